What follows belongs to an exercise in optimizing a design on an open flow for small area, a short achievable clock period and few clock cycles; a production flow would make more cautious choices.
Where RTL was checked, it was by simulation tests only, not by an equivalence proof against the original.
Runs are listed by start time; runs that overlapped did not see each other's results, and the first one shown may already differ from the original design.
Some runs may be left out. An edit can pass the tests and still lose a function that they never use.
For runs 7 to 9, 11, 12 and 23, only the layout was checked, not whether the RTL still works.
Power and IR drop assume default switching activity.

==> design/flow/design.v <==
`timescale 1ns / 1ps
module arithmetic_logic_unit(
    input [15:0] input1,
    input [15:0] input2,
    input Cin,
    input [3:0] OP,
    output reg [15:0] result,
    output reg Cout
    );
    reg [16:0] temp;
    always @ (*) begin
        result = 0;
        temp = 0;
        Cout = 0;
        case (OP)
            4'b0000: begin
                temp = input1 + input2 + Cin;
                result = temp[15:0];
                Cout = temp[16];
            end
            4'b0001: begin
                temp = input1 - (input2 + Cin);
                result = temp[15:0];
                Cout = temp[16];
            end
            4'b0010: begin
                result = input1;
            end
            4'b0011: begin
                result = input1 == input2;
            end
            4'b0100: begin
                result = input1 != input2;
            end
            4'b0101: begin
                result = (input1[15] == 0 && input1 != 0);
            end
            4'b0110: begin
                result = ~input1;
            end
            4'b0111: begin
                result = input1 & input2;
            end
            4'b1000: begin
                result = input1 | input2;
            end
            4'b1001: begin
                result = input1 ^ input2;
            end
            4'b1010: begin
                result = ~input1 + 1;
            end
            4'b1011: begin
                result = input1 >> 1;
                result[15] = input1[15];
            end
            4'b1100: begin
                result = { input2[7:0], 8'b0 };
            end
            4'b1101: begin
                result = input1[15] == 1;
            end
            4'b1110: begin
                result = input1 <<< 1;
            end
            4'b1111: begin
                result = input1 | { 8'b0, input2[7:0] };
            end
        endcase
    end
endmodule
`timescale 1ns / 1ps
module control_unit(
    input clk,
    input reset_n,
    input [3:0] opcode,
    input [5:0] func_code,
    output reg [17-1:0] control_signal
    );
    reg [17-1:0] next_control_signal;
    always @ (*) begin
        control_signal = 0;
        case (opcode)
            4'd15: begin
                control_signal[6:5] = 2'd2;
                control_signal[15] = 1;
                case (func_code)
                    6'd28: begin
                        control_signal[2] = 1;
                        control_signal[11:8] = 4'b0010;
                    end
                    6'd25: begin
                        control_signal[1:0] = 2'd3;
                    end
                    6'd26: begin
                        control_signal[1:0] = 2'd3;
                        control_signal[4] = 1;
                        control_signal[6:5] = 2'd3;
                    end
                    6'd29: begin
                        control_signal[3] = 1;
                        control_signal[15] = 0;
                    end
                    6'd0: begin
                        control_signal[4] = 1;
                        control_signal[11:8] = 4'b0000;
                        control_signal[16] = 1;
                    end
                    6'd1: begin
                        control_signal[4] = 1;
                        control_signal[11:8] = 4'b0001;
                        control_signal[16] = 1;
                    end
                    6'd2: begin
                        control_signal[4] = 1;
                        control_signal[11:8] = 4'b0111;
                        control_signal[16] = 1;
                    end
                    6'd3: begin
                        control_signal[4] = 1;
                        control_signal[11:8] = 4'b1000;
                        control_signal[16] = 1;
                    end
                    6'd4: begin
                        control_signal[4] = 1;
                        control_signal[11:8] = 4'b0110;
                    end
                    6'd5: begin
                        control_signal[4] = 1;
                        control_signal[11:8] = 4'b1010;
                    end
                    6'd6: begin
                        control_signal[4] = 1;
                        control_signal[11:8] = 4'b1110;
                    end
                    6'd7: begin
                        control_signal[4] = 1;
                        control_signal[11:8] = 4'b1011;
                    end
                endcase
            end
            4'd4: begin
                control_signal[4] = 1;
                control_signal[7] = 2'd1;
                control_signal[11:8] = 4'b0000;
                control_signal[15] = 1;
                control_signal[16] = 1;
            end
            4'd5: begin
                control_signal[4] = 1;
                control_signal[7] = 2'd1;
                control_signal[11:8] = 4'b1111;
                control_signal[15] = 1;
                control_signal[16] = 1;
            end
            4'd6: begin
                control_signal[4] = 1;
                control_signal[7] = 2'd1;
                control_signal[11:8] = 4'b1100;
                control_signal[16] = 1;
            end
            4'd7: begin
                control_signal[4] = 1;
                control_signal[7] = 2'd1;
                control_signal[11:8] = 4'b0000;
                control_signal[12] = 1;
                control_signal[14] = 1;
                control_signal[15] = 1;
                control_signal[16] = 1;
            end
            4'd8: begin
                control_signal[7] = 2'd1;
                control_signal[11:8] = 4'b0000;
                control_signal[13] = 1;
                control_signal[15] = 1;
                control_signal[16] = 1;
            end
            4'd0: begin
                control_signal[1:0] = 2'd2;
                control_signal[11:8] = 4'b0100;
                control_signal[15] = 1;
                control_signal[16] = 1;
            end
            4'd1: begin
                control_signal[1:0] = 2'd2;
                control_signal[11:8] = 4'b0011;
                control_signal[15] = 1;
                control_signal[16] = 1;
            end
            4'd2: begin
                control_signal[1:0] = 2'd2;
                control_signal[11:8] = 4'b0101;
                control_signal[15] = 1;
            end
            4'd3: begin
                control_signal[1:0] = 2'd2;
                control_signal[11:8] = 4'b1101;
                control_signal[15] = 1;
            end
            4'd9: begin
                control_signal[1:0] = 2'd1;
            end
            4'd10: begin
                control_signal[1:0] = 2'd1;
                control_signal[4] = 1;
                control_signal[6:5] = 2'd3;
            end
        endcase
    end
endmodule
`timescale 1ns / 1ps
module hazard_detector (
    input [1:0] rs_if,            
    input is_jump_rs,             
    input [1:0] rs_id,            
    input [1:0] rt_id,            
    input use_rs,                 
    input use_rt,                 
    input [1:0] dest_id,          
    input [1:0] dest_ex,          
    input [1:0] dest_mem,         
    input [1:0] dest_wb,          
    input reg_write_id,           
    input reg_write_ex,           
    input reg_write_mem,          
    input reg_write_wb,           
    input ex_load,                
    output [5:0] hazard_signal_if,
    output [5:0] hazard_signal_id,
    output stall_pc,                 
    output stall                     
);
    wire rs_ex_hazard_if  = (rs_if == dest_ex)  && is_jump_rs && reg_write_ex;
    wire rs_mem_hazard_if = (rs_if == dest_mem) && is_jump_rs && reg_write_mem;
    wire rs_wb_hazard_if  = (rs_if == dest_wb)  && is_jump_rs && reg_write_wb;
    wire rs_ex_hazard_id  = (rs_id == dest_ex)  && use_rs && reg_write_ex;
    wire rs_mem_hazard_id = (rs_id == dest_mem) && use_rs && reg_write_mem;
    wire rs_wb_hazard_id  = (rs_id == dest_wb)  && use_rs && reg_write_wb;
    wire rt_ex_hazard_id  = (rt_id == dest_ex)  && use_rt && reg_write_ex;
    wire rt_mem_hazard_id = (rt_id == dest_mem) && use_rt && reg_write_mem;
    wire rt_wb_hazard_id  = (rt_id == dest_wb)  && use_rt && reg_write_wb;
    assign hazard_signal_if = { rs_wb_hazard_if, rs_mem_hazard_if, rs_ex_hazard_if };
    assign hazard_signal_id = { rt_wb_hazard_id, rt_mem_hazard_id, rt_ex_hazard_id, rs_wb_hazard_id, rs_mem_hazard_id, rs_ex_hazard_id };
    assign stall_pc = is_jump_rs && (((rs_if == dest_id) && reg_write_id) ||
                                     ((rs_if == dest_ex) && ex_load));
    assign stall    = (rs_ex_hazard_id || rt_ex_hazard_id) && ex_load;
endmodule
`timescale 1ns / 1ps
module program_counter(
        input clk,
        input reset_n,
        input stall,
        input stall_pc,
        input bubble,
        input [15:0] pc_recovered,
        input jump,
        input [15:0] jump_target,
        output reg [15:0] pc_out,
        output [15:0] pc_plus_one
    );
    reg [15:0] next_pc;
    assign pc_plus_one = pc_out + 1;
    always @ (negedge reset_n, posedge clk) begin
        if (!reset_n) begin
            pc_out <= 0;
        end
        else if (bubble) begin
            pc_out <= pc_recovered;
        end
        else if (!stall_pc && !stall) begin
            if (jump) begin
                pc_out <= jump_target;
            end
            else begin
                pc_out <= pc_plus_one;
            end
        end
    end
endmodule
`timescale 1ns / 1ps
module pipeline_register_if_id(
    input clk,
    input reset_n,
    input stall,
    input stall_pc,
    input bubble,
    input [15:0] pc_in,
    input [15:0] instruction_in,
    output reg [15:0] pc_out,
    output reg [15:0] instruction_out
    );
    always @ (negedge reset_n, posedge clk) begin
        if (!reset_n) begin
            pc_out <= 0;
            instruction_out <= 16'hb000;
        end
        else if (bubble || (stall_pc && !stall)) begin
            pc_out <= 0;
            instruction_out <= 16'hb000;
        end
        else if (!stall) begin
            pc_out <= pc_in;
            instruction_out <= instruction_in;
        end
    end
endmodule
`timescale 1ns / 1ps
module pipeline_register_id_ex(
    input clk,
    input reset_n,
    input stall,
    input bubble,
    input [15:0] pc_in,
    input [15:0] read_data1_in,
    input [15:0] read_data2_in,
    input [15:0] sign_extend_imm_in,        
    input [1:0] rt_in,
    input [1:0] rd_in,
    input [17-1:0] control_signal_in,
    output reg [15:0] pc_out,
    output reg [15:0] read_data1_out,
    output reg [15:0] read_data2_out,
    output reg [15:0] sign_extend_imm_out,  
    output reg [1:0] rt_out,
    output reg [1:0] rd_out,
    output reg [17-1:0] control_signal_out
    );
    reg ignore_control_signal;       
    always @ (negedge reset_n, posedge clk) begin
        if (!reset_n) begin
            pc_out <= 0;
            read_data1_out <= 0;
            read_data2_out <= 0;
            sign_extend_imm_out <= 0;
            rt_out <= 0;
            rd_out <= 0;
            control_signal_out <= 0;
            ignore_control_signal <= 0;
        end
        else if (stall | bubble) begin
            pc_out <= 0;
            read_data1_out <= 0;
            read_data2_out <= 0;
            sign_extend_imm_out <= 0;
            rt_out <= 0;
            rd_out <= 0;
            control_signal_out <= 0;
            if (bubble) begin
                ignore_control_signal <= 1;
            end
            else begin
                ignore_control_signal <= 0;
            end
        end
        else if (ignore_control_signal) begin
            pc_out <= 0;
            read_data1_out <= 0;
            read_data2_out <= 0;
            sign_extend_imm_out <= 0;
            rt_out <= 0;
            rd_out <= 0;
            control_signal_out <= 0;
            ignore_control_signal <= 0;
        end
        else begin
            pc_out <= pc_in;
            read_data1_out <= read_data1_in;
            read_data2_out <= read_data2_in;
            sign_extend_imm_out <= sign_extend_imm_in;
            rt_out <= rt_in;
            rd_out <= rd_in;
            control_signal_out <= control_signal_in;
        end
    end
endmodule
`timescale 1ns / 1ps
module pipeline_register_ex_mem(
    input clk,
    input reset_n,
    input bubble,
    input [15:0] pc_in,
    input branch_cond_in,
    input [15:0] alu_result_in,          
    input [15:0] read_data2_in,
    input [1:0] reg_dst_in,
    input [17-1:0] control_signal_in,
    output reg [15:0] pc_out,
    output reg branch_cond_out,
    output reg [15:0] alu_result_out,
    output reg [15:0] read_data2_out,
    output reg [1:0] reg_dst_out,
    output reg [17-1:0] control_signal_out
    );
    always @ (negedge reset_n, posedge clk) begin
        if (!reset_n) begin
            pc_out <= 0;
            branch_cond_out <= 0;
            alu_result_out <= 0;
            read_data2_out <= 0;
            reg_dst_out <= 0;
            control_signal_out <= 0;
        end
        else if (bubble) begin
            pc_out <= 0;
            branch_cond_out <= 0;
            alu_result_out <= 0;
            read_data2_out <= 0;
            reg_dst_out <= 0;
            control_signal_out <= 0;
        end
        else begin
            pc_out <= pc_in;
            branch_cond_out <= branch_cond_in;
            alu_result_out <= alu_result_in;
            read_data2_out <= read_data2_in;
            reg_dst_out <= reg_dst_in;
            control_signal_out <= control_signal_in;
        end
    end
endmodule
`timescale 1ns / 1ps
module pipeline_register_mem_wb(
    input clk,
    input reset_n,
    input [15:0] pc_in,
    input [15:0] mem_data_in,
    input [15:0] alu_result_in,
    input [1:0] reg_dst_in,
    input [17-1:0] control_signal_in,
    output reg [15:0] pc_out,
    output reg [15:0] mem_data_out,
    output reg [15:0] alu_result_out,
    output reg [1:0] reg_dst_out,
    output reg [17-1:0] control_signal_out
    );
    always @ (negedge reset_n, posedge clk) begin
        if (!reset_n) begin
            pc_out <= 0;
            mem_data_out <= 0;
            alu_result_out <= 0;
            reg_dst_out <= 0;
            control_signal_out <= 0;
        end
        else begin
            pc_out <= pc_in;
            mem_data_out <= mem_data_in;
            alu_result_out <= alu_result_in;
            reg_dst_out <= reg_dst_in;
            control_signal_out <= control_signal_in;
        end
    end
endmodule
`timescale 1ns / 1ps
module register_file(
    input write,
    input clk,
    input reset_n,
    input [1:0] read_addr1,                  
    input [1:0] read_addr2,                  
    input [1:0] jump_addr_forwarding_in,     
    input [1:0] write_addr,                  
    input [15:0] write_data,                 
    output [15:0] read_data1,                
    output [15:0] read_data2,                
    output [15:0] jump_addr_forwarding_out,  
    output reg [15:0] wb_forwarding         
    );
    reg [15:0] memory [3:0];
    assign read_data1 = memory[read_addr1];
    assign read_data2 = memory[read_addr2];
    assign jump_addr_forwarding_out = memory[jump_addr_forwarding_in];
    always @ (negedge reset_n, posedge clk) begin
        if (!reset_n) begin
            memory[0] <= 16'h0000;
            memory[1] <= 16'h0000;
            memory[2] <= 16'h0000;
            memory[3] <= 16'h0000;
            wb_forwarding <= 16'h0000;
        end
        else begin
            if (write) begin
                memory[write_addr] <= write_data;
                wb_forwarding      <= write_data;
            end
        end
    end
endmodule
`timescale 1ns / 1ps
module datapath #(
    parameter WORD_SIZE = 16
)(
    input clk,
    input reset_n,
    output [16-1:0] i_address, 
    input  [16-1:0] i_data, 
    output reg d_readM, 
    output reg d_writeM, 
    output [16-1:0] d_address, 
    output [16-1:0] d_wdata, 
    input  [16-1:0] d_rdata, 
    output reg [16-1:0] num_inst, 
    output reg [WORD_SIZE-1:0] output_port,
    output reg is_halted,
    input  [17-1:0] control_signal,
    output [3:0] opcode,
    output [5:0] func_code
    );
    reg [15:0]  next_num_inst;
    wire [5:0]  hazard_signal_if;    
    wire [5:0]  hazard_signal_id;    
    reg  [5:0]  hazard_signal_ex;    
    wire        stall;               
    wire        stall_pc;            
    wire        bubble;
    wire [15:0] pc_recovered;
    wire        is_jump_rs;
    wire [15:0] reg_dst_id_ex;
    wire        ex_load;
    wire [1:0]  jump_addr_forwarding_in;
    wire [15:0] jump_addr_forwarding_out;
    wire [15:0] wb_forwarding;
    wire [15:0] pc_cand;
    wire [15:0] pc_out;
    wire [15:0] pc_plus_one;
    wire [15:0] jump_predicted;
    wire        jump;
    wire [15:0] jump_target;
    wire [15:0] pc_if_id_in;
    wire [15:0] pc_if_id_out;
    wire [15:0] instruction_if_id_in;
    wire [15:0] instruction_if_id_out;
    wire [1:0]  rs;
    wire [1:0]  rt;
    wire [1:0]  rd;
    wire [7:0]  immediate;
    wire [15:0] read_data1;
    wire [15:0] read_data2;
    wire [1:0]  write_addr;
    wire [15:0] write_data;
    wire [15:0] pc_id_ex_in;
    wire [15:0] pc_id_ex_out;
    wire [17-1:0] control_signal_id_ex_in;
    wire [17-1:0] control_signal_id_ex_out;
    wire [15:0] read_data1_id_ex_in;
    wire [15:0] read_data1_id_ex_out;
    wire [15:0] read_data2_id_ex_in;
    wire [15:0] read_data2_id_ex_out;
    wire [15:0] sign_extend_imm_id_ex_in;
    wire [15:0] sign_extend_imm_id_ex_out;
    wire [1:0]  rt_id_ex_in;
    wire [1:0]  rt_id_ex_out;
    wire [1:0]  rd_id_ex_in;
    wire [1:0]  rd_id_ex_out;
    wire [15:0] alu_input1;
    wire [15:0] alu_input2;
    wire [15:0] alu_result;
    wire [15:0] write_data_ex;       
    wire [15:0] pc_ex_mem_in;
    wire [15:0] pc_ex_mem_out;
    wire [17-1:0] control_signal_ex_mem_in;
    wire [17-1:0] control_signal_ex_mem_out;
    wire        branch_cond_ex_mem_in;
    wire        branch_cond_ex_mem_out;
    wire [15:0] alu_result_ex_mem_in;
    wire [15:0] alu_result_ex_mem_out;
    wire [15:0] read_data2_ex_mem_in;
    wire [15:0] read_data2_ex_mem_out;
    wire [15:0] reg_dst_ex_mem_in;
    wire [15:0] reg_dst_ex_mem_out;
    wire [15:0] write_data_mem;      
    wire [15:0] pc_mem_wb_in;
    wire [15:0] pc_mem_wb_out;
    wire [17-1:0] control_signal_mem_wb_in;
    wire [17-1:0] control_signal_mem_wb_out;
    wire [15:0] mem_data_mem_wb_in;
    wire [15:0] mem_data_mem_wb_out;
    wire [15:0] alu_resullt_mem_wb_in;
    wire [15:0] alu_resullt_mem_wb_out;
    wire [15:0] reg_dst_mem_wb_in;
    wire [15:0] reg_dst_mem_wb_out;
    assign is_jump_rs = instruction_if_id_in[15:12] == 4'd15 && 
                        (instruction_if_id_in[5:0] == 6'd25 || instruction_if_id_in[5:0] == 6'd26);
    assign reg_dst_id_ex = 
        (control_signal_id_ex_in[6:5] == 2'd0) ? rt :
        (control_signal_id_ex_in[6:5] == 2'd2) ? rd : 2'd2;    
    assign ex_load = control_signal_id_ex_out[14];
    hazard_detector HD (
        .rs_if(instruction_if_id_in[11:10]),
        .is_jump_rs(is_jump_rs),
        .rs_id(rs),
        .rt_id(rt_id_ex_in),
        .use_rs(control_signal_id_ex_in[15]),
        .use_rt(control_signal_id_ex_in[16]),
        .dest_id(reg_dst_id_ex),
        .dest_ex(reg_dst_ex_mem_in),
        .dest_mem(reg_dst_ex_mem_out),
        .dest_wb(reg_dst_mem_wb_out),
        .reg_write_id(control_signal_id_ex_in[4]),
        .reg_write_ex(control_signal_id_ex_out[4]), 
        .reg_write_mem(control_signal_ex_mem_out[4]),
        .reg_write_wb(control_signal_mem_wb_out[4]),
        .ex_load(ex_load),
        .hazard_signal_if(hazard_signal_if),
        .hazard_signal_id(hazard_signal_id),
        .stall_pc(stall_pc),
        .stall(stall)
    );
    arithmetic_logic_unit ALU_BRANCH (
        .input1(pc_plus_one),
        .input2({ { 8{instruction_if_id_in[7]}}, instruction_if_id_in[7:0] }),
        .Cin(0),
        .OP(4'b0000),
        .result(jump_predicted)
    );
    assign jump_addr_forwarding_in = instruction_if_id_in[11:10];
    assign jump = (instruction_if_id_in[15:12] == 4'd15 && 
                  (instruction_if_id_in[5:0] == 6'd25 || instruction_if_id_in[5:0] == 6'd26))
                  || instruction_if_id_in[15:12] == 4'd9
                  || instruction_if_id_in[15:12] == 4'd10
                  || instruction_if_id_in[15:12] == 4'd0
                  || instruction_if_id_in[15:12] == 4'd1
                  || instruction_if_id_in[15:12] == 4'd2
                  || instruction_if_id_in[15:12] == 4'd3;
    assign jump_target = 
           (instruction_if_id_in[15:12] == 4'd15 && 
           (instruction_if_id_in[5:0] == 6'd25 || instruction_if_id_in[5:0] == 6'd26)) ? 
               hazard_signal_if[0]  ? write_data_ex          :
               hazard_signal_if[1] ? write_data_mem         :
               hazard_signal_if[2]  ? write_data             : jump_addr_forwarding_out :
           (instruction_if_id_in[15:12] == 4'd9 || instruction_if_id_in[15:12] == 4'd10) ? { pc_plus_one[15:12], instruction_if_id_in[11:0] }
           : jump_predicted;
    program_counter PC (
        .clk(clk),
        .reset_n(reset_n),
        .stall(stall),
        .stall_pc(stall_pc),
        .bubble(bubble),
        .pc_recovered(pc_recovered),
        .jump(jump),
        .jump_target(jump_target),
        .pc_out(pc_out),
        .pc_plus_one(pc_plus_one)
    );
    assign i_address = pc_out;
    assign pc_if_id_in = pc_plus_one;
    assign instruction_if_id_in = i_data;
    pipeline_register_if_id PR_IF_ID (
        .clk(clk),
        .reset_n(reset_n),
        .stall(stall),
        .stall_pc(stall_pc),
        .bubble(bubble),
        .pc_in(pc_if_id_in),
        .instruction_in(instruction_if_id_in),
        .pc_out(pc_if_id_out),
        .instruction_out(instruction_if_id_out)
    );
    assign opcode    = instruction_if_id_out[15:12];
    assign rs        = instruction_if_id_out[11:10];
    assign rt        = instruction_if_id_out[9:8];
    assign rd        = instruction_if_id_out[7:6];
    assign func_code = instruction_if_id_out[5:0];
    assign immediate = instruction_if_id_out[7:0];
    register_file RF (
        .write(control_signal_mem_wb_out[4]),
        .clk(clk),
        .reset_n(reset_n),
        .read_addr1(rs),
        .read_addr2(rt),
        .jump_addr_forwarding_in(jump_addr_forwarding_in),
        .write_addr(write_addr),
        .write_data(write_data),
        .read_data1(read_data1),
        .read_data2(read_data2),
        .jump_addr_forwarding_out(jump_addr_forwarding_out),
        .wb_forwarding(wb_forwarding)
    );
    assign pc_id_ex_in = pc_if_id_out;
    assign control_signal_id_ex_in = control_signal;
    assign read_data1_id_ex_in = read_data1;
    assign read_data2_id_ex_in = read_data2;
    assign sign_extend_imm_id_ex_in = { { 8{immediate[7]}}, immediate };
    assign rt_id_ex_in = rt;
    assign rd_id_ex_in = rd;
    pipeline_register_id_ex PR_ID_EX (
        .clk(clk),
        .reset_n(reset_n),
        .stall(stall),
        .bubble(bubble),
        .pc_in(pc_id_ex_in),
        .read_data1_in(read_data1_id_ex_in),
        .read_data2_in(read_data2_id_ex_in),
        .sign_extend_imm_in(sign_extend_imm_id_ex_in),
        .rt_in(rt_id_ex_in),
        .rd_in(rd_id_ex_in),
        .control_signal_in(control_signal_id_ex_in),
        .pc_out(pc_id_ex_out),
        .read_data1_out(read_data1_id_ex_out),
        .read_data2_out(read_data2_id_ex_out),
        .sign_extend_imm_out(sign_extend_imm_id_ex_out),
        .rt_out(rt_id_ex_out),
        .rd_out(rd_id_ex_out),
        .control_signal_out(control_signal_id_ex_out)
    );
    assign alu_input1 = hazard_signal_ex[0]  ? write_data_mem         :
                        hazard_signal_ex[1] ? write_data             :
                        hazard_signal_ex[2]  ? wb_forwarding          :
                        read_data1_id_ex_out;
    assign alu_input2 = (control_signal_id_ex_out[7] == 2'd1) ? sign_extend_imm_id_ex_out :
                        hazard_signal_ex[3]  ? write_data_mem         :
                        hazard_signal_ex[4] ? write_data             :
                        hazard_signal_ex[5]  ? wb_forwarding          :
                        read_data2_id_ex_out;
    assign read_data2_ex_mem_in = 
                        hazard_signal_ex[3]  ? write_data_mem         :
                        hazard_signal_ex[4] ? write_data             :
                        hazard_signal_ex[5]  ? wb_forwarding          :
                        read_data2_id_ex_out;
    arithmetic_logic_unit ALU (
        .input1(alu_input1),
        .input2(alu_input2),
        .Cin(0),
        .OP(control_signal_id_ex_out[11:8]),
        .result(alu_result)
    );
    assign write_data_ex =
            control_signal_id_ex_out[6:5] == 2'd3 ? pc_id_ex_out :
            alu_result_ex_mem_in;
    assign pc_ex_mem_in = pc_id_ex_out;
    assign control_signal_ex_mem_in = control_signal_id_ex_out;
    assign branch_cond_ex_mem_in = alu_result;                       
    assign alu_result_ex_mem_in = alu_result;
    assign reg_dst_ex_mem_in = 
            (control_signal_id_ex_out[6:5] == 2'd0) ? rt_id_ex_out :
            (control_signal_id_ex_out[6:5] == 2'd2) ? rd_id_ex_out : 2'd2;    
    pipeline_register_ex_mem PR_EX_MEM (
        .clk(clk),
        .reset_n(reset_n),
        .bubble(bubble),
        .pc_in(pc_ex_mem_in),
        .branch_cond_in(branch_cond_ex_mem_in),
        .alu_result_in(alu_result_ex_mem_in),
        .read_data2_in(read_data2_ex_mem_in),
        .reg_dst_in(reg_dst_ex_mem_in),
        .control_signal_in(control_signal_ex_mem_in),
        .pc_out(pc_ex_mem_out),
        .branch_cond_out(branch_cond_ex_mem_out),
        .alu_result_out(alu_result_ex_mem_out),
        .read_data2_out(read_data2_ex_mem_out),
        .reg_dst_out(reg_dst_ex_mem_out),
        .control_signal_out(control_signal_ex_mem_out)
    );
    assign bubble = (control_signal_ex_mem_out[1:0] == 2'd2) && !branch_cond_ex_mem_out;        
    assign pc_recovered = pc_ex_mem_out;
    assign write_data_mem =
            control_signal_ex_mem_out[14] ? mem_data_mem_wb_in : 
            control_signal_ex_mem_out[6:5] == 2'd3 ? pc_ex_mem_out :
            alu_result_ex_mem_out;
    assign d_address = alu_result_ex_mem_out;
    assign d_wdata = read_data2_ex_mem_out;
    assign pc_mem_wb_in = pc_ex_mem_out;
    assign control_signal_mem_wb_in = control_signal_ex_mem_out;
    assign mem_data_mem_wb_in = d_rdata;
    assign alu_resullt_mem_wb_in = alu_result_ex_mem_out;
    assign reg_dst_mem_wb_in = reg_dst_ex_mem_out;
    pipeline_register_mem_wb PR_MEM_WB (
        .clk(clk),
        .reset_n(reset_n),
        .pc_in(pc_mem_wb_in),
        .mem_data_in(mem_data_mem_wb_in),
        .alu_result_in(alu_resullt_mem_wb_in),
        .reg_dst_in(reg_dst_mem_wb_in),
        .control_signal_in(control_signal_mem_wb_in),
        .pc_out(pc_mem_wb_out),
        .mem_data_out(mem_data_mem_wb_out),
        .alu_result_out(alu_resullt_mem_wb_out),
        .reg_dst_out(reg_dst_mem_wb_out),
        .control_signal_out(control_signal_mem_wb_out)
    );
    assign write_addr = 
            control_signal_mem_wb_out[6:5] == 2'd3 ? 2'd2 : reg_dst_mem_wb_out;
    assign write_data = 
            control_signal_mem_wb_out[14] ? mem_data_mem_wb_out : 
            control_signal_mem_wb_out[6:5] == 2'd3 ? pc_mem_wb_out :
            alu_resullt_mem_wb_out;
    always @ (negedge reset_n, posedge clk) begin
        if (!reset_n) begin
            d_readM <= 0;
            d_writeM <= 0;
            num_inst <= 0;
            output_port <= 0;
            is_halted <= 0;
            hazard_signal_ex <= 0;
        end
        else begin
            num_inst <= next_num_inst;
            hazard_signal_ex <= hazard_signal_id;
            if (control_signal_ex_mem_in[12] && !bubble) begin
                d_readM <= 1;
            end
            else begin
                d_readM <= 0;
            end
            if (control_signal_ex_mem_in[13] && !bubble) begin
                d_writeM <= 1;
            end
            else begin
                d_writeM <= 0;
            end
            if (control_signal_mem_wb_out[2]) begin
                output_port <= write_data;
            end
            if (control_signal_mem_wb_out[3]) begin
                is_halted <= 1;
            end
        end
    end
    always @ (*) begin
        next_num_inst = num_inst;
        if (control_signal_mem_wb_out) begin
            next_num_inst = next_num_inst + 1;
        end
    end
endmodule
`timescale 1ns / 1ps
module cpu(
        input Clk, 
        input Reset_N, 
        output [16-1:0] i_address, 
        input  [16-1:0] i_data, 
        output d_readM, 
        output d_writeM, 
        output [16-1:0] d_address, 
        output [16-1:0] d_wdata, 
        input  [16-1:0] d_rdata, 
        output [16-1:0] num_inst, 
        output [16-1:0] output_port, 
        output is_halted
);
    wire [3:0] opcode;
    wire [5:0] func_code;
    wire [17-1:0] control_signal;
    control_unit Control (
        .clk(Clk),
        .reset_n(Reset_N),
        .opcode(opcode),
        .func_code(func_code),
        .control_signal(control_signal)
        ); 
    datapath #(.WORD_SIZE (16)) 
        DP (
        .clk(Clk),
        .reset_n(Reset_N),
        .i_address(i_address),
        .i_data(i_data),
        .d_readM(d_readM),
        .d_writeM(d_writeM),
        .d_address(d_address),
        .d_wdata(d_wdata),
        .d_rdata(d_rdata),
        .num_inst(num_inst),
        .output_port(output_port),
        .is_halted(is_halted),
        .control_signal(control_signal),
        .opcode(opcode),
        .func_code (func_code)
        );
endmodule
==> design/flow/run.sh <==
#!/bin/bash
# synth_recipe.tcl (not shown) runs the flow's synth.tcl, then flattens the netlist and writes it again
# the make line also repeats each setting of config.mk as NAME=value (left out here)
make -C /OpenROAD-flow-scripts/flow DESIGN_CONFIG=/design/flow/config.mk WORK_HOME=/design/flow/orfs CLKGATE_MAP_FILE= SYNTH_SCRIPT=/design/flow/synth_recipe.tcl finish
==> design/flow/config.mk <==
export PLATFORM = sky130hd
export DESIGN_NAME = cpu
export DESIGN_NICKNAME = cpu
export VERILOG_FILES = /design/flow/design.v
export SDC_FILE = /design/flow/constraint.sdc
export NUM_CORES = 4
export LEC_CHECK = 0
export CAP_MARGIN = 20
export CORE_MARGIN = 2
export CORE_UTILIZATION = 40
export SLEW_MARGIN = 20
==> design/flow/constraint.sdc <==
create_clock -name core_clock -period 8.0 [get_ports {Clk}]
set_input_delay 1.6000 -clock core_clock [delete_from_list [all_inputs] [get_ports {Clk}]]
set_output_delay 1.6000 -clock core_clock [all_outputs]
set_load 0.01 [all_outputs]
==> out/qor.yml, run 1 <==
status: "complete, no violations"
synth_edf_count: 0
core-area_um2: 54030
place_congestion: 0.9796
p_leak_nw: 10.82
min_period_over_period_pct: 83.65
cts.path.max_buffers: 3
synth_area_per_cell_um2: 9.726
max_flop_register: "DP.RF.memory"
r2r_start: "DP.PR_EX_MEM.control_signal_out[6]"
hold_path_depth: 0
cts_made_buffers: 43
routed_wl_mm: 84.00
setup_violations: 0
hold_class: "flop to flop"
yosysWarnings: 20
area_growth_pct: 15.28
vias: 18930
place_hpwl_mm: 61.08
drive_gt1_share_pct: 11.02
tns_ns: 0
fp.dieW_um: 238.1
worstMarginPinSlew_ns: 1.123
grt_max_degree: 120
slowest_delay_ns: 0.87
path_cells: "clkdlybuf4s50_1 -> nand2_1 -> o311ai_0 -> nand2_1 -> o21ai_0 -> mux2i_1 -> inv_1 -> ha_1 -> fa_1 -> a211oi_1 -> nor2_1 -> or4_1 -> a21oi_1 -> o22a_1 -> a21oi_1 -> a2111oi_0 -> o221ai_1 -> a31o_2"
overflow: 0
ant_nets: 0
io-pin-count: 117
syn_nets: 2361
numClockSinks: 374
worstHoldStart: "DP.PR_EX_MEM.control_signal_out[2]"
cts_root_buf: "clkbuf_16"
grt_pass1_vias: 18510
syn_inst: 2253
cts_hold_buf: 0
preCtsSetupSlack_ns: 0.9107
start_util_pct: 40.56
clk_latency_ns: 0.60
drc: 0
maxCapViolations: 0
synth_ff_type: "dfrtp_1"
finalHoldViolations: 0
cpMaxStageDelayCell: "a2111oi_0"
post-cts-setup-buffers: 0
dr.pass1.iters: 6
cts_tree: "done"
antenna_found_initial: 1
largest_register_ffs: 64
synthArstFlopShare_pct: 100.0
die_h_um: 238.1
worst_slack_ns: 1.308
io_buffers: 116
rrSetupSlack_ns: 1.46
clk_pin_slew_worst_paths_ns: 0.06
viasPerCell: 6.216
drv_slew: 0
crit_type: "primary input to flop"
grt_pass1_wl_mm: 125.3
ys_seq_area_share_pct: 42.73
htreeDepth: 2
synth_cell_types: 93
rows: 85
start_kind: "primary input"
cp_max_fo: 4
rsz0062_at_grt: "false"
critPathRequiredTime_ns: 8.47
nets: 2427
gr-usage-all-layers_pct: 29.77
netlist_area_um2: 21910
slew_headroom_pct: 24.67
synth_seq_cells: 374
holdPathEnd: "DP.PR_MEM_WB.control_signal_out[2]"
ir_drop_uv: 186.1
antennaDiodeCount: 0
drt_iter0_markers: 2120
r2r.worst_path.cells: 17
crit_arrival_ns: 7.17
ctsResizeCount: 0
max_clock_freq_ghz: 0.1494
dieArea_um2: 56670
skew_ns: 0.02484
wl_per_cell_um: 27.58
r2r-end: "DP.PC.pc_out[8]"
crit_path_end_kind: "flop"
fillers: 5064
fin_crit_ns: 6.692
p_per_area_nw_per_um2: 441.4
## logic make-up (layout without fill, tap and decap cells)
group	count (synthesis)	after routing	synth area share [%]
AOI/OAI and AO/OA	602	602	18.76
xor gates and xnor gates	82	82	3.278
adders and majority gates	74	74	4.328
buffers and inverters	251	348	4.676
DFF	374	374	42.73
muxes	122	122	8.502
and+or+nand+nor	748	748	17.72
## critical path: cells and delay by family
family          cells  cell delay (ns)
buf+inv             2             0.68
simple gates        4             0.82
mux                 1             0.57
compound gates      9             2.67
fa+ha+maj           2             0.82
## placed cells by master (no fill, tap or decap), types with 22 or more instances in the layout
cell and instances:
nand2b_1 23, and3_1 33, nor3_1 29, clkdlybuf4s50_1 114
xnor2_1 55, nor2_1 148, o211ai_1 27, nand2_1 207
buf_4 53, xor2_1 27, nand4_1 22, mux4_2 48
o21ai_0 180, dfrtp_1 369, nand3_1 44, ha_1 71
a21oi_1 87, inv_1 95, a211oi_1 45, and2_1 113
clkbuf_16 43, mux2i_1 41, mux2_2 33, nor2b_1 25
## per-layer routing
layer / vias up / GRT usage, % / routed length (um)
met5: - / 0 / 0
met4: 0 / 12.48 / 3838
met3: 189 / 6.398 / 7272
met2: 932 / 46.19 / 37570
met1: 9507 / 40.47 / 35320
li1: 8305 / - / -
## layout make-up
class	instances	area (um^2)	area share [%]
Tap cell	696	870.8	3.447
Clock inverter	18	236.5	0.9362
Clock buffer	58	1232	4.879
Inverter	101	379.1	1.501
Timing Repair Buffer	171	1607	6.360
Sequential cell	374	9365	37.07
Multi-Input combinational cell	1628	11570	45.80
## synth_stat cells, types with 30 or more instances
library cell	number	area, um^2
and2_1	113	706.9
dfrtp_1	371	9284
a211oi_1	46	345.3
clkbuf_1	104	390.4
nand3_1	44	220.2
inv_1	95	356.6
o21ai_0	180	900.9
mux2i_1	41	410.4
nand2_1	208	780.8
mux4_2	48	1081
and3_1	33	206.5
a21oi_1	87	435.4
mux2_2	33	371.6
nor2_1	149	559.3
ha_1	71	888.4
xnor2_1	55	481.7
nor3_1	30	150.1
## worst max-delay path by stage
stage                           from               to  slack, ns  cells after the start
after floorplan           d_rdata[0]  DP.PC.pc_out[8]       2.77                     15
after global placement    d_rdata[0]  DP.PC.pc_out[8]       1.00                     18
after detailed placement  d_rdata[0]  DP.PC.pc_out[8]       0.91                     18
after CTS                 d_rdata[0]  DP.PC.pc_out[8]       1.50                     18
after global routing      d_rdata[5]  DP.PC.pc_out[8]       1.19                     15
final                     d_rdata[0]  DP.PC.pc_out[8]       1.31                     18
## per-stage QoR
| step | hold WS, ns | utilization [%] | instance area [um^2] | instances | total power [mW] |
|---|---|---|---|---|---|
| 5_1_grt | 0.3550 | 46.76 | 25260 | 3046 | 11.75 |
| 2_1_floorplan | 0.3312 | - | 21910 | 2253 | 6.660 |
| 3_5_place_dp | 0.3347 | 43.98 | 23760 | 2969 | 8.973 |
| 4_1_cts | 0.3438 | 46.70 | 25230 | 3045 | 11.05 |
| 6_report | 0.3460 | 46.76 | 25260 | 3046 | 11.15 |
| 3_3_place_gp | 0.3331 | 43.98 | 23760 | 2969 | 8.944 |
## power breakdown
group          internal (mW)  switching, mW  leakage, nW
clock                   1.19          0.866        0.709
combinational           2.26           3.52         5.37
sequential              2.59          0.734         4.74
total                   6.03           5.12         10.8
Testbench counts, summed over its fixed seeds: cycles 383,420.
==> inputs of run 2 (changes only) <==
==> design/flow/design.v (replaced) <==
`timescale 1ns / 1ps
module cpu(
    input             Clk,
    input             Reset_N,
    output     [15:0] i_address,
    input      [15:0] i_data,
    output reg        d_readM,
    output reg        d_writeM,
    output     [15:0] d_address,
    output     [15:0] d_wdata,
    input      [15:0] d_rdata,
    output reg [15:0] num_inst,
    output reg [15:0] output_port,
    output reg        is_halted
);
    reg [15:0] pc;
    reg [15:0] r0, r1, r2, r3;
    reg        ex_v;           
    reg [15:0] ex_ir;
    reg [15:0] ex_pc1;         
    reg        ex_pt;          
    reg        ex_wen;         
    reg [1:0]  ex_dst;
    reg        mem_wen;
    reg [1:0]  mem_dst;
    reg        mem_ld;
    reg [15:0] mem_res;        
    reg [15:0] mem_wd;
    assign i_address = pc;
    assign d_address = mem_res;
    assign d_wdata   = mem_wd;
    wire [15:0] mem_val = mem_ld ? d_rdata : mem_res;
    function [15:0] rf;
        input [1:0] a;
        case (a)
            2'd0: rf = r0;
            2'd1: rf = r1;
            2'd2: rf = r2;
            default: rf = r3;
        endcase
    endfunction
    wire [3:0] op  = ex_ir[15:12];
    wire [1:0] rs  = ex_ir[11:10];
    wire [1:0] rt  = ex_ir[9:8];
    wire [5:0] fn  = ex_ir[5:0];
    wire [15:0] simm = {{8{ex_ir[7]}}, ex_ir[7:0]};
    wire [15:0] imm0 = {8'h00, ex_ir[7:0]};
    wire [15:0] a = (mem_wen && mem_dst == rs) ? mem_val : rf(rs);
    wire [15:0] b = (mem_wen && mem_dst == rt) ? mem_val : rf(rt);
    wire is_r   = op == 4'd15;
    wire is_br  = op[3:2] == 2'b00;
    wire is_ld  = op == 4'd7;
    wire is_st  = op == 4'd8;
    wire is_wwd = is_r && fn == 6'd28;
    wire is_hlt = is_r && fn == 6'd29;
    wire is_lnk = op == 4'd10 || (is_r && fn == 6'd26);
    reg [15:0] res;
    always @(*) begin
        case (op)
            4'd4, 4'd7, 4'd8: res = a + simm;
            4'd5:             res = a | imm0;
            4'd6:             res = {ex_ir[7:0], 8'h00};
            default: begin
                if (is_lnk) res = ex_pc1;
                else case (fn[2:0])
                    3'd0: res = a + b;
                    3'd1: res = a - b;
                    3'd2: res = a & b;
                    3'd3: res = a | b;
                    3'd4: res = ~a;
                    3'd5: res = -a;
                    3'd6: res = {a[14:0], 1'b0};
                    default: res = {a[15], a[15:1]};
                endcase
            end
        endcase
    end
    wire eq = a == b;
    reg  cond;
    always @(*) begin
        case (op[1:0])
            2'd0: cond = !eq;
            2'd1: cond = eq;
            2'd2: cond = !a[15] && a != 16'h0000;
            default: cond = a[15];
        endcase
    end
    wire        flush  = ex_v && is_br && (cond != ex_pt);
    wire [15:0] ex_tgt = ex_pc1 + simm;
    wire [15:0] fix_pc = ex_pt ? ex_pc1 : ex_tgt;
    wire [3:0]  iop   = i_data[15:12];
    wire [1:0]  irs   = i_data[11:10];
    wire [15:0] pc1   = pc + 16'd1;
    wire        i_r   = iop == 4'd15;
    wire        i_jmp = iop == 4'd9 || iop == 4'd10;
    wire        i_bt  = iop[3:2] == 2'b00 && i_data[7];
    wire        i_jr  = i_r && (i_data[5:0] == 6'd25 || i_data[5:0] == 6'd26);
    wire        i_wait = i_jr && ex_v && ex_wen && ex_dst == irs;
    wire [15:0] i_rsv = (mem_wen && mem_dst == irs) ? mem_val : rf(irs);
    reg        i_wen;
    reg [1:0]  i_dst;
    always @(*) begin
        i_wen = 1'b0;
        i_dst = i_data[9:8];
        case (iop)
            4'd4, 4'd5, 4'd6, 4'd7: i_wen = 1'b1;
            4'd10: begin i_wen = 1'b1; i_dst = 2'd2; end
            4'd15: begin
                i_dst = i_data[7:6];
                if (i_data[5:3] == 3'd0) i_wen = 1'b1;
                if (i_data[5:0] == 6'd26) begin i_wen = 1'b1; i_dst = 2'd2; end
            end
            default: ;
        endcase
    end
    reg [15:0] npc;
    always @(*) begin
        if (flush)       npc = fix_pc;
        else if (i_wait) npc = pc;
        else if (i_jmp)  npc = {pc1[15:12], i_data[11:0]};
        else if (i_bt)   npc = pc1 + {{8{i_data[7]}}, i_data[7:0]};
        else if (i_jr)   npc = i_rsv;
        else             npc = pc1;
    end
    always @(posedge Clk or negedge Reset_N) begin
        if (!Reset_N) begin
            pc          <= 16'h0000;
            r0 <= 16'h0000; r1 <= 16'h0000; r2 <= 16'h0000; r3 <= 16'h0000;
            ex_v        <= 1'b0;
            ex_wen      <= 1'b0;
            mem_wen     <= 1'b0;
            mem_ld      <= 1'b0;
            d_readM     <= 1'b0;
            d_writeM    <= 1'b0;
            num_inst    <= 16'h0000;
            output_port <= 16'h0000;
            is_halted   <= 1'b0;
        end else begin
            pc <= npc;
            ex_v   <= !flush && !i_wait;
            ex_wen <= !flush && !i_wait && i_wen;
            mem_wen  <= ex_v && ex_wen;
            mem_ld   <= ex_v && is_ld;
            d_readM  <= ex_v && is_ld;
            d_writeM <= ex_v && is_st;
            if (mem_wen) begin
                case (mem_dst)
                    2'd0: r0 <= mem_val;
                    2'd1: r1 <= mem_val;
                    2'd2: r2 <= mem_val;
                    default: r3 <= mem_val;
                endcase
            end
            if (ex_v) num_inst <= num_inst + 16'd1;
            if (ex_v && is_wwd) output_port <= a;
            if (ex_v && is_hlt) is_halted <= 1'b1;
        end
    end
    always @(posedge Clk) begin
        ex_ir   <= i_data;
        ex_pc1  <= pc1;
        ex_pt   <= i_bt;
        ex_dst  <= i_dst;
        mem_dst <= ex_dst;
        mem_res <= res;
        mem_wd  <= b;
    end
endmodule
==> run 2 against run 1 <==
Hold slack better by 0.020 ns. Synthesized cell count is 29% lower. Routed wire length is 39% lower. Clock-buffer cell count is 40 lower. Clock skew is 0.0096 ns lower. Non-clock buffer count is 4 lower. Sequential power is 48% lower. Via count is 31% lower. Register-to-register slack better by 0.85 ns. Clock power is 59% lower. Global-route usage is 1.3 points lower. Largest power group unchanged.
==> out/qor.yml, run 2 <==
status: "complete, no violations"
area_growth_pct: 16.21
post-cts-setup-buffers: 0  # unchanged
ctsResizeCount: 0  # unchanged
synth_area_per_cell_um2: 8.859  # -8.9%
htreeDepth: 4  # +2
path_cells: "clkdlybuf4s50_1 -> mux2i_1 -> o21ai_0 -> inv_1 -> ha_1 -> or4b_2 -> nor4_1 -> a21oi_2 -> xnor2_1 -> a41oi_2 -> xnor2_1 -> nor4b_4 -> buf_4 -> mux2i_1"
drt-met1-wl_mm: 23.08  # -35%
io_buffers: 116  # unchanged
clk_latency_ns: 0.46  # -0.14 ns
fin_util_pct: 47.36  # +0.61 points
skew_ns: 0.01526  # -0.009579 ns
place_hpwl_mm: 39.17  # -36%
synth_edf_count: 0  # unchanged
grt_pass1_wl_mm: 78.07  # -38%
ys_top_cells_by_area: "dfrtp_1 21%, dfxtp_1 9.8%, ha_1 9.1%, mux4_2 7.3%, o21ai_0 5.4%"
ys_seq_area_share_pct: 30.64  # -12 points
core-area_um2: 34710  # -36%
cts_tree: "done"
max_clock_freq_ghz: 0.1658  # +11%
maxCapViolations: 0  # unchanged
p_leak_nw: 6.807  # -37%
yosys.area.top_type: "dfrtp_1"
slowest_delay_ns: 0.71  # -0.16 ns
cts.path.max_buffers: 2  # -1
ir_drop_uv: 209.4  # +13%
io-pin-count: 117  # unchanged
syn_inst: 1597  # -29%
tns_ns: 0  # unchanged
final_common_cell: "nand2_1"
ant_nets: 0  # unchanged
cp_max_fo: 9  # +5
antenna_found_initial: 2  # +1
synthArstFlopShare_pct: 63.10  # -37 points
setup_violations: 0  # unchanged
synth_cell_types: 88  # -5.4%
synth_ff_type: "dfrtp_1"
dieArea_um2: 36890  # -35%
min_period_over_period_pct: 75.39  # -8.3 points
nets: 1835  # -24%
fillers: 3398  # -33%
start_kind: "primary input"
worstMarginPinSlew_ns: 1.076  # -0.04747 ns
vias: 13160  # -31%
antennaDiodeCount: 0  # unchanged
crit_path_end_kind: "flop"
numClockSinks: 187  # -50%
yosysWarnings: 1  # -95%
crit_arrival_ns: 6.41  # -0.76 ns
hold_class: "flop to flop"
drc: 0  # unchanged
cpMaxStageDelayCell: "or4b_2"
synth.most_common_cell: "nand2_1"
syn_nets: 1739  # -26%
place_congestion: 0.9806  # +0.10%
viasPerCell: 6.088  # -2.1%
grt_max_degree: 65  # -46%
routed_wl_mm: 51.37  # -39%
synth_seq_cells: 187  # -50%
cts_hold_buf: 0  # unchanged
layout_common_cells: "176 x nand2_1, 152 x o21ai_0, 118 x nor2_1, 118 x dfrtp_1, 115 x clkdlybuf4s50_1"
grt_pass1_vias: 12610  # -32%
cts_root_buf: "clkbuf_16"
wl_per_cell_um: 23.77  # -14%
routed.top_layer: "met4"
cts_made_buffers: 17  # -60%
gr-usage-all-layers_pct: 28.44  # -1.3 points
clk_pin_slew_worst_paths_ns: 0.08  # +0.02 ns
finalHoldViolations: 0  # unchanged
rows: 68  # -20%
overflow: 0  # unchanged
netlist_area_um2: 14150  # -35%
critPathRequiredTime_ns: 8.38  # -0.09 ns
crit_type: "primary input to flop"
fp.dieW_um: 192.1  # -19%
start_util_pct: 40.75  # +0.20 points
met3_length_mm: 4.663  # -36%
drive_gt1_share_pct: 9.848  # -1.2 points
drt_iter0_markers: 1459  # -31%
rsz0062_at_grt: "false"
met2_length_mm: 21.67  # -42%
synth_commonest_cells: "176 x nand2_1, 152 x o21ai_0, 118 x dfrtp_1, 118 x nor2_1, 114 x a21oi_1"
p_per_area_nw_per_um2: 415.3  # -5.9%
drv_slew: 0  # unchanged
slew_headroom_pct: 26.24  # +1.6 points
dr.pass1.iters: 5  # -1
yosysTopAreaCellShare_pct: 20.87  # -21 points
die_h_um: 192.1  # -19%
fin_crit_ns: 6.031  # -0.6609 ns
==> run 2: cell count changes after synthesis, sizes merged, moves of 22 or more <==
cell,change
mux2,-24
and2,-104
dfxtp,+69
clkbuf,-37
nand2,-34
a21oi,+29
nor2,-31
ha,+32
dfrtp,-253
and3,-22
inv,-35
o21ai,-29
buf,-23
==> run 2: cell families after synthesis <==
logic type | share of synthesized area (%)
AOI/OAI and AO/OA | 21.31
buffers and inverters | 4.625
DFF | 30.64
muxes | 11.04
adders and majority gates | 9.817
xor gates and xnor gates | 6.668
and+or+nand+nor | 15.90
==> run 2: critical path: cells and delay by family <==
family | cells | cell delay (ns)
compound gates | 3 | 0.61
fa+ha+maj | 1 | 0.31
xor+xnor | 2 | 0.29
buf+inv | 3 | 0.87
mux | 2 | 0.85
simple gates | 3 | 1.87
==> run 2: where the power goes <==
part | total, mW | internal [mW] | leakage (nW) | switching (mW)
Sequential | 1.72 | 1.30 | 1.97 | 0.420
Combinational | 4.27 | 1.84 | 4.57 | 2.44
Clock | 0.838 | 0.412 | 0.271 | 0.426
==> run 2: metrics by stage <==
stage	instances	cell area [um^2]	total power, mW	worst slack (ns)	hold WS (ns)
3_3_place_gp	2129	15870	5.864	1.635	0.3579
4_1_cts	2161	16430	6.755	2.037	0.3652
5_1_grt	2161	16440	7.312	1.722	0.3785
2_1_floorplan	1597	14150	4.354	2.992	0.3499
3_5_place_dp	2129	15880	5.892	1.541	0.3555
6_report	2161	16440	6.828	1.969	0.3660
==> run 2: cell type report <==
class                           instances  area (um^2)  area share (%)
Clock buffer                           18        429.2           2.610
Multi-Input combinational cell       1254         9190           55.90
Tap cell                              455        569.3           3.463
Sequential cell                       187         4334           26.36
Timing Repair Buffer                  167         1541           9.376
Clock inverter                         14        126.4          0.7686
Inverter                               66        250.2           1.522
==> run 2: path summary, 6_finish.rpt <==
kind / start / end / slack, ns / cells past startpoint
setup / recovery: d_rdata[2] / pc[2] / 1.97 / 14
hold / removal: ex_dst[1] / mem_dst[1] / 0.37 / 0
setup reg to reg: d_readM / pc[2] / 2.31 / 15
hold reg to reg: ex_dst[1] / mem_dst[1] / 0.37 / 0
max in group asynchronous: Reset_N / output_port[15] / 5.46 / 2
min in group asynchronous: Reset_N / r2[13] / 1.26 / 1
==> run 2: per-layer routing <==
metal,vias up,track usage [%]
li1,6046,-
met1,6379,40.97
met2,650,41.92
met3,81,5.354
met4,0,11.24
met5,-,0
Testbench counts for the RTL of run 2, summed over its fixed seeds: cycles 335,544.
==> inputs of run 3 (changes only) <==
==> design/flow/design.v (replaced) <==
`timescale 1ns / 1ps
module cpu(
    input             Clk,
    input             Reset_N,
    output     [15:0] i_address,
    input      [15:0] i_data,
    output reg        d_readM,
    output reg        d_writeM,
    output     [15:0] d_address,
    output     [15:0] d_wdata,
    input      [15:0] d_rdata,
    output reg [15:0] num_inst,
    output reg [15:0] output_port,
    output reg        is_halted
);
    reg [15:0] pc;
    reg [15:0] r0, r1, r2, r3;
    reg        ex_v;           
    reg [15:0] ex_ir;
    reg [15:0] ex_alt;         
    reg        ex_pt;          
    reg        ex_wen;         
    reg        ex_ld;          
    reg [1:0]  ex_dst;
    reg        ex_fa, ex_fb;   
    reg        mem_wen;
    reg [1:0]  mem_dst;
    reg        mem_ld;
    reg [15:0] mem_res;        
    reg [15:0] mem_wd;
    assign i_address = pc;
    assign d_address = mem_res;
    assign d_wdata   = mem_wd;
    wire [15:0] mem_val = mem_ld ? d_rdata : mem_res;
    function [15:0] rf;
        input [1:0] a;
        case (a)
            2'd0: rf = r0;
            2'd1: rf = r1;
            2'd2: rf = r2;
            default: rf = r3;
        endcase
    endfunction
    wire [3:0] op  = ex_ir[15:12];
    wire [1:0] rs  = ex_ir[11:10];
    wire [1:0] rt  = ex_ir[9:8];
    wire [5:0] fn  = ex_ir[5:0];
    wire [15:0] simm = {{8{ex_ir[7]}}, ex_ir[7:0]};
    wire [15:0] a = ex_fa ? mem_res : rf(rs);
    wire [15:0] b = ex_fb ? mem_res : rf(rt);
    wire is_r   = op == 4'd15;
    wire is_br  = op[3:2] == 2'b00;
    wire is_st  = op == 4'd8;
    wire is_wwd = is_r && fn == 6'd28;
    wire is_hlt = is_r && fn == 6'd29;
    wire is_lnk = op == 4'd10 || (is_r && fn == 6'd26);
    wire        r_sub = is_r && fn[2:0] == 3'd1;
    wire        r_tcp = is_r && fn[2:0] == 3'd5;
    wire [15:0] ax    = r_tcp ? 16'h0000 : a;
    wire [15:0] ay    = r_tcp ? ~a : r_sub ? ~b : is_r ? b : simm;
    wire [15:0] sum   = ax + ay + {15'd0, r_sub | r_tcp};
    reg [15:0] res;
    always @(*) begin
        case (op)
            4'd5:  res = a | {8'h00, ex_ir[7:0]};
            4'd6:  res = {ex_ir[7:0], 8'h00};
            4'd15: begin
                if (fn[4]) res = ex_alt;              
                else case (fn[2:0])
                    3'd2: res = a & b;
                    3'd3: res = a | b;
                    3'd4: res = ~a;
                    3'd6: res = {a[14:0], 1'b0};
                    3'd7: res = {a[15], a[15:1]};
                    default: res = sum;               
                endcase
            end
            4'd10: res = ex_alt;                      
            default: res = sum;                       
        endcase
    end
    reg cond;
    always @(*) begin
        case (op[1:0])
            2'd0: cond = a != b;
            2'd1: cond = a == b;
            2'd2: cond = !a[15] && a != 16'h0000;
            default: cond = a[15];
        endcase
    end
    wire flush = ex_v && is_br && (cond != ex_pt);
    wire [3:0]  iop  = i_data[15:12];
    wire [1:0]  irs  = i_data[11:10];
    wire [1:0]  irt  = i_data[9:8];
    wire [5:0]  ifn  = i_data[5:0];
    wire [15:0] pc1  = pc + 16'd1;
    wire        i_r   = iop == 4'd15;
    wire        i_br  = iop[3:2] == 2'b00;
    wire        i_jmp = iop == 4'd9 || iop == 4'd10;
    wire        i_jr  = i_r && (ifn == 6'd25 || ifn == 6'd26);
    wire [8:0]  t_lo  = {1'b0, pc1[7:0]} + {1'b0, i_data[7:0]};
    wire [7:0]  hi_p  = pc1[15:8] + 8'd1;
    wire [7:0]  hi_m  = pc1[15:8] - 8'd1;
    wire [7:0]  t_hi  = (t_lo[8] == i_data[7]) ? pc1[15:8] :
                        t_lo[8] ? hi_p : hi_m;
    wire [15:0] i_tgt = {t_hi, t_lo[7:0]};
    wire        i_req = irs == irt;
    reg         i_bt;
    always @(*) begin
        case (iop[1:0])
            2'd0: i_bt = i_data[7] || !i_req;
            2'd1: i_bt = i_data[7] || i_req;
            2'd2: i_bt = 1'b1;
            default: i_bt = i_data[7];
        endcase
        i_bt = i_bt && i_br;
    end
    wire i_use_rs = !(iop == 4'd6 || iop == 4'd9 || iop == 4'd10);
    wire i_use_rt = (i_r && ifn[5:2] == 4'd0) || iop == 4'd8 ||
                    iop == 4'd0 || iop == 4'd1;
    reg        i_wen;
    reg [1:0]  i_dst;
    always @(*) begin
        i_wen = 1'b0;
        i_dst = irt;
        case (iop)
            4'd4, 4'd5, 4'd6, 4'd7: i_wen = 1'b1;
            4'd10: begin i_wen = 1'b1; i_dst = 2'd2; end
            4'd15: begin
                i_dst = i_data[7:6];
                if (ifn[5:3] == 3'd0) i_wen = 1'b1;
                if (ifn == 6'd26) begin i_wen = 1'b1; i_dst = 2'd2; end
            end
            default: ;
        endcase
    end
    wire ex_w    = ex_v && ex_wen;
    wire hit_rs  = ex_w && ex_dst == irs;
    wire hit_rt  = ex_w && ex_dst == irt;
    wire ld_wait = ex_ld && ((i_use_rs && ex_dst == irs) || (i_use_rt && ex_dst == irt));
    wire ex_fwd  = op == 4'd5 || op == 4'd6;
    wire jr_wait = i_jr && hit_rs && !ex_fwd;
    wire stall   = ld_wait || jr_wait;
    wire [15:0] ex_fv = op[0] ? (a | {8'h00, ex_ir[7:0]}) : {ex_ir[7:0], 8'h00};
    wire [15:0] i_rsv = hit_rs ? ex_fv :
                        (mem_wen && mem_dst == irs) ? mem_val : rf(irs);
    reg [15:0] npc;
    always @(*) begin
        if (flush)      npc = ex_alt;
        else if (stall) npc = pc;
        else if (i_jmp) npc = {pc1[15:12], i_data[11:0]};
        else if (i_bt)  npc = i_tgt;
        else if (i_jr)  npc = i_rsv;
        else            npc = pc1;
    end
    wire go = !flush && !stall;
    always @(posedge Clk or negedge Reset_N) begin
        if (!Reset_N) begin
            pc          <= 16'h0000;
            r0 <= 16'h0000; r1 <= 16'h0000; r2 <= 16'h0000; r3 <= 16'h0000;
            ex_v        <= 1'b0;
            ex_wen      <= 1'b0;
            ex_ld       <= 1'b0;
            mem_wen     <= 1'b0;
            mem_ld      <= 1'b0;
            d_readM     <= 1'b0;
            d_writeM    <= 1'b0;
            num_inst    <= 16'h0000;
            output_port <= 16'h0000;
            is_halted   <= 1'b0;
        end else begin
            pc <= npc;
            ex_v   <= go;
            ex_wen <= go && i_wen;
            ex_ld  <= go && iop == 4'd7;
            mem_wen  <= ex_w;
            mem_ld   <= ex_ld;
            d_readM  <= ex_ld;
            d_writeM <= ex_v && is_st;
            if (mem_wen) begin
                case (mem_dst)
                    2'd0: r0 <= mem_val;
                    2'd1: r1 <= mem_val;
                    2'd2: r2 <= mem_val;
                    default: r3 <= mem_val;
                endcase
            end
            if (ex_v) num_inst <= num_inst + 16'd1;
            if (ex_v && is_wwd) output_port <= a;
            if (ex_v && is_hlt) is_halted <= 1'b1;
        end
    end
    always @(posedge Clk) begin
        ex_ir   <= i_data;
        ex_alt  <= (i_bt || !i_br) ? pc1 : i_tgt;
        ex_pt   <= i_bt;
        ex_dst  <= i_dst;
        ex_fa   <= hit_rs;
        ex_fb   <= hit_rt;
        mem_dst <= ex_dst;
        mem_res <= res;
        mem_wd  <= b;
    end
endmodule
==> run 3 against run 2 <==
Still clean. Area after synthesis decreased by 6.7%. Sequential power rose by 5%. Clock-buffer cell count is 2 higher. Combinational power shrank 21%. Clock power is 4.4% higher. Cell area down 6.4%. Synthesized cell count fell by 5.6%. Die area shrank 6.6%. Fmax increased by 13%. First-iteration DRC count down 24%. Critical path depth is 2 higher. Global-route usage grew 1.1 points. Largest cell class unchanged. Largest power group unchanged.
==> out/qor.yml, run 3 <==
crit_path_end_kind: "flop"
syn_inst: 1507  # -5.6%
tns_ns: 0  # unchanged
cp_max_fo: 11  # +2
cpMaxStageDelayCell: "o211ai_1"
cts_root_buf: "clkbuf_16"
grt_pass1_wl_mm: 75.51  # -3.3%
area_growth_pct: 16.57
synth.most_common_cell: "nand2_1"
ys_seq_area_share_pct: 33.33  # +2.7 points
place_hpwl_mm: 35.90  # -8.4%
rsz0062_at_grt: "false"
r2r.worst_path.cells: 17  # +2
yosysTopAreaCellShare_pct: 22.56  # +1.7 points
overflow: 0  # unchanged
nets: 1683  # -8.3%
drive_gt1_share_pct: 9.894  # +0.046 points
slew_headroom_pct: 22.62  # -3.6 points
synth_area_per_cell_um2: 8.759  # -1.1%
skew_ns: 0.02822  # +0.01296 ns
crit_buf_inv: 2  # -1
die_h_um: 185.7  # -3.3%
min_period_over_period_pct: 66.95  # -8.4 points
hold_class: "flop to flop"
layout_common_cells: "163 x nand2_1, 160 x o21ai_0, 119 x dfrtp_1"
setup_violations: 0  # unchanged
wl_per_cell_um: 24.43  # +2.8%
synth_commonest_cells: "163 x nand2_1, 160 x o21ai_0, 119 x dfrtp_1"
cts_made_buffers: 17  # unchanged
gr-usage-all-layers_pct: 29.53  # +1.1 points
io-pin-count: 117  # unchanged
maxCapViolations: 0  # unchanged
post-cts-setup-buffers: 0  # unchanged
synth_edf_count: 0  # unchanged
yosysWarnings: 1  # unchanged
syn_nets: 1606  # -7.6%
hold_path_depth: 0  # unchanged
start_util_pct: 40.57  # -0.18 points
final_common_cell: "nand2_1"
core-area_um2: 32540  # -6.3%
htreeDepth: 4  # unchanged
antennaDiodeCount: 0  # unchanged
dr.pass1.iters: 5  # unchanged
numClockSinks: 190  # +1.6%
worstMarginPinSlew_ns: 1.156  # +0.08068 ns
place_congestion: 0.9774  # -0.33%
ys_top_cells_by_area: "dfrtp_1 23%, dfxtp_1 11%, mux4_2 7.8%, o21ai_0 6.1%, ha_1 5.8%"
synth_ff_type: "dfrtp_1"
fin_crit_ns: 5.356  # -0.6749 ns
ir_drop_uv: 187.9  # -10%
finalHoldViolations: 0  # unchanged
cts_tree: "done"
path_delay_family: "compound AO/OA/AOI/OAI gates"
p_leak_nw: 6.274  # -7.8%
cts.path.max_buffers: 2  # unchanged
io_buffers: 116  # unchanged
fp.dieW_um: 185.7  # -3.3%
path_cells: "clkdlybuf4s50_1 -> ha_1 -> fa_1 -> a21oi_1 -> o2111ai_1 -> o211ai_1 -> inv_1 -> fa_1 -> nor2b_1 -> o21ai_0 -> a21boi_0 -> o21ai_0 -> a21boi_0 -> o211ai_1 -> a32oi_1 -> a21oi_1"
vias: 12530  # -4.8%
fin_util_pct: 47.29  # -0.069 points
yosys.area.top_type: "dfrtp_1"
clk_pin_slew_worst_paths_ns: 0.08  # about the same
dieArea_um2: 34470  # -6.6%
grt_pass1_vias: 12090  # -4.1%
synth_cell_types: 71  # -19%
ctsResizeCount: 0  # unchanged
p_per_area_nw_per_um2: 392.1  # -5.6%
antenna_found_initial: 1  # -1
max_clock_freq_ghz: 0.1867  # +13%
grt_max_degree: 51  # -22%
ant_nets: 0  # unchanged
synthArstFlopShare_pct: 62.63  # -0.47 points
rows: 66  # -2.9%
clk_latency_ns: 0.48  # +0.02 ns
crit_type: "primary input to flop"
viasPerCell: 6.143  # +0.91%
netlist_area_um2: 13200  # -6.7%
cts_hold_buf: 0  # unchanged
drv_slew: 0  # unchanged
crit_arrival_ns: 5.67  # -0.74 ns
slowest_delay_ns: 0.51  # -0.20 ns
start_kind: "primary input"
critPathRequiredTime_ns: 8.32  # -0.06 ns
status: "complete, no violations"
drc: 0  # unchanged
drt_iter0_markers: 1108  # -24%
synth_seq_cells: 190  # +1.6%
worstSetupPathDepth: 16  # +2
routed_wl_mm: 49.82  # -3.0%
run 3: cell types whose count changed in the layout (fill, tap and decap cells not counted), moves of 9 or more:
cell / previous run / this run
nand2_1: 176 / 163
mux2_2: 4 / 24
o211ai_1: 17 / 30
xnor2_1: 74 / 37
mux2i_1: 33 / 48
buf_4: 52 / 33
a21o_1: 14 / 5
inv_1: 62 / 72
ha_1: 103 / 61
a221oi_1: 18 / 6
a211oi_1: 27 / 17
a21oi_1: 114 / 104
a31oi_1: 11 / 25
run 3: final timing paths:
check | from | endpoint | slack, ns
setup / recovery | i_data[0] | pc[14] | 2.64
hold / removal | ex_ld | mem_ld | 0.37
setup reg to reg | ex_ir[9] | mem_res[12] | 2.88
hold reg to reg | ex_ld | mem_ld | 0.37
max in group asynchronous | Reset_N | pc[11] | 5.31
min in group asynchronous | Reset_N | output_port[12] | 1.10
run 3: area by class of cell:
class                      count  area, um^2
sequential                   190        4399
inverter                      77       289.0
tap                          442       553.0
fill                        3222       17150
timing repair buffer         150        1421
clock inverter                12       92.59
multi-input combinational   1148        8153
clock buffer                  20       479.2
run 3: kinds of logic after synthesis:
family	count (synthesis)	share of synthesized area, %
flops	190	33.33
simple gates	446	15.47
xor+xnor	65	4.455
compound gates	448	20.93
mux	124	14.28
buf+inv	169	5.147
fa+ha+maj	65	6.389
run 3: routing by layer:
metal  GRT usage (%)  vias up  part of all wire, %
li1                -     5666                    -
met1           40.86     6189                   44
met2           44.69      576                   44
met3           5.733       95                  7.7
met4           13.39        0                  4.2
met5               0        -                    0
run 3: power breakdown:
group	internal, mW	total, mW	switching [mW]
registers	1.32	1.80	0.481
logic	1.44	3.36	1.91
clock network	0.442	0.875	0.433
total	3.21	6.03	2.83
run 3: stage by stage:
step	instances	hold WS, ns	total power, mW	worst slack (ns)	cell area [um^2]
6_report	2039	0.3714	6.033	2.644	15390
5_1_grt	2039	0.3977	6.410	2.328	15390
4_1_cts	2037	0.3786	5.973	2.482	15360
3_5_place_dp	2005	0.3646	5.085	2.262	14790
3_3_place_gp	2005	0.3660	5.042	2.411	14790
2_1_floorplan	1507	0.3478	3.739	3.342	13200
Testbench counts for the RTL of run 3, summed over its fixed seeds: cycles 315,823.
==> inputs of run 4 (changes only) <==
--- a/design/flow/config.mk
+++ b/design/flow/config.mk
@@ -8,4 +8,5 @@
 export CAP_MARGIN = 20
 export CORE_MARGIN = 2
 export CORE_UTILIZATION = 40
+export SETUP_SLACK_MARGIN = 4.5
 export SLEW_MARGIN = 20
==> run 4 against run 3 <==
Still clean on timing, DRC and antenna. Combinational power increased by 51%. Via count rose by 8.8%. Area after synthesis stayed put. Synthesized cell count did not move. First-iteration DRC count increased by 38%. Die area unchanged.
==> out/qor.yml, run 4 <==
core-area_um2: 32540  # unchanged
crit_start: "i_data[0]"
max_clock_freq_ghz: 0.2444  # +31%
critPathRequiredTime_ns: 8.37  # +0.05 ns
antennaDiodeCount: 0  # unchanged
cts_hold_buf: 0  # unchanged
min_period_over_period_pct: 51.14  # -16 points
numClockSinks: 190  # unchanged
switching_share_pct: 45.80  # -1.0 points
rows: 66  # unchanged
cts_made_buffers: 17  # unchanged
grt_pass1_vias: 13110  # +8.5%
routed_wl_mm: 54.80  # +10%
p_int_mw: 4.238  # +32%
clk_latency_ns: 0.46  # -0.02 ns
multi_input_area_um2: 9415  # +15%
syn_inst: 1507  # unchanged
worst_slack_ns: 3.908  # +1.265 ns
place_congestion: 0.9587  # -1.9%
synth_edf_count: 0  # unchanged
start_util_pct: 40.57  # unchanged
ys_seq_area_share_pct: 33.33  # unchanged
synth.most_common_cell: "nand2_1"
synth_area_per_cell_um2: 8.759  # unchanged
path_common_cell: "ha_4"
ant_nets: 0  # unchanged
die_h_um: 185.7  # unchanged
critPathCapture: "pc[15]"
synthArstFlopShare_pct: 62.63  # unchanged
path_cells: "buf_8 -> ha_4 -> fa_2 -> a21oi_2 -> o2111ai_1 -> o211ai_1 -> buf_4 -> ha_4 -> buf_6 -> a21oi_4 -> nand4_1 -> a21boi_4 -> nor2_1 -> a211o_1 -> a41o_1 -> o221ai_1"
yosysWarnings: 1  # unchanged
htreeDepth: 4  # unchanged
preCtsSetupSlack_ns: 2.584  # +0.3221 ns
setup_violations: 0  # unchanged
drv_slew: 0  # unchanged
ir_drop_uv: 221.2  # +18%
synth_seq_cells: 190  # unchanged
r2r.worst_path.cells: 20  # +3
layout_common_cells: "160 x nand2_1, 134 x o21ai_0, 115 x dfrtp_1, 115 x buf_4, 111 x nor2_1"
regArea_um2: 4428  # +0.65%
grt_pass1_wl_mm: 81.35  # +7.7%
clk_pin_slew_worst_paths_ns: 0.08  # about the same
io-pin-count: 117  # unchanged
gr-usage-all-layers_pct: 31.87  # +2.3 points
r2r_start: "ex_ir[8]"
skew_ns: 0.01454  # -0.01368 ns
start_kind: "primary input"
status: "complete, no violations"
nets: 1829  # +8.7%
cp_max_fo: 6  # -5
worstMarginPinSlew_ns: 0.9169  # -0.2394 ns
vias: 13630  # +8.8%
slowest_delay_ns: 0.39  # -0.12 ns
seq_power_share_pct: 23.3  # -6.5 points
tns_ns: 0  # unchanged
p_leak_nw: 7.343  # +17%
crit_arrival_ns: 4.46  # -1.21 ns
final_common_cell: "nand2_1"
hold_path_depth: 0  # unchanged
yosys.area.top_type: "dfrtp_1"
cts_tree: "done"
p_clk_share_pct: 11.6  # -2.9 points
power_mw: 7.819  # +30%
cts.path.max_buffers: 2  # unchanged
cpMaxStageDelayCell: "fa_2"
synth_commonest_cells: "163 x nand2_1, 160 x o21ai_0, 119 x dfrtp_1"
worstHoldStart: "ex_ld"
dieArea_um2: 34470  # unchanged
synth_ff_type: "dfrtp_1"
fillers: 2864  # -11%
drive_gt1_share_pct: 28.46  # +19 points
wl_per_cell_um: 25.08  # +2.7%
rrSetupSlack_ns: 3.98  # +1.10 ns
io_buffers: 116  # unchanged
crit_buf_inv: 3  # +1
slew_headroom_pct: 38.64  # +16 points
antenna_found_initial: 0  # -1
ys_top_cells_by_area: "dfrtp_1 23%, dfxtp_1 11%, mux4_2 7.8%, o21ai_0 6.1%, ha_1 5.8%"
viasPerCell: 6.238  # +1.6%
worstSetupPathDepth: 16  # unchanged
finalHoldViolations: 0  # unchanged
netlist_area_um2: 13200  # unchanged
synth_cell_types: 71  # unchanged
hold_class: "flop to flop"
dr.pass1.iters: 8  # +3
crit_path_end_kind: "flop"
maxCapViolations: 0  # unchanged
area_growth_pct: 38.16
r2r-end: "mem_res[8]"
drc: 0  # unchanged
drt_iter0_markers: 1527  # +38%
syn_nets: 1606  # unchanged
cts_root_buf: "clkbuf_16"
fp.dieW_um: 185.7  # unchanged
rsz0062_at_grt: "true"
p_sw_mw: 3.581  # +27%
yosysTopAreaCellShare_pct: 22.56  # unchanged
fin_util_pct: 56.05  # +8.8 points
grt_max_degree: 62  # +22%
overflow: 0  # unchanged
p_per_area_nw_per_um2: 428.7  # +9.3%
path_delay_family: "compound AO/OA/AOI/OAI gates"
pwr-share-comb_pct: 65.0  # +9.4 points
crit_type: "primary input to flop"
fin_crit_ns: 4.092  # -1.265 ns
place_hpwl_mm: 35.78  # -0.33%
run 4: cell counts after synthesis:
No cell type changed its count.
run 4: how the worst min path moves through the flow:
stage | endpoint | slack, ns
floorplan | mem_ld | 0.35
global placement | mem_ld | 0.37
detailed placement | mem_ld | 0.38
CTS | mem_ld | 0.39
global route | mem_ld | 0.40
finish | mem_ld | 0.39
run 4: through the flow:
step	std cells	instance area, um^2	hold slack [ns]
3_5_place_dp	1997	14880	0.3752
6_report	2185	18240	0.3919
2_1_floorplan	1507	13420	0.3478
4_1_cts	2169	17670	0.3949
3_3_place_gp	1996	14870	0.3660
5_1_grt	2185	18240	0.4029
run 4: worst reg2reg max path, stage by stage, from the launching register on:
cell	delay, ns
dfxtp_2	0.35
buf_12	0.10
mux4_2	0.52
mux2i_4	0.19
buf_12	0.15
clkinv_8	0.06
nor2_4	0.09
a21oi_2	0.06
o21ai_2	0.16
a21oi_2	0.08
fa_2	0.40
inv_2	0.07
fa_2	0.21
a21oi_2	0.08
o211ai_1	0.22
a31oi_2	0.16
buf_4	0.18
xnor2_4	0.14
a211oi_2	0.33
o221ai_2	0.17
o21a_2	0.18
run 4: timing repair:
action	4_1_cts	5_1_grt
endpoints found under the setup margin	46	43
pin swaps	86	58
gates cloned	5	1
gates resized for setup	246	95
setup buffers	135	15
run 4: metal layers:
layer / vias to the layer above / part of all wire (%) / GRT usage [%]
li1: 5981 / - / -
met1: 6600 / 40 / 42.02
met2: 838 / 44 / 49.76
met3: 212 / 9.6 / 6.457
met4: 0 / 5.9 / 16.13
met5: - / 0 / 0
run 4: cells by family (layout without fill, tap and decap cells):
kind of cell / Yosys count / count (layout) / synth area share, %
compound gates: 448 / 448 / 20.93
xor+xnor: 65 / 65 / 4.455
fa+ha+maj: 65 / 65 / 6.389
buf+inv: 169 / 404 / 5.147
flops: 190 / 190 / 33.33
mux: 124 / 124 / 14.28
simple gates: 446 / 447 / 15.47
run 4: area by class of cell:
class,instances,share of cell area (%)
well taps,442,3.032
flip-flops and latches,190,24.28
clock buffers,18,2.408
repair buffers,294,15.87
repair inverters,1,0.02744
clock inverters,14,0.9605
multi-input cells,1149,51.63
inverters,77,1.797
run 4: power by group through the flow:
stage,clock network (mW),registers [mW],logic (mW)
after floorplan,0,1.68,2.16
after global placement,0,1.80,3.34
after detailed placement,0,1.81,3.37
after CTS,0.915,1.80,4.44
after global routing,0.955,1.86,5.36
final,0.908,1.83,5.09
==> inputs of run 5 (changes only) <==
==> design/flow/design.v (replaced) <==
`timescale 1ns / 1ps
module cpu(
    input             Clk,
    input             Reset_N,
    output     [15:0] i_address,
    input      [15:0] i_data,
    output reg        d_readM,
    output reg        d_writeM,
    output     [15:0] d_address,
    output     [15:0] d_wdata,
    input      [15:0] d_rdata,
    output reg [15:0] num_inst,
    output reg [15:0] output_port,
    output reg        is_halted
);
    reg [15:0] pc;
    reg [15:0] r0, r1, r2, r3;
    reg        ex_v;           
    reg [15:0] ex_a;           
    reg [15:0] ex_y;           
    reg [15:0] ex_b;           
    reg        ex_cin;         
    reg [15:0] ex_alt;         
    reg        ex_pt;          
    reg        ex_br;          
    reg [1:0]  ex_bop;         
    reg [5:0]  ex_sel;         
    reg        ex_wen;         
    reg        ex_ld;          
    reg        ex_st;          
    reg        ex_wwd;         
    reg        ex_hlt;         
    reg        ex_fwd;         
    reg [1:0]  ex_dst;
    reg        mem_wen;
    reg [1:0]  mem_dst;
    reg        mem_ld;
    reg [15:0] mem_res;        
    reg [15:0] mem_wd;
    assign i_address = pc;
    assign d_address = mem_res;
    assign d_wdata   = mem_wd;
    wire [15:0] mem_val = mem_ld ? d_rdata : mem_res;
    function [15:0] rf;
        input [1:0] a;
        case (a)
            2'd0: rf = r0;
            2'd1: rf = r1;
            2'd2: rf = r2;
            default: rf = r3;
        endcase
    endfunction
    wire [16:0] s_g0 = {ex_a & ex_y, ex_cin};
    wire [16:0] s_p0 = {ex_a ^ ex_y, 1'b0};
    wire [16:0] s_g1 = s_g0 | (s_p0 & {s_g0[15:0], 1'b0});
    wire [16:0] s_p1 = s_p0 & {s_p0[15:0], 1'b0};
    wire [16:0] s_g2 = s_g1 | (s_p1 & {s_g1[14:0], 2'b0});
    wire [16:0] s_p2 = s_p1 & {s_p1[14:0], 2'b0};
    wire [16:0] s_g3 = s_g2 | (s_p2 & {s_g2[12:0], 4'b0});
    wire [16:0] s_p3 = s_p2 & {s_p2[12:0], 4'b0};
    wire [16:0] s_g4 = s_g3 | (s_p3 & {s_g3[8:0], 8'b0});
    wire [15:0] sum  = s_p0[16:1] ^ s_g4[15:0];
    wire [15:0] res = ({16{ex_sel[0]}} & sum) |
                      ({16{ex_sel[1]}} & (ex_a & ex_y)) |
                      ({16{ex_sel[2]}} & (ex_a | ex_y)) |
                      ({16{ex_sel[3]}} & ~ex_a) |
                      ({16{ex_sel[4]}} & {ex_a[14:0], 1'b0}) |
                      ({16{ex_sel[5]}} & {ex_a[15], ex_a[15:1]});
    reg cond;
    always @(*) begin
        case (ex_bop)
            2'd0: cond = ex_a != ex_y;
            2'd1: cond = ex_a == ex_y;
            2'd2: cond = !ex_a[15] && ex_a != 16'h0000;
            default: cond = ex_a[15];
        endcase
    end
    wire flush = ex_br && (cond != ex_pt);
    wire [3:0]  iop  = i_data[15:12];
    wire [1:0]  irs  = i_data[11:10];
    wire [1:0]  irt  = i_data[9:8];
    wire [5:0]  ifn  = i_data[5:0];
    wire [7:0]  imm  = i_data[7:0];
    wire [15:0] pc1  = pc + 16'd1;
    wire i_r    = iop == 4'd15;
    wire i_br   = iop[3:2] == 2'b00;
    wire i_jmp  = iop == 4'd9 || iop == 4'd10;
    wire i_jal  = iop == 4'd10;
    wire i_jr   = i_r && (ifn == 6'd25 || ifn == 6'd26);
    wire i_jrl  = i_r && ifn == 6'd26;
    wire i_alu  = i_r && ifn[5:3] == 3'd0;
    wire i_tcp  = i_alu && ifn[2:0] == 3'd5;
    wire i_sub  = i_alu && ifn[2:0] == 3'd1;
    wire i_adi  = iop == 4'd4;
    wire i_ori  = iop == 4'd5;
    wire i_lhi  = iop == 4'd6;
    wire i_ld   = iop == 4'd7;
    wire i_st   = iop == 4'd8;
    wire [7:0]  k_g0 = pc1[7:0] & imm;
    wire [7:0]  k_p0 = pc1[7:0] ^ imm;
    wire [7:0]  k_g1 = k_g0 | (k_p0 & {k_g0[6:0], 1'b0});
    wire [7:0]  k_p1 = k_p0 & {k_p0[6:0], 1'b0};
    wire [7:0]  k_g2 = k_g1 | (k_p1 & {k_g1[5:0], 2'b0});
    wire [7:0]  k_p2 = k_p1 & {k_p1[5:0], 2'b0};
    wire [7:0]  k_g3 = k_g2 | (k_p2 & {k_g2[3:0], 4'b0});
    wire [7:0]  t_lo = k_p0 ^ {k_g3[6:0], 1'b0};
    wire        t_c8 = k_g3[7];
    wire [7:0]  hi_p = pc1[15:8] + 8'd1;
    wire [7:0]  hi_m = pc1[15:8] - 8'd1;
    wire [7:0]  hi_0 = imm[7] ? hi_m : pc1[15:8];    
    wire [7:0]  hi_1 = imm[7] ? pc1[15:8] : hi_p;    
    wire [7:0]  t_hi = ({8{t_c8}} & hi_1) | ({8{~t_c8}} & hi_0);
    wire [15:0] i_tgt = {t_hi, t_lo};
    wire        i_req = irs == irt;
    reg         i_bt;
    always @(*) begin
        case (iop[1:0])
            2'd0: i_bt = imm[7] || !i_req;
            2'd1: i_bt = imm[7] || i_req;
            2'd2: i_bt = 1'b1;
            default: i_bt = imm[7];
        endcase
        i_bt = i_bt && i_br;
    end
    wire i_use_rs = !(i_lhi || i_jmp);
    wire i_use_rt = (i_alu && ifn[2:1] == 2'd0) || (i_alu && ifn[2:1] == 2'd1) ||
                    i_st || iop == 4'd0 || iop == 4'd1;
    wire i_wen = i_adi || i_ori || i_lhi || i_ld || i_jal || i_alu || i_jrl;
    wire [1:0] i_dst = (i_jal || i_jrl) ? 2'd2 : i_r ? i_data[7:6] : irt;
    wire ex_w    = ex_v && ex_wen;
    wire hit_rs  = ex_w && ex_dst == irs;
    wire [1:0] i_srcb = i_tcp ? irs : irt;       
    wire hit_b   = ex_w && ex_dst == i_srcb;
    wire ld_wait = ex_ld && ((i_use_rs && ex_dst == irs) || (i_use_rt && ex_dst == irt));
    wire jr_wait = i_jr && hit_rs && !ex_fwd;
    wire stall   = ld_wait || jr_wait;
    wire [15:0] a_base = (mem_wen && mem_dst == irs) ? mem_val : rf(irs);
    wire [15:0] b_base = (mem_wen && mem_dst == i_srcb) ? mem_val : rf(i_srcb);
    wire [15:0] i_rsv  = hit_rs ? res : a_base;
    wire        a_zero = i_tcp || i_lhi || i_jal || i_jrl;
    wire        y_inv  = i_sub || i_tcp;
    wire        y_reg  = i_alu || i_br;
    reg  [15:0] y_imm;
    always @(*) begin
        if (i_ori)             y_imm = {8'h00, imm};
        else if (i_lhi)        y_imm = {imm, 8'h00};
        else if (i_jal || i_jrl) y_imm = pc1;
        else                   y_imm = {{8{imm[7]}}, imm};
    end
    reg [15:0] npc;
    always @(*) begin
        if (flush)      npc = ex_alt;
        else if (stall) npc = pc;
        else if (i_jmp) npc = {pc1[15:12], i_data[11:0]};
        else if (i_bt)  npc = i_tgt;
        else if (i_jr)  npc = i_rsv;
        else            npc = pc1;
    end
    wire go = !flush && !stall;
    always @(posedge Clk or negedge Reset_N) begin
        if (!Reset_N) begin
            pc          <= 16'h0000;
            r0 <= 16'h0000; r1 <= 16'h0000; r2 <= 16'h0000; r3 <= 16'h0000;
            ex_v        <= 1'b0;
            ex_wen      <= 1'b0;
            ex_ld       <= 1'b0;
            ex_st       <= 1'b0;
            ex_br       <= 1'b0;
            ex_wwd      <= 1'b0;
            ex_hlt      <= 1'b0;
            mem_wen     <= 1'b0;
            mem_ld      <= 1'b0;
            d_readM     <= 1'b0;
            d_writeM    <= 1'b0;
            num_inst    <= 16'h0000;
            output_port <= 16'h0000;
            is_halted   <= 1'b0;
        end else begin
            pc <= npc;
            ex_v   <= go;
            ex_wen <= go && i_wen;
            ex_ld  <= go && i_ld;
            ex_st  <= go && i_st;
            ex_br  <= go && i_br;
            ex_wwd <= go && i_r && ifn == 6'd28;
            ex_hlt <= go && i_r && ifn == 6'd29;
            mem_wen  <= ex_w;
            mem_ld   <= ex_ld;
            d_readM  <= ex_ld;
            d_writeM <= ex_st;
            if (mem_wen) begin
                case (mem_dst)
                    2'd0: r0 <= mem_val;
                    2'd1: r1 <= mem_val;
                    2'd2: r2 <= mem_val;
                    default: r3 <= mem_val;
                endcase
            end
            if (ex_v) num_inst <= num_inst + 16'd1;
            if (ex_wwd) output_port <= ex_a;
            if (ex_hlt) is_halted <= 1'b1;
        end
    end
    always @(posedge Clk) begin
        ex_a    <= a_zero ? 16'h0000 : hit_rs ? res : a_base;
        ex_y    <= !y_reg ? y_imm :
                   hit_b  ? (res ^ {16{y_inv}}) : (b_base ^ {16{y_inv}});
        ex_b    <= hit_b ? res : b_base;
        ex_cin  <= y_inv;
        ex_alt  <= (i_bt || !i_br) ? pc1 : i_tgt;
        ex_pt   <= i_bt;
        ex_bop  <= iop[1:0];
        ex_sel  <= {i_alu && ifn[2:0] == 3'd7,
                    i_alu && ifn[2:0] == 3'd6,
                    i_alu && ifn[2:0] == 3'd4,
                    (i_alu && ifn[2:0] == 3'd3) || i_ori || i_lhi || i_jal || i_jrl,
                    i_alu && ifn[2:0] == 3'd2,
                    (i_alu && (ifn[2:0] == 3'd0 || ifn[2:0] == 3'd1 || ifn[2:0] == 3'd5)) ||
                    i_adi || i_ld || i_st};
        ex_fwd  <= i_ori || i_lhi;
        ex_dst  <= i_dst;
        mem_dst <= ex_dst;
        mem_res <= res;
        mem_wd  <= ex_b;
    end
endmodule
--- a/design/flow/config.mk
+++ b/design/flow/config.mk
@@ -5,6 +5,7 @@
 export SDC_FILE = /design/flow/constraint.sdc
 export NUM_CORES = 4
 export LEC_CHECK = 0
+export ABC_AREA = 1
 export CAP_MARGIN = 20
 export CORE_MARGIN = 2
 export CORE_UTILIZATION = 40
==> run 5 against run 4 <==
Critical path type unchanged. Clock-buffer cell count increased by 23. Total power decreased by 35%. Worst setup slack improved by 0.64 ns. Die area increased by 2.7%. Largest cell class unchanged. Utilization decreased by 5.7 points. Fmax increased by 18%. Hold slack got worse by 0.066 ns.
==> out/qor.yml, run 5 <==
finalHoldViolations: 0  # unchanged
power_mw: 5.120  # -35%
critPathRequiredTime_ns: 8.44  # +0.07 ns
ys_top_cells_by_area: "dfrtp_1 23%, dfxtp_1 16%, nand2_1 16%, inv_1 6.9%, nand3_1 6.8%"
fp.dieW_um: 188.1  # +1.3%
worstHoldStart: "ex_b[9]"
worstMarginPinSlew_ns: 1.007  # +0.08976 ns
vias: 14030  # +2.9%
gr-usage-all-layers_pct: 27.87  # -4.0 points
grt_pass1_wl_mm: 76.78  # -5.6%
nets: 2181  # +19%
io_buffers: 116  # unchanged
crit_path_end_kind: "flop"
r2r-end: "pc[8]"
holdPathEnd: "mem_wd[9]"
syn_inst: 1958  # +30%
place_hpwl_mm: 37.63  # +5.2%
dr.pass1.iters: 6  # -2
max_clock_freq_ghz: 0.2894  # +18%
synth_edf_count: 0  # unchanged
clk_pin_slew_worst_paths_ns: 0.06  # -0.02 ns
cts_made_buffers: 27  # +10
cts_tree: "done"
crit_arrival_ns: 3.89  # -0.57 ns
io-pin-count: 117  # unchanged
synth_commonest_cells: "570 x nand2_1, 251 x inv_1, 184 x nand3_1"
preCtsSetupSlack_ns: 2.558  # -0.02694 ns
r2r.worst_path.cells: 21  # +5.0%
r2r_start: "pc[0]"
regArea_um2: 5301  # +20%
ys_seq_area_share_pct: 39.09  # +5.8 points
synth_seq_cells: 234  # +23%
clk_latency_ns: 0.57  # +0.11 ns
drv_slew: 0  # unchanged
start_kind: "primary input"
hold_class: "flop to flop"
drt_iter0_markers: 1322  # -13%
slew_headroom_pct: 32.18  # -6.5 points
numClockSinks: 234  # +23%
drive_gt1_share_pct: 10.32  # -18 points
grt_max_degree: 76  # +23%
netlist_area_um2: 13560  # +2.7%
setup_violations: 0  # unchanged
final_common_cell: "nand2_1"
syn_nets: 2038  # +27%
antenna_found_initial: 0  # unchanged
yosysTopAreaCellShare_pct: 22.70  # +0.14 points
dieArea_um2: 35380  # +2.7%
overflow: 0  # unchanged
fillers: 3279  # +14%
synth.most_common_cell: "nand2_1"
status: "complete, no violations"
cts.path.max_buffers: 3  # +1
crit_type: "primary input to flop"
multi_input_area_um2: 7381  # -22%
slowest_delay_ns: 0.43  # +0.04 ns
cts_hold_buf: 0  # unchanged
place_congestion: 0.9905  # +3.3%
core-area_um2: 33450  # +2.8%
layout_common_cells: "552 x nand2_1, 241 x inv_1, 171 x nand3_1"
cp_max_fo: 7  # +1
p_leak_nw: 7.950  # +8.3%
yosysWarnings: 1  # unchanged
min_period_over_period_pct: 43.19  # -8.0 points
fin_crit_ns: 3.455  # -0.6365 ns
cts_root_buf: "clkbuf_16"
tns_ns: 0  # unchanged
skew_ns: 0.02876  # +0.01422 ns
worst_slack_ns: 4.545  # +0.6365 ns
routed_wl_mm: 50.91  # -7.1%
rrSetupSlack_ns: 4.69  # +0.71 ns
crit_buf_inv: 3  # unchanged
p_per_area_nw_per_um2: 304.2  # -29%
synth_cell_types: 50  # -30%
cpMaxStageDelayCell: "fa_1"
viasPerCell: 5.458  # -13%
synthArstFlopShare_pct: 52.56  # -10 points
synth_area_per_cell_um2: 6.924  # -21%
path_delay_family: "simple AND/OR/NAND/NOR gates"
antennaDiodeCount: 0  # unchanged
maxCapViolations: 0  # unchanged
htreeDepth: 1  # -3
path_cells: "buf_2 -> ha_2 -> fa_1 -> nand3_1 -> nand3_2 -> buf_4 -> a21oi_2 -> nand4_1 -> nand3_1 -> nand3_1 -> nand2_1 -> inv_1 -> nand2_1 -> nand2_1 -> nand2_1 -> nand2_1"
wl_per_cell_um: 19.81  # -21%
grt_pass1_vias: 13180  # +0.48%
yosys.area.top_type: "dfrtp_1"
area_growth_pct: 24.17
rsz0062_at_grt: "true"
ir_drop_uv: 161.7  # -27%
path_common_cell: "nand2_1"
start_util_pct: 40.53  # about the same
hold_path_depth: 0  # unchanged
ant_nets: 0  # unchanged
synth_ff_type: "dfrtp_1"
die_h_um: 188.1  # +1.3%
rows: 67  # +1.5%
drc: 0  # unchanged
## run 5: where the power goes
group / internal [mW] / switching [mW] / leakage, nW
sequential: 1.51 / 0.296 / 2.43
combinational: 0.763 / 1.31 / 5.08
clock: 0.712 / 0.522 / 0.440
total: 2.99 / 2.13 / 7.95
## run 5: repair_timing
item	CTS	global route
gates resized for setup	78	63
buffers inserted	19	25
cloned	3	2
pin swaps	7	14
setup endpoints to repair	81	44
hold endpoints to repair	0	0
## run 5: metal layers
metal  track usage (%)  vias up  share of wire (%)
met5                 0        -                  0
met4             8.995        0                3.3
met3             4.585      123                7.2
met2             46.49      632                 46
met1             36.81     6614                 43
li1                  -     6657                  -
## run 5: how the worst max path moves through the flow
stage / start / endpoint / slack [ns] / depth (start not counted)
detailed placement: i_data[10] / pc[3] / 2.56 / 12
CTS: i_data[0] / pc[9] / 4.51 / 15
finish: i_data[0] / pc[11] / 4.54 / 16
global route: i_data[0] / pc[8] / 4.43 / 17
floorplan: i_data[0] / pc[9] / 4.51 / 14
global placement: i_data[10] / pc[3] / 2.58 / 12
## run 5: through the flow
step           hold WS, ns  util (%)  area [um^2]  cells
6_report            0.3261     50.33        16830   2570
5_1_grt             0.3284     50.33        16830   2570
4_1_cts             0.3254     49.03        16400   2543
3_5_place_dp        0.3121     45.15        15100   2471
3_3_place_gp        0.3126     45.15        15100   2471
2_1_floorplan       0.3096         -        13570   1958
## run 5: kinds of logic (layout without fill, tap and decap cells)
kind of cell	after synthesis	in the layout	share of synthesized area (%)
buffers and inverters	325	486	9.404
flip-flops	234	234	39.09
adder cells (fa/ha/maj)	46	46	4.356
AO/OA/AOI/OAI	326	326	13.64
XOR/XNOR	29	29	1.929
AND/OR/NAND/NOR	992	995	31.13
multiplexers	6	6	0.4522
## run 5: worst register-to-register path, cell delays in order (launching register included)
cell	delay [ns]
dfrtp_2	0.47
ha_1	0.24
nand3_1	0.18
nor2_1	0.23
inv_1	0.07
nand2_1	0.22
inv_1	0.12
ha_4	0.32
nand2_1	0.07
nor3_2	0.19
nand2_2	0.10
nand3_4	0.12
nor2_4	0.07
inv_1	0.07
nand2_1	0.10
xor2_2	0.17
nor2_1	0.11
nor2_1	0.06
nand2_1	0.07
nand2_1	0.04
nand2_1	0.12
nand2_1	0.06
## run 5: layout make-up
class | count | area share (%)
multi-input combinational | 1402 | 43.84
sequential | 234 | 31.49
timing repair buffer | 173 | 9.862
inverter | 261 | 6.109
clock buffer | 41 | 4.876
tap | 448 | 3.330
clock inverter | 9 | 0.4013
timing repair inverter | 2 | 0.08919
Testbench counts for the RTL of run 5, summed over its fixed seeds: cycles 315,823.
==> inputs of run 6 (changes only) <==
--- a/design/flow/config.mk
+++ b/design/flow/config.mk
@@ -9,5 +9,5 @@
 export CAP_MARGIN = 20
 export CORE_MARGIN = 2
 export CORE_UTILIZATION = 40
-export SETUP_SLACK_MARGIN = 4.5
+export SETUP_SLACK_MARGIN = 4
 export SLEW_MARGIN = 20
==> run 6 against run 5 <==
Still clean. Clock skew increased by 0.0067 ns. Hold slack got worse by 0.0015 ns. Sequential share of layout area increased by 1.1 points. First-iteration DRC count down 2.8%. Routed wire length is 3.6% lower. Die area unchanged. Critical path depth down 5. Critical endpoint is now ex_y[8]. Highest routed layer unchanged.
==> out/qor.yml, run 6 <==
ir_drop_uv: 180.1  # +11%
synth_edf_count: 0  # unchanged
synth_commonest_cells: "570 x nand2_1, 251 x inv_1, 184 x nand3_1"
r2r_start: "pc[0]"
cts_tree: "done"
rows: 67  # unchanged
synth.most_common_cell: "nand2_1"
viasPerCell: 5.416  # -0.76%
gr-usage-all-layers_pct: 27.40  # -0.47 points
drv_slew: 0  # unchanged
ant_nets: 0  # unchanged
cts_root_buf: "clkbuf_16"
tns_ns: 0  # unchanged
fin_crit_ns: 3.837  # +0.3815 ns
setup_violations: 0  # unchanged
drt_iter0_markers: 1285  # -2.8%
routed_wl_mm: 49.10  # -3.6%
crit_type: "primary input to flop"
fin_cells: 2537  # -1.3%
drc: 0  # unchanged
grt_max_degree: 73  # -3.9%
syn_nets: 2038  # unchanged
synth_seq_cells: 234  # unchanged
cts_made_buffers: 27  # unchanged
ys_seq_area_share_pct: 39.09  # unchanged
finalHoldViolations: 0  # unchanged
dieArea_um2: 35380  # unchanged
dr.pass1.iters: 5  # -1
hold_path_depth: 0  # unchanged
core-area_um2: 33450  # unchanged
cts_hold_buf: 0  # unchanged
cp_max_fo: 9  # +2
wl_per_cell_um: 19.35  # -2.3%
p_per_area_nw_per_um2: 310.4  # +2.1%
io-pin-count: 117  # unchanged
synth_area_per_cell_um2: 6.924  # unchanged
die_h_um: 188.1  # unchanged
start_kind: "primary input"
preCtsSetupSlack_ns: 2.555  # -0.002590 ns
worst_slack_ns: 4.163  # -0.3815 ns
vias: 13740  # -2.0%
place_congestion: 0.9761  # -1.5%
rrSetupSlack_ns: 4.38  # -0.31 ns
overflow: 0  # unchanged
start_util_pct: 40.53  # unchanged
synth_ff_type: "dfrtp_1"
p_leak_nw: 7.754  # -2.5%
hold_class: "flop to flop"
yosysWarnings: 1  # unchanged
r2r-end: "pc[10]"
synthArstFlopShare_pct: 52.56  # unchanged
area_growth_pct: 19.96
clk_latency_ns: 0.57  # about the same
antenna_found_initial: 1  # +1
netlist_area_um2: 13560  # unchanged
r2r.worst_path.cells: 19  # -9.5%
clk_pin_slew_worst_paths_ns: 0.05  # about the same
crit_arrival_ns: 4.31  # +0.42 ns
grt_pass1_wl_mm: 75.37  # -1.8%
drive_gt1_share_pct: 6.513  # -3.8 points
synth_cell_types: 50  # unchanged
yosys.area.top_type: "dfrtp_1"
place_inst: 2470  # -0.040%
rsz0062_at_grt: "true"
numClockSinks: 234  # unchanged
cts.path.max_buffers: 3  # unchanged
slew_headroom_pct: 32.23  # +0.051 points
layout_common_cells: "567 x nand2_1, 245 x inv_1, 181 x nand3_1"
nets: 2147  # -1.6%
fin_util_pct: 48.63  # -1.7 points
io_buffers: 116  # unchanged
maxCapViolations: 0  # unchanged
worstMarginPinSlew_ns: 1.006  # -0.0007576 ns
final_common_cell: "nand2_1"
place_hpwl_mm: 37.58  # -0.12%
crit_path_end_kind: "flop"
skew_ns: 0.03545  # +0.006691 ns
holdPathEnd: "mem_wd[4]"
ys_top_cells_by_area: "dfrtp_1 23%, dfxtp_1 16%, nand2_1 16%, inv_1 6.9%, nand3_1 6.8%"
worstHoldStart: "ex_b[4]"
max_clock_freq_ghz: 0.2607  # -9.9%
grt_pass1_vias: 12790  # -3.0%
min_period_over_period_pct: 47.96  # +4.8 points
yosysTopAreaCellShare_pct: 22.70  # unchanged
syn_inst: 1958  # unchanged
status: "complete, no violations"
htreeDepth: 1  # unchanged
fp.dieW_um: 188.1  # unchanged
critPathRequiredTime_ns: 8.47  # +0.03 ns
==> run 6: cell counts after synthesis <==
No cell type changed its count.
==> run 6: metal layers <==
metal / part of all wire [%] / vias to the layer above / global-route usage, %
met2: 47 / 621 / 45.98
met3: 6.7 / 107 / 2.826
li1: - / 6581 / -
met1: 43 / 6431 / 37.15
met4: 3.4 / 0 / 8.601
met5: 0 / - / 0
==> run 6: final cells by class <==
cell class | count | area, um^2
timing repair buffer | 142 | 1374
timing repair inverter | 2 | 12.51
sequential | 234 | 5300
clock buffer | 40 | 850.8
tap | 448 | 560.5
clock inverter | 10 | 100.1
fill | 3372 | 17180
antenna | 1 | 2.502
multi-input combinational | 1399 | 7061
inverter | 261 | 1003
==> run 6: cell families after synthesis <==
group | Yosys count | synth area share (%)
and+or+nand+nor | 992 | 31.13
AOI/OAI and AO/OA | 326 | 13.64
buffers and inverters | 325 | 9.404
DFF | 234 | 39.09
adders and majority gates | 46 | 4.356
xor gates and xnor gates | 29 | 1.929
muxes | 6 | 0.4522
==> run 6: worst max-delay path, stage by stage <==
cell and delay [ns]:
clkdlybuf4s50_1 0.63, inv_2 0.10, nand3_1 0.18, nor2_4 0.08, nor2_1 0.50, inv_1 0.21, a21oi_1 0.22, o21ai_0 0.11
inv_1 0.21, o221ai_1 0.30, nand3_1 0.17
==> run 6: how the worst max path moves through the flow <==
stage	start	end	slack, ns	cells past startpoint
2_1_floorplan	i_data[0]	pc[9]	4.42	14
3_3_place_gp	i_data[11]	ex_wwd	2.62	12
3_5_place_dp	i_data[11]	pc[2]	2.55	15
4_1_cts	i_data[10]	pc[2]	4.00	15
5_1_grt	i_data[0]	pc[9]	3.97	15
6_report	i_data[4]	ex_y[8]	4.16	11
==> run 6: repair_timing <==
item	in CTS	in global routing
endpoints found under the hold margin	0	0
setup endpoints to repair	54	58
resized for setup	18	24
buffers inserted	5	9
pin swaps	1	1
cloned	2	0
==> run 6: through the flow <==
stage          hold WS [ns]  cell area [um^2]  power [mW]
3_3_place_gp         0.3121             15090       3.700
2_1_floorplan        0.3096             13560       2.920
3_5_place_dp         0.3128             15090       3.714
4_1_cts              0.3256             16120       5.027
5_1_grt              0.3289             16260       5.373
6_report             0.3246             16260       5.049
==> run 6: report_power, final <==
group	switching, mW	leakage [nW]	internal (mW)
Clock	0.524	0.468	0.776
Sequential	0.286	2.43	1.51
Combinational	1.25	4.85	0.705
==> inputs of run 7 (changes only) <==
--- a/design/flow/design.v
+++ b/design/flow/design.v
@@ -18,7 +18,6 @@
     reg        ex_v;           
     reg [15:0] ex_a;           
     reg [15:0] ex_y;           
-    reg [15:0] ex_b;           
     reg        ex_cin;         
     reg [15:0] ex_alt;         
     reg        ex_pt;          
@@ -31,15 +30,14 @@
     reg        ex_wwd;         
     reg        ex_hlt;         
     reg        ex_fwd;         
-    reg [1:0]  ex_dst;
+    reg [1:0]  ex_dst;         
     reg        mem_wen;
     reg [1:0]  mem_dst;
     reg        mem_ld;
     reg [15:0] mem_res;        
-    reg [15:0] mem_wd;
     assign i_address = pc;
     assign d_address = mem_res;
-    assign d_wdata   = mem_wd;
+    assign d_wdata   = rf(mem_dst);
     wire [15:0] mem_val = mem_ld ? d_rdata : mem_res;
     function [15:0] rf;
         input [1:0] a;
@@ -96,14 +94,17 @@
     wire i_lhi  = iop == 4'd6;
     wire i_ld   = iop == 4'd7;
     wire i_st   = iop == 4'd8;
-    wire [7:0]  k_g0 = pc1[7:0] & imm;
-    wire [7:0]  k_p0 = pc1[7:0] ^ imm;
-    wire [7:0]  k_g1 = k_g0 | (k_p0 & {k_g0[6:0], 1'b0});
+    wire [7:0]  k_x  = pc1[7:0];
+    wire [7:0]  k_g0 = k_x & imm;
+    wire [7:0]  k_p0 = k_x | imm;
+    wire        k_gb = (k_x[1] & imm[1]) | ((k_x[1] & k_x[0]) & imm[0]) |
+                       ((imm[1] & k_x[0]) & imm[0]);
+    wire [7:0]  k_g1 = {k_g0[7:2] | (k_p0[7:2] & k_g0[6:1]), k_gb, k_g0[0]};
     wire [7:0]  k_p1 = k_p0 & {k_p0[6:0], 1'b0};
     wire [7:0]  k_g2 = k_g1 | (k_p1 & {k_g1[5:0], 2'b0});
     wire [7:0]  k_p2 = k_p1 & {k_p1[5:0], 2'b0};
     wire [7:0]  k_g3 = k_g2 | (k_p2 & {k_g2[3:0], 4'b0});
-    wire [7:0]  t_lo = k_p0 ^ {k_g3[6:0], 1'b0};
+    wire [7:0]  t_lo = k_x ^ (imm ^ {k_g3[6:0], 1'b0});
     wire        t_c8 = k_g3[7];
     wire [7:0]  hi_p = pc1[15:8] + 8'd1;
     wire [7:0]  hi_m = pc1[15:8] - 8'd1;
@@ -205,7 +206,6 @@
         ex_a    <= a_zero ? 16'h0000 : hit_rs ? res : a_base;
         ex_y    <= !y_reg ? y_imm :
                    hit_b  ? (res ^ {16{y_inv}}) : (b_base ^ {16{y_inv}});
-        ex_b    <= hit_b ? res : b_base;
         ex_cin  <= y_inv;
         ex_alt  <= (i_bt || !i_br) ? pc1 : i_tgt;
         ex_pt   <= i_bt;
@@ -221,6 +221,5 @@
         ex_dst  <= i_dst;
         mem_dst <= ex_dst;
         mem_res <= res;
-        mem_wd  <= ex_b;
     end
 endmodule
--- a/design/flow/config.mk
+++ b/design/flow/config.mk
@@ -9,5 +9,5 @@
 export CAP_MARGIN = 20
 export CORE_MARGIN = 2
 export CORE_UTILIZATION = 40
-export SETUP_SLACK_MARGIN = 4
+export SETUP_SLACK_MARGIN = 5
 export SLEW_MARGIN = 20
==> run 7 against run 6 <==
Area after synthesis is 1.8% lower. Largest power group unchanged. Flip-flop and latch count down 32. Combinational power grew 17%. Via count increased by 9.1%. Utilization increased by 5.3 points. Fmax increased by 8.8%. Largest cell class unchanged. Clock power shrank 12%. Still clean. Critical path depth is 3 lower. Clock skew fell by 0.027 ns. First-iteration DRC count is 20% higher.
==> out/qor.yml, run 7 <==
holdPathEnd: "d_writeM"
synth_area_per_cell_um2: 6.661  # -3.8%
yosysTopAreaCellShare_pct: 23.12  # +0.41 points
maxCapViolations: 0  # unchanged
finalHoldViolations: 0  # unchanged
yosysWarnings: 1  # unchanged
dieArea_um2: 34760  # -1.8%
path_delay_family: "buffers and inverters"
antennaDiodeCount: 0  # -1
grt_pass1_vias: 14110  # +10%
cts_tree: "done"
drc: 0  # unchanged
path_cells: "buf_6 -> nor2_4 -> clkinvlp_4 -> buf_8 -> o22ai_2 -> a21oi_1 -> o21ai_2 -> buf_2"
place_hpwl_mm: 37.70  # +0.31%
syn_nets: 2072  # +1.7%
io_buffers: 116  # unchanged
ys_seq_area_share_pct: 34.99  # -4.1 points
syn_inst: 1999  # +2.1%
antenna_found_initial: 0  # -1
fp.dieW_um: 186.5  # -0.88%
tns_ns: 0  # unchanged
cts.path.max_buffers: 3  # unchanged
critPathRequiredTime_ns: 6.40  # -2.07 ns
drive_gt1_share_pct: 19.43  # +13 points
crit_buf_inv: 4  # unchanged
skew_ns: 0.008607  # -0.02684 ns
overflow: 0  # unchanged
worstHoldStart: "ex_st"
io-pin-count: 117  # unchanged
clk_pin_slew_worst_paths_ns: 0.06  # about the same
nets: 2273  # +5.9%
slowest_delay_ns: 0.36  # -0.27 ns
ys_top_cells_by_area: "dfrtp_1 23%, nand2_1 17%, dfxtp_1 12%, inv_1 6.9%, o21ai_0 6.5%"
final_common_cell: "nand2_1"
setup_violations: 0  # unchanged
max_clock_freq_ghz: 0.2835  # +8.8%
p_per_area_nw_per_um2: 285.2  # -8.1%
crit_type: "flop to output pin"
status: "complete, no violations"
grt_pass1_wl_mm: 81.08  # +7.6%
crit_arrival_ns: 1.93  # -2.38 ns
crit_path_end_kind: "output pin"
rsz0062_at_grt: "true"
synth_ff_type: "dfrtp_1"
area_growth_pct: 32.16
gr-usage-all-layers_pct: 29.65  # +2.2 points
synth.most_common_cell: "nand2_1"
rrSetupSlack_ns: 5.06  # +0.68 ns
synth_cell_types: 55  # +10%
yosys.area.top_type: "dfrtp_1"
r2r_start: "pc[0]"
hold_path_depth: 0  # unchanged
cts_root_buf: "clkbuf_16"
clk_latency_ns: 0.54  # -0.03 ns
r2r.worst_path.cells: 19  # unchanged
worstMarginPinSlew_ns: 0.9146  # -0.09135 ns
numClockSinks: 202  # -14%
cpMaxStageDelayCell: "dfxtp_4"
min_period_over_period_pct: 44.08  # -3.9 points
synth_commonest_cells: "619 x nand2_1, 246 x inv_1, 174 x o21ai_0"
drv_slew: 0  # unchanged
power_mw: 5.020  # -0.58%
ir_drop_uv: 198.4  # +10%
netlist_area_um2: 13320  # -1.8%
grt_max_degree: 67  # -8.2%
slew_headroom_pct: 39.03  # +6.8 points
wl_per_cell_um: 20.49  # +5.9%
fin_crit_ns: 3.527  # -0.3098 ns
synthArstFlopShare_pct: 60.89  # +8.3 points
place_congestion: 0.9938  # +1.8%
die_h_um: 186.5  # -0.88%
cp_max_fo: 7  # -2
rows: 66  # -1.5%
ant_nets: 0  # unchanged
start_util_pct: 40.82  # +0.29 points
dr.pass1.iters: 6  # +1
cts_made_buffers: 25  # -7.4%
drt_iter0_markers: 1545  # +20%
core-area_um2: 32620  # -2.5%
start_kind: "flop"
fillers: 3150  # -6.6%
hold_class: "flop to flop"
htreeDepth: 1  # unchanged
vias: 14990  # +9.1%
synth_seq_cells: 202  # -14%
synth_edf_count: 0  # unchanged
r2r-end: "pc[10]"
p_leak_nw: 8.432  # +8.7%
viasPerCell: 5.635  # +4.1%
layout_common_cells: "569 x nand2_1, 226 x inv_1, 149 x o21ai_0"
routed_wl_mm: 54.52  # +11%
-- run 7: changes by cell type in the layout (fill, tap and decap cells not counted), sizes merged, moves of 8 or more --
cell | previous run | this run
nand2 | 580 | 629
dfxtp | 111 | 79
dlygate4sd2 | 3 | 66
a221oi | 2 | 11
clkdlybuf4s50 | 106 | 16
nand3 | 194 | 174
o22ai | 18 | 26
a21oi | 115 | 92
buf | 27 | 144
o221ai | 15 | 27
clkinv | 8 | 16
o21ai | 129 | 179
inv | 258 | 247
-- run 7: what timing repair did --
action                                  CTS  global route
gates resized for setup                 362           144
buffers inserted                         66            41
cloned                                    5             3
pin swaps                                33            58
hold buffers                              0             0
endpoints found under the setup margin  156            67
-- run 7: cell type report --
type | count | area, um^2 | share of cell area [%]
clock buffers | 35 | 735.7 | 4.181
repair buffers | 234 | 2113 | 12.01
clock inverters | 10 | 80.08 | 0.4550
flip-flops and latches | 202 | 4695 | 26.68
well taps | 442 | 553.0 | 3.143
inverters | 260 | 1102 | 6.264
repair inverters | 1 | 7.507 | 0.04266
multi-input cells | 1476 | 8312 | 47.23
-- run 7: kinds of logic after synthesis --
group           synth area share (%)
fa+ha+maj                      3.721
xor+xnor                       2.039
simple gates                   32.53
compound gates                 16.72
buf+inv                        9.491
mux                           0.5074
flops                          34.99
-- run 7: how the worst max path moves through the flow --
stage,cells after the start,end,slack (ns),start
finish,8,d_wdata[4],4.47,mem_dst[0]
CTS,8,d_wdata[6],4.53,mem_dst[0]
global route,8,d_wdata[3],4.45,mem_dst[0]
detailed placement,13,pc[3],3.04,i_data[12]
global placement,13,pc[3],3.11,i_data[12]
floorplan,18,ex_y[10],4.77,i_data[12]
-- run 7: where the power goes --
group	total (mW)	switching (mW)	internal [mW]	leakage, nW
logic	2.28	1.48	0.801	5.81
registers	1.61	0.297	1.31	2.21
clock network	1.14	0.464	0.671	0.410
total	5.02	2.24	2.78	8.43
-- run 7: metal layers --
metal | share of wire, % | track usage (%) | routed length [um] | up-vias
li1 | - | - | - | 6963
met4 | 6.7 | 16.30 | 3675 | 0
met2 | 45 | 47.86 | 24410 | 834
met1 | 39 | 37.34 | 21320 | 6973
met5 | 0 | 0 | 0 | -
met3 | 9.4 | 5.868 | 5111 | 220
-- run 7: per-stage QoR --
step                cell area, um^2  hold WS, ns  worst slack, ns  util (%)  instances
detailed placement            14930       0.3511            3.036     45.77       2500
finish                        17600       0.3628            4.473     53.95       2660
floorplan                     13470       0.3312            4.767         -       1999
global placement              14930       0.3473            3.114     45.77       2500
global route                  17600       0.3742            4.449     53.95       2660
CTS                           16710       0.3648            4.535     51.23       2616
-- run 7: worst register-to-register path, cell delays in order, from the launching register on --
cell and delay [ns]:
dfrtp_2 0.43, buf_4 0.24, ha_4 0.20, inv_1 0.08
nor2_4 0.21, buf_4 0.15, nand2_1 0.06, nand2_1 0.22
nand2_2 0.13, nand2_1 0.10, nor2_2 0.05, nand2_4 0.11
nand3_4 0.16, buf_4 0.17, nand2_1 0.07, nand3_1 0.14
nand3b_1 0.12, nand2_1 0.07, nand2_1 0.06, nand2_1 0.04
==> inputs of run 8 (changes only) <==
==> design/flow/flow/run.sh (new file) <==
#!/bin/bash
# The standard layout, with repair aiming further below the clock period
set -euo pipefail
M=$(cat flow/margin.txt)
bash standard.sh SETUP_SLACK_MARGIN=$M finish > standard_flow.log 2>&1
==> design/flow/flow/margin.txt (new file) <==
6
==> design/flow/standard.sh (new file) <==
#!/bin/bash
# synth_recipe.tcl (not shown) runs the flow's synth.tcl, then flattens the netlist and writes it again
# the make line also repeats each setting of config.mk as NAME=value (left out here)
make -C /OpenROAD-flow-scripts/flow DESIGN_CONFIG=/design/flow/config.mk WORK_HOME=/design/flow/orfs CLKGATE_MAP_FILE= SYNTH_SCRIPT=/design/flow/synth_recipe.tcl "${@:-finish}"
removed: design/flow/run.sh
==> run 8 against run 7 <==
Register-to-register slack gained 0.10 ns. Flip-flop and latch count is the same. First-iteration DRC count grew 2.8%. Total power grew 13%. Largest cell class unchanged. Largest power group unchanged.
==> out/qor.yml, run 8 <==
status: "complete, no violations"
io-pin-count: 117  # unchanged
netlist_area_um2: 13320  # unchanged
die_h_um: 186.5  # unchanged
maxCapViolations: 0  # unchanged
cts_tree: "done"
overflow: 0  # unchanged
io_buffers: 116  # unchanged
antenna_found_initial: 1  # +1
start_kind: "flop"
yosysTopAreaCellShare_pct: 23.12  # unchanged
r2r.worst_path.cells: 15  # -4
yosys.area.top_type: "dfrtp_1"
synth_area_per_cell_um2: 6.661  # unchanged
clk_pin_slew_worst_paths_ns: 0.07  # about the same
area_growth_pct: 51.06
yosysWarnings: 1  # unchanged
p_leak_nw: 9.376  # +11%
rows: 66  # unchanged
synthMuxAreaShare_pct: 0.5074  # unchanged
start_util_pct: 40.82  # unchanged
fin_crit_ns: 3.347  # -0.1797 ns
met2_length_mm: 26.87  # +10%
clk_latency_ns: 0.56  # +0.02 ns
cts_made_buffers: 25  # unchanged
synth_commonest_cells: "619 x nand2_1, 246 x inv_1, 174 x o21ai_0"
ys_seq_area_share_pct: 34.99  # unchanged
critPathRequiredTime_ns: 6.40  # about the same
slew_headroom_pct: 39.24  # +0.21 points
nets: 2397  # +5.5%
antennaDiodeCount: 0  # unchanged
cts.path.max_buffers: 3  # unchanged
power_mw: 5.682  # +13%
synth_fa_ha_area_share_pct: 3.721  # unchanged
min_period_over_period_pct: 41.84  # -2.2 points
grt_pass1_vias: 14800  # +4.9%
gr-usage-all-layers_pct: 31.78  # +2.1 points
crit_type: "flop to output pin"
p_per_area_nw_per_um2: 282.5  # -0.97%
met3_length_mm: 4.757  # -6.9%
ant_nets: 0  # unchanged
synthArstFlopShare_pct: 60.89  # unchanged
drt-met1-wl_mm: 23.41  # +9.8%
grt_pass1_wl_mm: 86.93  # +7.2%
cts_root_buf: "clkbuf_16"
viasPerCell: 5.685  # +0.89%
synth_ff_type: "dfrtp_1"
layout_common_cells: "510 x nand2_1, 179 x inv_1, 161 x buf_4"
routed.top_layer: "met4"
crit_path_end_kind: "output pin"
synth.most_common_cell: "nand2_1"
syn_nets: 2072  # unchanged
final_common_cell: "nand2_1"
drive_gt1_share_pct: 36.83  # +17 points
cts_hold_buf: 0  # unchanged
place_inst: 2500  # unchanged
ir_drop_uv: 184.3  # -7.1%
hold_path_depth: 0  # unchanged
fin_cells: 2785  # +4.7%
synth_cell_types: 55  # unchanged
dieArea_um2: 34760  # unchanged
worstMarginPinSlew_ns: 0.9115  # -0.003121 ns
core-area_um2: 32620  # unchanged
rsz0062_at_grt: "true"
grt_max_degree: 54  # -19%
synth_seq_cells: 202  # unchanged
numClockSinks: 202  # unchanged
setup_violations: 0  # unchanged
drc: 0  # unchanged
synth_compound_area_share_pct: 16.72  # unchanged
place_hpwl_mm: 38.40  # +1.9%
wl_per_cell_um: 20.94  # +2.2%
vias: 15830  # +5.6%
drv_slew: 0  # unchanged
crit_arrival_ns: 1.75  # -0.18 ns
htreeDepth: 1  # unchanged
synth_xor_area_share_pct: 2.039  # unchanged
hold_class: "flop to flop"
synth-simple-area-share_pct: 32.53  # unchanged
synth_top_family_by_area: "simple AND/OR/NAND/NOR gates"
drt_iter0_markers: 1588  # +2.8%
skew_ns: 0.02096  # +0.01235 ns
synth_edf_count: 0  # unchanged
max_clock_freq_ghz: 0.2988  # +5.4%
finalHoldViolations: 0  # unchanged
tns_ns: 0  # unchanged
routed_wl_mm: 58.32  # +7.0%
ys_top_cells_by_area: "dfrtp_1 23%, nand2_1 17%, dfxtp_1 12%, inv_1 6.9%, o21ai_0 6.5%"
fp.dieW_um: 186.5  # unchanged
cp_max_fo: 5  # -2
place_congestion: 0.9617  # -3.2%
syn_inst: 1999  # unchanged
fillers: 2860  # -9.2%
dr.pass1.iters: 6  # unchanged
==> run 8: changes by cell type in the layout (fill, tap and decap cells not counted), moves of 54 or more <==
cell / before / now
dlygate4sd2_1: 66 / 12
buf_4: 95 / 161
o21ai_0: 149 / 49
nand2_1: 569 / 510
buf_6: 17 / 95
o21ai_1: 23 / 99
==> run 8: worst max-delay path, cell delays in order, from the launching register on <==
cell and delay (ns):
dfxtp_4 0.37, nor2_2 0.12, buf_6 0.12, clkinvlp_4 0.14, nor2_2 0.16, a221oi_2 0.04, o21ai_1 0.08, buf_2 0.14
==> run 8: final cells by class <==
| type | instances | area, um^2 | area share [%] |
|---|---|---|---|
| Sequential cell | 202 | 4745 | 23.59 |
| Timing Repair Buffer | 356 | 3281 | 16.31 |
| Inverter | 260 | 1264 | 6.283 |
| Tap cell | 442 | 553.0 | 2.749 |
| Clock inverter | 11 | 78.83 | 0.3919 |
| Clock buffer | 35 | 822.0 | 4.087 |
| Multi-Input combinational cell | 1479 | 9371 | 46.59 |
==> run 8: stage by stage <==
step                      instance area [um^2]  hold WS [ns]  util [%]  worst slack (ns)
after floorplan                          13890        0.3312         -             4.776
after global placement                   15240        0.3685     46.72             3.219
after detailed placement                 15240        0.3491     46.72             3.181
after CTS                                18640        0.3638     57.13             4.632
after global routing                     20110        0.3795     61.66             4.587
final                                    20110        0.3593     61.66             4.653
==> run 8: where the power goes <==
part | total (mW) | internal, mW | switching [mW]
clock | 1.23 | 0.727 | 0.504
sequential | 1.57 | 1.32 | 0.255
combinational | 2.88 | 1.16 | 1.71
total | 5.68 | 3.21 | 2.47
==> run 8: logic make-up after synthesis <==
kind of cell    after synthesis
simple gates               1014
compound gates              383
buf+inv                     327
flops                       202
fa+ha+maj                    39
xor+xnor                     28
mux                           6
==> run 8: path summary, 6_finish.rpt <==
| check | start | endpoint | slack [ns] |
|---|---|---|---|
| min in group asynchronous | Reset_N | r3[14] | 0.97 |
| setup / recovery | mem_dst[0] | d_wdata[9] | 4.65 |
| max in group asynchronous | Reset_N | pc[0] | 6.24 |
| setup reg to reg | ex_a[15] | pc[4] | 5.16 |
| hold / removal | ex_st | d_writeM | 0.36 |
| hold reg to reg | ex_st | d_writeM | 0.36 |
==> run 8: layer usage <==
metal	up-vias	GRT usage [%]
met5	-	0
met1	7503	41.25
met2	857	52.50
li1	7254	-
met4	0	14.07
met3	220	4.852
==> run 8: timing repair <==
item / CTS / global route
pin swaps: 68 / 108
setup endpoints to repair: 322 / 248
buffers inserted: 167 / 60
cloned: 9 / 3
resized for setup: 812 / 252
==> inputs of run 9 (changes only) <==
--- a/design/flow/design.v
+++ b/design/flow/design.v
@@ -18,6 +18,7 @@
     reg        ex_v;           
     reg [15:0] ex_a;           
     reg [15:0] ex_y;           
+    reg [15:0] ex_b;           
     reg        ex_cin;         
     reg [15:0] ex_alt;         
     reg        ex_pt;          
@@ -30,14 +31,15 @@
     reg        ex_wwd;         
     reg        ex_hlt;         
     reg        ex_fwd;         
-    reg [1:0]  ex_dst;         
+    reg [1:0]  ex_dst;
     reg        mem_wen;
     reg [1:0]  mem_dst;
     reg        mem_ld;
     reg [15:0] mem_res;        
+    reg [15:0] mem_wd;         
     assign i_address = pc;
     assign d_address = mem_res;
-    assign d_wdata   = rf(mem_dst);
+    assign d_wdata   = mem_wd;
     wire [15:0] mem_val = mem_ld ? d_rdata : mem_res;
     function [15:0] rf;
         input [1:0] a;
@@ -206,6 +208,7 @@
         ex_a    <= a_zero ? 16'h0000 : hit_rs ? res : a_base;
         ex_y    <= !y_reg ? y_imm :
                    hit_b  ? (res ^ {16{y_inv}}) : (b_base ^ {16{y_inv}});
+        ex_b    <= hit_b ? res : b_base;
         ex_cin  <= y_inv;
         ex_alt  <= (i_bt || !i_br) ? pc1 : i_tgt;
         ex_pt   <= i_bt;
@@ -221,5 +224,6 @@
         ex_dst  <= i_dst;
         mem_dst <= ex_dst;
         mem_res <= res;
+        mem_wd  <= ex_b;
     end
 endmodule
==> design/flow/run.sh (new file) <==
#!/bin/bash
# synth_recipe.tcl (not shown) runs the flow's synth.tcl, then flattens the netlist and writes it again
# the make line also repeats each setting of config.mk as NAME=value (left out here)
make -C /OpenROAD-flow-scripts/flow DESIGN_CONFIG=/design/flow/config.mk WORK_HOME=/design/flow/orfs CLKGATE_MAP_FILE= SYNTH_SCRIPT=/design/flow/synth_recipe.tcl finish
removed: design/flow/flow/run.sh
removed: design/flow/flow/margin.txt
removed: design/flow/standard.sh
==> run 9 against run 8 <==
Worst setup slack improved by 0.22 ns. Total power is 5.9% lower. First-iteration DRC count down 6.5%. Final cell count shrank 6.6%. Highest routed layer is now met5.
==> out/qor.yml, run 9 <==
synth_edf_count: 0  # unchanged
yosysTopAreaCellShare_pct: 22.89  # -0.23 points
syn_inst: 1952  # -2.4%
cts_root_buf: "clkbuf_16"
io_buffers: 116  # unchanged
layout_common_cells: "503 x nand2_1, 207 x inv_1, 161 x nor2_1"
rows: 67  # +1.5%
status: "complete, no violations"
tns_ns: 0  # unchanged
fin_crit_ns: 3.124  # -0.2230 ns
crit_type: "primary input to flop"
worstMarginPinSlew_ns: 0.9268  # +0.01528 ns
synth_cell_types: 51  # -7.3%
die_h_um: 187.4  # +0.49%
drive_gt1_share_pct: 19.00  # -18 points
vias: 14470  # -8.6%
grt_pass1_vias: 14110  # -4.6%
clk_latency_ns: 0.58  # +0.02 ns
routed_wl_mm: 52.78  # -9.5%
drv_slew: 0  # unchanged
io-pin-count: 117  # unchanged
slowest_delay_ns: 0.28  # -0.09 ns
grt_pass1_wl_mm: 80.80  # -7.0%
p_per_area_nw_per_um2: 299.0  # +5.9%
drt_iter0_markers: 1484  # -6.5%
p_leak_nw: 8.523  # -9.1%
synth_area_per_cell_um2: 6.889  # +3.4%
slew_headroom_pct: 38.22  # -1.0 points
critPathRequiredTime_ns: 8.43  # +2.03 ns
place_hpwl_mm: 36.34  # -5.4%
yosysWarnings: 1  # unchanged
overflow: 0  # unchanged
htreeDepth: 1  # unchanged
cpMaxStageDelayCell: "clkinvlp_4"
worst_slack_ns: 4.876  # +0.2230 ns
start_util_pct: 40.41  # -0.41 points
nets: 2205  # -8.0%
cts.path.max_buffers: 3  # unchanged
place_congestion: 0.9347  # -2.8%
area_growth_pct: 32.91
syn_nets: 2025  # -2.3%
finalHoldViolations: 0  # unchanged
ys_top_cells_by_area: "dfrtp_1 23%, dfxtp_1 17%, nand2_1 16%, inv_1 6.3%, nand3_1 5.9%"
final_common_cell: "nand2_1"
crit_arrival_ns: 3.56  # +1.81 ns
cts_hold_buf: 0  # unchanged
preCtsSetupSlack_ns: 2.639  # -0.5420 ns
numClockSinks: 234  # +16%
max_clock_freq_ghz: 0.3201  # +7.1%
crit_path_end_kind: "flop"
cts_tree: "done"
min_period_over_period_pct: 39.05  # -2.8 points
synth_commonest_cells: "573 x nand2_1, 224 x inv_1, 177 x nor2_1"
cp_max_fo: 6  # +1
dieArea_um2: 35100  # +0.97%
grt_max_degree: 68  # +26%
netlist_area_um2: 13450  # +1.0%
wl_per_cell_um: 20.28  # -3.1%
drc: 0  # unchanged
yosys.area.top_type: "dfrtp_1"
synth_ff_type: "dfrtp_1"
synth.most_common_cell: "nand2_1"
synthArstFlopShare_pct: 52.56  # -8.3 points
antenna_found_initial: 3  # +2
hold_class: "flop to flop"
core-area_um2: 33280  # +2.0%
rsz0062_at_grt: "true"
clk_pin_slew_worst_paths_ns: 0.06  # about the same
cts_made_buffers: 27  # +8.0%
synth_seq_cells: 234  # +16%
ys_seq_area_share_pct: 39.41  # +4.4 points
fp.dieW_um: 187.4  # +0.49%
ant_nets: 0  # unchanged
start_kind: "primary input"
maxCapViolations: 0  # unchanged
path_cells: "buf_12 -> nand2_8 -> inv_4 -> nand3_4 -> nor2_4 -> buf_6 -> buf_6 -> nand3_4 -> buf_4 -> nand2_8 -> a21oi_4 -> nand2_4 -> clkinvlp_4 -> nand2_2 -> nand2_2 -> nand2_1 -> nand3_2"
skew_ns: 0.03102  # +0.01007 ns
ir_drop_uv: 184.5  # +0.11%
setup_violations: 0  # unchanged
gr-usage-all-layers_pct: 29.44  # -2.3 points
viasPerCell: 5.560  # -2.2%
dr.pass1.iters: 6  # unchanged
-- run 9: cell count changes after synthesis, sizes merged, moves of 5 or more --
cell | previous run | this run
mux2 | 6 | 1
nand3 | 172 | 166
nand4 | 26 | 16
nor2 | 162 | 184
dfxtp | 79 | 111
o21ai | 179 | 144
nand2 | 625 | 581
o22ai | 26 | 16
a21oi | 92 | 125
xor2 | 18 | 24
o221ai | 27 | 22
o211ai | 20 | 14
inv | 254 | 228
-- run 9: layout make-up --
cell class	count	area, um^2
diodes	1	2.502
clock buffers	38	790.8
clock inverters	12	111.4
fillers	3221	15410
inverters	235	958.4
multi-input cells	1420	8068
flip-flops and latches	234	5318
well taps	448	560.5
repair buffers	210	2026
repair inverters	4	38.79
-- run 9: repair_timing --
item / in CTS / in global routing
endpoints found under the setup margin: 171 / 73
gates cloned: 13 / 0
resized for setup: 336 / 145
pin swaps: 52 / 64
buffers inserted: 73 / 7
-- run 9: metrics by stage --
step                      instances  util (%)  instance area [um^2]  power, mW  hold WS [ns]
final                          2602     53.71                 17870      5.344        0.3280
after global routing           2601     53.70                 17870      5.671        0.3317
after CTS                      2594     52.17                 17360      5.229        0.3298
after detailed placement       2458     45.30                 15080      3.863        0.3158
after global placement         2458     45.30                 15080      3.846        0.3147
after floorplan                1952         -                 13600      3.049        0.3096
-- run 9: where the power goes --
part | internal [mW] | switching (mW) | leakage (nW)
clock network | 0.729 | 0.542 | 0.450
registers | 1.53 | 0.282 | 2.42
logic | 0.790 | 1.47 | 5.65
total | 3.05 | 2.29 | 8.52
-- run 9: metal layers --
layer  track usage (%)  routed length, um  part of all wire (%)  vias up
li1                  -                  -                     -     6753
met1             37.70              21510                    41     6856
met2             49.13              24510                    46      691
met3             4.390               4065                   7.7      166
met4             13.43               2686                   5.1        2
met5                 0                  9                 0.017        -
-- run 9: critical path, delay by kind of cell --
family,cells,cell delay (ns)
simple gates,10,1.02
compound gates,1,0.08
buf+inv,6,0.82
-- run 9: worst paths after layout --
path / from / endpoint / slack [ns] / cells after the start
min: ex_b[10] / mem_wd[10] / 0.33 / 0
min reg2reg: ex_b[10] / mem_wd[10] / 0.33 / 0
min in group asynchronous: Reset_N / num_inst[0] / 1.16 / 1
max reg2reg: ex_a[9] / pc[14] / 5.11 / 14
max: i_data[13] / ex_y[8] / 4.88 / 17
max in group asynchronous: Reset_N / mem_ld / 5.30 / 2
-- run 9: cells by family (layout without fill, tap and decap cells) --
family | after synthesis | in the layout | synth area share, %
AOI/OAI and AO/OA | 355 | 355 | 15.06
xor gates and xnor gates | 38 | 38 | 2.531
adders and majority gates | 39 | 39 | 3.684
buffers and inverters | 304 | 499 | 8.718
DFF | 234 | 234 | 39.41
muxes | 2 | 2 | 0.1582
other | 0 | 1 | 0
and+or+nand+nor | 980 | 986 | 30.43
==> inputs of run 10 (changes only) <==
--- a/design/flow/design.v
+++ b/design/flow/design.v
@@ -36,7 +36,7 @@
     reg [1:0]  mem_dst;
     reg        mem_ld;
     reg [15:0] mem_res;        
-    reg [15:0] mem_wd;         
+    reg [15:0] mem_wd;
     assign i_address = pc;
     assign d_address = mem_res;
     assign d_wdata   = mem_wd;
@@ -96,17 +96,14 @@
     wire i_lhi  = iop == 4'd6;
     wire i_ld   = iop == 4'd7;
     wire i_st   = iop == 4'd8;
-    wire [7:0]  k_x  = pc1[7:0];
-    wire [7:0]  k_g0 = k_x & imm;
-    wire [7:0]  k_p0 = k_x | imm;
-    wire        k_gb = (k_x[1] & imm[1]) | ((k_x[1] & k_x[0]) & imm[0]) |
-                       ((imm[1] & k_x[0]) & imm[0]);
-    wire [7:0]  k_g1 = {k_g0[7:2] | (k_p0[7:2] & k_g0[6:1]), k_gb, k_g0[0]};
+    wire [7:0]  k_g0 = pc1[7:0] & imm;
+    wire [7:0]  k_p0 = pc1[7:0] ^ imm;
+    wire [7:0]  k_g1 = k_g0 | (k_p0 & {k_g0[6:0], 1'b0});
     wire [7:0]  k_p1 = k_p0 & {k_p0[6:0], 1'b0};
     wire [7:0]  k_g2 = k_g1 | (k_p1 & {k_g1[5:0], 2'b0});
     wire [7:0]  k_p2 = k_p1 & {k_p1[5:0], 2'b0};
     wire [7:0]  k_g3 = k_g2 | (k_p2 & {k_g2[3:0], 4'b0});
-    wire [7:0]  t_lo = k_x ^ (imm ^ {k_g3[6:0], 1'b0});
+    wire [7:0]  t_lo = k_p0 ^ {k_g3[6:0], 1'b0};
     wire        t_c8 = k_g3[7];
     wire [7:0]  hi_p = pc1[15:8] + 8'd1;
     wire [7:0]  hi_m = pc1[15:8] - 8'd1;
==> run 10 against run 9 <==
Final cell count increased by 1.2%. Synthesized cell count increased by 0.31%. Total power increased by 0.48%. Fmax increased by 1.2%. Non-clock buffer count increased by 23. Via count decreased by 0.53%. Critical path type unchanged. Largest power group unchanged.
==> out/qor.yml, run 10 <==
overflow: 0  # unchanged
hold_class: "flop to flop"
p_per_area_nw_per_um2: 292.2  # -2.3%
viasPerCell: 5.468  # -1.7%
regArea_um2: 5315  # about the same
place_area_um2: 15280  # +1.4%
cpMaxStageDelayCell: "fa_2"
rows: 67  # unchanged
crit_arrival_ns: 3.60  # +0.04 ns
finalHoldViolations: 0  # unchanged
yosys.area.top_type: "dfrtp_1"
ant_nets: 0  # unchanged
antennaDiodeCount: 0  # -1
area_growth_pct: 35.54
synthArstFlopShare_pct: 52.56  # unchanged
start_util_pct: 40.53  # +0.13 points
synth_edf_count: 0  # unchanged
min_period_over_period_pct: 38.58  # -0.47 points
clk_pin_slew_worst_paths_ns: 0.06  # about the same
skew_ns: 0.03547  # +0.004451 ns
ys_top_cells_by_area: "dfrtp_1 23%, dfxtp_1 16%, nand2_1 16%, inv_1 6.9%, nand3_1 6.8%"
ys_seq_area_share_pct: 39.09  # -0.32 points
syn_inst: 1958  # +0.31%
wl_per_cell_um: 19.97  # -1.5%
setup_violations: 0  # unchanged
cts_hold_buf: 0  # unchanged
synth_area_per_cell_um2: 6.924  # +0.51%
synth_seq_cells: 234  # unchanged
worstSetupPathDepth: 15  # -2
grt_max_degree: 72  # +5.9%
r2r.worst_path.cells: 18  # +4
path_delay_family: "simple AND/OR/NAND/NOR gates"
cts_made_buffers: 27  # unchanged
ir_drop_uv: 175.3  # -5.0%
crit_buf_inv: 2  # -4
dr.pass1.iters: 6  # unchanged
synth_cell_types: 50  # -2.0%
final_area_um2: 18380  # +2.8%
yosysWarnings: 1  # unchanged
worstMarginPinSlew_ns: 1.341  # +0.4145 ns
holdWs_ns: 0.3255  # -0.002532 ns
cts_tree: "done"
drt_iter0_markers: 1096  # -26%
cts_root_buf: "clkbuf_16"
r2r-end: "pc[9]"
nets: 2243  # +1.7%
syn_nets: 2038  # +0.64%
fin_util_pct: 54.94  # +1.2 points
htreeDepth: 1  # unchanged
r2r_start: "pc[0]"
drive_gt1_share_pct: 20.56  # +1.6 points
multi_input_area_um2: 8214  # +1.8%
start_kind: "primary input"
numClockSinks: 234  # unchanged
place_hpwl_mm: 37.32  # +2.7%
dieArea_um2: 35380  # +0.80%
vias: 14390  # -0.53%
cts.path.max_buffers: 3  # unchanged
layout_common_cells: "489 x nand2_1, 231 x inv_1, 141 x nor2_1"
final_common_cell: "nand2_1"
grt_pass1_vias: 13760  # -2.5%
drv_slew: 0  # unchanged
clk_latency_ns: 0.57  # about the same
fin_crit_ns: 3.087  # -0.03748 ns
drc: 0  # unchanged
place_congestion: 0.9728  # +4.1%
yosysTopAreaCellShare_pct: 22.70  # -0.19 points
fp.dieW_um: 188.1  # +0.40%
crit_path_end_kind: "flop"
die_h_um: 188.1  # +0.40%
slew_headroom_pct: 9.637  # -29 points
fillers: 3144  # -2.4%
core-area_um2: 33450  # +0.50%
synth_ff_type: "dfrtp_1"
path_cells: "buf_12 -> ha_4 -> fa_2 -> nand3_2 -> nand3_4 -> nand2_4 -> nand3_4 -> nor2_4 -> inv_2 -> nand2_4 -> o21ai_2 -> or2_4 -> nand3_2 -> nand2_2 -> nand2_1"
io-pin-count: 117  # unchanged
crit_start: "i_data[0]"
netlist_area_um2: 13560  # +0.82%
antenna_found_initial: 0  # -3
slowest_delay_ns: 0.37  # +0.09 ns
rrSetupSlack_ns: 5.01  # -0.10 ns
status: "complete, no violations"
p_leak_nw: 8.844  # +3.8%
routed_wl_mm: 52.57  # -0.39%
synth.most_common_cell: "nand2_1"
io_buffers: 116  # unchanged
rsz0062_at_grt: "true"
gr-usage-all-layers_pct: 28.73  # -0.71 points
tns_ns: 0  # unchanged
synth_commonest_cells: "570 x nand2_1, 251 x inv_1, 184 x nand3_1"
maxCapViolations: 0  # unchanged
crit_type: "primary input to flop"
grt_pass1_wl_mm: 78.97  # -2.3%
max_clock_freq_ghz: 0.3240  # +1.2%
cp_max_fo: 7  # +1
critPathCapture: "pc[9]"
critPathRequiredTime_ns: 8.51  # +0.08 ns
==> run 10: cell families (layout without fill, tap and decap cells) <==
| group | count (synthesis) | after routing | synth area share [%] |
|---|---|---|---|
| simple gates | 992 | 997 | 31.13 |
| compound gates | 326 | 326 | 13.64 |
| buf+inv | 325 | 546 | 9.404 |
| flops | 234 | 234 | 39.09 |
| fa+ha+maj | 46 | 46 | 4.356 |
| xor+xnor | 29 | 29 | 1.929 |
| mux | 6 | 6 | 0.4522 |
==> run 10: worst register-to-register path: cells and delay by family (launching register included) <==
| family | cells | cell delay (ns) |
|---|---|---|
| AO/OA/AOI/OAI | 1 | 0.09 |
| adder cells (fa/ha/maj) | 1 | 0.36 |
| AND/OR/NAND/NOR | 13 | 1.80 |
| buffers and inverters | 3 | 0.27 |
| flip-flops | 1 | 0.43 |
==> run 10: worst min-delay path by stage <==
stage,start,endpoint,slack (ns),cells after the start
after floorplan,ex_b[0],mem_wd[0],0.31,0
after detailed placement,ex_b[14],mem_wd[14],0.31,0
after global routing,ex_b[14],mem_wd[14],0.33,0
after CTS,ex_b[6],mem_wd[6],0.33,0
after global placement,ex_b[14],mem_wd[14],0.31,0
final,ex_b[14],mem_wd[14],0.33,0
==> run 10: what timing repair did <==
item | in CTS | in global routing
hold endpoints to repair | 0 | 0
buffers inserted | 64 | 37
pin swaps | 32 | 93
gates resized for setup | 284 | 214
endpoints found under the setup margin | 169 | 58
gates cloned | 6 | 4
==> run 10: metal layers <==
metal | global-route usage (%) | vias to the layer above | wire length [um]
li1 | - | 6785 | -
met1 | 36.82 | 6818 | 21220
met2 | 47.01 | 628 | 24430
met3 | 4.342 | 161 | 3818
met4 | 14.84 | 0 | 3100
met5 | 0 | - | 0
==> run 10: metrics by stage <==
step,setup slack [ns],std cells,power [mW]
6_report,4.913,2632,5.370
4_1_cts,4.875,2591,5.152
5_1_grt,4.812,2632,5.706
2_1_floorplan,4.711,1958,2.972
3_3_place_gp,3.120,2471,3.764
3_5_place_dp,3.075,2471,3.780
==> run 10: cell type report <==
type                    instances  area share, %
multi-input cells            1404          44.70
repair buffers                233          12.36
inverters                     261          5.910
well taps                     448          3.050
repair inverters                2         0.1021
flip-flops and latches        234          28.92
clock inverters                11         0.7626
clock buffers                  39          4.194
==> run 10: where the power goes <==
part,switching [mW],internal (mW),total (mW)
clock network,0.520,0.741,1.26
logic,1.46,0.866,2.33
registers,0.265,1.52,1.78
Testbench counts for the RTL of run 10, summed over its fixed seeds: cycles 315,823.
==> inputs of run 11 (changes only) <==
--- a/design/flow/design.v
+++ b/design/flow/design.v
@@ -36,7 +36,7 @@
     reg [1:0]  mem_dst;
     reg        mem_ld;
     reg [15:0] mem_res;        
-    reg [15:0] mem_wd;
+    reg [15:0] mem_wd;         
     assign i_address = pc;
     assign d_address = mem_res;
     assign d_wdata   = mem_wd;
@@ -96,14 +96,17 @@
     wire i_lhi  = iop == 4'd6;
     wire i_ld   = iop == 4'd7;
     wire i_st   = iop == 4'd8;
-    wire [7:0]  k_g0 = pc1[7:0] & imm;
-    wire [7:0]  k_p0 = pc1[7:0] ^ imm;
-    wire [7:0]  k_g1 = k_g0 | (k_p0 & {k_g0[6:0], 1'b0});
+    wire [7:0]  k_x  = pc1[7:0];
+    wire [7:0]  k_g0 = k_x & imm;
+    wire [7:0]  k_p0 = k_x | imm;
+    wire        k_gb = (k_x[1] & imm[1]) | ((k_x[1] & k_x[0]) & imm[0]) |
+                       ((imm[1] & k_x[0]) & imm[0]);
+    wire [7:0]  k_g1 = {k_g0[7:2] | (k_p0[7:2] & k_g0[6:1]), k_gb, k_g0[0]};
     wire [7:0]  k_p1 = k_p0 & {k_p0[6:0], 1'b0};
     wire [7:0]  k_g2 = k_g1 | (k_p1 & {k_g1[5:0], 2'b0});
     wire [7:0]  k_p2 = k_p1 & {k_p1[5:0], 2'b0};
     wire [7:0]  k_g3 = k_g2 | (k_p2 & {k_g2[3:0], 4'b0});
-    wire [7:0]  t_lo = k_p0 ^ {k_g3[6:0], 1'b0};
+    wire [7:0]  t_lo = k_x ^ (imm ^ {k_g3[6:0], 1'b0});
     wire        t_c8 = k_g3[7];
     wire [7:0]  hi_p = pc1[15:8] + 8'd1;
     wire [7:0]  hi_m = pc1[15:8] - 8'd1;
--- a/design/flow/config.mk
+++ b/design/flow/config.mk
@@ -8,6 +8,7 @@
 export ABC_AREA = 1
 export CAP_MARGIN = 20
 export CORE_MARGIN = 2
-export CORE_UTILIZATION = 40
+export CORE_UTILIZATION = 65
+export CTS_BUF_LIST = sky130_fd_sc_hd__clkbuf_4 sky130_fd_sc_hd__clkbuf_8
 export SETUP_SLACK_MARGIN = 5
 export SLEW_MARGIN = 20
==> run 11 against run 10 <==
The run now fails in global routing. Synthesized cell count fell by 0.31%. Area after synthesis fell by 0.81%.
==> out/qor.yml, run 11 <==
worstEpCategory: "register data pin"
place_inst: 2277  # -7.9%
cts_made_buffers: 39  # +44%
io-pin-count: 117  # unchanged
preCtsSetupSlack_ns: 2.803  # -0.2720 ns
status: "did not finish"
gr-usage-all-layers_pct: 78.93
place_hpwl_mm: 34.40  # -7.8%
syn_inst: 1952  # -0.31%
io_buffers: 116  # unchanged
synth_seq_cells: 234  # unchanged
synth_cell_types: 51  # +2.0%
stop_stage: "global routing"
syn_nets: 2025  # -0.64%
start_util_pct: 66.25  # +26 points
ys_seq_area_share_pct: 39.41  # +0.32 points
htreeDepth: 2  # +1
synth.most_common_cell: "nand2_1"
synth_commonest_cells: "573 x nand2_1, 224 x inv_1, 177 x nor2_1"
ys_top_cells_by_area: "dfrtp_1 23%, dfxtp_1 17%, nand2_1 16%, inv_1 6.3%, nand3_1 5.9%"
cts_hold_buf: 0  # unchanged
rows: 52  # -22%
cts.path.max_buffers: 3  # unchanged
netlist_area_um2: 13450  # -0.81%
numClockSinks: 234  # unchanged
error_line: "[ERROR GRT-0232] Routing congestion too high. Check the congestion heatmap in the GUI."
grt_max_degree: 78
fp.dieW_um: 147.8  # -21%
crit_endpoint: "ex_y[4]$_DFF_P_/D"
die_h_um: 147.8  # -21%
cts_root_buf: "clkbuf_8"
synth_edf_count: 0  # unchanged
overflow: 42
yosysWarnings: 1  # unchanged
synth_ff_type: "dfrtp_1"
place_congestion: 0.9882  # +1.6%
yosys.area.top_type: "dfrtp_1"
synth_area_per_cell_um2: 6.889  # -0.51%
antenna_found_initial: 13
synthArstFlopShare_pct: 52.56  # unchanged
yosysTopAreaCellShare_pct: 22.89  # +0.19 points
## run 11: cell types whose count changed after synthesis, moves of 7 or more
cell      before  now
a21oi_1      114  125
inv_1        251  224
nand3_1      184  158
nor2_1       157  177
o21ai_0      126  140
o221ai_1      15   22
## run 11: worst max path at each step
stage	startpoint	to	slack, ns	cells after the start
floorplan	i_data[12]	ex_y[10]	4.69	18
global placement	i_data[12]	ex_y[7]	2.95	13
detailed placement	i_data[12]	ex_y[11]	2.80	16
CTS	i_data[5]	ex_y[11]	4.94	17
## run 11: stage by stage
step | hold slack, ns | power, mW | instance area [um^2]
CTS | 0.3366 | 5.019 | 16620
detailed placement | 0.3256 | 3.830 | 14850
global placement | 0.3217 | 3.768 | 14830
floorplan | 0.3096 | 3.049 | 13600
## run 11: what timing repair did
action                                  4_1_cts
buffers inserted                             59
endpoints found under the setup margin      168
gates cloned                                 12
resized for setup                           281
pin swaps                                    29
## run 11: cell families after synthesis
group           Yosys count  share of synthesized area (%)
mux                       2                         0.1582
compound gates          355                          15.06
flops                   234                          39.41
fa+ha+maj                39                          3.684
simple gates            980                          30.43
xor+xnor                 38                          2.531
buf+inv                 304                          8.718
## run 11: layer usage
| metal | GRT overflow | global-route usage (%) |
|---|---|---|
| met1 | 0 | 80.13 |
| met5 | 0 | 31.82 |
| met4 | 25 | 74.29 |
| met2 | 17 | 91.51 |
| met3 | 0 | 69.78 |
## run 11: power groups by stage
stage | clock network [mW] | registers, mW | logic [mW]
floorplan | 0 | 1.78 | 1.27
global placement | 0 | 1.81 | 1.96
detailed placement | 0 | 1.83 | 2.00
CTS | 1.12 | 1.78 | 2.11
==> inputs of run 12 (changes only) <==
--- a/design/flow/config.mk
+++ b/design/flow/config.mk
@@ -9,6 +9,5 @@
 export CAP_MARGIN = 20
 export CORE_MARGIN = 2
 export CORE_UTILIZATION = 65
-export CTS_BUF_LIST = sky130_fd_sc_hd__clkbuf_4 sky130_fd_sc_hd__clkbuf_8
 export SETUP_SLACK_MARGIN = 5
 export SLEW_MARGIN = 20
==> run 12 against run 11 <==
The flow again stops in global routing. Synthesized cell count unchanged. Area after synthesis unchanged.
==> out/qor.yml, run 12 <==
syn_inst: 1952  # unchanged
cts.path.max_buffers: 3  # unchanged
rows: 52  # unchanged
place_congestion: 0.9882  # unchanged
die_h_um: 147.8  # unchanged
io_buffers: 116  # unchanged
numClockSinks: 234  # unchanged
synth_area_per_cell_um2: 6.889  # unchanged
fp.dieW_um: 147.8  # unchanged
synth.most_common_cell: "nand2_1"
io-pin-count: 117  # unchanged
yosysTopAreaCellShare_pct: 22.89  # unchanged
grt_max_degree: 78
cts_root_buf: "clkbuf_16"
synth_seq_cells: 234  # unchanged
place_inst: 2277  # unchanged
yosys.area.top_type: "dfrtp_1"
overflow: 98
synth_edf_count: 0  # unchanged
syn_nets: 2025  # unchanged
crit_endpoint: "ex_y[14]$_DFF_P_/D"
yosysWarnings: 1  # unchanged
ys_top_cells_by_area: "dfrtp_1 23%, dfxtp_1 17%, nand2_1 16%, inv_1 6.3%, nand3_1 5.9%"
synthArstFlopShare_pct: 52.56  # unchanged
synth_ff_type: "dfrtp_1"
place_area_um2: 14850  # unchanged
netlist_area_um2: 13450  # unchanged
htreeDepth: 1  # -1
error_line: "[ERROR GRT-0232] Routing congestion too high. Check the congestion heatmap in the GUI."
gr-usage-all-layers_pct: 78.98
cts_made_buffers: 25  # -36%
ys_seq_area_share_pct: 39.41  # unchanged
start_util_pct: 66.25  # unchanged
stop_stage: "global routing"
cts_hold_buf: 0  # unchanged
status: "did not finish"
place_hpwl_mm: 34.40  # unchanged
worstEpCategory: "register data pin"
synth_commonest_cells: "573 x nand2_1, 224 x inv_1, 177 x nor2_1"
synth_cell_types: 51  # unchanged
run 12: cell counts after synthesis:
Identical to the previous run, type by type.
run 12: layer usage:
layer / global-route usage, % / GRT overflow
met4: 76.38 / 35
met1: 79.57 / 3
met2: 94.56 / 50
met5: 41.36 / 0
met3: 64.17 / 10
run 12: metrics by stage:
| stage | power, mW | setup WS (ns) | utilization, % | hold slack [ns] |
|---|---|---|---|---|
| after floorplan | 3.049 | 4.687 | - | 0.3096 |
| after global placement | 3.768 | 2.948 | 73.06 | 0.3217 |
| after detailed placement | 3.830 | 2.803 | 73.13 | 0.3256 |
| after CTS | 5.147 | 4.919 | 83.19 | 0.3472 |
run 12: cells by family after synthesis:
family          after synthesis  share of synthesized area [%]
compound gates              355                          15.06
simple gates                980                          30.43
buf+inv                     304                          8.718
xor+xnor                     38                          2.531
mux                           2                         0.1582
fa+ha+maj                    39                          3.684
flops                       234                          39.41
run 12: power groups by stage:
stage	clock [mW]	combinational, mW	sequential [mW]
after floorplan	0	1.27	1.78
after global placement	0	1.96	1.81
after detailed placement	0	2.00	1.83
after CTS	1.19	2.18	1.77
run 12: what timing repair did:
| action | in CTS |
|---|---|
| pin swaps | 40 |
| setup buffers | 75 |
| cloned | 8 |
| setup endpoints to repair | 154 |
| hold endpoints to repair | 0 |
| gates resized for setup | 294 |
run 12: how the worst max path moves through the flow:
stage                           to  slack (ns)  cells after the start
after floorplan           ex_y[10]        4.69                     18
after global placement     ex_y[7]        2.95                     13
after detailed placement  ex_y[11]        2.80                     16
after CTS                  ex_y[8]        4.92                     16
==> inputs of run 13 (changes only) <==
--- a/design/flow/design.v
+++ b/design/flow/design.v
@@ -24,7 +24,7 @@
     reg        ex_pt;          
     reg        ex_br;          
     reg [1:0]  ex_bop;         
-    reg [5:0]  ex_sel;         
+    reg [6:0]  ex_sel;         
     reg        ex_wen;         
     reg        ex_ld;          
     reg        ex_st;          
@@ -65,7 +65,8 @@
                       ({16{ex_sel[2]}} & (ex_a | ex_y)) |
                       ({16{ex_sel[3]}} & ~ex_a) |
                       ({16{ex_sel[4]}} & {ex_a[14:0], 1'b0}) |
-                      ({16{ex_sel[5]}} & {ex_a[15], ex_a[15:1]});
+                      ({16{ex_sel[5]}} & {ex_a[15], ex_a[15:1]}) |
+                      ({16{ex_sel[6]}} & ex_alt);
     reg cond;
     always @(*) begin
         case (ex_bop)
@@ -132,23 +133,25 @@
     wire [1:0] i_dst = (i_jal || i_jrl) ? 2'd2 : i_r ? i_data[7:6] : irt;
     wire ex_w    = ex_v && ex_wen;
     wire hit_rs  = ex_w && ex_dst == irs;
-    wire [1:0] i_srcb = i_tcp ? irs : irt;       
-    wire hit_b   = ex_w && ex_dst == i_srcb;
+    wire hit_b   = ex_w && ex_dst == irt;
     wire ld_wait = ex_ld && ((i_use_rs && ex_dst == irs) || (i_use_rt && ex_dst == irt));
     wire jr_wait = i_jr && hit_rs && !ex_fwd;
     wire stall   = ld_wait || jr_wait;
     wire [15:0] a_base = (mem_wen && mem_dst == irs) ? mem_val : rf(irs);
-    wire [15:0] b_base = (mem_wen && mem_dst == i_srcb) ? mem_val : rf(i_srcb);
-    wire [15:0] i_rsv  = hit_rs ? res : a_base;
-    wire        a_zero = i_tcp || i_lhi || i_jal || i_jrl;
+    wire [15:0] b_base = (mem_wen && mem_dst == irt) ? mem_val : rf(irt);
+    wire [15:0] a_val  = hit_rs ? res : a_base;
+    wire [15:0] b_val  = hit_b ? res : b_base;
+    wire [15:0] i_rsv  = a_val;
+    wire        a_zero = i_tcp || i_lhi;
     wire        y_inv  = i_sub || i_tcp;
-    wire        y_reg  = i_alu || i_br;
+    wire        y_reg  = i_r || i_br;
     reg  [15:0] y_imm;
     always @(*) begin
-        if (i_ori)             y_imm = {8'h00, imm};
-        else if (i_lhi)        y_imm = {imm, 8'h00};
-        else if (i_jal || i_jrl) y_imm = pc1;
-        else                   y_imm = {{8{imm[7]}}, imm};
+        case (iop[1:0])
+            2'd1:    y_imm = {8'h00, imm};            
+            2'd2:    y_imm = {imm, 8'h00};            
+            default: y_imm = {{8{imm[7]}}, imm};      
+        endcase
     end
     reg [15:0] npc;
     always @(*) begin
@@ -205,18 +208,18 @@
         end
     end
     always @(posedge Clk) begin
-        ex_a    <= a_zero ? 16'h0000 : hit_rs ? res : a_base;
-        ex_y    <= !y_reg ? y_imm :
-                   hit_b  ? (res ^ {16{y_inv}}) : (b_base ^ {16{y_inv}});
-        ex_b    <= hit_b ? res : b_base;
+        ex_a    <= a_val & {16{~a_zero}};
+        ex_y    <= (i_tcp ? a_val : y_reg ? b_val : y_imm) ^ {16{y_inv}};
+        ex_b    <= b_val;
         ex_cin  <= y_inv;
         ex_alt  <= (i_bt || !i_br) ? pc1 : i_tgt;
         ex_pt   <= i_bt;
         ex_bop  <= iop[1:0];
-        ex_sel  <= {i_alu && ifn[2:0] == 3'd7,
+        ex_sel  <= {i_jal || i_jrl,
+                    i_alu && ifn[2:0] == 3'd7,
                     i_alu && ifn[2:0] == 3'd6,
                     i_alu && ifn[2:0] == 3'd4,
-                    (i_alu && ifn[2:0] == 3'd3) || i_ori || i_lhi || i_jal || i_jrl,
+                    (i_alu && ifn[2:0] == 3'd3) || i_ori || i_lhi,
                     i_alu && ifn[2:0] == 3'd2,
                     (i_alu && (ifn[2:0] == 3'd0 || ifn[2:0] == 3'd1 || ifn[2:0] == 3'd5)) ||
                     i_adi || i_ld || i_st};
--- a/design/flow/config.mk
+++ b/design/flow/config.mk
@@ -8,6 +8,6 @@
 export ABC_AREA = 1
 export CAP_MARGIN = 20
 export CORE_MARGIN = 2
-export CORE_UTILIZATION = 65
+export CORE_UTILIZATION = 40
 export SETUP_SLACK_MARGIN = 5
 export SLEW_MARGIN = 20
==> run 13 against run 12 <==
The run now finishes clean. Synthesized cell count up 4.1%. Area after synthesis up 3.6%.
==> out/qor.yml, run 13 <==
synth_seq_cells: 235  # +0.43%
maxCapViolations: 0
die_h_um: 190.6  # +29%
cts_hold_buf: 0  # unchanged
p_per_area_nw_per_um2: 320.3
start_util_pct: 40.42  # -26 points
cts_root_buf: "clkbuf_16"
fin_crit_ns: 2.975
hold_class: "flop to flop"
synth_area_per_cell_um2: 6.855  # -0.50%
place_hpwl_mm: 39.53  # +15%
wl_per_cell_um: 20.89
grt_pass1_vias: 13930
final_common_cell: "nand2_1"
grt_max_degree: 85
worstMarginPinSlew_ns: 1.030
routed_wl_mm: 55.66
syn_inst: 2032  # +4.1%
grt_pass1_wl_mm: 83.63
p_clk_share_pct: 22.1
io-pin-count: 117  # unchanged
ir_drop_uv: 184.3
setup_violations: 0
synth.most_common_cell: "nand2_1"
max_clock_freq_ghz: 0.3361
place_congestion: 0.9586  # -3.0%
numClockSinks: 235  # +0.43%
place_inst: 2539  # +12%
netlist_area_um2: 13930  # +3.6%
cts_made_buffers: 28  # +12%
viasPerCell: 5.533
syn_nets: 2109  # +4.1%
antennaDiodeCount: 0
synth_commonest_cells: "548 x nand2_1, 265 x inv_1, 173 x nor2_1"
ys_top_cells_by_area: "dfrtp_1 22%, dfxtp_1 16%, nand2_1 15%, inv_1 7.1%, nand3_1 5.5%"
clk_pin_slew_worst_paths_ns: 0.06
ant_nets: 0
place_area_um2: 15490  # +4.4%
cp_max_fo: 4
io_buffers: 116  # unchanged
synth_cell_types: 51  # unchanged
yosys.area.top_type: "dfrtp_1"
core-area_um2: 34460
clk_latency_ns: 0.58
preCtsSetupSlack_ns: 3.213  # +0.4093 ns
area_growth_pct: 24.09
overflow: 0
vias: 14750
yosysWarnings: 1  # unchanged
slew_headroom_pct: 31.32
min_period_over_period_pct: 37.19
critPathRequiredTime_ns: 8.44
pwr-share-comb_pct: 43.9
fin_util_pct: 50.16
rrSetupSlack_ns: 5.07
layout_common_cells: "530 x nand2_1, 248 x inv_1, 167 x nor2_1"
fp.dieW_um: 190.6  # +29%
start_kind: "primary input"
synth_edf_count: 0  # unchanged
status: "complete, no violations"
drc: 0
p_leak_nw: 8.508
synthArstFlopShare_pct: 52.34  # -0.22 points
crit_type: "primary input to flop"
finalHoldViolations: 0
rows: 68  # +31%
p_sw_mw: 2.422
crit_arrival_ns: 3.42
htreeDepth: 1  # unchanged
p_int_mw: 3.114
synth_ff_type: "dfrtp_1"
drt_iter0_markers: 1406
dieArea_um2: 36330
yosysTopAreaCellShare_pct: 22.10  # -0.79 points
final_area_um2: 17290
nets: 2266
tns_ns: 0
fillers: 3522
drv_slew: 0
gr-usage-all-layers_pct: 30.33
worst_slack_ns: 5.025
fin_cells: 2665
seq_power_share_pct: 34.0
drive_gt1_share_pct: 13.67
rsz0062_at_grt: "true"
cts.path.max_buffers: 3  # unchanged
skew_ns: 0.02470
cts_tree: "done"
crit_path_end_kind: "flop"
ys_seq_area_share_pct: 38.19  # -1.2 points
switching_share_pct: 43.75
dr.pass1.iters: 5
antenna_found_initial: 1
run 13: changes by cell type after synthesis, moves of 9 or more:
cell,previous run,this run
buf_2,15,25
inv_1,224,265
inv_2,4,17
nand2_1,573,548
o211ai_1,14,31
o21ai_1,3,12
o221ai_1,22,8
o22ai_1,16,29
or2_2,3,12
run 13: logic make-up (layout without fill, tap and decap cells):
family	after synthesis	after routing	synth area share, %
DFF	235	235	38.19
buffers and inverters	359	532	10.01
and+or+nand+nor	972	977	29.83
AOI/OAI and AO/OA	392	392	16.08
adders and majority gates	43	43	3.916
xor gates and xnor gates	29	29	1.823
muxes	2	2	0.1527
run 13: path summary, 6_finish.rpt:
kind | to | cells after the start | start
max in group asynchronous | num_inst[14] | 2 | Reset_N
max reg2reg | ex_y[7] | 16 | ex_a[0]
min in group asynchronous | r3[0] | 1 | Reset_N
min reg2reg | mem_wd[4] | 0 | ex_b[4]
max | ex_y[15] | 10 | d_rdata[15]
min | mem_wd[4] | 0 | ex_b[4]
run 13: worst max-delay path, stage by stage:
cell and delay [ns]:
clkdlybuf4s50_1 0.39, or2_2 0.29, o21ai_1 0.30, inv_1 0.14, o21ai_0 0.20, o21ai_1 0.14
nand2_1 0.09, nand3_1 0.12, nand2_1 0.08, o21ai_0 0.07
run 13: metal layers:
metal | global-route usage [%] | routed length (um) | vias to the layer above
li1 | - | - | 6927
met1 | 41.72 | 24130 | 6943
met2 | 47.06 | 24400 | 735
met3 | 5.134 | 4798 | 141
met4 | 12.82 | 2331 | 0
met5 | 0 | 0 | -
run 13: area by class of cell:
| cell class | count | area, um^2 | share of cell area, % |
|---|---|---|---|
| timing repair inverter | 2 | 16.27 | 0.09410 |
| timing repair buffer | 197 | 1693 | 9.794 |
| inverter | 282 | 1119 | 6.471 |
| multi-input combinational | 1443 | 7666 | 44.35 |
| clock buffer | 41 | 800.8 | 4.633 |
| sequential | 235 | 5344 | 30.92 |
| clock inverter | 10 | 77.57 | 0.4488 |
| tap | 455 | 569.3 | 3.294 |
run 13: repair_timing:
action / in CTS / in global routing
endpoints found under the setup margin: 179 / 53
resized for setup: 239 / 75
pin swaps: 20 / 17
buffers inserted: 44 / 22
cloned: 7 / 2
run 13: through the flow:
stage | power, mW | hold WS [ns]
after floorplan | 3.229 | 0.3096
after global placement | 4.105 | 0.3116
after detailed placement | 4.127 | 0.3121
after CTS | 5.419 | 0.3249
after global routing | 5.890 | 0.3292
final | 5.536 | 0.3250
run 13: power groups by stage:
| stage | clock, mW | combinational (mW) | sequential [mW] |
|---|---|---|---|
| 2_1_floorplan | 0 | 1.39 | 1.84 |
| 3_5_place_dp | 0 | 2.19 | 1.93 |
| 5_1_grt | 1.29 | 2.68 | 1.91 |
| 6_report | 1.22 | 2.43 | 1.88 |
| 3_3_place_gp | 0 | 2.17 | 1.93 |
| 4_1_cts | 1.24 | 2.31 | 1.87 |
Testbench counts for the RTL of run 13, summed over its fixed seeds: cycles 315,823.
==> inputs of run 14 (changes only) <==
--- a/design/flow/config.mk
+++ b/design/flow/config.mk
@@ -9,5 +9,6 @@
 export CAP_MARGIN = 20
 export CORE_MARGIN = 2
 export CORE_UTILIZATION = 40
+export CTS_BUF_LIST = sky130_fd_sc_hd__clkbuf_4 sky130_fd_sc_hd__clkbuf_8
 export SETUP_SLACK_MARGIN = 5
 export SLEW_MARGIN = 20
==> run 14 against run 13 <==
Critical path type unchanged. First-iteration DRC count increased by 12%. Hold slack worse by 0.00091 ns. Clock-buffer cell count grew 27. Clock power grew 11%. Combinational power about the same. Non-clock buffer count down 4.
==> out/qor.yml, run 14 <==
antenna_found_initial: 2  # +1
cts_made_buffers: 43  # +54%
r2r.worst_path.cells: 14  # -2
max_clock_freq_ghz: 0.3363  # about the same
final_common_cell: "nand2_1"
area_growth_pct: 25.13
slew_headroom_pct: 34.45  # +3.1 points
ir_drop_uv: 177.2  # -3.8%
p_leak_nw: 8.597  # +1.0%
synth_area_per_cell_um2: 6.855  # unchanged
place_congestion: 0.9586  # unchanged
crit_arrival_ns: 3.49  # +0.07 ns
cts_hold_buf: 0  # unchanged
syn_inst: 2032  # unchanged
synth_commonest_cells: "548 x nand2_1, 265 x inv_1, 173 x nor2_1"
die_h_um: 190.6  # unchanged
critPathRequiredTime_ns: 8.51  # +0.07 ns
switching_share_pct: 43.15  # -0.59 points
ys_seq_area_share_pct: 38.19  # unchanged
worstMarginPinSlew_ns: 0.9833  # -0.04685 ns
wl_per_cell_um: 20.69  # -0.92%
antennaDiodeCount: 0  # unchanged
setup_violations: 0  # unchanged
yosysTopAreaCellShare_pct: 22.10  # unchanged
cpMaxStageDelayCell: "nor4_4"
p_int_mw: 3.207  # +3.0%
vias: 14820  # +0.50%
crit_type: "primary input to flop"
p_per_area_nw_per_um2: 323.7  # +1.1%
drv_slew: 0  # unchanged
rrSetupSlack_ns: 5.10  # +0.03 ns
viasPerCell: 5.511  # -0.40%
slowest_delay_ns: 0.28  # -0.11 ns
hold_path_depth: 0  # unchanged
nets: 2276  # +0.44%
grt_pass1_wl_mm: 83.59  # about the same
path_common_cell: "buf_4"
multi_input_area_um2: 7667  # about the same
grt_max_degree: 85  # unchanged
status: "complete, no violations"
core-area_um2: 34460  # unchanged
place_area_um2: 15490  # unchanged
drive_gt1_share_pct: 15.13  # +1.5 points
start_kind: "primary input"
synthArstFlopShare_pct: 52.34  # unchanged
fp.dieW_um: 190.6  # unchanged
htreeDepth: 2  # +1
cp_max_fo: 8  # +4
yosys.area.top_type: "dfrtp_1"
io_buffers: 116  # unchanged
cts_root_buf: "clkbuf_8"
drt_iter0_markers: 1579  # +12%
overflow: 0  # unchanged
path_cells: "buf_6 -> ha_4 -> nand3_4 -> buf_12 -> nor4_4 -> inv_2 -> nor2_4 -> buf_4 -> clkinvlp_4 -> buf_4 -> o21ai_1"
regArea_um2: 5344  # unchanged
p_sw_mw: 2.435  # +0.53%
seq_power_share_pct: 33.3  # -0.7 points
ant_nets: 0  # unchanged
syn_nets: 2109  # unchanged
path_delay_family: "buffers and inverters"
hold_class: "flop to flop"
rows: 68  # unchanged
r2r-end: "ex_y[7]"
rsz0062_at_grt: "false"
start_util_pct: 40.42  # unchanged
dieArea_um2: 36330  # unchanged
finalHoldViolations: 0  # unchanged
clk_pin_slew_worst_paths_ns: 0.06  # about the same
synth_cell_types: 51  # unchanged
drc: 0  # unchanged
netlist_area_um2: 13930  # unchanged
final_area_um2: 17430  # +0.84%
grt_pass1_vias: 13850  # -0.55%
yosysWarnings: 1  # unchanged
power_mw: 5.642  # +1.9%
synth_ff_type: "dfrtp_1"
synth_edf_count: 0  # unchanged
p_clk_share_pct: 23.9  # +1.8 points
fin_crit_ns: 2.973  # -0.002050 ns
r2r_start: "ex_a[2]"
crit_path_end_kind: "flop"
crit_buf_inv: 6  # +4
synth.most_common_cell: "nand2_1"
io-pin-count: 117  # unchanged
fillers: 3534  # +0.34%
clk_latency_ns: 0.59  # about the same
gr-usage-all-layers_pct: 30.22  # -0.11 points
synth_seq_cells: 235  # unchanged
worstHoldStart: "ex_b[11]"
min_period_over_period_pct: 37.16  # about the same
place_hpwl_mm: 39.53  # unchanged
maxCapViolations: 0  # unchanged
holdPathEnd: "mem_wd[11]"
numClockSinks: 235  # unchanged
pwr-share-comb_pct: 42.8  # -1.1 points
cts_tree: "done"
routed_wl_mm: 55.65  # about the same
cts.path.max_buffers: 3  # unchanged
skew_ns: 0.03332  # +0.008615 ns
ys_top_cells_by_area: "dfrtp_1 22%, dfxtp_1 16%, nand2_1 15%, inv_1 7.1%, nand3_1 5.5%"
layout_common_cells: "528 x nand2_1, 248 x inv_1, 167 x nor2_1"
dr.pass1.iters: 6  # +1
tns_ns: 0  # unchanged
## run 14: worst max path at each step
stage | from | end | slack [ns] | cells after the start
final | i_data[13] | ex_y[2] | 5.03 | 11
after detailed placement | i_data[2] | pc[1] | 3.21 | 12
after CTS | i_data[10] | pc[10] | 5.00 | 13
after floorplan | i_data[12] | pc[10] | 4.94 | 14
after global placement | i_data[2] | pc[4] | 3.18 | 12
after global routing | i_data[13] | ex_y[5] | 4.98 | 11
## run 14: routing by layer
metal / track usage, % / share of wire, % / vias to the layer above
met5: 0 / 0.025 / -
met1: 41.98 / 43 / 6938
met3: 4.693 / 8.8 / 143
met4: 12.10 / 4.0 / 4
met2: 47.03 / 44 / 767
li1: - / - / 6968
## run 14: worst reg2reg max path, stage by stage (launching register included)
cell and delay (ns):
dfxtp_1 0.31, inv_1 0.27, ha_1 0.37, a21oi_2 0.20, nand2_1 0.12, nand2_1 0.07
nand2_1 0.12, o21ai_1 0.38, nand2_2 0.16, o21ai_0 0.22, inv_1 0.13, nand2_1 0.08
nand3_1 0.13, o21ai_0 0.11, o21ai_0 0.11
## run 14: kinds of logic after synthesis
family,share of synthesized area (%)
multiplexers,0.1527
buffers and inverters,10.01
AO/OA/AOI/OAI,16.08
AND/OR/NAND/NOR,29.83
adder cells (fa/ha/maj),3.916
XOR/XNOR,1.823
flip-flops,38.19
## run 14: area by class of cell
type / instances / area share, %
sequential: 235 / 30.66
clock buffer: 68 / 5.010
tap: 455 / 3.266
inverter: 282 / 6.410
timing repair buffer: 193 / 9.705
timing repair inverter: 2 / 0.07178
clock inverter: 12 / 0.8901
multi-input combinational: 1442 / 43.99
## run 14: what timing repair did
action	4_1_cts	5_1_grt
setup endpoints to repair	179	52
setup buffers	40	22
cloned	4	4
pin swaps	18	22
gates resized for setup	227	96
## run 14: through the flow
step / setup slack, ns / hold slack (ns) / util, % / instances
floorplan: 4.938 / 0.3096 / - / 2032
global placement: 3.180 / 0.3116 / 44.96 / 2539
detailed placement: 3.213 / 0.3121 / 44.96 / 2539
CTS: 5.000 / 0.3249 / 49.25 / 2663
global route: 4.979 / 0.3308 / 50.58 / 2689
finish: 5.027 / 0.3241 / 50.58 / 2689
## run 14: power groups by stage
stage               Clock [mW]  Sequential, mW  Combinational (mW)
floorplan                    0            1.84                1.39
global placement             0            1.93                2.17
detailed placement           0            1.93                2.19
CTS                       1.37            1.87                2.31
global route              1.42            1.91                2.67
finish                    1.35            1.88                2.41
==> inputs of run 15 (changes only) <==
--- a/design/flow/config.mk
+++ b/design/flow/config.mk
@@ -8,7 +8,6 @@
 export ABC_AREA = 1
 export CAP_MARGIN = 20
 export CORE_MARGIN = 2
-export CORE_UTILIZATION = 40
-export CTS_BUF_LIST = sky130_fd_sc_hd__clkbuf_4 sky130_fd_sc_hd__clkbuf_8
+export CORE_UTILIZATION = 50
 export SETUP_SLACK_MARGIN = 5
 export SLEW_MARGIN = 20
==> run 15 against run 14 <==
Clock skew shrank 0.017 ns. Critical path depth shrank 10. Largest power group unchanged. Global-route usage rose by 5.8 points. Fmax shrank 0.44%.
==> out/qor.yml, run 15 <==
tns_ns: 0  # unchanged
syn_inst: 2032  # unchanged
r2r.worst_path.cells: 13  # -1
synth_edf_count: 0  # unchanged
place_inst: 2461  # -3.1%
max_clock_freq_ghz: 0.3349  # -0.44%
place_congestion: 0.9723  # +1.4%
die_h_um: 170.9  # -10%
switching_share_pct: 43.17  # about the same
crit_arrival_ns: 1.39  # -2.10 ns
dieArea_um2: 29210  # -20%
ys_top_cells_by_area: "dfrtp_1 22%, dfxtp_1 16%, nand2_1 15%, inv_1 7.1%, nand3_1 5.5%"
clk_latency_ns: 0.55  # -0.04 ns
cpMaxStageDelayCell: "clkdlybuf4s50_1"
nets: 2257  # -0.83%
synth_commonest_cells: "548 x nand2_1, 265 x inv_1, 173 x nor2_1"
synth_seq_cells: 235  # unchanged
viasPerCell: 5.734  # +4.0%
hold_class: "flop to flop"
io-pin-count: 117  # unchanged
yosysWarnings: 1  # unchanged
synthArstFlopShare_pct: 52.34  # unchanged
ir_drop_uv: 207.7  # +17%
cts.path.max_buffers: 3  # unchanged
rrSetupSlack_ns: 5.17  # +0.07 ns
holdWs_ns: 0.3267  # +0.002678 ns
cts_hold_buf: 0  # unchanged
path_cells: "clkdlybuf4s50_1"
place_hpwl_mm: 38.31  # -3.1%
yosysTopAreaCellShare_pct: 22.10  # unchanged
finalHoldViolations: 0  # unchanged
drive_gt1_share_pct: 14.36  # -0.77 points
start_util_pct: 50.42  # +10 points
p_sw_mw: 2.432  # -0.11%
start_kind: "flop"
cts_tree: "done"
synth_ff_type: "dfrtp_1"
setup_violations: 0  # unchanged
grt_pass1_wl_mm: 79.78  # -4.6%
rows: 61  # -10%
worstMarginPinSlew_ns: 1.005  # +0.02206 ns
worstSetupPathDepth: 1  # -10
core-area_um2: 27630  # -20%
numClockSinks: 235  # unchanged
crit_buf_inv: 1  # -5
cts_root_buf: "clkbuf_16"
worstHoldStart: "ex_b[2]"
seq_power_share_pct: 33.7  # +0.4 points
htreeDepth: 1  # -1
antennaDiodeCount: 0  # unchanged
wl_per_cell_um: 20.92  # +1.1%
overflow: 0  # unchanged
ys_seq_area_share_pct: 38.19  # unchanged
dr.pass1.iters: 6  # unchanged
synth_area_per_cell_um2: 6.855  # unchanged
drv_slew: 0  # unchanged
yosys.area.top_type: "dfrtp_1"
synth_cell_types: 51  # unchanged
p_int_mw: 3.202  # -0.16%
grt_pass1_vias: 13500  # -2.6%
path_delay_family: "buffers and inverters"
critPathCapture: "d_wdata[2]"
drc: 0  # unchanged
slowest_delay_ns: 0.53  # +0.25 ns
slew_headroom_pct: 32.98  # -1.5 points
synth.most_common_cell: "nand2_1"
p_clk_share_pct: 23.8  # about the same
antenna_found_initial: 1  # -1
drt_iter0_markers: 1782  # +13%
rsz0062_at_grt: "false"
crit_path_end_kind: "output pin"
critPathRequiredTime_ns: 6.40  # -2.11 ns
layout_common_cells: "526 x nand2_1, 249 x inv_1, 170 x nor2_1"
status: "complete, no violations"
fp.dieW_um: 170.9  # -10%
r2r-end: "pc[13]"
cp_max_fo: 1  # -7
area_growth_pct: 24.62
p_per_area_nw_per_um2: 324.6  # +0.27%
min_period_over_period_pct: 37.33  # +0.16 points
routed_wl_mm: 53.92  # -3.1%
fin_crit_ns: 2.986  # +0.01319 ns
vias: 14780  # -0.25%
final_common_cell: "nand2_1"
grt_max_degree: 69  # -19%
ant_nets: 0  # unchanged
netlist_area_um2: 13930  # unchanged
clk_pin_slew_worst_paths_ns: 0.06  # about the same
maxCapViolations: 0  # unchanged
cts_made_buffers: 27  # -37%
skew_ns: 0.01670  # -0.01662 ns
p_leak_nw: 8.583  # -0.17%
pwr-share-comb_pct: 42.4  # -0.4 points
r2r_start: "ex_a[14]"
crit_start: "mem_wd[2]"
syn_nets: 2109  # unchanged
io_buffers: 116  # unchanged
crit_type: "flop to output pin"
gr-usage-all-layers_pct: 36.04  # +5.8 points
fin_cells: 2578  # -4.1%
## run 15: cell counts after synthesis
Identical to the previous run, type by type.
## run 15: per-stage QoR
| step | total power, mW | utilization (%) | setup slack (ns) | area [um^2] |
|---|---|---|---|---|
| after floorplan | 3.229 | - | 4.938 | 14020 |
| after global placement | 4.078 | 55.71 | 3.014 | 15390 |
| after detailed placement | 4.106 | 55.71 | 3.016 | 15390 |
| after CTS | 5.515 | 61.19 | 5.000 | 16910 |
| after global routing | 5.955 | 62.83 | 4.965 | 17360 |
| final | 5.634 | 62.83 | 5.014 | 17360 |
## run 15: worst min-delay path by stage
stage / end / slack (ns) / depth (start not counted)
floorplan: mem_wd[0] / 0.31 / 0
global placement: mem_wd[2] / 0.31 / 0
detailed placement: mem_wd[2] / 0.31 / 0
CTS: mem_wd[2] / 0.33 / 0
global route: mem_wd[14] / 0.33 / 0
finish: mem_wd[2] / 0.33 / 0
## run 15: cell families after synthesis
family / count (synthesis) / share of synthesized area [%]
compound gates: 392 / 16.08
simple gates: 972 / 29.83
fa+ha+maj: 43 / 3.916
buf+inv: 359 / 10.01
mux: 2 / 0.1527
xor+xnor: 29 / 1.823
flops: 235 / 38.19
## run 15: layout make-up
| class | count | area [um^2] |
|---|---|---|
| Clock buffer | 31 | 753.2 |
| Clock inverter | 18 | 214.0 |
| Fill cell | 2610 | 10270 |
| Inverter | 282 | 1110 |
| Multi-Input combinational cell | 1442 | 7767 |
| Sequential cell | 235 | 5340 |
| Tap cell | 378 | 473.0 |
| Timing Repair Buffer | 191 | 1690 |
| Timing Repair inverter | 1 | 11.26 |
## run 15: power groups by stage
stage / sequential (mW) / combinational (mW) / clock (mW)
global placement: 1.93 / 2.15 / 0
global route: 1.94 / 2.63 / 1.39
detailed placement: 1.93 / 2.17 / 0
CTS: 1.88 / 2.29 / 1.35
finish: 1.90 / 2.39 / 1.34
floorplan: 1.84 / 1.39 / 0
## run 15: what timing repair did
item / CTS / global route
setup endpoints to repair: 172 / 65
pin swaps: 16 / 15
setup buffers: 45 / 16
cloned: 5 / 2
resized for setup: 221 / 113
## run 15: per-layer routing
metal	wire length, um	part of all wire [%]	global-route usage [%]
met1	21990	41	48.93
met2	24300	45	58.32
met3	5361	9.9	5.505
met4	2269	4.2	13.38
met5	0	0	0
==> inputs of run 16 (changes only) <==
--- a/design/flow/design.v
+++ b/design/flow/design.v
@@ -18,7 +18,6 @@
     reg        ex_v;           
     reg [15:0] ex_a;           
     reg [15:0] ex_y;           
-    reg [15:0] ex_b;           
     reg        ex_cin;         
     reg [15:0] ex_alt;         
     reg        ex_pt;          
@@ -210,9 +209,8 @@
     always @(posedge Clk) begin
         ex_a    <= a_val & {16{~a_zero}};
         ex_y    <= (i_tcp ? a_val : y_reg ? b_val : y_imm) ^ {16{y_inv}};
-        ex_b    <= b_val;
         ex_cin  <= y_inv;
-        ex_alt  <= (i_bt || !i_br) ? pc1 : i_tgt;
+        ex_alt  <= i_st ? b_val : (i_bt || !i_br) ? pc1 : i_tgt;
         ex_pt   <= i_bt;
         ex_bop  <= iop[1:0];
         ex_sel  <= {i_jal || i_jrl,
@@ -227,6 +225,6 @@
         ex_dst  <= i_dst;
         mem_dst <= ex_dst;
         mem_res <= res;
-        mem_wd  <= ex_b;
+        mem_wd  <= ex_alt;
     end
 endmodule
--- a/design/flow/config.mk
+++ b/design/flow/config.mk
@@ -8,6 +8,6 @@
 export ABC_AREA = 1
 export CAP_MARGIN = 20
 export CORE_MARGIN = 2
-export CORE_UTILIZATION = 50
-export SETUP_SLACK_MARGIN = 5
+export CORE_UTILIZATION = 40
+export SETUP_SLACK_MARGIN = 4.8
 export SLEW_MARGIN = 20
==> run 16 against run 15 <==
Sequential share of layout area fell by 0.53 points. Critical path depth is the same. Final cell count fell by 0.39%. Register-to-register slack lost 0.21 ns. Global-route usage fell by 5.7 points. Still clean. Routed wire length grew 2.1%. Worst setup slack got worse by 0.18 ns. Synthesized cell count fell by 2.8%. Hold slack improved by 0.091 ns.
==> out/qor.yml, run 16 <==
status: "complete, no violations"
nets: 2175  # -3.6%
wl_per_cell_um: 21.45  # +2.5%
cts_tree: "done"
r2r_start: "ex_a[1]"
yosys.area.top_type: "dfrtp_1"
p_per_area_nw_per_um2: 327.0  # +0.76%
htreeDepth: 1  # unchanged
synth_commonest_cells: "531 x nand2_1, 237 x inv_1, 170 x nor2_1"
vias: 14350  # -3.0%
syn_nets: 2052  # -2.7%
ys_top_cells_by_area: "dfrtp_1 23%, nand2_1 15%, dfxtp_1 14%, inv_1 6.5%, o21ai_0 5.7%"
crit_buf_inv: 1  # unchanged
hold_path_depth: 0  # unchanged
overflow: 0  # unchanged
tns_ns: 0  # unchanged
grt_pass1_wl_mm: 82.18  # +3.0%
finalHoldViolations: 0  # unchanged
fp.dieW_um: 188.5  # +10%
place_congestion: 1.056  # +8.6%
skew_ns: 0.01741  # +0.0007141 ns
place_hpwl_mm: 40.37  # +5.4%
slowest_delay_ns: 0.57  # +0.04 ns
core-area_um2: 33530  # +21%
place_area_um2: 15060  # -2.1%
dr.pass1.iters: 7  # +1
cts_made_buffers: 26  # -3.7%
cpMaxStageDelayCell: "clkdlybuf4s50_1"
yosysTopAreaCellShare_pct: 22.61  # +0.51 points
worst_slack_ns: 4.834  # -0.1799 ns
cp_max_fo: 6  # +5
routed_wl_mm: 55.08  # +2.1%
io-pin-count: 117  # unchanged
fillers: 3366  # +29%
crit_arrival_ns: 1.57  # +0.18 ns
min_period_over_period_pct: 39.58  # +2.2 points
numClockSinks: 219  # -6.8%
start_util_pct: 40.60  # -9.8 points
rows: 67  # +9.8%
drv_slew: 0  # unchanged
crit_path_end_kind: "output pin"
drive_gt1_share_pct: 11.85  # -2.5 points
synth_cell_types: 54  # +5.9%
rsz0062_at_grt: "false"
hold_class: "flop to flop"
netlist_area_um2: 13610  # -2.3%
path_cells: "clkdlybuf4s50_1"
synth_ff_type: "dfrtp_1"
critPathRequiredTime_ns: 6.40  # about the same
setup_violations: 0  # unchanged
worstHoldStart: "ex_dst[1]"
layout_common_cells: "513 x nand2_1, 220 x inv_1, 167 x nor2_1"
synth_seq_cells: 219  # -6.8%
ys_seq_area_share_pct: 36.72  # -1.5 points
gr-usage-all-layers_pct: 30.35  # -5.7 points
grt_max_degree: 69  # unchanged
preCtsSetupSlack_ns: 2.314  # -0.7024 ns
fin_crit_ns: 3.166  # +0.1799 ns
dieArea_um2: 35530  # +22%
worstMarginPinSlew_ns: 0.9276  # -0.07780 ns
synth.most_common_cell: "nand2_1"
viasPerCell: 5.586  # -2.6%
crit_type: "flop to output pin"
syn_inst: 1975  # -2.8%
yosysWarnings: 1  # unchanged
maxCapViolations: 0  # unchanged
synth_area_per_cell_um2: 6.893  # +0.56%
slew_headroom_pct: 38.16  # +5.2 points
fin_util_pct: 49.50  # -13 points
clk_latency_ns: 0.55  # about the same
cts.path.max_buffers: 3  # unchanged
final_area_um2: 16600  # -4.4%
ant_nets: 0  # unchanged
drc: 0  # unchanged
ir_drop_uv: 163.2  # -21%
crit_start: "pc[8]"
path_delay_family: "buffers and inverters"
area_growth_pct: 21.92
cts_root_buf: "clkbuf_16"
r2r.worst_path.cells: 13  # unchanged
drt_iter0_markers: 1618  # -9.2%
grt_pass1_vias: 13180  # -2.4%
io_buffers: 116  # unchanged
synthArstFlopShare_pct: 56.16  # +3.8 points
synth_edf_count: 0  # unchanged
clk_pin_slew_worst_paths_ns: 0.06  # about the same
die_h_um: 188.5  # +10%
antenna_found_initial: 1  # unchanged
final_common_cell: "nand2_1"
max_clock_freq_ghz: 0.3158  # -5.7%
worstSetupPathDepth: 1  # unchanged
start_kind: "flop"
p_leak_nw: 7.713  # -10%
-- run 16: cell types whose count changed after synthesis, moves of 7 or more --
| cell | previous run | this run |
|---|---|---|
| dfxtp_1 | 112 | 96 |
| a221oi_1 | 15 | 23 |
| o211ai_1 | 31 | 49 |
| and2_1 | 2 | 11 |
| nand3_1 | 152 | 133 |
| inv_2 | 17 | 8 |
| nand2_1 | 548 | 531 |
| xor2_1 | 18 | 25 |
| o22ai_1 | 29 | 21 |
| o21ai_0 | 141 | 154 |
| inv_1 | 265 | 237 |
-- run 16: cells by family after synthesis --
family | synth area share (%)
buffers and inverters | 9.567
adders and majority gates | 4.007
and+or+nand+nor | 29.58
AOI/OAI and AO/OA | 17.93
xor gates and xnor gates | 2.187
DFF | 36.72
-- run 16: path summary, 6_finish.rpt --
| kind | end | slack [ns] |
|---|---|---|
| max | i_address[8] | 4.83 |
| min | mem_dst[1] | 0.42 |
| max reg2reg | pc[2] | 4.96 |
| min reg2reg | mem_dst[1] | 0.42 |
| max in group asynchronous | pc[4] | 5.64 |
| min in group asynchronous | r2[11] | 1.06 |
-- run 16: stage by stage --
| step | total power, mW | cells | hold slack [ns] |
|---|---|---|---|
| floorplan | 3.109 | 1975 | 0.3312 |
| global placement | 4.092 | 2473 | 0.3927 |
| finish | 5.428 | 2568 | 0.4176 |
| global route | 5.758 | 2566 | 0.4184 |
| CTS | 5.349 | 2555 | 0.4112 |
| detailed placement | 4.109 | 2473 | 0.3937 |
-- run 16: per-layer routing --
metal | track usage, % | up-vias | share of wire [%]
met5 | 0 | - | 0
met4 | 13.64 | 0 | 4.6
met3 | 5.010 | 140 | 8.9
met2 | 46.27 | 716 | 43
met1 | 42.22 | 6747 | 43
li1 | - | 6742 | -
-- run 16: report_power, final --
group / total (mW) / internal, mW / switching, mW
sequential: 1.85 / 1.47 / 0.388
combinational: 2.41 / 0.866 / 1.55
clock: 1.16 / 0.681 / 0.482
-- run 16: final cells by class --
class	instances	area, um^2	share of cell area (%)
clock buffer	40	753.2	4.538
sequential	219	5017	30.23
antenna	2	5.005	0.03015
tap	448	560.5	3.377
clock inverter	8	82.58	0.4975
inverter	245	964.7	5.812
multi-input combinational	1434	7647	46.07
timing repair buffer	167	1531	9.227
timing repair inverter	5	36.28	0.2186
-- run 16: repair_timing --
item	CTS	global route
setup endpoints to repair	86	67
cloned	6	1
buffers inserted	28	10
pin swaps	13	14
gates resized for setup	116	76
hold buffers	0	0
Testbench counts for the RTL of run 16, summed over its fixed seeds: cycles 315,823.
==> inputs of run 17 (changes only) <==
--- a/design/flow/config.mk
+++ b/design/flow/config.mk
@@ -9,5 +9,6 @@
 export CAP_MARGIN = 20
 export CORE_MARGIN = 2
 export CORE_UTILIZATION = 40
-export SETUP_SLACK_MARGIN = 4.8
+export PLACE_DENSITY = 0.75
+export SETUP_SLACK_MARGIN = 5
 export SLEW_MARGIN = 20
==> run 17 against run 16 <==
Largest power group unchanged. Clock skew is 0.016 ns higher. Largest cell class unchanged. Global-route usage is 0.058 points higher. Synthesized cell count stayed put. Routed wire length is 1.1% higher. Non-clock buffer count is 45 higher. Hold slack worse by 0.071 ns. Clock-buffer cell count is 6 lower. Critical path type is now primary input to flop. Sequential power is 3% lower. Fmax is 5.0% higher.
==> out/qor.yml, run 17 <==
synth_cell_types: 54  # unchanged
crit_start: "i_data[9]"
io-pin-count: 117  # unchanged
crit_type: "primary input to flop"
antennaDiodeCount: 0  # -2
hold_class: "flop to flop"
r2r-end: "pc[8]"
cp_max_fo: 16  # +10
finalHoldViolations: 0  # unchanged
gr-usage-all-layers_pct: 30.40  # +0.058 points
vias: 14860  # +3.6%
numClockSinks: 219  # unchanged
p_leak_nw: 8.280  # +7.3%
critPathCapture: "ex_y[12]"
cts.path.max_buffers: 3  # unchanged
cts_tree: "done"
power_mw: 5.547  # +2.2%
crit_path_end_kind: "flop"
rrSetupSlack_ns: 5.11  # +0.15 ns
drive_gt1_share_pct: 16.94  # +5.1 points
start_kind: "primary input"
yosysWarnings: 1  # unchanged
viasPerCell: 5.697  # +2.0%
synth_seq_cells: 219  # unchanged
syn_inst: 1975  # unchanged
pwr-share-comb_pct: 45.7  # +1.3 points
rsz0062_at_grt: "true"
drv_slew: 0  # unchanged
netlist_area_um2: 13610  # unchanged
p_clk_share_pct: 22.0  # +0.6 points
critPathRequiredTime_ns: 8.41  # +2.01 ns
dieArea_um2: 35530  # unchanged
grt_max_degree: 67  # -2.9%
p_sw_mw: 2.476  # +2.5%
overflow: 0  # unchanged
clk_pin_slew_worst_paths_ns: 0.06  # about the same
synthArstFlopShare_pct: 56.16  # unchanged
fin_crit_ns: 3.017  # -0.1494 ns
synth_ff_type: "dfrtp_1"
ant_nets: 0  # unchanged
crit_arrival_ns: 3.42  # +1.85 ns
htreeDepth: 1  # unchanged
r2r.worst_path.cells: 16  # +3
synth_area_per_cell_um2: 6.893  # unchanged
fp.dieW_um: 188.5  # unchanged
p_per_area_nw_per_um2: 321.0  # -1.8%
area_growth_pct: 26.93
drt_iter0_markers: 1719  # +6.2%
setup_violations: 0  # unchanged
p_int_mw: 3.071  # +2.0%
ys_seq_area_share_pct: 36.72  # unchanged
ys_top_cells_by_area: "dfrtp_1 23%, nand2_1 15%, dfxtp_1 14%, inv_1 6.5%, o21ai_0 5.7%"
synth_edf_count: 0  # unchanged
start_util_pct: 40.60  # unchanged
grt_pass1_wl_mm: 83.66  # +1.8%
yosysTopAreaCellShare_pct: 22.61  # unchanged
cts_root_buf: "clkbuf_16"
seq_power_share_pct: 32.3  # -1.8 points
syn_nets: 2052  # unchanged
synth_commonest_cells: "531 x nand2_1, 237 x inv_1, 170 x nor2_1"
cts_hold_buf: 0  # unchanged
max_clock_freq_ghz: 0.3315  # +5.0%
skew_ns: 0.03329  # +0.01588 ns
tns_ns: 0  # unchanged
final_common_cell: "nand2_1"
die_h_um: 188.5  # unchanged
min_period_over_period_pct: 37.71  # -1.9 points
ir_drop_uv: 180.2  # +10%
yosys.area.top_type: "dfrtp_1"
status: "complete, no violations"
wl_per_cell_um: 21.35  # -0.47%
synth.most_common_cell: "nand2_1"
worstMarginPinSlew_ns: 0.8455  # -0.08204 ns
io_buffers: 116  # unchanged
slew_headroom_pct: 43.63  # +5.5 points
r2r_start: "pc[0]"
rows: 67  # unchanged
cts_made_buffers: 25  # -3.8%
core-area_um2: 33530  # unchanged
layout_common_cells: "503 x nand2_1, 210 x inv_1, 159 x nor2_1"
grt_pass1_vias: 14090  # +6.9%
maxCapViolations: 0  # unchanged
antenna_found_initial: 2  # +1
place_congestion: 1.008  # -4.5%
nets: 2219  # +2.0%
fillers: 3313  # -1.6%
switching_share_pct: 44.64  # +0.12 points
dr.pass1.iters: 7  # unchanged
routed_wl_mm: 55.70  # +1.1%
place_hpwl_mm: 39.43  # -2.3%
drc: 0  # unchanged
clk_latency_ns: 0.56  # about the same
==> run 17: timing repair <==
action / in CTS / in global routing
setup endpoints to repair: 143 / 57
cloned: 6 / 3
pin swaps: 24 / 21
buffers inserted: 63 / 24
resized for setup: 227 / 130
==> run 17: layout make-up <==
type / count / area, um^2 / share of cell area, %
clock buffers: 34 / 795.8 / 4.605
repair buffers: 212 / 1843 / 10.67
repair inverters: 4 / 26.28 / 0.1521
inverters: 245 / 992.2 / 5.742
multi-input cells: 1435 / 7943 / 45.96
flip-flops and latches: 219 / 5025 / 29.08
well taps: 448 / 560.5 / 3.244
clock inverters: 12 / 95.09 / 0.5503
==> run 17: cell families (layout without fill, tap and decap cells) <==
group	Yosys count	count (layout)	share of synthesized area (%)
buf+inv	324	507	9.567
simple gates	938	941	29.58
flops	219	219	36.72
fa+ha+maj	43	43	4.007
compound gates	417	417	17.93
xor+xnor	34	34	2.187
==> run 17: how the worst min path moves through the flow <==
| stage | startpoint | end | slack, ns | depth (start not counted) |
|---|---|---|---|---|
| floorplan | ex_st | d_writeM | 0.33 | 0 |
| global placement | ex_st | d_writeM | 0.34 | 0 |
| detailed placement | ex_st | d_writeM | 0.34 | 0 |
| CTS | ex_st | d_writeM | 0.35 | 0 |
| global route | ex_st | d_writeM | 0.37 | 0 |
| finish | ex_st | d_writeM | 0.35 | 0 |
==> run 17: power by group through the flow <==
| stage | Combinational [mW] | Sequential, mW | Clock, mW |
|---|---|---|---|
| 2_1_floorplan | 1.39 | 1.73 | 0 |
| 4_1_cts | 2.37 | 1.77 | 1.23 |
| 6_report | 2.53 | 1.79 | 1.22 |
| 3_5_place_dp | 2.21 | 1.85 | 0 |
| 3_3_place_gp | 2.18 | 1.84 | 0 |
| 5_1_grt | 2.75 | 1.82 | 1.28 |
==> run 17: critical path: stages <==
cell      delay, ns
clkbuf_4       0.20
o21ai_0        0.13
a21oi_2        0.26
nand2_8        0.16
o211ai_1       0.40
nand2_1        0.19
o211ai_1       0.33
o21ai_0        0.13
==> run 17: layer usage <==
layer	routed length (um)	vias up	global-route usage [%]	share of wire (%)
met4	3476	2	15.14	6.2
met3	5612	209	5.401	10
li1	-	6834	-	-
met1	22750	6909	41.07	41
met5	13	-	0	0.023
met2	23840	910	46.83	43
==> run 17: stage by stage <==
step	instances	worst slack (ns)	hold slack [ns]	cell area, um^2	utilization (%)
2_1_floorplan	1975	4.881	0.3312	13760	-
3_3_place_gp	2467	2.722	0.3362	15120	45.08
3_5_place_dp	2467	2.675	0.3358	15120	45.10
4_1_cts	2582	4.958	0.3489	16740	49.92
5_1_grt	2609	4.896	0.3665	17280	51.53
6_report	2609	4.983	0.3462	17280	51.53
==> inputs of run 18 (changes only) <==
--- a/design/flow/config.mk
+++ b/design/flow/config.mk
@@ -9,6 +9,6 @@
 export CAP_MARGIN = 20
 export CORE_MARGIN = 2
 export CORE_UTILIZATION = 40
-export PLACE_DENSITY = 0.75
+export PLACE_DENSITY = 0.45
 export SETUP_SLACK_MARGIN = 5
 export SLEW_MARGIN = 20
==> run 18 against run 17 <==
Clock power is essentially flat. Largest cell class unchanged. Critical path depth is 7 higher. Register-to-register slack improved by 0.07 ns. Still clean. Worst setup slack improved by 0.034 ns. Cell area is 1.3% higher. Area after synthesis is the same. Routed wire length increased by 4.8%. First-iteration DRC count shrank 14%. Hold slack better by 0.059 ns. Flip-flop and latch count stayed put. Fmax up 1.1%.
==> out/qor.yml, run 18 <==
synthMuxAreaShare_pct: 0  # unchanged
worst_slack_ns: 5.017  # +0.03379 ns
wl_per_cell_um: 22.21  # +4.1%
top_usage_layer: "met2"
ant_nets: 0  # unchanged
cts_root_buf: "clkbuf_16"
nets: 2235  # +0.72%
min_period_over_period_pct: 37.29  # -0.42 points
crit_buf_inv: 6  # +5
netlist_area_um2: 13610  # unchanged
ir_drop_uv: 193.7  # +7.5%
syn_inst: 1975  # unchanged
synth_ff_type: "dfrtp_1"
drive_gt1_share_pct: 17.71  # +0.78 points
place_congestion: 0.9671  # -4.1%
slowest_delay_ns: 0.24  # -0.16 ns
place_hpwl_mm: 41.65  # +5.6%
rsz0062_at_grt: "true"
synth_seq_cells: 219  # unchanged
synth_xor_area_share_pct: 2.187  # unchanged
core-area_um2: 33530  # unchanged
syn_nets: 2052  # unchanged
synth_top_family_by_area: "simple AND/OR/NAND/NOR gates"
synth_cell_types: 54  # unchanged
path_delay_family: "buffers and inverters"
yosysWarnings: 1  # unchanged
viasPerCell: 5.573  # -2.2%
fp.dieW_um: 188.5  # unchanged
worstHoldStart: "ex_dst[0]"
hold_class: "flop to flop"
synthArstFlopShare_pct: 56.16  # unchanged
gr-usage-all-layers_pct: 31.99  # +1.6 points
r2r_start: "pc[0]"
dieArea_um2: 35530  # unchanged
area_growth_pct: 28.63
clk_latency_ns: 0.56  # about the same
path_cells: "buf_6 -> clkinvlp_4 -> buf_4 -> nor2_4 -> buf_12 -> clkbuf_16 -> a221oi_2 -> o211ai_1 -> o211ai_1 -> buf_4 -> nand3_1 -> nand2_1 -> nand3_1 -> nand3_1 -> nand2_1"
p_per_area_nw_per_um2: 318.5  # -0.77%
p_leak_nw: 8.364  # +1.0%
cpMaxStageDelayCell: "a221oi_2"
start_kind: "primary input"
max_clock_freq_ghz: 0.3352  # +1.1%
status: "complete, no violations"
crit_type: "primary input to flop"
synth_area_per_cell_um2: 6.893  # unchanged
met1_usage_pct: 45.66  # +4.6 points
synth.most_common_cell: "nand2_1"
tns_ns: 0  # unchanged
numClockSinks: 219  # unchanged
fin_crit_ns: 2.983  # -0.03379 ns
clk_pin_slew_worst_paths_ns: 0.06  # about the same
grt_pass1_wl_mm: 86.40  # +3.3%
critPathRequiredTime_ns: 8.45  # +0.04 ns
synth_fa_ha_area_share_pct: 4.007  # unchanged
slew_headroom_pct: 35.63  # -8.0 points
synth_commonest_cells: "531 x nand2_1, 237 x inv_1, 170 x nor2_1"
setup_violations: 0  # unchanged
maxCapViolations: 0  # unchanged
use_met3_pct: 4.656  # -0.75 points
dr.pass1.iters: 6  # -1
crit_arrival_ns: 3.43  # about the same
start_util_pct: 40.60  # unchanged
routed_wl_mm: 58.36  # +4.8%
synth_edf_count: 0  # unchanged
met2_usage_pct: 49.77  # +2.9 points
drv_slew: 0  # unchanged
synth-simple-area-share_pct: 29.58  # unchanged
final_common_cell: "nand2_1"
die_h_um: 188.5  # unchanged
skew_ns: 0.01616  # -0.01713 ns
preCtsSetupSlack_ns: 2.694  # +0.01893 ns
crit_path_end_kind: "flop"
vias: 14640  # -1.5%
holdWs_ns: 0.4048  # +0.05862 ns
io-pin-count: 117  # unchanged
yosys.area.top_type: "dfrtp_1"
cts_made_buffers: 27  # +8.0%
overflow: 0  # unchanged
rows: 67  # unchanged
ys_top_cells_by_area: "dfrtp_1 23%, nand2_1 15%, dfxtp_1 14%, inv_1 6.5%, o21ai_0 5.7%"
layout_common_cells: "504 x nand2_1, 208 x inv_1, 159 x nor2_1"
ys_seq_area_share_pct: 36.72  # unchanged
grt_pass1_vias: 13630  # -3.2%
drt_iter0_markers: 1479  # -14%
drc: 0  # unchanged
io_buffers: 116  # unchanged
worstMarginPinSlew_ns: 0.9656  # +0.1201 ns
crit_start: "i_data[10]"
cp_max_fo: 6  # -10
cts.path.max_buffers: 3  # unchanged
path_common_cell: "nand3_1"
antenna_found_initial: 1  # -1
yosysTopAreaCellShare_pct: 22.61  # unchanged
antennaDiodeCount: 0  # unchanged
htreeDepth: 1  # unchanged
grt_max_degree: 65  # -3.0%
cts_tree: "done"
finalHoldViolations: 0  # unchanged
synth_compound_area_share_pct: 17.93  # unchanged
==> run 18: cell counts after synthesis <==
No cell type changed its count.
==> run 18: worst reg2reg max path: stages (launching register included) <==
cell	delay, ns
dfrtp_2	0.43
buf_4	0.19
ha_1	0.24
nand2_2	0.14
nor2_8	0.07
buf_4	0.14
nand3_4	0.06
nand2_1	0.05
nand2_1	0.17
nor2_1	0.13
a21oi_2	0.24
nand2_2	0.09
nor2_4	0.20
nand2_1	0.10
nand3_1	0.09
nand2_2	0.10
o21ai_1	0.18
nand2_1	0.07
==> run 18: repair_timing <==
action / 4_1_cts / 5_1_grt
cloned: 7 / 4
hold buffers: 0 / 0
setup buffers: 61 / 35
endpoints found under the setup margin: 155 / 72
gates resized for setup: 255 / 119
pin swaps: 31 / 32
==> run 18: area by class of cell <==
type,count,area (um^2)
clock buffers,42,813.3
clock inverters,8,82.58
fillers,3460,16020
inverters,245,998.5
multi-input cells,1434,7955
flip-flops and latches,219,5020
well taps,448,560.5
repair buffers,225,2041
repair inverters,6,41.29
==> run 18: per-stage QoR <==
stage / power (mW) / cells / utilization, % / instance area [um^2]
global route: 5.912 / 2627 / 52.22 / 17510
global placement: 4.109 / 2470 / 45.15 / 15140
CTS: 5.439 / 2588 / 50.16 / 16820
floorplan: 3.119 / 1975 / - / 13760
finish: 5.578 / 2627 / 52.22 / 17510
detailed placement: 4.116 / 2470 / 45.15 / 15140
==> run 18: where the power goes <==
group          internal (mW)  switching [mW]
clock                  0.734           0.511
combinational          0.876            1.64
sequential              1.47           0.351
==> run 18: cell families after synthesis <==
group / Yosys count
XOR/XNOR: 34
flip-flops: 219
AO/OA/AOI/OAI: 417
AND/OR/NAND/NOR: 938
buffers and inverters: 324
adder cells (fa/ha/maj): 43
==> run 18: final timing paths <==
path | end | slack (ns) | cells past startpoint
setup / recovery | pc[9] | 5.02 | 15
hold / removal | mem_dst[0] | 0.40 | 0
setup reg to reg | ex_alt[14] | 5.18 | 17
hold reg to reg | mem_dst[0] | 0.40 | 0
max in group asynchronous | pc[3] | 5.56 | 2
min in group asynchronous | num_inst[15] | 1.03 | 1
==> run 18: routing by layer <==
layer | up-vias | part of all wire, % | routed length [um]
li1 | 6870 | - | -
met1 | 7037 | 45 | 26200
met2 | 616 | 44 | 25790
met3 | 116 | 7.3 | 4239
met4 | 2 | 3.6 | 2109
met5 | - | 0.022 | 13
==> inputs of run 19 (changes only) <==
==> design/flow/flow/run.sh (new file) <==
#!/bin/bash
# The standard layout (standard.sh), with the port buffers that global
# placement inserts made from the smallest plain buffer; timing repair
# resizes them where needed.
set -euo pipefail
bash standard.sh "BUFFER_PORTS_ARGS=-buffer_cell sky130_fd_sc_hd__buf_1" finish > standard_flow.log 2>&1
==> design/flow/standard.sh (new file) <==
#!/bin/bash
# synth_recipe.tcl (not shown) runs the flow's synth.tcl, then flattens the netlist and writes it again
# the make line also repeats each setting of config.mk as NAME=value (left out here)
make -C /OpenROAD-flow-scripts/flow DESIGN_CONFIG=/design/flow/config.mk WORK_HOME=/design/flow/orfs CLKGATE_MAP_FILE= SYNTH_SCRIPT=/design/flow/synth_recipe.tcl "${@:-finish}"
--- a/design/flow/config.mk
+++ b/design/flow/config.mk
@@ -9,6 +9,5 @@
 export CAP_MARGIN = 20
 export CORE_MARGIN = 2
 export CORE_UTILIZATION = 40
-export PLACE_DENSITY = 0.45
 export SETUP_SLACK_MARGIN = 5
 export SLEW_MARGIN = 20
removed: design/flow/run.sh
==> run 19 against run 18 <==
Still clean. Total power decreased by 2.9%. Sequential share of layout area increased by 1.3 points. Worst setup slack got worse by 0.092 ns. Sequential power increased by 2%. Register-to-register slack got worse by 0.06 ns. Non-clock buffer count decreased by 17. Critical path type unchanged.
==> out/qor.yml, run 19 <==
htreeDepth: 1  # unchanged
seq_power_share_pct: 34.4  # +1.8 points
yosys.area.top_type: "dfrtp_1"
switching_share_pct: 45.90  # +1.0 points
p_int_mw: 2.929  # -4.8%
synthArstFlopShare_pct: 56.16  # unchanged
min_period_over_period_pct: 38.43  # +1.1 points
crit_type: "primary input to flop"
ys_top_cells_by_area: "dfrtp_1 23%, nand2_1 15%, dfxtp_1 14%, inv_1 6.5%, o21ai_0 5.7%"
grt_pass1_vias: 13430  # -1.5%
crit_arrival_ns: 3.50  # +0.07 ns
worstHoldStart: "ex_ld"
path_common_cell: "nand3_1"
synth_edf_count: 0  # unchanged
syn_inst: 1975  # unchanged
critPathRequiredTime_ns: 8.43  # -0.02 ns
synth_fa_ha_area_share_pct: 4.007  # unchanged
ys_seq_area_share_pct: 36.72  # unchanged
r2r_start: "ex_a[12]"
slowest_delay_ns: 0.28  # +0.04 ns
p_per_area_nw_per_um2: 323.5  # +1.6%
start_kind: "primary input"
synth_top_family_by_area: "simple AND/OR/NAND/NOR gates"
synth.most_common_cell: "nand2_1"
tns_ns: 0  # unchanged
r2r.worst_path.cells: 18  # +1
synth-simple-area-share_pct: 29.58  # unchanged
holdWs_ns: 0.4020  # -0.002825 ns
core-area_um2: 33530  # unchanged
multi_input_area_um2: 7943  # -0.16%
grt_pass1_wl_mm: 82.43  # -4.6%
crit_path_end_kind: "flop"
ant_nets: 0  # unchanged
drive_gt1_share_pct: 16.24  # -1.5 points
area_growth_pct: 22.93
synth_xor_area_share_pct: 2.187  # unchanged
numClockSinks: 219  # unchanged
cts_root_buf: "clkbuf_16"
start_util_pct: 40.60  # unchanged
io-pin-count: 117  # unchanged
slew_headroom_pct: 37.32  # +1.7 points
io_buffers: 116  # unchanged
cts.path.max_buffers: 3  # unchanged
dr.pass1.iters: 6  # unchanged
maxCapViolations: 0  # unchanged
cp_max_fo: 6  # unchanged
antenna_found_initial: 2  # +1
syn_nets: 2052  # unchanged
netlist_area_um2: 13610  # unchanged
gr-usage-all-layers_pct: 30.38  # -1.6 points
max_clock_freq_ghz: 0.3252  # -3.0%
yosysWarnings: 1  # unchanged
fin_util_pct: 49.91  # -2.3 points
overflow: 0  # unchanged
setup_violations: 0  # unchanged
viasPerCell: 5.624  # +0.92%
hold_path_depth: 0  # unchanged
nets: 2218  # -0.76%
synth_commonest_cells: "531 x nand2_1, 237 x inv_1, 170 x nor2_1"
place_hpwl_mm: 40.39  # -3.0%
routed_wl_mm: 56.02  # -4.0%
synth_cell_types: 54  # unchanged
p_leak_nw: 7.738  # -7.5%
worstMarginPinSlew_ns: 0.9402  # -0.02543 ns
clk_latency_ns: 0.55  # about the same
vias: 14670  # +0.23%
drv_slew: 0  # unchanged
synth_ff_type: "dfrtp_1"
crit_start: "i_data[10]"
dieArea_um2: 35530  # unchanged
clk_pin_slew_worst_paths_ns: 0.06  # about the same
final_common_cell: "nand2_1"
finalHoldViolations: 0  # unchanged
ir_drop_uv: 175.1  # -9.6%
drt_iter0_markers: 1675  # +13%
fin_crit_ns: 3.075  # +0.09162 ns
rows: 67  # unchanged
hold_class: "flop to flop"
p_sw_mw: 2.485  # -0.72%
skew_ns: 0.03026  # +0.01410 ns
antennaDiodeCount: 0  # unchanged
grt_max_degree: 67  # +3.1%
fin_cells: 2609  # -0.69%
cts_tree: "done"
fp.dieW_um: 188.5  # unchanged
cpMaxStageDelayCell: "o21ai_2"
cts_made_buffers: 26  # -3.7%
synth_compound_area_share_pct: 17.93  # unchanged
synth_seq_cells: 219  # unchanged
yosysTopAreaCellShare_pct: 22.61  # unchanged
rsz0062_at_grt: "true"
drc: 0  # unchanged
layout_common_cells: "498 x nand2_1, 217 x inv_1, 161 x nor2_1"
regArea_um2: 5011  # -0.17%
status: "complete, no violations"
synth_area_per_cell_um2: 6.893  # unchanged
path_cells: "buf_12 -> clkinvlp_4 -> o21ai_2 -> inv_4 -> nand2_8 -> buf_4 -> o211ai_1 -> o211ai_1 -> nand3_1 -> nand2_1 -> nand3_1 -> nand3_1 -> nand2_1"
p_clk_share_pct: 22.6  # +0.3 points
place_congestion: 0.9949  # +2.9%
fillers: 3408  # -1.5%
pwr-share-comb_pct: 42.9  # -2.2 points
synthMuxAreaShare_pct: 0  # unchanged
die_h_um: 188.5  # unchanged
wl_per_cell_um: 21.47  # -3.4%
place_inst: 2469  # -0.040%
## run 19: kinds of logic after synthesis
group | after synthesis
AOI/OAI and AO/OA | 417
xor gates and xnor gates | 34
adders and majority gates | 43
buffers and inverters | 324
DFF | 219
and+or+nand+nor | 938
## run 19: cell type report
cell class | count | area share [%]
clock inverter | 16 | 0.9943
multi-input combinational | 1437 | 47.46
sequential | 219 | 29.94
timing repair buffer | 208 | 7.783
tap | 448 | 3.349
clock buffer | 32 | 4.336
timing repair inverter | 4 | 0.1794
inverter | 245 | 5.958
## run 19: worst max-delay path: cells and delay by family
family / cells / cell delay [ns]
simple gates: 6 / 0.73
buf+inv: 4 / 0.54
compound gates: 3 / 0.60
## run 19: what timing repair did
item | in CTS | in global routing
gates cloned | 3 | 7
hold endpoints to repair | 0 | 0
endpoints found under the setup margin | 73 | 52
pin swaps | 16 | 56
buffers inserted | 38 | 44
gates resized for setup | 76 | 148
hold buffers | 0 | 0
## run 19: final timing paths
path / slack, ns / end
max in group asynchronous: 5.31 / pc[4]
hold / removal: 0.40 / mem_ld
min in group asynchronous: 1.17 / r0[7]
hold reg to reg: 0.40 / mem_ld
setup reg to reg: 5.12 / pc[6]
setup / recovery: 4.93 / pc[9]
## run 19: per-layer routing
metal  routed length (um)  global-route usage (%)  vias to the layer above
li1                     -                       -                     6830
met1                24320                   42.34                     7027
met2                24560                   47.30                      699
met3                 4968                   5.141                      118
met4                 2164                   11.15                        0
met5                    0                       0                        -
## run 19: power by group through the flow
stage | sequential [mW] | combinational [mW] | clock [mW]
finish | 1.86 | 2.32 | 1.23
detailed placement | 1.86 | 2.09 | 0
global route | 1.89 | 2.55 | 1.29
global placement | 1.85 | 2.08 | 0
floorplan | 1.73 | 1.39 | 0
CTS | 1.84 | 2.16 | 1.24
## run 19: through the flow
step | worst slack [ns] | instance area, um^2 | power, mW
2_1_floorplan | 4.881 | 13760 | 3.119
3_3_place_gp | 3.127 | 14410 | 3.928
3_5_place_dp | 3.026 | 14410 | 3.949
4_1_cts | 4.976 | 15870 | 5.237
5_1_grt | 4.861 | 16740 | 5.740
6_report | 4.925 | 16740 | 5.414
==> inputs of run 20 (changes only) <==
==> design/flow/run.sh (new file) <==
#!/bin/bash
# synth_recipe.tcl (not shown) runs the flow's synth.tcl, then flattens the netlist and writes it again
# the make line also repeats each setting of config.mk as NAME=value (left out here)
make -C /OpenROAD-flow-scripts/flow DESIGN_CONFIG=/design/flow/config.mk WORK_HOME=/design/flow/orfs CLKGATE_MAP_FILE= SYNTH_SCRIPT=/design/flow/synth_recipe.tcl finish
removed: design/flow/flow/run.sh
removed: design/flow/standard.sh
==> run 20 against run 19 <==
Clock power is essentially flat. Synthesized cell count is the same. Hold slack improved by 0.0047 ns. Fmax is 3.5% higher. Still clean. Largest cell class unchanged. Highest routed layer is now met5. Flip-flop and latch count is the same. Largest power group unchanged. Sequential share of layout area fell by 1.0 points. Clock skew down 0.016 ns. Cell area up 3.7%. Register-to-register slack about the same.
==> out/qor.yml, run 20 <==
path_cells: "clkdlybuf4s50_1"
final_area_um2: 17360  # +3.7%
area_growth_pct: 27.53
synthArstFlopShare_pct: 56.16  # unchanged
drv_slew: 0  # unchanged
p_leak_nw: 8.341  # +7.8%
critPathRequiredTime_ns: 6.40  # -2.03 ns
crit_path_end_kind: "output pin"
yosys.area.top_type: "dfrtp_1"
synth.most_common_cell: "nand2_1"
place_hpwl_mm: 40.95  # +1.4%
viasPerCell: 5.617  # -0.14%
max_clock_freq_ghz: 0.3365  # +3.5%
crit_type: "flop to output pin"
layout_common_cells: "503 x nand2_1, 213 x inv_1, 162 x nor2_1"
ant_nets: 0  # unchanged
crit_arrival_ns: 1.37  # -2.13 ns
tns_ns: 0  # unchanged
status: "complete, no violations"
wl_per_cell_um: 21.95  # +2.2%
skew_ns: 0.01418  # -0.01608 ns
worstHoldStart: "ex_dst[0]"
finalHoldViolations: 0  # unchanged
cts_root_buf: "clkbuf_16"
fp.dieW_um: 188.5  # unchanged
overflow: 0  # unchanged
nets: 2221  # +0.14%
setup_violations: 0  # unchanged
synth_edf_count: 0  # unchanged
hold_class: "flop to flop"
syn_inst: 1975  # unchanged
clk_pin_slew_worst_paths_ns: 0.06  # about the same
slowest_delay_ns: 0.52  # +0.24 ns
maxCapViolations: 0  # unchanged
crit_start: "mem_wd[2]"
fin_util_pct: 51.78  # +1.9 points
cp_max_fo: 1  # -5
numClockSinks: 219  # unchanged
yosysTopAreaCellShare_pct: 22.61  # unchanged
drt_iter0_markers: 1854  # +11%
grt_pass1_wl_mm: 85.21  # +3.4%
io-pin-count: 117  # unchanged
worstMarginPinSlew_ns: 0.8880  # -0.05220 ns
slew_headroom_pct: 40.80  # +3.5 points
dr.pass1.iters: 7  # +1
synth_commonest_cells: "531 x nand2_1, 237 x inv_1, 170 x nor2_1"
syn_nets: 2052  # unchanged
htreeDepth: 1  # unchanged
rows: 67  # unchanged
synth_cell_types: 54  # unchanged
grt_pass1_vias: 13510  # +0.64%
grt_max_degree: 65  # -3.0%
routed_wl_mm: 57.36  # +2.4%
ys_top_cells_by_area: "dfrtp_1 23%, nand2_1 15%, dfxtp_1 14%, inv_1 6.5%, o21ai_0 5.7%"
fin_crit_ns: 2.972  # -0.1032 ns
start_util_pct: 40.60  # unchanged
synth_area_per_cell_um2: 6.893  # unchanged
antenna_found_initial: 2  # unchanged
core-area_um2: 33530  # unchanged
path_delay_family: "buffers and inverters"
ys_seq_area_share_pct: 36.72  # unchanged
place_area_um2: 15140  # +5.1%
io_buffers: 116  # unchanged
drive_gt1_share_pct: 16.68  # +0.44 points
rsz0062_at_grt: "true"
r2r_start: "ex_a[7]"
min_period_over_period_pct: 37.14  # -1.3 points
p_per_area_nw_per_um2: 323.4  # about the same
ir_drop_uv: 172.0  # -1.8%
die_h_um: 188.5  # unchanged
dieArea_um2: 35530  # unchanged
yosysWarnings: 1  # unchanged
final_common_cell: "nand2_1"
clk_latency_ns: 0.55  # about the same
synth_seq_cells: 219  # unchanged
cts.path.max_buffers: 3  # unchanged
cpMaxStageDelayCell: "clkdlybuf4s50_1"
start_kind: "flop"
cts_made_buffers: 26  # unchanged
netlist_area_um2: 13610  # unchanged
crit_buf_inv: 1  # -3
gr-usage-all-layers_pct: 31.43  # +1.0 points
synth_ff_type: "dfrtp_1"
place_congestion: 1.030  # +3.5%
vias: 14680  # +0.014%
drc: 0  # unchanged
cts_tree: "done"
fillers: 3323  # -2.5%
run 20: cell counts after synthesis:
No cell type changed its count.
run 20: final timing paths:
| path | to | depth (start not counted) | slack [ns] |
|---|---|---|---|
| max | d_wdata[2] | 1 | 5.03 |
| max reg2reg | pc[12] | 14 | 5.11 |
| min reg2reg | mem_dst[0] | 0 | 0.41 |
| min | mem_dst[0] | 0 | 0.41 |
| min in group asynchronous | r2[3] | 1 | 1.05 |
| max in group asynchronous | r3[7] | 2 | 5.71 |
run 20: through the flow:
step	setup slack (ns)	hold slack [ns]	power (mW)	instances
final	5.028	0.4067	5.615	2613
after global routing	4.952	0.4124	5.921	2612
after CTS	5.000	0.4060	5.441	2585
after detailed placement	2.617	0.3863	4.126	2470
after global placement	2.826	0.3813	4.112	2470
after floorplan	4.881	0.3312	3.119	1975
run 20: final cells by class:
type | count | area (um^2) | area share (%)
inverters | 245 | 988.4 | 5.693
clock buffers | 38 | 745.7 | 4.295
well taps | 448 | 560.5 | 3.228
flip-flops and latches | 219 | 5019 | 28.90
repair buffers | 215 | 1969 | 11.34
clock inverters | 10 | 143.9 | 0.8287
multi-input cells | 1433 | 7904 | 45.52
repair inverters | 4 | 30.03 | 0.1729
diodes | 1 | 2.502 | 0.01441
run 20: cells by family (layout without fill, tap and decap cells):
family / Yosys count / after routing / synth area share, %
adders and majority gates: 43 / 43 / 4.007
DFF: 219 / 219 / 36.72
buffers and inverters: 324 / 512 / 9.567
other: 0 / 1 / 0
AOI/OAI and AO/OA: 417 / 417 / 17.93
xor gates and xnor gates: 34 / 34 / 2.187
and+or+nand+nor: 938 / 939 / 29.58
run 20: what timing repair did:
action / 4_1_cts / 5_1_grt
gates resized for setup: 236 / 127
setup buffers: 61 / 26
hold buffers: 0 / 0
gates cloned: 6 / 1
endpoints found under the setup margin: 149 / 73
pin swaps: 27 / 31
run 20: per-layer routing:
| metal | vias to the layer above | global-route usage (%) | share of wire, % |
|---|---|---|---|
| li1 | 6831 | - | - |
| met1 | 6958 | 44.68 | 43 |
| met2 | 749 | 47.75 | 43 |
| met3 | 136 | 4.768 | 9.1 |
| met4 | 2 | 12.68 | 4.5 |
| met5 | - | 0 | 0.024 |
run 20: power by group:
group	internal [mW]	switching, mW
Sequential	1.47	0.356
Clock	0.744	0.496
Combinational	0.893	1.66
Total	3.10	2.51
==> inputs of run 21 (changes only) <==
--- a/design/flow/config.mk
+++ b/design/flow/config.mk
@@ -5,7 +5,6 @@
 export SDC_FILE = /design/flow/constraint.sdc
 export NUM_CORES = 4
 export LEC_CHECK = 0
-export ABC_AREA = 1
 export CAP_MARGIN = 20
 export CORE_MARGIN = 2
 export CORE_UTILIZATION = 40
==> run 21 against run 20 <==
Still clean on timing, DRC and antenna. Die area is 4.8% lower. Routed wire length shrank 8.0%. First-iteration DRC count decreased by 7.2%. Largest cell class unchanged.
==> out/qor.yml, run 21 <==
status: "complete, no violations"
place_hpwl_mm: 34.73  # -15%
htreeDepth: 1  # unchanged
r2r-end: "ex_alt[15]"
fp.dieW_um: 183.9  # -2.4%
numClockSinks: 219  # unchanged
yosysWarnings: 1  # unchanged
place_congestion: 0.9766  # -5.2%
clk_latency_ns: 0.56  # about the same
io-pin-count: 117  # unchanged
worst_slack_ns: 4.599  # -0.4291 ns
fin_cells: 2103  # -20%
cts_root_buf: "clkbuf_16"
crit_path_end_kind: "flop"
syn_nets: 1516  # -26%
met1_usage_pct: 43.42  # -1.3 points
use_met3_pct: 4.358  # -0.41 points
drt_iter0_markers: 1720  # -7.2%
synth_area_per_cell_um2: 9.001  # +31%
yosys.area.top_type: "dfrtp_1"
critPathRequiredTime_ns: 8.43  # +2.03 ns
synthArstFlopShare_pct: 56.16  # unchanged
netlist_area_um2: 12950  # -4.9%
met2_usage_pct: 47.17  # -0.58 points
holdWs_ns: 0.3795  # -0.02719 ns
syn_inst: 1439  # -27%
crit_arrival_ns: 3.83  # +2.46 ns
synth_seq_cells: 219  # unchanged
overflow: 0  # unchanged
layout_common_cells: "149 x buf_4, 148 x nand2_1, 105 x dfrtp_1"
holdPathEnd: "d_writeM"
place_inst: 1890  # -23%
cts_made_buffers: 26  # unchanged
yosysTopAreaCellShare_pct: 23.76  # +1.2 points
fin_crit_ns: 3.401  # +0.4291 ns
place_area_um2: 14760  # -2.5%
p_leak_nw: 7.903  # -5.2%
gr-usage-all-layers_pct: 30.67  # -0.76 points
worstMarginPinSlew_ns: 0.9124  # +0.02447 ns
synth.most_common_cell: "nand2_1"
synth_ff_type: "dfrtp_1"
path_cells: "buf_2 -> a22oi_2 -> buf_4 -> a2111oi_4 -> and4bb_4 -> or4b_4 -> nand2_4 -> a211oi_1 -> or3_1"
fillers: 2733  # -18%
ys_seq_area_share_pct: 38.60  # +1.9 points
synth_cell_types: 85  # +57%
setup_violations: 0  # unchanged
nets: 1758  # -21%
start_kind: "primary input"
ys_top_cells_by_area: "dfrtp_1 24%, dfxtp_1 15%, mux4_2 5.6%, o21ai_0 5.3%, nand2_1 4.8%"
final_common_cell: "buf_4"
grt_pass1_wl_mm: 78.13  # -8.3%
crit_type: "primary input to flop"
vias: 13020  # -11%
hold_path_depth: 0  # unchanged
die_h_um: 183.9  # -2.4%
max_clock_freq_ghz: 0.2941  # -13%
drv_slew: 0  # unchanged
power_mw: 6.632  # +18%
rrSetupSlack_ns: 4.69  # -0.42 ns
min_period_over_period_pct: 42.51  # +5.4 points
cts_tree: "done"
drive_gt1_share_pct: 35.33  # +19 points
worstHoldStart: "ex_st"
r2r_start: "pc[0]"
preCtsSetupSlack_ns: 2.800  # +0.1835 ns
grt_max_degree: 79  # +22%
io_buffers: 116  # unchanged
synth_commonest_cells: "166 x nand2_1, 137 x o21ai_0, 123 x dfrtp_1"
cpMaxStageDelayCell: "or4b_4"
slowest_delay_ns: 0.50  # -0.02 ns
multi_input_area_um2: 8952  # +13%
area_growth_pct: 44.27
core-area_um2: 31720  # -5.4%
finalHoldViolations: 0  # unchanged
top_usage_layer: "met2"
rsz0062_at_grt: "true"
clk_pin_slew_worst_paths_ns: 0.07  # about the same
rows: 65  # -3.0%
cts.path.max_buffers: 3  # unchanged
drc: 0  # unchanged
p_per_area_nw_per_um2: 354.9  # +9.7%
dr.pass1.iters: 5  # -2
maxCapViolations: 0  # unchanged
ant_nets: 0  # unchanged
cp_max_fo: 10  # +9
grt_pass1_vias: 12340  # -8.7%
synth_edf_count: 0  # unchanged
ir_drop_uv: 232.5  # +35%
tns_ns: 0  # unchanged
routed_wl_mm: 52.80  # -8.0%
slew_headroom_pct: 38.73  # -2.1 points
regArea_um2: 5079  # +1.2%
hold_class: "flop to flop"
final_area_um2: 18690  # +7.6%
antenna_found_initial: 1  # -1
dieArea_um2: 33840  # -4.8%
skew_ns: 0.02091  # +0.006728 ns
viasPerCell: 6.193  # +10%
fin_util_pct: 58.92  # +7.1 points
r2r.worst_path.cells: 12  # -2
wl_per_cell_um: 25.10  # +14%
start_util_pct: 40.84  # +0.24 points
antennaDiodeCount: 0  # -1
-- run 21: worst max-delay path, delay by kind of cell --
| kind | cells | cell delay, ns |
|---|---|---|
| simple gates | 4 | 1.24 |
| compound gates | 3 | 0.53 |
| buf+inv | 2 | 0.46 |
-- run 21: power by group --
part           switching [mW]  internal (mW)  total, mW
sequential              0.405           1.52       1.92
combinational            1.87           1.58       3.45
clock                   0.517          0.741       1.26
-- run 21: worst max-delay path by stage --
| stage | startpoint | endpoint | cells past startpoint |
|---|---|---|---|
| floorplan | i_data[0] | ex_alt[15] | 9 |
| global placement | i_data[8] | ex_y[8] | 8 |
| detailed placement | i_data[2] | ex_alt[15] | 10 |
| CTS | i_data[0] | ex_alt[15] | 10 |
| global route | pc[0] | ex_alt[15] | 11 |
| finish | i_data[4] | ex_alt[15] | 9 |
-- run 21: timing repair --
| action | CTS | global route |
|---|---|---|
| hold buffers | 0 | 0 |
| setup endpoints to repair | 149 | 67 |
| gates cloned | 9 | 1 |
| resized for setup | 426 | 127 |
| pin swaps | 71 | 66 |
| setup buffers | 114 | 41 |
-- run 21: area by class of cell --
| type | instances | share of cell area (%) |
|---|---|---|
| inverter | 61 | 1.386 |
| timing repair buffer | 300 | 15.80 |
| tap | 402 | 2.692 |
| timing repair inverter | 1 | 0.03348 |
| multi-input combinational | 1072 | 47.91 |
| sequential | 219 | 27.18 |
| clock buffer | 36 | 4.473 |
| clock inverter | 12 | 0.5290 |
-- run 21: kinds of logic after synthesis --
family | synth area share (%)
mux | 10.93
flops | 38.60
fa+ha+maj | 4.376
buf+inv | 4.492
simple gates | 15.92
xor+xnor | 5.197
compound gates | 20.49
-- run 21: layer usage --
metal,share of wire [%],up-vias
li1,-,5746
met1,43,6437
met2,44,704
met3,8.5,134
met4,4.2,2
met5,0.025,-
==> inputs of run 22 (changes only) <==
==> design/flow/flow/run.sh (new file) <==
#!/bin/bash
# The standard layout (standard.sh), with the port buffers that global
# placement inserts made from the second-smallest plain buffer; timing repair
# resizes them where needed.
set -euo pipefail
bash standard.sh "BUFFER_PORTS_ARGS=-buffer_cell sky130_fd_sc_hd__buf_2" finish > standard_flow.log 2>&1
==> design/flow/standard.sh (new file) <==
#!/bin/bash
# synth_recipe.tcl (not shown) runs the flow's synth.tcl, then flattens the netlist and writes it again
# the make line also repeats each setting of config.mk as NAME=value (left out here)
make -C /OpenROAD-flow-scripts/flow DESIGN_CONFIG=/design/flow/config.mk WORK_HOME=/design/flow/orfs CLKGATE_MAP_FILE= SYNTH_SCRIPT=/design/flow/synth_recipe.tcl "${@:-finish}"
--- a/design/flow/config.mk
+++ b/design/flow/config.mk
@@ -5,6 +5,7 @@
 export SDC_FILE = /design/flow/constraint.sdc
 export NUM_CORES = 4
 export LEC_CHECK = 0
+export ABC_AREA = 1
 export CAP_MARGIN = 20
 export CORE_MARGIN = 2
 export CORE_UTILIZATION = 40
removed: design/flow/run.sh
==> run 22 against run 21 <==
Sequential share of layout area increased by 2.8 points. Sequential power is 4% lower. Register-to-register slack gained 0.46 ns. Critical path depth grew 1. Highest routed layer is now met4. Clock-buffer cell count is 2 lower. Hold slack improved by 0.024 ns. Synthesized cell count increased by 37%. Clock power down 6%. First-iteration DRC count is 5.3% lower. Flip-flop and latch count is the same.
==> out/qor.yml, run 22 <==
status: "complete, no violations"
cp_max_fo: 16  # +6
hold_path_depth: 0  # unchanged
crit_type: "primary input to flop"
die_h_um: 188.5  # +2.5%
grt_pass1_wl_mm: 82.76  # +5.9%
fp.dieW_um: 188.5  # +2.5%
grt_pass1_vias: 13440  # +8.9%
crit_buf_inv: 3  # +1
overflow: 0  # unchanged
rsz0062_at_grt: "true"
cts.path.max_buffers: 3  # unchanged
p_leak_nw: 7.985  # +1.0%
r2r_start: "ex_a[4]"
io-pin-count: 117  # unchanged
ys_seq_area_share_pct: 36.72  # -1.9 points
synth_commonest_cells: "531 x nand2_1, 237 x inv_1, 170 x nor2_1"
place_inst: 2469  # +31%
viasPerCell: 5.614  # -9.3%
path_delay_family: "compound AO/OA/AOI/OAI gates"
slowest_delay_ns: 0.40  # -0.10 ns
crit_arrival_ns: 3.48  # -0.35 ns
start_kind: "primary input"
ys_top_cells_by_area: "dfrtp_1 23%, nand2_1 15%, dfxtp_1 14%, inv_1 6.5%, o21ai_0 5.7%"
synth_area_per_cell_um2: 6.893  # -23%
synth_cell_types: 54  # -36%
nets: 2204  # +25%
io_buffers: 116  # unchanged
path_cells: "buf_4 -> inv_4 -> o22ai_1 -> inv_2 -> nand2_4 -> o211ai_1 -> nand2_1 -> o211ai_1 -> nand2_1 -> o21ai_1"
place_hpwl_mm: 40.84  # +18%
slew_headroom_pct: 39.31  # +0.58 points
r2r-end: "ex_y[12]"
yosysTopAreaCellShare_pct: 22.61  # -1.2 points
fin_crit_ns: 3.002  # -0.3989 ns
netlist_area_um2: 13610  # +5.1%
rrSetupSlack_ns: 5.15  # +0.46 ns
start_util_pct: 40.60  # -0.24 points
dieArea_um2: 35530  # +5.0%
numClockSinks: 219  # unchanged
critPathRequiredTime_ns: 8.48  # +0.05 ns
clk_pin_slew_worst_paths_ns: 0.06  # about the same
cpMaxStageDelayCell: "o211ai_1"
drt_iter0_markers: 1629  # -5.3%
min_period_over_period_pct: 37.52  # -5.0 points
cts_root_buf: "clkbuf_16"
yosysWarnings: 1  # unchanged
holdPathEnd: "mem_dst[1]"
htreeDepth: 1  # unchanged
worstHoldStart: "ex_dst[1]"
yosys.area.top_type: "dfrtp_1"
ant_nets: 0  # unchanged
synth.most_common_cell: "nand2_1"
gr-usage-all-layers_pct: 30.53  # -0.13 points
layout_common_cells: "498 x nand2_1, 218 x inv_1, 159 x nor2_1"
drv_slew: 0  # unchanged
dr.pass1.iters: 6  # +1
routed_wl_mm: 56.07  # +6.2%
syn_nets: 2052  # +35%
maxCapViolations: 0  # unchanged
synth_edf_count: 0  # unchanged
synthArstFlopShare_pct: 56.16  # unchanged
fin_cells: 2598  # +24%
crit_path_end_kind: "flop"
core-area_um2: 33530  # +5.7%
drive_gt1_share_pct: 20.08  # -15 points
skew_ns: 0.02544  # +0.004531 ns
area_growth_pct: 22.79
ir_drop_uv: 209.6  # -9.9%
rows: 67  # +3.1%
grt_max_degree: 74  # -6.3%
cts_made_buffers: 26  # unchanged
p_per_area_nw_per_um2: 323.7  # -8.8%
clk_latency_ns: 0.56  # about the same
synth_ff_type: "dfrtp_1"
synth_seq_cells: 219  # unchanged
setup_violations: 0  # unchanged
final_common_cell: "nand2_1"
tns_ns: 0  # unchanged
antenna_found_initial: 2  # +1
wl_per_cell_um: 21.58  # -14%
hold_class: "flop to flop"
vias: 14590  # +12%
drc: 0  # unchanged
max_clock_freq_ghz: 0.3331  # +13%
r2r.worst_path.cells: 14  # +2
syn_inst: 1975  # +37%
place_congestion: 0.9968  # +2.1%
cts_tree: "done"
worstMarginPinSlew_ns: 0.9103  # -0.002115 ns
finalHoldViolations: 0  # unchanged
## run 22: worst max-delay path by stage
stage,cells past startpoint,start,to,slack [ns]
after floorplan,13,i_data[12],pc[11],4.88
after global placement,13,i_data[12],pc[9],3.27
after detailed placement,13,i_data[12],pc[2],3.15
after CTS,12,i_data[10],pc[3],4.95
after global routing,14,i_data[10],pc[13],4.92
final,10,i_data[9],ex_y[11],5.00
## run 22: layout make-up
class | instances | area, um^2
diodes | 4 | 10.01
clock buffers | 34 | 730.7
clock inverters | 13 | 117.6
fillers | 3460 | 16810
inverters | 245 | 992.2
multi-input cells | 1435 | 7926
flip-flops and latches | 219 | 5009
well taps | 448 | 560.5
repair buffers | 196 | 1346
repair inverters | 4 | 25.02
## run 22: logic make-up after synthesis
group,after synthesis,share of synthesized area (%)
compound gates,417,17.93
flops,219,36.72
fa+ha+maj,43,4.007
xor+xnor,34,2.187
simple gates,938,29.58
buf+inv,324,9.567
## run 22: where the power goes
part | leakage [nW] | internal (mW) | switching (mW) | total (mW)
clock | 0.419 | 0.680 | 0.509 | 1.19
combinational | 5.23 | 0.793 | 1.58 | 2.37
sequential | 2.34 | 1.46 | 0.392 | 1.85
total | 7.99 | 2.93 | 2.48 | 5.41
## run 22: per-layer routing
layer  track usage (%)  share of wire (%)  vias up
met4             12.83                4.2        0
met5                 0                  0        -
met1             42.19                 43     6905
met2             46.76                 44      747
li1                  -                  -     6800
met3             5.774                9.0      133
## run 22: through the flow
step	utilization, %	instance area, um^2	worst slack [ns]	power, mW	hold slack [ns]
after global routing	49.84	16710	4.924	5.731	0.4163
after floorplan	-	13760	4.881	3.119	0.3312
after detailed placement	43.40	14550	3.149	3.972	0.3933
final	49.85	16720	4.998	5.412	0.4040
after global placement	43.40	14550	3.269	3.964	0.3847
after CTS	47.30	15860	4.952	5.220	0.4032
## run 22: timing repair
action / 4_1_cts / 5_1_grt
hold buffers: 0 / 0
buffers inserted: 23 / 45
cloned: 4 / 6
resized for setup: 68 / 123
pin swaps: 17 / 30
endpoints found under the setup margin: 72 / 49
==> inputs of run 23 (changes only) <==
--- a/design/flow/design.v
+++ b/design/flow/design.v
@@ -40,6 +40,30 @@
     assign d_address = mem_res;
     assign d_wdata   = mem_wd;
     wire [15:0] mem_val = mem_ld ? d_rdata : mem_res;
+    function [15:0] inc16;
+        input [15:0] x;
+        integer i;
+        begin
+            for (i = 0; i < 16; i = i + 1)
+                inc16[i] = x[i] ^ (&(x | ({16{1'b1}} << i)));
+        end
+    endfunction
+    function [7:0] inc8;
+        input [7:0] x;
+        integer i;
+        begin
+            for (i = 0; i < 8; i = i + 1)
+                inc8[i] = x[i] ^ (&(x | ({8{1'b1}} << i)));
+        end
+    endfunction
+    function [7:0] dec8;
+        input [7:0] x;
+        integer i;
+        begin
+            for (i = 0; i < 8; i = i + 1)
+                dec8[i] = x[i] ^ ~(|(x & ~({8{1'b1}} << i)));
+        end
+    endfunction
     function [15:0] rf;
         input [1:0] a;
         case (a)
@@ -81,7 +105,7 @@
     wire [1:0]  irt  = i_data[9:8];
     wire [5:0]  ifn  = i_data[5:0];
     wire [7:0]  imm  = i_data[7:0];
-    wire [15:0] pc1  = pc + 16'd1;
+    wire [15:0] pc1  = inc16(pc);
     wire i_r    = iop == 4'd15;
     wire i_br   = iop[3:2] == 2'b00;
     wire i_jmp  = iop == 4'd9 || iop == 4'd10;
@@ -108,8 +132,8 @@
     wire [7:0]  k_g3 = k_g2 | (k_p2 & {k_g2[3:0], 4'b0});
     wire [7:0]  t_lo = k_x ^ (imm ^ {k_g3[6:0], 1'b0});
     wire        t_c8 = k_g3[7];
-    wire [7:0]  hi_p = pc1[15:8] + 8'd1;
-    wire [7:0]  hi_m = pc1[15:8] - 8'd1;
+    wire [7:0]  hi_p = inc8(pc1[15:8]);
+    wire [7:0]  hi_m = dec8(pc1[15:8]);
     wire [7:0]  hi_0 = imm[7] ? hi_m : pc1[15:8];    
     wire [7:0]  hi_1 = imm[7] ? pc1[15:8] : hi_p;    
     wire [7:0]  t_hi = ({8{t_c8}} & hi_1) | ({8{~t_c8}} & hi_0);
@@ -201,7 +225,7 @@
                     default: r3 <= mem_val;
                 endcase
             end
-            if (ex_v) num_inst <= num_inst + 16'd1;
+            if (ex_v) num_inst <= inc16(num_inst);
             if (ex_wwd) output_port <= ex_a;
             if (ex_hlt) is_halted <= 1'b1;
         end
==> run 23 against run 22 <==
Still clean. Flip-flop and latch count is the same. Utilization fell by 0.38 points. Clock power about the same. Sequential share of layout area grew 0.32 points. Register-to-register slack worse by 0.05 ns. Routed wire length decreased by 6.1%. Worst setup slack got worse by 0.042 ns. Final cell count fell by 0.15%. Cell area is 1.0% lower. Combinational power down 2%. Total power is 1.4% lower. Clock skew rose by 0.0026 ns. Critical path type unchanged.
==> out/qor.yml, run 23 <==
status: "complete, no violations"
met3_length_mm: 4.397  # -13%
grt_pass1_vias: 13020  # -3.1%
gr-usage-all-layers_pct: 29.04  # -1.5 points
start_kind: "primary input"
tns_ns: 0  # unchanged
drt_iter0_markers: 1625  # -0.25%
numClockSinks: 219  # unchanged
final_common_cell: "nand2_1"
holdWs_ns: 0.3536  # -0.05039 ns
antennaDiodeCount: 0  # -4
die_h_um: 188.1  # -0.22%
grt_max_degree: 67  # -9.5%
path_delay_family: "compound AO/OA/AOI/OAI gates"
cts_root_buf: "clkbuf_16"
place_congestion: 0.9520  # -4.5%
fillers: 3323  # -4.0%
area_growth_pct: 22.09
place_hpwl_mm: 38.68  # -5.3%
hold_class: "flop to flop"
setup_violations: 0  # unchanged
fin_crit_ns: 3.044  # +0.04205 ns
crit_buf_inv: 3  # unchanged
ir_drop_uv: 200.3  # -4.4%
syn_inst: 1983  # +0.41%
worstHoldStart: "ex_st"
synth_area_per_cell_um2: 6.835  # -0.85%
drive_gt1_share_pct: 18.13  # -2.0 points
htreeDepth: 1  # unchanged
dieArea_um2: 35370  # -0.44%
synth.most_common_cell: "nand2_1"
synth_ff_type: "dfrtp_1"
synth_cell_types: 51  # -5.6%
viasPerCell: 5.442  # -3.1%
ys_top_cells_by_area: "dfrtp_1 23%, nand2_1 15%, dfxtp_1 14%, inv_1 7.0%, nand3_1 5.5%"
cpMaxStageDelayCell: "o21ai_0"
synth_seq_cells: 219  # unchanged
yosysTopAreaCellShare_pct: 22.71  # +0.10 points
antenna_found_initial: 0  # -2
cp_max_fo: 26  # +10
worstMarginPinSlew_ns: 1.052  # +0.1415 ns
crit_type: "primary input to flop"
synth_edf_count: 0  # unchanged
ant_nets: 0  # unchanged
place_inst: 2484  # +0.61%
slowest_delay_ns: 0.29  # -0.11 ns
grt_pass1_wl_mm: 79.23  # -4.3%
drv_slew: 0  # unchanged
netlist_area_um2: 13550  # -0.45%
overflow: 0  # unchanged
crit_path_end_kind: "flop"
drc: 0  # unchanged
io-pin-count: 117  # unchanged
final_area_um2: 16550  # -1.0%
yosys.area.top_type: "dfrtp_1"
maxCapViolations: 0  # unchanged
routed_wl_mm: 52.62  # -6.1%
r2r_start: "ex_a[1]"
syn_nets: 2070  # +0.88%
synthArstFlopShare_pct: 56.16  # unchanged
rsz0062_at_grt: "true"
fp.dieW_um: 188.1  # -0.22%
min_period_over_period_pct: 38.05  # +0.53 points
critPathRequiredTime_ns: 8.44  # -0.04 ns
start_util_pct: 40.52  # -0.082 points
cts_tree: "done"
finalHoldViolations: 0  # unchanged
core-area_um2: 33450  # -0.25%
crit_arrival_ns: 3.48  # about the same
p_per_area_nw_per_um2: 322.3  # -0.44%
synth_commonest_cells: "550 x nand2_1, 253 x inv_1, 164 x nor2_1"
p_leak_nw: 8.174  # +2.4%
dr.pass1.iters: 6  # unchanged
clk_pin_slew_worst_paths_ns: 0.06  # about the same
wl_per_cell_um: 20.29  # -6.0%
slew_headroom_pct: 29.14  # -10 points
place_area_um2: 14480  # -0.51%
cts.path.max_buffers: 3  # unchanged
cts_hold_buf: 0  # unchanged
clk_latency_ns: 0.55  # about the same
max_clock_freq_ghz: 0.3285  # -1.4%
rows: 67  # unchanged
met2_length_mm: 22.48  # -8.9%
path_cells: "buf_4 -> o21ai_0 -> a21oi_1 -> nand2_1 -> buf_12 -> clkinvlp_4 -> nand2_1 -> nand3_1 -> o21ai_1 -> o211ai_1 -> o21ai_0"
nets: 2213  # +0.41%
layout_common_cells: "521 x nand2_1, 242 x inv_1, 152 x nor2_1"
yosysWarnings: 1  # unchanged
crit_start: "i_data[8]"
vias: 14120  # -3.2%
skew_ns: 0.02802  # +0.002579 ns
cts_made_buffers: 26  # unchanged
routed.top_layer: "met4"
fin_cells: 2594  # -0.15%
drt-met1-wl_mm: 23.61  # -1.5%
ys_seq_area_share_pct: 36.89  # +0.17 points
io_buffers: 116  # unchanged
run 23: cell count changes after synthesis, sizes merged, moves of 12 or more:
cell    change
o21ai      -14
o211ai     -14
nand3      +14
a221oi     -21
nand2      +12
inv        +18
run 23: final cells by class:
| class | instances | area (um^2) | share of cell area (%) |
|---|---|---|---|
| timing repair buffer | 185 | 1334 | 8.061 |
| inverter | 265 | 1056 | 6.382 |
| tap | 448 | 560.5 | 3.388 |
| multi-input combinational | 1427 | 7705 | 46.56 |
| clock inverter | 15 | 120.1 | 0.7259 |
| sequential | 219 | 5011 | 30.28 |
| clock buffer | 33 | 749.5 | 4.529 |
| timing repair inverter | 2 | 11.26 | 0.06805 |
run 23: power breakdown:
group | total (mW) | switching [mW] | internal, mW
clock network | 1.19 | 0.519 | 0.675
registers | 1.81 | 0.349 | 1.46
logic | 2.33 | 1.51 | 0.815
total | 5.33 | 2.38 | 2.95
run 23: worst paths after layout:
path / end / slack [ns] / cells past startpoint
worst min register to register: d_writeM / 0.35 / 0
max in group asynchronous: pc[6] / 5.66 / 2
min in group asynchronous: r2[13] / 1.03 / 1
worst min-delay path: d_writeM / 0.35 / 0
worst max register to register: ex_y[10] / 5.10 / 15
worst max-delay path: ex_y[0] / 4.96 / 11
run 23: logic make-up (layout without fill, tap and decap cells):
kind of cell / after synthesis / after routing / share of synthesized area [%]
flip-flops: 219 / 219 / 36.89
AO/OA/AOI/OAI: 395 / 395 / 16.73
multiplexers: 7 / 7 / 0.5539
XOR/XNOR: 31 / 31 / 2.003
adder cells (fa/ha/maj): 53 / 53 / 4.948
buffers and inverters: 340 / 500 / 9.952
AND/OR/NAND/NOR: 938 / 941 / 28.92
run 23: layer usage:
| metal | up-vias | track usage (%) |
|---|---|---|
| li1 | 6749 | - |
| met1 | 6590 | 41.79 |
| met2 | 674 | 43.59 |
| met3 | 104 | 4.604 |
| met4 | 0 | 11.08 |
| met5 | - | 0 |
run 23: timing repair:
item,CTS,global route
gates resized for setup,76,113
pin swaps,9,37
buffers inserted,23,32
gates cloned,5,2
setup endpoints to repair,70,49
endpoints found under the hold margin,0,0
run 23: stage by stage:
stage / util, % / power, mW / setup WS [ns]
after floorplan: - / 3.093 / 4.877
after global routing: 49.47 / 5.669 / 4.899
after CTS: 47.44 / 5.168 / 4.984
after global placement: 43.29 / 3.887 / 3.749
final: 49.47 / 5.333 / 4.956
after detailed placement: 43.29 / 3.910 / 3.758

-- port drivers added, routing unchanged --
The results above use ideal ports. As a check the final layouts listed here were re-extracted and re-timed, cells and wires unchanged. Step 1 (the two cells are an assumption about what drives the block):
set clk [get_ports {Clk}]
set_driving_cell -lib_cell sky130_fd_sc_hd__clkbuf_16 $clk
set_driving_cell -lib_cell sky130_fd_sc_hd__buf_2 [delete_from_list [all_inputs] $clk]
Step 2 moves the port delays by t, midway between the first and last clock arrival at a register: inputs arrive t later, outputs are due t later. That takes back most of the time a late clock gives input paths. a / b / c = no drivers / after step 1 / after step 2; a / b = the first two.
run | shift t [ns] | setup WS [ns] | hold slack, ns | worst register clock-pin slew, ns | pins driven straight from the clock port
run 1 | 0.649 | 1.308 / 1.345 / 0.695 | 0.346 / 0.346 / 0.346 | 0.08 / 0.08 | 1
run 2 | 0.498 | 1.969 / 1.990 / 1.492 | 0.366 / 0.366 / 0.366 | 0.08 / 0.08 | 1
run 3 | 0.514 | 2.644 / 2.670 / 2.156 | 0.371 / 0.371 / 0.371 | 0.09 / 0.09 | 1
run 4 | 0.497 | 3.908 / 3.919 / 3.422 | 0.392 / 0.392 / 0.392 | 0.09 / 0.09 | 1
run 5 | 0.605 | 4.545 / 4.577 / 3.971 | 0.326 / 0.326 / 0.326 | 0.07 / 0.07 | 1
run 6 | 0.612 | 4.163 / 4.192 / 3.580 | 0.325 / 0.325 / 0.325 | 0.07 / 0.07 | 1
run 7 | 0.585 | 4.473 / 4.420 / 4.176 | 0.363 / 0.363 / 0.363 | 0.06 / 0.06 | 1
run 8 | 0.595 | 4.653 / 4.603 / 4.102 | 0.359 / 0.359 / 0.359 | 0.07 / 0.07 | 1
run 9 | 0.618 | 4.876 / 4.861 / 4.243 | 0.328 / 0.328 / 0.328 | 0.07 / 0.07 | 1
run 10 | 0.603 | 4.913 / 4.919 / 4.316 | 0.325 / 0.325 / 0.325 | 0.07 / 0.07 | 1
run 13 | 0.617 | 5.025 / 4.989 / 4.435 | 0.325 / 0.325 / 0.325 | 0.06 / 0.06 | 1
run 14 | 0.624 | 5.027 / 4.984 / 4.411 | 0.324 / 0.324 / 0.324 | 0.07 / 0.07 | 1
run 15 | 0.593 | 5.014 / 4.962 / 4.469 | 0.327 / 0.327 / 0.327 | 0.07 / 0.07 | 1
run 16 | 0.595 | 4.834 / 4.778 / 4.276 | 0.418 / 0.418 / 0.418 | 0.07 / 0.07 | 1
run 17 | 0.593 | 4.983 / 4.969 / 4.407 | 0.346 / 0.346 / 0.346 | 0.07 / 0.07 | 1
run 18 | 0.603 | 5.017 / 5.018 / 4.433 | 0.405 / 0.405 / 0.405 | 0.06 / 0.06 | 1
run 19 | 0.591 | 4.925 / 4.916 / 4.325 | 0.402 / 0.402 / 0.402 | 0.07 / 0.07 | 1
run 20 | 0.595 | 5.028 / 4.979 / 4.452 | 0.407 / 0.407 / 0.407 | 0.07 / 0.07 | 1
run 21 | 0.606 | 4.599 / 4.570 / 3.964 | 0.380 / 0.380 / 0.380 | 0.07 / 0.07 | 1
run 22 | 0.595 | 4.998 / 5.022 / 4.429 | 0.404 / 0.404 / 0.404 | 0.07 / 0.07 | 1
run 23 | 0.586 | 4.956 / 4.986 / 4.400 | 0.354 / 0.354 / 0.354 | 0.08 / 0.08 | 1
After both steps every run listed still meets setup and hold. The setup slack of run 21, which loses most, moves by -0.029 ns with the drivers and by -0.635 ns with both steps.
